What follows belongs to an exercise in optimizing a design on an open flow for small area; a production flow would make more cautious choices.
At most, simulation tests tie the RTL to the original design; equivalence was not proved.
Order is by start time. A run may have started before the one above it ended, and the first run may already hold edits.
Not every run is shown, and edits may drop behaviour that the tests do not exercise.
Function not checked in run 10: the RTL went through the layout flow alone.
In runs 16 to 18 the design's own scripts or RTL, not TritonCTS, make the clock network.
The flow treats the clock pin as an ideal source. Dropping or thinning the clock tree relies on that and would not hold on a real chip.
No activity file was given, so power comes from the tool's default toggle rates.

==> design/flow/design.v <==
module lift_go_to_target (
    input wire clk,            
    input wire rst,            
    input wire btn_set,        
    input wire [3:0] sw,       
    output reg [14:0] leds,    
    output reg [3:0] floor,     
    output reg  [3:0] target_floor
);
    parameter integer MOVE_TICKS =  500;  
    reg [31:0] move_counter;
    reg b0, b1;
    always @(posedge clk) begin
        b0 <= btn_set;
        b1 <= b0;
    end
    wire set_pulse = b0 & ~b1;    
    always @(posedge clk) begin
        if (rst) begin
            target_floor <= 4'd0;
        end else if (set_pulse) begin
            target_floor <= sw;        
        end
    end
    always @(posedge clk) begin
        if (rst) begin
            floor <= 4'd0;
            move_counter <= 0;
        end else begin
            if (floor == target_floor) begin
                move_counter <= 0;   
            end else begin
                if (move_counter + 1 >= MOVE_TICKS) begin
                    move_counter <= 0;
                    if (floor < target_floor)
                        floor <= floor + 1;
                    else if (floor > target_floor)
                        floor <= floor - 1;
                end else begin
                    move_counter <= move_counter + 1;
                end
            end
        end
    end
    always @(posedge clk) begin
        leds <= 16'b0;
        leds[floor] <= 1'b1;
    end
endmodule
module sevenseg_display (
    input  wire clk,           
    input  wire rst,           
    input  wire music_en,      
    input  wire door_open,     
    output reg  [6:0] seg,
    output reg  [3:0] an
);
    localparam BLANK = 7'b1111111;
    localparam NSEG  = 7'b0101011;  
    localparam OSEG  = 7'b1000000;  
    localparam CSEG  = 7'b1000110;  
    reg [15:0] refresh;
    always @(posedge clk) begin
        if (rst) refresh <= 16'd0;
        else     refresh <= refresh + 1;
    end
    wire [1:0] digit = refresh[15:14];
    always @(*) begin
        an = 4'b1111;
        seg = BLANK;
        case (digit)
            2'd0: begin
                an = 4'b1110;
                seg = music_en ? NSEG : BLANK;
            end
            2'd1: begin
                an = 4'b1101;
                seg = door_open ? OSEG : CSEG;
            end
            default: begin
                an = 4'b1111; 
                seg = BLANK;
            end
        endcase
    end
endmodule
module top_lift_with_doors (
    input  wire clk,
    input  wire rst,
    input  wire btn_set,
    input  wire [3:0] sw,
    output wire [14:0] leds,
    output wire [6:0] seg,
    output wire [3:0] an
);
    wire [3:0] floor;
    wire [3:0] target_floor;
    lift_go_to_target lift_inst (
        .clk(clk),
        .rst(rst),
        .btn_set(btn_set),
        .sw(sw),
        .leds(leds),
        .floor(floor),
        .target_floor(target_floor)
    );
    wire music_en = (floor != 4'd0 && floor != 4'd14);
    reg door_open;
    reg [33:0] door_timer;
    reg [33:0] door_limit;
    localparam TIME_UNIT = 1000;  
    reg [3:0] prev_floor;
    reg arrived;
    always @(posedge clk) begin
        if (rst) begin
            door_open  <= 0;
            door_timer <= 0;
            door_limit <= 0;
            arrived    <= 0;
            prev_floor <= 0;
        end else begin
            if (prev_floor != floor && floor == target_floor) begin
                arrived    <= 1;
                door_timer <= 0;
                if (floor == 0) begin
                    door_limit <= TIME_UNIT;
                end else if (floor[0] == 1'b1) begin
                    door_limit <= (4 * floor) * TIME_UNIT;
                end else begin
                    door_limit <= (7 * floor) * TIME_UNIT;
                end
                door_open <= 1;
            end
            prev_floor <= floor;
            if (floor != target_floor) begin
                arrived    <= 0;
                door_open  <= 0;
                door_limit <= 0;
                door_timer <= 0;
            end
            if (arrived && door_open) begin
                if (door_timer < door_limit)
                    door_timer <= door_timer + 1;
                else
                    door_open <= 0;    
            end
        end
    end
    sevenseg_display sseg (
        .clk(clk),
        .rst(rst),
        .music_en(music_en),
        .door_open(door_open),
        .seg(seg),
        .an(an)
    );
endmodule
==> design/flow/config.mk <==
export PLATFORM = sky130hd
export DESIGN_NAME = top_lift_with_doors
export DESIGN_NICKNAME = top_lift_with_doors
export VERILOG_FILES = /design/flow/design.v
export SDC_FILE = /design/flow/constraint.sdc
export NUM_CORES = 4
export LEC_CHECK = 0
export CAP_MARGIN = 20
export CORE_MARGIN = 2
export CORE_UTILIZATION = 40
export SLEW_MARGIN = 20
==> design/flow/constraint.sdc <==
create_clock -name core_clock -period 10.0 [get_ports {clk}]
set_input_delay 2.0000 -clock core_clock [delete_from_list [all_inputs] [get_ports {clk}]]
set_output_delay 2.0000 -clock core_clock [all_outputs]
set_load 0.01 [all_outputs]
==> design/flow/run.sh <==
#!/bin/bash
# synth_recipe.tcl (not shown) runs the flow's synth.tcl, then flattens the netlist and writes it again
# the make line also repeats each setting of config.mk as NAME=value (left out here)
make -C /OpenROAD-flow-scripts/flow DESIGN_CONFIG=/design/flow/config.mk WORK_HOME=/design/flow/orfs CLKGATE_MAP_FILE= SYNTH_SCRIPT=/design/flow/synth_recipe.tcl finish
==> results by group, run 1 <==
Critical path
  • CP Launch Type: register
  • Critical Path AT: about 6600 ps
  • Worst reg2reg path startpoint: lift_inst.floor[1]$_SDFFE_PP0P_
  • Crit Path Category: reg -> reg
  • Worst Reg-to-Reg Cells: 20
  • Crit path from: lift_inst.floor[1]$_SDFFE_PP0P_
  • R2R Setup Slk: 3670 ps
  • Critical path's slowest cell: fa_1
  • Critical Path RT: 10300 ps
  • FF-to-FF End: door_limit[14]$_SDFFE_PP0P_
  • CP endpoint: door_limit[14]$_SDFFE_PP0P_
  • Worst path cell trace: fa_1 -> inv_1 -> fa_1 -> inv_1 -> ha_1 -> ha_1 -> inv_1 -> fa_1 -> inv_1 -> ha_1 -> xor2_1 -> ha_1 -> a21o_1 -> a21oi_1 -> o21bai_1 -> a2111oi_0 -> nor2_1 -> xor2_1 -> a21oi_1 -> o41ai_1
  • Worst-path fanout max: 17
  • Crit end category: register
  • Slowest stage delay, CP: approximately 850 ps

Synth
  • Ranking of synthesized cells by area: dfxtp_1, ha_1, fa_1
  • EDFF count, synth: 0
  • Flops & latches, synth: approximately 130
  • Most common cell in the netlist: dfxtp_1
  • Count of different cell masters after synthesis: between 50 and 60
  • Synthesized area: around 0.0075 sq mm
  • Top_reg_cell synth: dfxtp_1
  • Register area share after synthesis: between 30% and 40%
  • Mapped Cells: 827
  • Asr flop ratio synth: 0%
  • Commonest cells post-synth: dfxtp_1, ha_1, nor2_1
  • Post-synth top area cell: dfxtp_1
  • Avg Cell Area, Syn: 9.02 sq um
  • Yosys warns: 3
  • Area share of the largest cell type after synthesis: roughly a third

Route
  • Vias per inst: approximately 5.1
  • Vias: roughly 5700
  • DR DRC count: 0
  • ANT nets after route: 0
  • DRT Wirelength: ~15000 microns
  • DRT Pass-1 Iters: 5
  • Drt wl/cell: around 14 microns
  • Iter 0 DRT Violations: between 300 and 400

Global routing
  • GRT Util Overall: roughly 17%
  • Vias in the first global route: around 5400
  • GR Overflow Total: 0
  • First-pass GRT wire length: roughly 26000 microns
  • Maximum number of pins on one net before global-route repair: 32
  • Initial antenna violation count: 0

CTS
  • Post-CTS Setup Inserts: 0
  • CTS Hold Buffers Added: 0
  • CTS buffer count: 17
  • H-tree levels: 4
  • CTS tree: built
  • Clock Pin Slew Worst Setup and Hold Paths: about 60 ps
  • Clk sinks: approximately 130
  • Root buf cell: clkbuf_16
  • Clk buf depth: 2
  • CTS resizes: 0
  • Clock latency (worst-skew pair): ~430 ps

Final layout
  • Layout cells sized above 1: under 10%
  • Nets@finish: about 1000
  • # diodes: 0
  • Area growth from synthesis to final layout: 15.9%

Flow run
  • MaxCap Viol Count: 0

STA
  • Pins Over Slew Limit: 0
  • Hold WS: about 350 ps
  • Clock Skew: 7.90 ps
  • Setup TNS: 0 ps
  • Final setup viols: 0
  • Final min period: between 6000 and 7000 ps
  • Worst slew margin: 43.7%
  • Worst slew pin tran: between 800 and 900 ps
  • Final hold violations: 0
  • Maximum clock rate: 158 MHz
  • Fin crit share: a little over three fifths
  • RSZ-0062 raised after global routing: no

Floorplan
  • I/O pin cnt: 33
  • Cell Rows: 49
  • Starting Density: 41.1%
  • Die ar.: just under 0.02 sq mm
  • Area of the core: roughly 0.018 sq mm
  • Die W: approximately 140 microns
  • Height of the die: 141 microns

Place
  • Post-DP HPWL: ~11000 microns
  • GP Congestion: just under 0.9
  • Port Buffers: 30

Hold path
  • Hold crit path type: reg -> reg

Status
  • Outcome: timing/DRC/antenna clean
flip-flops by register name (all words and copies together), names as in the netlist, 4 cells and up:
name,cells
lift_inst.floor,4
lift_inst.target_floor,4
prev_floor,4
lift_inst.move_counter,32
sseg.refresh,16
lift_inst.leds,15
door_limit,14
door_timer,34
worst min-delay path by stage:
stage / endpoint / slack (ps) / from / cells after the start
global placement: lift_inst.b1$_DFF_P_ / 330 / lift_inst.b0$_DFF_P_ / 0
global route: lift_inst.b1$_DFF_P_ / 370 / lift_inst.b0$_DFF_P_ / 0
finish: lift_inst.b1$_DFF_P_ / 350 / lift_inst.b0$_DFF_P_ / 0
floorplan: lift_inst.b1$_DFF_P_ / 320 / lift_inst.b0$_DFF_P_ / 0
detailed placement: lift_inst.b1$_DFF_P_ / 340 / lift_inst.b0$_DFF_P_ / 0
CTS: lift_inst.b1$_DFF_P_ / 350 / lift_inst.b0$_DFF_P_ / 0
worst max-delay path: cells and delay by family, from the launching register on:
| family | cells | cell delay [ps] |
|---|---|---|
| buffers and inverters | 4 | 310 |
| AOI/OAI and AO/OA | 6 | 1470 |
| DFF | 1 | 590 |
| adders and majority gates | 7 | 3330 |
| xor gates and xnor gates | 2 | 350 |
| and+or+nand+nor | 1 | 140 |
kinds of logic (layout without fill, tap and decap cells):
logic type | count (synthesis) | in the layout | synth area share (%)
and+or+nand+nor | 275 | 275 | 19.2
AOI/OAI and AO/OA | 145 | 145 | 12.4
DFF | 127 | 127 | 34.1
adders and majority gates | 104 | 104 | 19.8
buffers and inverters | 100 | 135 | 5.44
xor gates and xnor gates | 61 | 61 | 7.16
muxes | 13 | 13 | 1.83
other | 2 | 25 | 0.101
layout by cell type (no fill, tap or decap), drive strengths merged, types with 30 or more instances in the layout:
cell type and instances:
a21oi 36, and3 34, clkdlybuf4s50 30, dfxtp 127, ha 81, inv 70
nand2 38, nand3 36, nor2 80, o21ai 34, xor2 34
area by class of cell:
type | instances | area [sq um]
Clock buffer | 18 | 429
Fill cell | 1733 | 9500
Inverter | 68 | 255
Clock inverter | 14 | 189
Multi-Input combinational cell | 623 | 4600
Tap cell | 229 | 287
Sequential cell | 127 | 2540
Timing Repair Buffer | 35 | 338
routing by layer:
layer	up-vias	global-route usage, %	wire length, microns
met5	-	0	0
met4	0	6.16	268
met3	20	3.69	437
met2	82	26.1	6860
met1	2646	22.4	7820
li1	2924	-	-
metrics by stage:
stage / cell area [sq um] / setup slack, ps / std cells / utilization, %
after floorplan: 7540 / 4420 / 850 / -
after global placement: 8030 / 4030 / 1082 / 44.2
after CTS: 8640 / 3750 / 1114 / 47.6
final: 8640 / 3670 / 1114 / 47.6
after detailed placement: 8030 / 3790 / 1082 / 44.2
after global routing: 8640 / 3330 / 1114 / 47.6
Power of run 1 is left out: the tool's default activity adds up to more than one toggle a clock period on the data nets, which glitch-free logic cannot reach.
==> run 2, diff against run 1 <==
==> design/flow/design.v (replaced) <==
module lift_go_to_target (
    input  wire clk,
    input  wire rst,
    input  wire btn_set,
    input  wire [3:0] sw,
    output wire [14:0] leds,
    output reg  [3:0] floor,
    output reg  [3:0] target_floor,
    output reg  door_open
);
    reg b0, b1;
    always @(posedge clk) begin
        b0 <= btn_set;
        b1 <= b0;
    end
    wire set_pulse = b0 & ~b1;
    reg [3:0] prev_floor;    
    reg       stepped;       
    reg [8:0] p;
    reg [7:0] u;
    wire at_target = (floor == target_floor);
    wire p_end = (p == 9'd499);
    wire start_move = set_pulse && (sw != floor);
    reg [7:0] half_units;
    always @(*) begin
        if (floor == 4'd0)   half_units = 8'd2;
        else if (floor[0])   half_units = {floor, 3'b000};
        else                 half_units = floor * 8'd14;
    end
    wire door_end = p_end && (u == half_units);
    always @(posedge clk) begin
        if (rst) target_floor <= 4'd0;
        else if (set_pulse) target_floor <= sw;
    end
    always @(posedge clk) begin
        prev_floor <= floor;
        if (rst) begin
            floor <= 4'd0;
            stepped <= 1'b0;
            door_open <= 1'b0;
            p <= 9'd0;
        end else if (!at_target) begin
            door_open <= 1'b0;
            stepped <= p_end;
            p <= p_end ? 9'd0 : p + 9'd1;
            if (p_end) floor <= (floor < target_floor) ? floor + 4'd1 : floor - 4'd1;
        end else begin
            stepped <= 1'b0;
            door_open <= stepped | (door_open & ~door_end);
            if (start_move) p <= 9'd0;
            else if (stepped) begin p <= 9'd499; end
            else p <= p_end ? 9'd0 : p + 9'd1;
            if (stepped) u <= 8'd0;
            else if (p_end) u <= u + 8'd1;
        end
    end
    assign leds = (prev_floor == 4'd15) ? 15'd0 : (15'd1 << prev_floor);
endmodule
module sevenseg_display (
    input  wire clk,
    input  wire rst,
    input  wire music_en,
    input  wire door_open,
    output reg  [6:0] seg,
    output reg  [3:0] an
);
    localparam BLANK = 7'b1111111;
    localparam NSEG  = 7'b0101011;
    localparam OSEG  = 7'b1000000;
    localparam CSEG  = 7'b1000110;
    reg [15:0] refresh;
    always @(posedge clk) begin
        if (rst) refresh <= 16'd0;
        else     refresh <= refresh + 1;
    end
    always @(*) begin
        case (refresh[15:14])
            2'd0: begin an = 4'b1110; seg = music_en ? NSEG : BLANK; end
            2'd1: begin an = 4'b1101; seg = door_open ? OSEG : CSEG; end
            default: begin an = 4'b1111; seg = BLANK; end
        endcase
    end
endmodule
module top_lift_with_doors (
    input  wire clk,
    input  wire rst,
    input  wire btn_set,
    input  wire [3:0] sw,
    output wire [14:0] leds,
    output wire [6:0] seg,
    output wire [3:0] an
);
    wire [3:0] floor;
    wire [3:0] target_floor;
    wire       door_open;
    lift_go_to_target lift_inst (
        .clk(clk), .rst(rst), .btn_set(btn_set), .sw(sw),
        .leds(leds), .floor(floor), .target_floor(target_floor),
        .door_open(door_open)
    );
    wire music_en = (floor != 4'd0 && floor != 4'd14);
    sevenseg_display sseg (
        .clk(clk), .rst(rst), .music_en(music_en), .door_open(door_open),
        .seg(seg), .an(an)
    );
endmodule
==> run 2 against run 1 <==
- still clean
- global-route usage shrank 2.3 points
- core utilization grew 0.42 points
- via count shrank 63%
- cell count shrank 61%
- critical path type is now reg -> out
==> results by group, run 2 <==
Status
  • Outcome: timing/DRC/antenna clean

Synth
  • Yosys warns: 2 (-1)
  • Register area share after synthesis: 37.9% (+3.8 points)
  • Synthesized area: 0.00280 sq mm (-62%)
  • Count of different cell masters after synthesis: 45 (-22%)
  • Commonest cells post-synth: nor2_1, dfxtp_1, nand2_1
  • Area share of the largest cell type after synthesis: 29.3% (-4.8 points)
  • Avg Cell Area, Syn: 8.92 sq um (-1.1%)
  • Asr flop ratio synth: 0% (unchanged)
  • EDFF count, synth: 8 (+8)
  • Ranking of synthesized cells by area: dfxtp_1, edfxtp_1, ha_1
  • Post-synth top area cell: dfxtp_1
  • Flops & latches, synth: 49 (-61%)
  • Most common cell in the netlist: nor2_1
  • Mapped Cells: 314 (-62%)
  • Top_reg_cell synth: dfxtp_1

Power
  • NetSw: about 76 uW
  • Maximum VDD drop: around 0.000069 V
  • Seq pwr share: 55.4%
  • Pint: roughly 290 uW
  • Sw Share: between 20% and 30%
  • Clock power frac: between 30% and 40%
  • Static Leak: between 0.001 and 0.0015 uW
  • P per Cell Area: 113 mW/mm^2
  • Logic gate share of total power: under 10%

Place
  • Pre-CTS WS: 5610 ps (+1820 ps)
  • GP Congestion: 0.796 (-9.3%)
  • Port Buffers: 30 (unchanged)
  • Post-DP HPWL: 3720 microns (-67%)

Critical path
  • Cell count along the critical path: 7 (-65%)
  • Crit Path Category: reg -> out
  • Critical path's slowest cell: dfxtp_1
  • Bufs and invs on worst path: 2 (-2)
  • Worst Reg-to-Reg Cells: 11 (-45%)
  • Crit path from: lift_inst.floor[0]$_SDFFE_PP0P_
  • FF-to-FF End: lift_inst.floor[3]$_SDFFE_PP0P_
  • Worst-path fanout max: 13 (-4)
  • Worst reg2reg path startpoint: lift_inst.floor[1]$_SDFFE_PP0P_
  • Critical Path RT: 8000 ps (-2300 ps)
  • Crit end category: primary output
  • R2R Setup Slk: 6780 ps (+3110 ps)
  • Critical Path AT: 2670 ps (-3950 ps)
  • CP endpoint: seg[2]
  • CP Launch Type: register
  • Critical path's top delay family: buffers and inverters
  • Slowest stage delay, CP: 660 ps (-190 ps)
  • Worst path cell trace: inv_1 -> ha_1 -> and2_1 -> a21oi_1 -> nand2_1 -> and2_1 -> clkdlybuf4s50_1
  • Most used cell, CP: and2_1

Route
  • Drt wl/cell: 11.6 microns (-16%)
  • ANT nets after route: 0 (unchanged)
  • Vias: 2100 (-63%)
  • DRT Pass-1 Iters: 4 (-1)
  • Vias per inst: 4.82 (-5.4%)
  • Iter 0 DRT Violations: 80 (-75%)
  • DRT Wirelength: 5070 microns (-67%)
  • DR DRC count: 0 (unchanged)

Floorplan
  • Starting Density: 41.2% (+0.13 points)
  • Height of the die: 87.7 microns (-38%)
  • Die ar.: 0.00769 sq mm (-61%)
  • Cell Rows: 30 (-39%)
  • I/O pin cnt: 33 (unchanged)
  • Die W: 87.7 microns (-38%)
  • Area of the core: 0.00679 sq mm (-63%)

CTS
  • Clock Pin Slew Worst Setup and Hold Paths: 80 ps (+20 ps)
  • CTS Hold Buffers Added: 0 (unchanged)
  • Post-CTS Setup Inserts: 0 (unchanged)
  • CTS buffer count: 5 (-12)
  • CTS resizes: 0 (unchanged)
  • Clk buf depth: 2 (unchanged)
  • Root buf cell: clkbuf_8
  • CTS tree: built
  • H-tree levels: 2 (-2)
  • Clk sinks: 49 (-61%)
  • Clock latency (worst-skew pair): 300 ps (-130 ps)

Final layout
  • Multi-input logic area: 0.00161 sq mm (-65%)
  • Max reg flops: 16 (-53%)
  • Largest reg by FF count: sseg.refresh
  • Nets@finish: 369 (-62%)
  • Area growth from synthesis to final layout: 16.5%
  • # diodes: 0 (unchanged)
  • Most frequent cells in the layout: nor2_1, dfxtp_1, clkdlybuf4s50_1, nand2_1, a21oi_1
  • Layout cells sized above 1: 5.00% (-0.76 points)
  • Regs by FF count: sseg.refresh: 16 flops, lift_inst.p: 9 flops, lift_inst.u: 8 flops
  • # fillers: 650 (-62%)
  • Reg area: 0.00106 sq mm (-58%)
  • Commonest non-fill, non-tap cell in the layout: nor2_1

Global routing
  • Initial antenna violation count: 0 (unchanged)
  • Maximum number of pins on one net before global-route repair: 32 (unchanged)
  • First-pass GRT wire length: 8840 microns (-66%)
  • GR Overflow Total: 0 (unchanged)
  • GRT Util Overall: 14.3% (-2.3 points)
  • Vias in the first global route: 1866 (-66%)

STA
  • Clock Skew: 9.64 ps (+1.75 ps)
  • Final hold violations: 0 (unchanged)
  • Pins Over Slew Limit: 0 (unchanged)
  • Final setup viols: 0 (unchanged)
  • Worst slew pin tran: 621 ps (-223 ps)
  • Final min period: 4670 ps (-1660 ps)
  • Setup TNS: 0 ps (unchanged)
  • Worst slew margin: 58.4% (+15 points)
  • Setup ws final: 5330 ps (+1660 ps)
  • Maximum clock rate: 214 MHz (+36%)
  • RSZ-0062 raised after global routing: no
  • Fin crit share: 46.7% (-17 points)

Hold path
  • Hold crit path type: reg -> reg

Flow run
  • MaxCap Viol Count: 0 (unchanged)
run 2: worst min-delay path by stage:
stage                               startpoint                   end  depth (start not counted)
after floorplan           lift_inst.b0$_DFF_P_  lift_inst.b1$_DFF_P_                          0
after global placement    lift_inst.b0$_DFF_P_  lift_inst.b1$_DFF_P_                          0
after detailed placement  lift_inst.b0$_DFF_P_  lift_inst.b1$_DFF_P_                          0
after CTS                 lift_inst.b0$_DFF_P_  lift_inst.b1$_DFF_P_                          0
after global routing      lift_inst.b0$_DFF_P_  lift_inst.b1$_DFF_P_                          0
final                     lift_inst.b0$_DFF_P_  lift_inst.b1$_DFF_P_                          0
run 2: cell type report:
class	instances	area share (%)
repair buffers	31	9.43
multi-input cells	238	49.2
flip-flops and latches	49	32.5
clock inverters	1	0.920
well taps	96	3.68
clock buffers	7	2.64
inverters	14	1.61
run 2: power groups by stage:
stage	clock [uW]	sequential (uW)	combinational, uW
2_1_floorplan	0	209	15.8
3_3_place_gp	0	210	20.7
3_5_place_dp	0	210	20.7
4_1_cts	149	205	20.9
5_1_grt	158	206	24.1
6_report	144	205	20.8
run 2: logic make-up (layout without fill, tap and decap cells):
| kind of cell | after synthesis | in the layout | synth area share (%) |
|---|---|---|---|
| XOR/XNOR | 33 | 33 | 10.3 |
| AO/OA/AOI/OAI | 44 | 44 | 10.0 |
| flip-flops | 49 | 49 | 37.9 |
| buffers and inverters | 28 | 53 | 5.09 |
| adder cells (fa/ha/maj) | 23 | 23 | 11.6 |
| multiplexers | 4 | 4 | 1.47 |
| AND/OR/NAND/NOR | 132 | 132 | 23.5 |
| other | 1 | 2 | 0.134 |
run 2: stage by stage:
stage / cell area (sq um) / hold WS [ps] / total power, uW / util [%] / std cells
after floorplan: 2810 / 324 / 225 / - / 315
after global placement: 3140 / 328 / 230 / 46.3 / 428
after detailed placement: 3140 / 337 / 230 / 46.3 / 428
after CTS: 3260 / 354 / 375 / 48.0 / 436
after global routing: 3260 / 365 / 387 / 48.0 / 436
final: 3260 / 350 / 370 / 48.0 / 436
run 2: per-layer routing:
metal  vias to the layer above  GRT usage (%)  wire length [microns]
li1                       1114              -                      -
met1                       940           20.6                   2590
met2                        39           21.5                   2240
met3                         7           2.26                    151
met4                         0           5.45                     85
met5                         -              0                      0
==> run 3, diff against run 2 <==
==> design/flow/design.v (replaced) <==
module lift_go_to_target (
    input  wire clk,
    input  wire rst,
    input  wire btn_set,
    input  wire [3:0] sw,
    output wire [14:0] leds,
    output reg  [3:0] floor,
    output reg  [3:0] target_floor,
    output reg  door_open
);
    localparam [8:0] P_END    = 9'd55;
    localparam [8:0] P_START  = 9'd110;
    localparam [8:0] P_START1 = 9'd220;
    localparam [8:0] P_MASK   = 9'd0;
    localparam [7:0] U_END    = 8'd1;
    localparam [7:0] U_MASK   = 8'd0;
    reg b0, b1;
    always @(posedge clk) begin
        b0 <= btn_set;
        b1 <= b0;
    end
    wire set_pulse = b0 & ~b1;
    reg [3:0] prev_floor;    
    reg       stepped;       
    reg [8:0] pq;
    reg [7:0] uq;
    wire [8:0] p = pq ^ P_MASK;
    wire [7:0] u = uq ^ U_MASK;
    wire [3:0] dif = floor ^ target_floor;
    wire at_target = ~|dif;
    wire below = (dif[3] & target_floor[3]) |
                 (~dif[3] & dif[2] & target_floor[2]) |
                 (~dif[3] & ~dif[2] & dif[1] & target_floor[1]) |
                 (~dif[3] & ~dif[2] & ~dif[1] & target_floor[0]);
    wire p_end    = (p == P_END);
    wire [8:0] p_step = {p[7:0], p[8] ^ p[4] ^ p_end};
    wire [7:0] u_step = {u[6:0], u[7] ^ u[5] ^ u[4] ^ u[3]};
    wire door_end = p_end & (u == U_END);
    wire [15:0] f_is;
    genvar i;
    generate for (i = 0; i < 16; i = i + 1) begin : g_dec
        assign f_is[i] = (floor == i);
    end endgenerate
    wire [7:0] u_load;
    assign u_load[0] = f_is[1] | f_is[2] | f_is[5] | f_is[6] | f_is[9] | f_is[10] | f_is[11] | f_is[13];
    assign u_load[1] = f_is[2] | f_is[3] | f_is[4] | f_is[6] | f_is[7] | f_is[8] | f_is[11] | f_is[12] | f_is[13] | f_is[14];
    assign u_load[2] = f_is[1] | f_is[2] | f_is[3] | f_is[4] | f_is[5] | f_is[6] | f_is[7] | f_is[9] | f_is[13] | f_is[15];
    assign u_load[3] = f_is[1] | f_is[2] | f_is[3] | f_is[4] | f_is[6] | f_is[7] | f_is[9] | f_is[10] | f_is[11] | f_is[12] | f_is[14];
    assign u_load[4] = f_is[2] | f_is[3] | f_is[6] | f_is[8] | f_is[10] | f_is[11] | f_is[12] | f_is[14];
    assign u_load[5] = f_is[3] | f_is[5] | f_is[6] | f_is[10] | f_is[11] | f_is[12] | f_is[13] | f_is[15];
    assign u_load[6] = f_is[0] | f_is[3] | f_is[5] | f_is[8] | f_is[9] | f_is[10] | f_is[11] | f_is[12] | f_is[14];
    assign u_load[7] = f_is[1] | f_is[2] | f_is[3] | f_is[5] | f_is[6] | f_is[9] | f_is[13] | f_is[14] | f_is[15];
    wire first_move = ~at_target & door_open;   
    wire move_step  = ~at_target & ~door_open & p_end;
    reg [8:0] p_nx;
    always @(*) begin
        if (at_target & stepped)             p_nx = P_END;      
        else if (at_target & ~door_open)     p_nx = P_START;    
        else if (first_move)                 p_nx = P_START1;
        else                                 p_nx = p_step;     
    end
    wire [3:0] tog;
    assign tog[0] = 1'b1;
    assign tog[1] = ~(floor[0] ^ below);
    assign tog[2] = tog[1] & ~(floor[1] ^ below);
    assign tog[3] = tog[2] & ~(floor[2] ^ below);
    always @(posedge clk) begin
        if (rst) target_floor <= 4'd0;
        else if (set_pulse) target_floor <= sw;
    end
    always @(posedge clk) begin
        prev_floor <= floor;
        pq <= p_nx ^ P_MASK;
        if (at_target & stepped) uq <= u_load ^ U_MASK;
        else if (p_end) uq <= u_step ^ U_MASK;
        if (rst) begin
            floor <= 4'd0;
            stepped <= 1'b0;
            door_open <= 1'b0;
        end else begin
            stepped <= move_step;
            door_open <= at_target & (stepped | (door_open & ~door_end));
            if (move_step) floor <= floor ^ tog;
        end
    end
    generate for (i = 0; i < 15; i = i + 1) begin : g_leds
        assign leds[i] = (prev_floor == i);
    end endgenerate
endmodule
module sevenseg_display (
    input  wire clk,
    input  wire rst,
    input  wire music_en,
    input  wire door_open,
    output reg  [6:0] seg,
    output reg  [3:0] an
);
    localparam BLANK = 7'b1111111;
    localparam NSEG  = 7'b0101011;
    localparam OSEG  = 7'b1000000;
    localparam CSEG  = 7'b1000110;
    localparam [13:0] R_MASK = 14'd0;
    reg [13:0] rq;
    wire [13:0] r = rq ^ R_MASK;
    reg [1:0]  digit;
    wire low_zero = ~|r[12:0];
    wire wrap     = low_zero & ~r[13];
    wire [13:0] r_nx = rst ? 14'd1 : {r[12:0], r[13] ^ r[4] ^ r[2] ^ r[0] ^ low_zero};
    always @(posedge clk) begin
        rq <= r_nx ^ R_MASK;
        if (rst) digit <= 2'd0;
        else digit <= {digit[1] ^ (digit[0] & wrap), digit[0] ^ wrap};
    end
    always @(*) begin
        case (digit)
            2'd0: begin an = 4'b1110; seg = music_en ? NSEG : BLANK; end
            2'd1: begin an = 4'b1101; seg = door_open ? OSEG : CSEG; end
            default: begin an = 4'b1111; seg = BLANK; end
        endcase
    end
endmodule
module top_lift_with_doors (
    input  wire clk,
    input  wire rst,
    input  wire btn_set,
    input  wire [3:0] sw,
    output wire [14:0] leds,
    output wire [6:0] seg,
    output wire [3:0] an
);
    wire [3:0] floor;
    wire [3:0] target_floor;
    wire       door_open;
    lift_go_to_target lift_inst (
        .clk(clk), .rst(rst), .btn_set(btn_set), .sw(sw),
        .leds(leds), .floor(floor), .target_floor(target_floor),
        .door_open(door_open)
    );
    wire music_en = (floor != 4'd0 && floor != 4'd14);
    sevenseg_display sseg (
        .clk(clk), .rst(rst), .music_en(music_en), .door_open(door_open),
        .seg(seg), .an(an)
    );
endmodule
==> run 3 against run 2 <==
- largest power group unchanged
- combinational power up 66%
- still clean on timing, DRC and antenna
- register-to-register slack better by 470 ps
- power up 0.40%
- count of clock-buffer cells in the layout down 2
- largest cell class unchanged
- die area down 18%
==> results by group, run 3 <==
Final layout
  • Regs by FF count: sseg.rq: 14 flops, lift_inst.pq: 9 flops, lift_inst.uq: 8 flops
  • Area growth from synthesis to final layout: 17.5%
  • Commonest non-fill, non-tap cell in the layout: dfxtp_1
  • Nets@finish: 286 (-22%)
  • Max reg flops: 14 (-2)
  • # diodes: 0 (unchanged)
  • Layout cells sized above 1: 5.04% (+0.036 points)
  • Most frequent cells in the layout: dfxtp_1, nor2_1, clkdlybuf4s50_1, nor2b_1, nand2_1
  • Largest reg by FF count: sseg.rq

Power
  • Static Leak: 0.000968 uW (-22%)
  • P per Cell Area: 139 mW/mm^2 (+23%)
  • Pwr Total: 371 uW (+0.40%)
  • Maximum VDD drop: 0.0000993 V (+44%)

Synth
  • Commonest cells post-synth: dfxtp_1, nor2_1, nor2b_1
  • Top_reg_cell synth: dfxtp_1
  • Ranking of synthesized cells by area: dfxtp_1, edfxtp_1, nor2_1
  • Count of different cell masters after synthesis: 43 (-4.4%)
  • Flops & latches, synth: 49 (unchanged)
  • Register area share after synthesis: 46.6% (+8.7 points)
  • Area share of the largest cell type after synthesis: 36.1% (+6.8 points)
  • Most common cell in the netlist: dfxtp_1
  • EDFF count, synth: 8 (unchanged)
  • Mapped Cells: 257 (-18%)
  • Asr flop ratio synth: 0% (unchanged)
  • Synthesized area: 0.00228 sq mm (-19%)
  • Yosys warns: 2 (unchanged)
  • Post-synth top area cell: dfxtp_1
  • Avg Cell Area, Syn: 8.86 sq um (-0.74%)

Floorplan
  • I/O pin cnt: 33 (unchanged)
  • Height of the die: 79.4 microns (-9.4%)
  • Die ar.: 0.00631 sq mm (-18%)
  • Die W: 79.4 microns (-9.4%)
  • Cell Rows: 27 (-10%)
  • Area of the core: 0.00551 sq mm (-19%)
  • Starting Density: 41.3% (+0.098 points)

Global routing
  • First-pass GRT wire length: 7220 microns (-18%)
  • GR Overflow Total: 0 (unchanged)
  • Maximum number of pins on one net before global-route repair: 30 (-6.3%)
  • Vias in the first global route: 1532 (-18%)
  • GRT Util Overall: 14.6% (+0.31 points)
  • Initial antenna violation count: 0 (unchanged)

Route
  • Top sig layer: met4
  • DR WL met2: 1870 microns (-17%)
  • WL met3: 137 microns (-9.3%)
  • DR DRC count: 0 (unchanged)
  • Vias per inst: 4.93 (+2.4%)
  • Iter 0 DRT Violations: 61 (-24%)
  • Routed met1 length: 2320 microns (-11%)
  • DRT Pass-1 Iters: 4 (unchanged)
  • Vias: 1727 (-18%)
  • ANT nets after route: 0 (unchanged)
  • DRT Wirelength: 4370 microns (-14%)
  • Drt wl/cell: 12.5 microns (+7.5%)

STA
  • RSZ-0062 raised after global routing: no
  • Setup TNS: 0 ps (unchanged)
  • Final min period: 4350 ps (-317 ps)
  • Worst slew margin: 36.2% (-22 points)
  • Final setup viols: 0 (unchanged)
  • Worst slew pin tran: 954 ps (+334 ps)
  • Maximum clock rate: 230 MHz (+7.3%)
  • Final hold violations: 0 (unchanged)
  • Clock Skew: 6.11 ps (-3.53 ps)
  • Fin crit share: 43.5% (-3.2 points)
  • Pins Over Slew Limit: 0 (unchanged)

CTS
  • Root buf cell: clkbuf_8
  • Clock latency (worst-skew pair): 300 ps (about the same)
  • H-tree levels: 2 (unchanged)
  • CTS buffer count: 5 (unchanged)
  • Clk buf depth: 2 (unchanged)
  • Clk sinks: 49 (unchanged)
  • Clock Pin Slew Worst Setup and Hold Paths: 100 ps (+20 ps)
  • Post-CTS Setup Inserts: 0 (unchanged)
  • CTS resizes: 0 (unchanged)
  • CTS Hold Buffers Added: 0 (unchanged)
  • CTS tree: built

Critical path
  • Worst Reg-to-Reg Cells: 5 (-6)
  • Worst-path fanout max: 20 (+7)
  • CP Launch Type: register
  • Critical Path AT: 2350 ps (-320 ps)
  • Critical Path RT: 8000 ps (about the same)
  • Crit Path Category: reg -> out
  • Crit end category: primary output

Hold path
  • Hold path depth: 0 (unchanged)
  • Hold crit path type: reg -> reg

Place
  • Port Buffers: 30 (unchanged)
  • GP Congestion: 0.811 (+1.9%)
  • Post-DP HPWL: 3130 microns (-16%)

Status
  • Outcome: timing/DRC/antenna clean

Flow run
  • MaxCap Viol Count: 0 (unchanged)
-- run 3: cell count changes in the layout (fill, tap and decap cells not counted), moves of 11 or more --
cell	delta
xor2_1	-16
nand3_1	-13
nor2b_1	+13
ha_1	-16
nor2_1	-11
-- run 3: routing by layer --
| metal | vias to the layer above | track usage (%) |
|---|---|---|
| met5 | - | 0 |
| met4 | 0 | 5.17 |
| met1 | 780 | 21.0 |
| met3 | 5 | 3.39 |
| met2 | 23 | 21.3 |
| li1 | 919 | - |
-- run 3: path summary, 6_finish.rpt --
| path | from | to | slack, ps |
|---|---|---|---|
| max | lift_inst.floor[1]$_SDFFE_PP0P_ | seg[2] | 5650 |
| min | lift_inst.b0$_DFF_P_ | lift_inst.b1$_DFF_P_ | 350 |
| max reg2reg | lift_inst.floor[3]$_SDFFE_PP0P_ | lift_inst.uq[3]$_DFFE_PP_ | 7250 |
| min reg2reg | lift_inst.b0$_DFF_P_ | lift_inst.b1$_DFF_P_ | 350 |
-- run 3: through the flow --
step                utilization (%)  cells  hold slack (ps)  setup WS (ps)  area, sq um
global route                   48.6    350              364           5420         2670
global placement               46.9    342              328           5980         2580
finish                         48.6    350              352           5650         2670
floorplan                         -    258              324           6730         2280
CTS                            48.6    350              354           5630         2670
detailed placement             46.9    342              334           5970         2580
-- run 3: kinds of logic (layout without fill, tap and decap cells) --
kind of cell               count (synthesis)  count (layout)  synth area share [%]
AOI/OAI and AO/OA                         47              47                  12.7
muxes                                      9               9                  4.12
and+or+nand+nor                          111             111                  25.2
DFF                                       49              49                  46.6
other                                      1               2                 0.165
buffers and inverters                     25              45                  5.11
xor gates and xnor gates                  13              13                  5.00
adders and majority gates                  2               2                  1.10
-- run 3: layout make-up --
type | instances | area (sq um)
Inverter | 7 | 26.3
Timing Repair Buffer | 30 | 300
Sequential cell | 49 | 1060
Clock buffer | 5 | 68.8
Multi-Input combinational cell | 184 | 1100
Tap cell | 72 | 90.1
Clock inverter | 3 | 25.0
Fill cell | 530 | 2830
-- run 3: where the power goes --
group	internal, uW	switching [uW]
Combinational	18.0	16.5
Clock	51.2	71.4
Sequential	208	6.41
-- run 3: critical path, stage by stage, from the launching register on --
cell             delay (ps)
dfxtp_1                 740
nor2_1                  160
nand2_1                 100
a21oi_1                  90
or2_2                   330
and2_1                  150
clkdlybuf4s50_1         470
==> run 4, diff against run 3 <==
--- a/design/flow/config.mk
+++ b/design/flow/config.mk
@@ -7,5 +7,5 @@
 export LEC_CHECK = 0
 export CAP_MARGIN = 20
 export CORE_MARGIN = 2
-export CORE_UTILIZATION = 40
+export CORE_UTILIZATION = 85
 export SLEW_MARGIN = 20
==> run 4 against run 3 <==
- the flow now stops in global placement without I/O
- synthesized cell count did not move
- synthesized area did not move
==> results by group, run 4 <==
Status
  • Outcome: aborted with a tool error
  • Fail Step: global placement without I/O
  • Error msg: [ERROR GPL-0301] Utilization 101.278 % exceeds 100%.

Synth
  • Compound-Gate Fraction of Synth Area: 12.7% (unchanged)
  • Simple-Gate Fraction of Synth Area: 25.2% (unchanged)
  • EDFF count, synth: 8 (unchanged)
  • Area share of the largest cell type after synthesis: 36.1% (unchanged)
  • Ranking of synthesized cells by area: dfxtp_1, edfxtp_1, nor2_1
  • Yosys warns: 2 (unchanged)
  • Post-synth top area cell: dfxtp_1
  • Post-Synth Adder-Cell Area: 1.10% (unchanged)
  • Flops & latches, synth: 49 (unchanged)
  • XOR/XNOR Fraction of Synth Area: 5.00% (unchanged)
  • Main combinational cell family by area after synthesis: simple AND/OR/NAND/NOR gates
  • Register area share after synthesis: 46.6% (unchanged)
  • Commonest cells post-synth: dfxtp_1, nor2_1, nor2b_1
  • Post-synthesis mux area share: 4.12% (unchanged)
  • Mapped Cells: 257 (unchanged)
  • Avg Cell Area, Syn: 8.86 sq um (unchanged)
  • Count of different cell masters after synthesis: 43 (unchanged)
  • Asr flop ratio synth: 0% (unchanged)
  • Top_reg_cell synth: dfxtp_1
  • Most common cell in the netlist: dfxtp_1
  • Synthesized area: 0.00228 sq mm (unchanged)

Floorplan
  • Height of the die: 55.7 microns (-30%)
  • Cell Rows: 18 (-33%)
  • Starting Density: 91.0% (+50 points)
  • Die W: 55.7 microns (-30%)
[run 4: cell counts after synthesis]
No cell type changed its count.
[run 4: logic make-up after synthesis]
kind of cell / Yosys count
other: 1
flip-flops: 49
AO/OA/AOI/OAI: 47
XOR/XNOR: 13
buffers and inverters: 25
multiplexers: 9
adder cells (fa/ha/maj): 2
AND/OR/NAND/NOR: 111
==> run 5, diff against run 4 <==
--- a/design/flow/config.mk
+++ b/design/flow/config.mk
@@ -7,5 +7,8 @@
 export LEC_CHECK = 0
 export CAP_MARGIN = 20
 export CORE_MARGIN = 2
-export CORE_UTILIZATION = 85
+export CORE_UTILIZATION = 70
+export CTS_BUF_LIST = sky130_fd_sc_hd__clkbuf_8
+export CTS_CLUSTER_DIAMETER = 200
+export CTS_CLUSTER_SIZE = 64
 export SLEW_MARGIN = 20
==> run 5 against run 4 <==
- now clean on timing, DRC and antenna
- synthesized area unchanged
- synthesized cell count unchanged
==> results by group, run 5 <==
Synth
  • Avg Cell Area, Syn: 8.86 sq um (unchanged)
  • Synthesized area: 0.00228 sq mm (unchanged)
  • Post-synthesis mux area share: 4.12% (unchanged)
  • Top_reg_cell synth: dfxtp_1
  • Mapped Cells: 257 (unchanged)
  • Asr flop ratio synth: 0% (unchanged)
  • Yosys warns: 2 (unchanged)
  • Simple-Gate Fraction of Synth Area: 25.2% (unchanged)
  • Ranking of synthesized cells by area: dfxtp_1, edfxtp_1, nor2_1
  • Post-Synth Adder-Cell Area: 1.10% (unchanged)
  • EDFF count, synth: 8 (unchanged)
  • Main combinational cell family by area after synthesis: simple AND/OR/NAND/NOR gates
  • Area share of the largest cell type after synthesis: 36.1% (unchanged)
  • Register area share after synthesis: 46.6% (unchanged)
  • Post-synth top area cell: dfxtp_1
  • Commonest cells post-synth: dfxtp_1, nor2_1, nor2b_1
  • Count of different cell masters after synthesis: 43 (unchanged)
  • Flops & latches, synth: 49 (unchanged)
  • Most common cell in the netlist: dfxtp_1
  • XOR/XNOR Fraction of Synth Area: 5.00% (unchanged)
  • Compound-Gate Fraction of Synth Area: 12.7% (unchanged)

Final layout
  • Most frequent cells in the layout: dfxtp_1, nor2_1, clkdlybuf4s50_1, nor2b_1, nand2_1
  • Commonest non-fill, non-tap cell in the layout: dfxtp_1
  • Nets@finish: 286
  • Largest reg by FF count: sseg.rq
  • Post-Layout Cell Count: between 300 and 400
  • Regs by FF count: sseg.rq: 14 flops, lift_inst.pq: 9 flops, lift_inst.uq: 8 flops
  • Layout cells sized above 1: ~4.3%
  • # diodes: 0
  • Area growth from synthesis to final layout: 15.6%
  • Max reg flops: 14

CTS
  • Clk buf depth: 2
  • Clk sinks: 49
  • CTS Hold Buffers Added: 0
  • Post-CTS Setup Inserts: 0
  • Clock Pin Slew Worst Setup and Hold Paths: 80 ps
  • CTS buffer count: 5
  • CTS tree: built
  • Clock latency (worst-skew pair): roughly 300 ps
  • Root buf cell: clkbuf_8
  • H-tree levels: 2
  • CTS resizes: 0

Global routing
  • GRT Util Overall: about a quarter
  • Initial antenna violation count: 0
  • First-pass GRT wire length: ~7400 microns
  • Maximum number of pins on one net before global-route repair: 30
  • Vias in the first global route: approximately 1700
  • GR Overflow Total: 0

Floorplan
  • Area of the core: 0.00308 sq mm
  • Height of the die: 61.0 microns (+9.5%)
  • Cell Rows: 20 (+2)
  • Die ar.: 0.00372 sq mm
  • Starting Density: 73.9% (-17 points)
  • Die W: 61.0 microns (+9.5%)
  • I/O pin cnt: 33

Critical path
  • Critical Path AT: about 2300 ps
  • Crit end category: primary output
  • Worst Reg-to-Reg Cells: 5
  • Worst-path fanout max: 20
  • Critical path's slowest cell: dfxtp_1
  • Slowest stage delay, CP: 720 ps
  • Crit Path Category: reg -> out
  • Cell count along the critical path: 6
  • Bufs and invs on worst path: 1
  • CP Launch Type: register
  • Worst path cell trace: nor2_1 -> nand2_1 -> a21oi_1 -> or2_2 -> and2_1 -> clkdlybuf4s50_1
  • Critical path's top delay family: simple AND/OR/NAND/NOR gates
  • Critical Path RT: around 8000 ps

STA
  • Worst slew margin: around a third
  • Worst slew pin tran: between 1000 and 1500 ps
  • Setup TNS: 0 ps
  • Final hold violations: 0
  • Final setup viols: 0
  • Final min period: around 4300 ps
  • Setup ws final: approximately 5700 ps
  • RSZ-0062 raised after global routing: no
  • Maximum clock rate: ~230 MHz
  • Clock Skew: around 4.7 ps
  • Hold WS: 353 ps
  • Pins Over Slew Limit: 0
  • Fin crit share: 43.3%

Route
  • DR DRC count: 0
  • Drt wl/cell: around 14 microns
  • Vias: 1884
  • Vias per inst: just under 6
  • Iter 0 DRT Violations: ~100
  • DRT Wirelength: around 4600 microns
  • DRT Pass-1 Iters: 4
  • ANT nets after route: 0

Place
  • Post-DP HPWL: roughly 3200 microns
  • GP Congestion: ~0.86
  • Inst Count DP: between 300 and 400
  • Port Buffers: 30
  • Pre-CTS WS: between 6000 and 7000 ps

Flow run
  • MaxCap Viol Count: 0

Power
  • P per Cell Area: between 100 and 150 mW/mm^2
  • Static Leak: between 0.0009 and 0.001 uW
  • Maximum VDD drop: approximately 0.00014 V

Hold path
  • Hold path depth: 0
  • Hold crit path type: reg -> reg

Status
  • Outcome: timing/DRC/antenna clean
## run 5: cell counts after synthesis
No cell type changed its count.
## run 5: layout make-up
type / instances / area, sq um
clock buffer: 6 / 82.6
clock inverter: 1 / 3.75
fill: 193 / 447
inverter: 7 / 26.3
multi-input combinational: 184 / 1100
sequential: 49 / 1060
tap: 44 / 55.1
timing repair buffer: 30 / 300
## run 5: metal layers
metal  vias to the layer above  routed length, microns  GRT usage, %
met5                         -                       0             0
met4                         0                     103          8.70
met3                        12                     269          6.51
met2                        81                    2210          45.7
met1                       876                    2000          32.9
li1                        915                       -             -
## run 5: kinds of logic (layout without fill, tap and decap cells)
family                     Yosys count  in the layout
and+or+nand+nor                    111            111
DFF                                 49             49
AOI/OAI and AO/OA                   47             47
buffers and inverters               25             44
xor gates and xnor gates            13             13
muxes                                9              9
adders and majority gates            2              2
other                                1              2
## run 5: path summary, 6_finish.rpt
path	startpoint	end	slack (ps)
worst max-delay path	lift_inst.floor[1]$_SDFFE_PP0P_	seg[2]	5670
worst min-delay path	lift_inst.b0$_DFF_P_	lift_inst.b1$_DFF_P_	350
worst max register to register	lift_inst.floor[3]$_SDFFE_PP0P_	lift_inst.uq[0]$_DFFE_PP_	7190
worst min register to register	lift_inst.b0$_DFF_P_	lift_inst.b1$_DFF_P_	350
## run 5: where the power goes
group          internal [uW]  total (uW)  switching [uW]  leakage (uW)
clock network           53.9         114            60.0     0.0000485
registers                208         214            6.78      0.000407
logic                   18.0        36.6            18.6      0.000515
total                    280         365            85.4      0.000970
## run 5: stage by stage
stage	area [sq um]	power (uW)	util, %
final	2630	365	85.5
after global routing	2630	376	85.5
after CTS	2630	365	85.5
after detailed placement	2540	254	82.7
after global placement	2540	252	82.7
after floorplan	2280	244	-
==> run 6, diff against run 5 <==
--- a/design/flow/config.mk
+++ b/design/flow/config.mk
@@ -7,8 +7,8 @@
 export LEC_CHECK = 0
 export CAP_MARGIN = 20
 export CORE_MARGIN = 2
-export CORE_UTILIZATION = 70
-export CTS_BUF_LIST = sky130_fd_sc_hd__clkbuf_8
-export CTS_CLUSTER_DIAMETER = 200
-export CTS_CLUSTER_SIZE = 64
+export CORE_UTILIZATION = 60
+export CTS_BUF_LIST = sky130_fd_sc_hd__clkbuf_16
+export CTS_CLUSTER_DIAMETER = 500
+export CTS_CLUSTER_SIZE = 100
 export SLEW_MARGIN = 20
==> run 6 against run 5 <==
- still clean on timing, DRC and antenna
- synthesized cell count unchanged
- die area is 16% higher
- sequential share of layout area is 0.90 points lower
- cell count rose by 1.6%
- largest cell class unchanged
- largest power group unchanged
==> results by group, run 6 <==
Status
  • Outcome: timing/DRC/antenna clean

STA
  • Worst slew margin: 33.4% (+1.5 points)
  • RSZ-0062 raised after global routing: no
  • Fin crit share: 42.9% (-0.38 points)
  • Pins Over Slew Limit: 0 (unchanged)
  • Setup ws final: 5710 ps (+38.2 ps)
  • Final hold violations: 0 (unchanged)
  • Final setup viols: 0 (unchanged)
  • Setup TNS: 0 ps (unchanged)
  • Worst slew pin tran: 996 ps (-22.9 ps)
  • Final min period: 4290 ps (-38.2 ps)
  • Clock Skew: 4.95 ps (+0.263 ps)
  • Maximum clock rate: 233 MHz (+0.89%)

Global routing
  • GR Overflow Total: 0 (unchanged)
  • Initial antenna violation count: 0 (unchanged)
  • Maximum number of pins on one net before global-route repair: 30 (unchanged)
  • Vias in the first global route: 1676 (+0.60%)
  • First-pass GRT wire length: 7370 microns (+0.19%)
  • GRT Util Overall: 22.6% (-4.0 points)

Synth
  • Ranking of synthesized cells by area: dfxtp_1, edfxtp_1, nor2_1
  • Most common cell in the netlist: dfxtp_1
  • Yosys warns: 2 (unchanged)
  • Mapped Cells: 257 (unchanged)
  • Register area share after synthesis: 46.6% (unchanged)
  • Post-synth top area cell: dfxtp_1
  • Commonest cells post-synth: dfxtp_1, nor2_1, nor2b_1
  • Asr flop ratio synth: 0% (unchanged)
  • Count of different cell masters after synthesis: 43 (unchanged)
  • Synthesized area: 0.00228 sq mm (unchanged)
  • Top_reg_cell synth: dfxtp_1
  • Flops & latches, synth: 49 (unchanged)
  • Avg Cell Area, Syn: 8.86 sq um (unchanged)
  • Area share of the largest cell type after synthesis: 36.1% (unchanged)
  • EDFF count, synth: 8 (unchanged)

Floorplan
  • Starting Density: 62.2% (-12 points)
  • Die ar.: 0.00430 sq mm (+16%)
  • I/O pin cnt: 33 (unchanged)
  • Area of the core: 0.00366 sq mm (+19%)
  • Cell Rows: 22 (+10%)
  • Die W: 65.6 microns (+7.5%)
  • Height of the die: 65.6 microns (+7.5%)

Critical path
  • Critical Path AT: 2290 ps (-40 ps)
  • R2R Setup Slk: 7240 ps (+50 ps)
  • Crit Path Category: reg -> out
  • Slowest stage delay, CP: 700 ps (-20 ps)
  • Critical Path RT: 8000 ps (about the same)
  • Worst path cell trace: nor2_1 -> nand2_1 -> a21oi_1 -> or2_2 -> and2_1 -> clkdlybuf4s50_1
  • Critical path's slowest cell: dfxtp_1
  • Crit end category: primary output
  • Worst Reg-to-Reg Cells: 5 (unchanged)
  • CP Launch Type: register
  • Worst-path fanout max: 20 (unchanged)

CTS
  • Clk buf depth: 2 (unchanged)
  • CTS tree: built
  • CTS resizes: 0 (unchanged)
  • Clk sinks: 49 (unchanged)
  • Root buf cell: clkbuf_16
  • Clock Pin Slew Worst Setup and Hold Paths: 60 ps (-20 ps)
  • Clock latency (worst-skew pair): 290 ps (about the same)
  • CTS buffer count: 5 (unchanged)
  • H-tree levels: 2 (unchanged)
  • CTS Hold Buffers Added: 0 (unchanged)
  • Post-CTS Setup Inserts: 0 (unchanged)

Final layout
  • Area growth from synthesis to final layout: 18.3%
  • Regs by FF count: sseg.rq: 14 flops, lift_inst.pq: 9 flops, lift_inst.uq: 8 flops
  • Nets@finish: 286 (unchanged)
  • Max reg flops: 14 (unchanged)
  • Most frequent cells in the layout: dfxtp_1, nor2_1, clkdlybuf4s50_1, nor2b_1, nand2_1
  • Commonest non-fill, non-tap cell in the layout: dfxtp_1
  • # diodes: 0 (unchanged)
  • Final instance area: 0.00269 sq mm (+2.3%)
  • Largest reg by FF count: sseg.rq
  • Layout cells sized above 1: 5.04% (+0.70 points)

Place
  • Post-DP HPWL: 3070 microns (-2.6%)
  • Port Buffers: 30 (unchanged)
  • Placed Area: 0.00255 sq mm (+0.20%)
  • Pre-CTS WS: 6030 ps (+7.64 ps)
  • GP Congestion: 0.853 (-1.1%)

Route
  • Iter 0 DRT Violations: 127 (+25%)
  • Vias per inst: 5.43 (-7.5%)
  • DRT Pass-1 Iters: 4 (unchanged)
  • DR DRC count: 0 (unchanged)
  • Drt wl/cell: 13.2 microns (-7.3%)
  • ANT nets after route: 0 (unchanged)
  • Vias: 1770 (-6.1%)
  • DRT Wirelength: 4310 microns (-5.8%)

Flow run
  • MaxCap Viol Count: 0 (unchanged)

Power
  • P per Cell Area: 153 mW/mm^2 (+10%)
  • Logic gate share of total power: 8.7% (-1.3 points)
  • Maximum VDD drop: 0.000136 V (-0.16%)
  • NetSw: 93.1 uW (+9.0%)
  • Static Leak: 0.000995 uW (+2.6%)
  • Pint: 318 uW (+14%)
  • Clock power frac: 39.2% (+8.0 points)
  • Sw Share: 22.6% (-0.75 points)
  • Seq pwr share: 52.1% (-6.7 points)

Hold path
  • Hold crit path type: reg -> reg
  • Hold path depth: 0 (unchanged)
[run 6: cell counts after synthesis]
Identical to the previous run, type by type.
[run 6: power groups by stage]
stage,logic [uW],registers [uW],clock network (uW)
3_5_place_dp,35.5,219,0
3_3_place_gp,34.5,218,0
5_1_grt,39.3,215,172
6_report,35.6,214,161
4_1_cts,36.0,214,165
2_1_floorplan,26.8,217,0
[run 6: area by class of cell]
type	count	area (sq um)
tap	48	60.1
sequential	49	1060
multi-input combinational	184	1100
timing repair buffer	30	300
inverter	7	26.3
clock buffer	5	125
fill	297	970
clock inverter	3	16.3
[run 6: worst max-delay path, delay by kind of cell, from the launching register on]
family	cells	cell delay [ps]
AND/OR/NAND/NOR	4	750
flip-flops	1	700
buffers and inverters	1	470
AO/OA/AOI/OAI	1	90
[run 6: per-layer routing]
layer / part of all wire, % / vias up / track usage, %
met4: 1.9 / 0 / 10.2
met2: 47 / 38 / 37.1
met3: 3.8 / 6 / 4.62
li1: - / 912 / -
met5: 0 / - / 0
met1: 47 / 814 / 28.7
[run 6: through the flow]
step                      instances  utilization [%]  power [uW]  hold slack, ps
after global routing            326             73.5         427             370
after detailed placement        318             69.7         254             335
final                           326             73.5         411             350
after global placement          318             69.7         253             329
after CTS                       326             73.5         415             349
after floorplan                 258                -         244             324
[run 6: final timing paths]
check / from / to
hold / removal: lift_inst.b0$_DFF_P_ / lift_inst.b1$_DFF_P_
setup reg to reg: lift_inst.floor[3]$_SDFFE_PP0P_ / lift_inst.uq[7]$_DFFE_PP_
setup / recovery: lift_inst.floor[1]$_SDFFE_PP0P_ / seg[2]
hold reg to reg: lift_inst.b0$_DFF_P_ / lift_inst.b1$_DFF_P_
[run 6: cells by family after synthesis]
group,count (synthesis),synth area share (%)
AND/OR/NAND/NOR,111,25.2
flip-flops,49,46.6
AO/OA/AOI/OAI,47,12.7
buffers and inverters,25,5.11
XOR/XNOR,13,5.00
multiplexers,9,4.12
adder cells (fa/ha/maj),2,1.10
other,1,0.165
==> run 7, diff against run 6 <==
--- a/design/flow/design.v
+++ b/design/flow/design.v
@@ -24,6 +24,8 @@
     reg       stepped;       
     reg [8:0] pq;
     reg [7:0] uq;
+    reg [3:0] hv;    
+    reg [3:0] w;     
     wire [8:0] p = pq ^ P_MASK;
     wire [7:0] u = uq ^ U_MASK;
     wire [3:0] dif = floor ^ target_floor;
@@ -35,7 +37,10 @@
     wire p_end    = (p == P_END);
     wire [8:0] p_step = {p[7:0], p[8] ^ p[4] ^ p_end};
     wire [7:0] u_step = {u[6:0], u[7] ^ u[5] ^ u[4] ^ u[3]};
-    wire door_end = p_end & (u == U_END);
+    wire f_zero = ~|floor;
+    wire hv_lim = f_zero ? (hv == 4'd1) : floor[0] ? (hv == 4'd7) : (hv == 4'd13);
+    wire grp_end = p_end & hv_lim;
+    wire door_end = grp_end & ~|w[3:1];
     wire [15:0] f_is;
     genvar i;
     generate for (i = 0; i < 16; i = i + 1) begin : g_dec
@@ -71,8 +76,13 @@
     always @(posedge clk) begin
         prev_floor <= floor;
         pq <= p_nx ^ P_MASK;
-        if (at_target & stepped) uq <= u_load ^ U_MASK;
-        else if (p_end) uq <= u_step ^ U_MASK;
+        if (at_target & stepped) begin
+            hv <= 4'd15;
+            w <= floor;
+        end else begin
+            if (p_end) hv <= hv_lim ? 4'd0 : hv + 4'd1;
+            if (grp_end) w <= w - 4'd1;
+        end
         if (rst) begin
             floor <= 4'd0;
             stepped <= 1'b0;
==> design/flow/flow/run.sh (new file) <==
#!/bin/bash
# Standard ORFS layout with smaller port buffers and a flatter clock tree.
set -o pipefail
bash standard.sh \
  BUFFER_PORTS_ARGS="-buffer_cell sky130_fd_sc_hd__buf_1" \
  CTS_ARGS="-sink_clustering_enable -repair_clock_nets -dont_use_dummy_load -buf_list sky130_fd_sc_hd__clkbuf_8 -sink_clustering_size 64 -sink_clustering_max_diameter 300" \
  finish > standard.log 2>&1
==> design/flow/standard.sh (new file) <==
#!/bin/bash
# synth_recipe.tcl (not shown) runs the flow's synth.tcl, then flattens the netlist and writes it again
# the make line also repeats each setting of config.mk as NAME=value (left out here)
make -C /OpenROAD-flow-scripts/flow DESIGN_CONFIG=/design/flow/config.mk WORK_HOME=/design/flow/orfs CLKGATE_MAP_FILE= SYNTH_SCRIPT=/design/flow/synth_recipe.tcl "${@:-finish}"
--- a/design/flow/config.mk
+++ b/design/flow/config.mk
@@ -7,8 +7,5 @@
 export LEC_CHECK = 0
 export CAP_MARGIN = 20
 export CORE_MARGIN = 2
-export CORE_UTILIZATION = 60
-export CTS_BUF_LIST = sky130_fd_sc_hd__clkbuf_16
-export CTS_CLUSTER_DIAMETER = 500
-export CTS_CLUSTER_SIZE = 100
+export CORE_UTILIZATION = 65
 export SLEW_MARGIN = 20
removed: design/flow/run.sh
==> run 7 against run 6 <==
- still clean on timing, DRC and antenna
- synthesized area decreased by 2.9%
- via count decreased by 5.1%
- worst hold slack got worse by 1.6 ps
- sequential power about the same
==> results by group, run 7 <==
Critical path
  • Worst-path fanout max: 13 (-35%)
  • Slowest stage delay, CP: 430 ps (-270 ps)
  • Worst path cell trace: or3_1 -> a21oi_1 -> or2_2 -> and2_1 -> buf_1
  • Crit end category: primary output
  • Crit Path Category: reg -> out
  • CP Launch Type: register
  • Critical path's slowest cell: dfxtp_1
  • Critical Path AT: 1760 ps (-530 ps)
  • Critical Path RT: 8000 ps (about the same)

CTS
  • CTS tree: built
  • Clock Pin Slew Worst Setup and Hold Paths: 80 ps (+20 ps)
  • CTS resizes: 0 (unchanged)
  • H-tree levels: 2 (unchanged)
  • CTS buffer count: 5 (unchanged)
  • Clk sinks: 49 (unchanged)
  • Clk buf depth: 2 (unchanged)
  • Post-CTS Setup Inserts: 0 (unchanged)
  • Clock latency (worst-skew pair): 300 ps (about the same)
  • CTS Hold Buffers Added: 0 (unchanged)
  • Root buf cell: clkbuf_8

Power
  • Clock power frac: 29.2% (-10 points)
  • Maximum VDD drop: 0.000105 V (-23%)
  • Seq pwr share: 61.4% (+9.3 points)
  • Pint: 267 uW (-16%)
  • Pwr Total: 347 uW (-16%)
  • P per Cell Area: 146 mW/mm^2 (-4.7%)
  • Sw Share: 23.1% (+0.45 points)
  • Logic gate share of total power: 9.4% (+0.7 points)
  • NetSw: 80.2 uW (-14%)
  • Static Leak: 0.000929 uW (-6.6%)

STA
  • RSZ-0062 raised after global routing: no
  • Setup ws final: 6240 ps (+527 ps)
  • Setup TNS: 0 ps (unchanged)
  • Fin crit share: 37.6% (-5.3 points)
  • Worst slew margin: 64.7% (+31 points)
  • Hold WS: 348 ps (-1.61 ps)
  • Final min period: 3760 ps (-527 ps)
  • Maximum clock rate: 266 MHz (+14%)
  • Final setup viols: 0 (unchanged)
  • Final hold violations: 0 (unchanged)
  • Clock Skew: 13.9 ps (+8.92 ps)
  • Worst slew pin tran: 524 ps (-472 ps)
  • Pins Over Slew Limit: 0 (unchanged)

Status
  • Outcome: timing/DRC/antenna clean

Synth
  • Most common cell in the netlist: dfxtp_1
  • Flops & latches, synth: 49 (unchanged)
  • Post-synth top area cell: dfxtp_1
  • Ranking of synthesized cells by area: dfxtp_1, edfxtp_1, nor2_1
  • Avg Cell Area, Syn: 8.95 sq um (+1.0%)
  • Area share of the largest cell type after synthesis: 40.8% (+4.7 points)
  • Count of different cell masters after synthesis: 44 (+2.3%)
  • Commonest cells post-synth: dfxtp_1, nor2_1, nor2b_1
  • Top_reg_cell synth: dfxtp_1
  • Mapped Cells: 247 (-3.9%)
  • Asr flop ratio synth: 0% (unchanged)
  • Synthesized area: 0.00221 sq mm (-2.9%)
  • Register area share after synthesis: 46.2% (-0.41 points)
  • EDFF count, synth: 4 (-4)
  • Yosys warns: 2 (unchanged)

Floorplan
  • Height of the die: 62.3 microns (-5.0%)
  • Die ar.: 0.00388 sq mm (-9.8%)
  • Cell Rows: 21 (-4.5%)
  • Die W: 62.3 microns (-5.0%)
  • Starting Density: 66.7% (+4.6 points)
  • I/O pin cnt: 33 (unchanged)
  • Area of the core: 0.00331 sq mm (-9.6%)

Final layout
  • Commonest non-fill, non-tap cell in the layout: dfxtp_1
  • Area growth from synthesis to final layout: 7.93%
  • Reg area: 0.00102 sq mm (-3.8%)
  • Largest reg by FF count: sseg.rq
  • Layout cells sized above 1: 6.30% (+1.3 points)
  • # diodes: 0 (unchanged)
  • Nets@finish: 283 (-1.0%)
  • Multi-input logic area: 0.00107 sq mm (-3.1%)
  • Regs by FF count: sseg.rq: 14 flops, lift_inst.pq: 9 flops
  • Most frequent cells in the layout: dfxtp_1, nor2_1, buf_1, nor2b_1
  • # fillers: 275 (-7.4%)
  • Max reg flops: 14 (unchanged)

Route
  • Drt wl/cell: 11.8 microns (-11%)
  • DRT Wirelength: 3730 microns (-13%)
  • ANT nets after route: 0 (unchanged)
  • DR DRC count: 0 (unchanged)
  • Vias: 1680 (-5.1%)
  • DRT Pass-1 Iters: 4 (unchanged)
  • Vias per inst: 5.32 (-2.1%)
  • Iter 0 DRT Violations: 80 (-37%)

Global routing
  • GRT Util Overall: 20.7% (-1.9 points)
  • GR Overflow Total: 0 (unchanged)
  • Maximum number of pins on one net before global-route repair: 30 (unchanged)
  • First-pass GRT wire length: 6530 microns (-11%)
  • Vias in the first global route: 1548 (-7.6%)
  • Initial antenna violation count: 0 (unchanged)

Place
  • Pre-CTS WS: 6550 ps (+521 ps)
  • Port Buffers: 30 (unchanged)
  • Post-DP HPWL: 2660 microns (-13%)
  • GP Congestion: 0.769 (-9.8%)

Flow run
  • MaxCap Viol Count: 0 (unchanged)

Hold path
  • Hold crit path type: reg -> reg
[run 7: worst paths after layout]
path | startpoint | endpoint | slack, ps | cells past startpoint
worst max-delay path | lift_inst.floor[1]$_SDFFE_PP0P_ | seg[2] | 6240 | 5
worst min-delay path | lift_inst.b0$_DFF_P_ | lift_inst.b1$_DFF_P_ | 350 | 0
worst min register to register | lift_inst.b0$_DFF_P_ | lift_inst.b1$_DFF_P_ | 350 | 0
worst max register to register | lift_inst.floor[0]$_SDFFE_PP0P_ | lift_inst.w[0]$_DFFE_PP_ | 7670 | 4
[run 7: final cells by class]
class | instances | area share (%)
Multi-Input combinational cell | 172 | 44.8
Sequential cell | 49 | 42.8
Timing Repair Buffer | 31 | 5.04
Clock buffer | 5 | 2.89
Tap cell | 46 | 2.41
Inverter | 13 | 2.05
[run 7: worst max-delay path: cells and delay by family (launching register included)]
| kind | cells | cell delay, ps |
|---|---|---|
| and+or+nand+nor | 3 | 660 |
| AOI/OAI and AO/OA | 1 | 240 |
| buffers and inverters | 1 | 150 |
| DFF | 1 | 430 |
[run 7: per-layer routing]
layer	global-route usage [%]	share of wire, %
met5	0	0
met4	9.17	2.1
met3	3.99	4.7
met2	33.2	44
met1	27.4	49
[run 7: stage by stage]
step           instance area [sq um]  util, %  cells
3_5_place_dp                    2320     70.0    311
2_1_floorplan                   2210        -    248
5_1_grt                         2380     72.0    316
6_report                        2380     72.0    316
3_3_place_gp                    2320     70.0    311
4_1_cts                         2380     72.0    316
[run 7: cells by family (layout without fill, tap and decap cells)]
kind of cell               after synthesis  after routing  synth area share (%)
adders and majority gates                4              4                  2.27
xor gates and xnor gates                12             12                  4.76
buffers and inverters                   27             49                  5.61
and+or+nand+nor                        110            110                  27.2
other                                    1              2                 0.170
DFF                                     49             49                  46.2
AOI/OAI and AO/OA                       37             37                  10.5
muxes                                    7              7                  3.34
[run 7: power groups by stage]
stage / clock (uW) / sequential (uW) / combinational (uW)
detailed placement: 0 / 217 / 32.5
floorplan: 0 / 216 / 28.5
finish: 101 / 213 / 32.6
CTS: 104 / 213 / 32.8
global route: 111 / 214 / 37.4
global placement: 0 / 217 / 32.2
==> run 8, diff against run 7 <==
==> design/flow/flow/run.sh (replaced) <==
#!/bin/bash
# Layout flow: the standard ORFS flow with three changes.
#  1. Synthesis is the standard flow's own synthesis script unchanged, except that the
#     ABC mapping step uses flow/abc_area.script (area-oriented mapping)
#     instead of ORFS's speed script. Registers are mapped before ABC, so
#     they are exactly the standard synthesis's.
#  2. Port buffers use the smallest buffer cell (buf_1).
#  3. Clock tree: no dummy loads, clkbuf_8 only.
# Each step's full output goes to its own log file in this folder.
set -o pipefail
here=$(pwd)
{
  cat <<'T'
proc abc {args} {
  set i [lsearch -exact $args -script]
  if { $i >= 0 } { lset args [expr {$i + 1}] $::env(AREA_ABC_SCRIPT) }
  yosys abc {*}$args
}
T
  cat synth_recipe.tcl
} > synth_area.tcl
export AREA_ABC_SCRIPT=$here/flow/abc_area.script
bash standard.sh SYNTH_SCRIPT=$here/synth_area.tcl synth > synth.log 2>&1 || exit 1
bash standard.sh \
  BUFFER_PORTS_ARGS="-buffer_cell sky130_fd_sc_hd__buf_1" \
  CTS_ARGS="-sink_clustering_enable -repair_clock_nets -dont_use_dummy_load -buf_list sky130_fd_sc_hd__clkbuf_8" \
  finish > layout.log 2>&1
==> design/flow/flow/abc_area.script (new file) <==
strash
dch -f
amap
strash
dch -f
amap
topo
stime -c
==> run 8 against run 7 <==
- critical endpoint unchanged
- flip-flop and latch count did not move
- design area fell by 9.0%
- power fell by 3.2%
- still clean
- wire length fell by 11%
- largest cell class is now sequential cells
- worst hold slack improved by 0.85 ps
- non-clock buffer count fell by 1
- sequential power barely moved
- clock skew rose by 8.1 ps
- first-iteration DRC count fell by 14%
- maximum frequency rose by 1.7%
==> results by group, run 8 <==
Status
  • Outcome: timing/DRC/antenna clean

Route
  • ANT nets after route: 0 (unchanged)
  • DR DRC count: 0 (unchanged)
  • DRT Pass-1 Iters: 5 (+1)
  • DRT Wirelength: 3330 microns (-11%)
  • Drt wl/cell: 11.1 microns (-5.8%)
  • Vias per inst: 5.30 (-0.23%)
  • Iter 0 DRT Violations: 69 (-14%)
  • Vias: 1586 (-5.6%)

Synth
  • Synthesized area: 0.00198 sq mm (-10%)
  • Avg Cell Area, Syn: 8.43 sq um (-5.8%)
  • Commonest cells post-synth: nor2_1, dfxtp_1, clkinv_1
  • Post-synth top area cell: dfxtp_1
  • Register area share after synthesis: 51.5% (+5.3 points)
  • Most common cell in the netlist: nor2_1
  • Area share of the largest cell type after synthesis: 45.5% (+4.7 points)
  • Top_reg_cell synth: dfxtp_1
  • Yosys warns: 2 (unchanged)
  • Mapped Cells: 235 (-4.9%)
  • Flops & latches, synth: 49 (unchanged)
  • Ranking of synthesized cells by area: dfxtp_1, nor2_1, edfxtp_1
  • Asr flop ratio synth: 0% (unchanged)
  • Count of different cell masters after synthesis: 29 (-34%)
  • EDFF count, synth: 4 (unchanged)

Power
  • P per Cell Area: 155 mW/mm^2 (+6.4%)
  • Static Leak: 0.000818 uW (-12%)
  • Maximum VDD drop: 0.000129 V (+23%)

Floorplan
  • Die ar.: 0.00350 sq mm (-9.7%)
  • Cell Rows: 20 (-4.8%)
  • Die W: 59.2 microns (-5.0%)
  • Area of the core: 0.00298 sq mm (-10%)
  • I/O pin cnt: 33 (unchanged)
  • Starting Density: 66.5% (-0.23 points)
  • Height of the die: 59.2 microns (-5.0%)

Final layout
  • Layout cells sized above 1: 1.88% (-4.4 points)
  • Nets@finish: 279 (-1.4%)
  • Area growth from synthesis to final layout: 9.54%
  • Most frequent cells in the layout: nor2_1, dfxtp_1, clkinv_1, buf_1, nand2_1
  • Largest reg by FF count: sseg.rq
  • Regs by FF count: sseg.rq: 14 flops, lift_inst.pq: 9 flops
  • Commonest non-fill, non-tap cell in the layout: nor2_1
  • Max reg flops: 14 (unchanged)
  • Final core utilization: 72.9% (+0.82 points)
  • # diodes: 0 (unchanged)

Critical path
  • Crit end category: primary output
  • Worst Reg-to-Reg Cells: 9 (+5)
  • Crit Path Category: reg -> out
  • Worst-path fanout max: 7 (-6)
  • Critical Path AT: 1700 ps (-60 ps)
  • CP Launch Type: register
  • Critical Path RT: 8000 ps (about the same)
  • FF-to-FF End: lift_inst.floor[3]$_SDFFE_PP0P_
  • Worst reg2reg path startpoint: lift_inst.pq[7]$_SDFF_PP0_
  • Critical path's slowest cell: nor4_1
  • R2R Setup Slk: 6870 ps (-800 ps)
  • Slowest stage delay, CP: 490 ps (+60 ps)
  • Worst path cell trace: nor4_1 -> a41oi_1 -> nor2b_1 -> nor2_1 -> buf_1

Flow run
  • MaxCap Viol Count: 0 (unchanged)

Place
  • Port Buffers: 30 (unchanged)
  • Post-DP HPWL: 2530 microns (-4.9%)
  • GP Congestion: 0.822 (+6.8%)

STA
  • Pins Over Slew Limit: 0 (unchanged)
  • Final min period: 3700 ps (-63.6 ps)
  • Maximum clock rate: 270 MHz (+1.7%)
  • Final setup viols: 0 (unchanged)
  • Worst slew margin: 30.7% (-34 points)
  • Hold WS: 349 ps (+0.854 ps)
  • Setup TNS: 0 ps (unchanged)
  • Fin crit share: 37.0% (-0.64 points)
  • RSZ-0062 raised after global routing: no
  • Clock Skew: 21.9 ps (+8.06 ps)
  • Final hold violations: 0 (unchanged)
  • Worst slew pin tran: 1040 ps (+516 ps)

Hold path
  • Hold crit path type: reg -> reg
  • Hold path depth: 0 (unchanged)
  • Hold_sp: lift_inst.b0$_DFF_P_
  • Hold path endpoint: lift_inst.b1$_DFF_P_

CTS
  • Clock Pin Slew Worst Setup and Hold Paths: 80 ps (about the same)
  • CTS resizes: 0 (unchanged)
  • CTS Hold Buffers Added: 0 (unchanged)
  • Clk sinks: 49 (unchanged)
  • Clk buf depth: 2 (unchanged)
  • H-tree levels: 2 (unchanged)
  • CTS buffer count: 5 (unchanged)
  • CTS tree: built
  • Clock latency (worst-skew pair): 290 ps (about the same)
  • Post-CTS Setup Inserts: 0 (unchanged)
  • Root buf cell: clkbuf_8

Global routing
  • Vias in the first global route: 1323 (-15%)
  • GRT Util Overall: 20.9% (+0.20 points)
  • First-pass GRT wire length: 5500 microns (-16%)
  • Maximum number of pins on one net before global-route repair: 27 (-10%)
  • GR Overflow Total: 0 (unchanged)
  • Initial antenna violation count: 0 (unchanged)
run 8: cell types whose count changed after synthesis, moves of 6 or more:
cell / previous run / this run
clkinv_1: 0 / 30
nor2_1: 32 / 50
inv_1: 13 / 0
nand2_1: 11 / 24
a21oi_1: 13 / 3
nand2b_1: 10 / 0
a22oi_1: 0 / 8
xnor2_1: 8 / 0
clkbuf_1: 6 / 0
nor3_1: 10 / 4
run 8: cell type report:
type	instances	area [sq um]
repair buffers	30	113
multi-input cells	152	813
flip-flops and latches	49	1020
fillers	243	808
clock buffers	5	68.8
inverters	30	113
well taps	33	41.3
run 8: where the power goes:
group	internal, uW	switching (uW)
sequential	206	5.38
combinational	10.6	15.4
clock	45.1	53.5
run 8: kinds of logic after synthesis:
group | after synthesis | share of synthesized area (%)
AO/OA/AOI/OAI | 41 | 14.6
adder cells (fa/ha/maj) | 4 | 2.53
buffers and inverters | 35 | 7.58
flip-flops | 49 | 51.5
other | 1 | 0.189
AND/OR/NAND/NOR | 105 | 23.6
run 8: how the worst max path moves through the flow:
stage	end	start	slack, ps
after floorplan	seg[2]	lift_inst.floor[0]$_SDFFE_PP0P_	6850
after global placement	seg[6]	lift_inst.floor[0]$_SDFFE_PP0P_	6660
after detailed placement	seg[6]	lift_inst.floor[0]$_SDFFE_PP0P_	6630
after CTS	seg[6]	lift_inst.floor[0]$_SDFFE_PP0P_	6300
after global routing	seg[6]	lift_inst.floor[0]$_SDFFE_PP0P_	6150
final	seg[2]	lift_inst.floor[0]$_SDFFE_PP0P_	6300
run 8: layer usage:
layer	wire length, microns	vias up	track usage, %
met2	1500	38	33.4
li1	-	858	-
met1	1670	687	26.4
met5	0	-	0
met3	135	3	7.21
met4	18	0	6.82
run 8: through the flow:
| step | total power (uW) | cells | setup slack, ps | instance area, sq um |
|---|---|---|---|---|
| floorplan | 236 | 236 | 6850 | 1980 |
| global placement | 241 | 294 | 6660 | 2100 |
| detailed placement | 242 | 294 | 6630 | 2100 |
| CTS | 340 | 299 | 6300 | 2170 |
| global route | 353 | 299 | 6150 | 2170 |
| finish | 336 | 299 | 6300 | 2170 |
run 8: critical path: cells and delay by family, from the launching register on:
kind | cells | cell delay [ps]
AO/OA/AOI/OAI | 1 | 130
AND/OR/NAND/NOR | 3 | 750
buffers and inverters | 1 | 150
flip-flops | 1 | 370
==> run 9, diff against run 8 <==
--- a/design/flow/flow/run.sh
+++ b/design/flow/flow/run.sh
@@ -5,7 +5,8 @@
 #     instead of ORFS's speed script. Registers are mapped before ABC, so
 #     they are exactly the standard synthesis's.
 #  2. Port buffers use the smallest buffer cell (buf_1).
-#  3. Clock tree: no dummy loads, clkbuf_8 only.
+#  3. Clock tree: a single clock buffer drives every register (CTS builds
+#     the tree, flow/one_clkbuf.tcl then folds it into its root buffer).
 # Each step's full output goes to its own log file in this folder.
 set -o pipefail
 here=$(pwd)
@@ -21,7 +22,9 @@
 } > synth_area.tcl
 export AREA_ABC_SCRIPT=$here/flow/abc_area.script
 bash standard.sh SYNTH_SCRIPT=$here/synth_area.tcl synth > synth.log 2>&1 || exit 1
+export ONE_CLKBUF_CELL=sky130_fd_sc_hd__clkbuf_16
 bash standard.sh \
+  POST_CTS_TCL=$here/flow/one_clkbuf.tcl \
   BUFFER_PORTS_ARGS="-buffer_cell sky130_fd_sc_hd__buf_1" \
   CTS_ARGS="-sink_clustering_enable -repair_clock_nets -dont_use_dummy_load -buf_list sky130_fd_sc_hd__clkbuf_8" \
   finish > layout.log 2>&1
==> design/flow/flow/one_clkbuf.tcl (new file) <==
# POST_CTS_TCL hook: collapse the clock tree that CTS built into its root
# buffer alone. Every clock sink that a leaf buffer drove is moved to the
# root buffer's output net, the leaf buffers are removed, and the root is
# sized up so that it drives all sinks itself. All registers then see the
# same clock buffer (no skew between them).
set block [ord::get_db_block]
set root ""
set leaves {}
foreach inst [$block getInsts] {
  set name [$inst getName]
  if { [string match "clkbuf_0_*" $name] } {
    set root $inst
  } elseif { [string match "clkbuf_*" $name] } {
    lappend leaves $inst
  }
}
if { $root ne "" && [llength $leaves] > 0 } {
  set rootnet [[$root findITerm X] getNet]
  foreach leaf $leaves {
    set outnet [[$leaf findITerm X] getNet]
    set inet [[$leaf findITerm A] getNet]
    if { $inet ne "" && [$inet getName] ne [$rootnet getName] } { continue }
    foreach it [$outnet getITerms] {
      if { [$it getInst] eq $leaf } { continue }
      $it disconnect
      $it connect $rootnet
    }
    [$leaf findITerm A] disconnect
    [$leaf findITerm X] disconnect
    odb::dbInst_destroy $leaf
    odb::dbNet_destroy $outnet
  }
  replace_cell $root $::env(ONE_CLKBUF_CELL)
  detailed_placement
  estimate_parasitics -placement
  repair_timing -hold -verbose
  detailed_placement
  check_placement -verbose
  report_clock_skew
  report_check_types -max_slew -max_capacitance
}
==> run 9 against run 8 <==
- the run now fails in clock tree synthesis
- synthesized cell count did not move
- synthesized area did not move
==> results by group, run 9 <==
Status
  • Fail Step: clock tree synthesis
  • Error msg: [ERROR STA-0124] instance type 'odb__dbInst' is not an instance.
  • Outcome: aborted with a tool error

Synth
  • Synthesized area: 0.00198 sq mm (unchanged)
  • Register area share after synthesis: 51.5% (unchanged)
  • EDFF count, synth: 4 (unchanged)
  • Commonest cells post-synth: nor2_1, dfxtp_1, clkinv_1
  • Post-synth top area cell: dfxtp_1
  • Flops & latches, synth: 49 (unchanged)
  • Most common cell in the netlist: nor2_1
  • Ranking of synthesized cells by area: dfxtp_1, nor2_1, edfxtp_1
  • Top_reg_cell synth: dfxtp_1
  • Avg Cell Area, Syn: 8.43 sq um (unchanged)
  • Asr flop ratio synth: 0% (unchanged)
  • Mapped Cells: 235 (unchanged)
  • Yosys warns: 2 (unchanged)
  • Area share of the largest cell type after synthesis: 45.5% (unchanged)
  • Count of different cell masters after synthesis: 29 (unchanged)

Floorplan
  • Cell Rows: 20 (unchanged)
  • I/O pin cnt: 33 (unchanged)
  • Starting Density: 66.5% (unchanged)
  • Height of the die: 59.2 microns (unchanged)
  • Die W: 59.2 microns (unchanged)

Place
  • Port Buffers: 30 (unchanged)
  • Post-DP HPWL: 2530 microns (unchanged)
  • Placed Area: 0.00210 sq mm (unchanged)
  • GP Congestion: 0.822 (unchanged)

CTS
  • Clk sinks: 49 (unchanged)
-- run 9: cell counts after synthesis --
No cell type changed its count.
-- run 9: worst min path at each step --
stage / from / slack, ps / cells after the start / to
after detailed placement: lift_inst.b0$_DFF_P_ / 340 / 0 / lift_inst.b1$_DFF_P_
after floorplan: lift_inst.b0$_DFF_P_ / 320 / 0 / lift_inst.b1$_DFF_P_
after global placement: lift_inst.b0$_DFF_P_ / 330 / 0 / lift_inst.b1$_DFF_P_
-- run 9: metrics by stage --
step	hold WS (ps)	setup WS, ps	cells
2_1_floorplan	324	6850	236
3_3_place_gp	329	6660	294
3_5_place_dp	336	6630	294
-- run 9: cell families after synthesis --
| family | Yosys count | share of synthesized area (%) |
|---|---|---|
| AO/OA/AOI/OAI | 41 | 14.6 |
| AND/OR/NAND/NOR | 105 | 23.6 |
| other | 1 | 0.189 |
| buffers and inverters | 35 | 7.58 |
| adder cells (fa/ha/maj) | 4 | 2.53 |
| flip-flops | 49 | 51.5 |
==> run 10, diff against run 9 <==
--- a/design/flow/design.v
+++ b/design/flow/design.v
@@ -12,8 +12,6 @@
     localparam [8:0] P_START  = 9'd110;
     localparam [8:0] P_START1 = 9'd220;
     localparam [8:0] P_MASK   = 9'd0;
-    localparam [7:0] U_END    = 8'd1;
-    localparam [7:0] U_MASK   = 8'd0;
     reg b0, b1;
     always @(posedge clk) begin
         b0 <= btn_set;
@@ -23,11 +21,9 @@
     reg [3:0] prev_floor;    
     reg       stepped;       
     reg [8:0] pq;
-    reg [7:0] uq;
-    reg [3:0] hv;    
-    reg [3:0] w;     
+    reg [3:0] hv;            
+    reg [3:0] w;             
     wire [8:0] p = pq ^ P_MASK;
-    wire [7:0] u = uq ^ U_MASK;
     wire [3:0] dif = floor ^ target_floor;
     wire at_target = ~|dif;
     wire below = (dif[3] & target_floor[3]) |
@@ -36,30 +32,16 @@
                  (~dif[3] & ~dif[2] & ~dif[1] & target_floor[0]);
     wire p_end    = (p == P_END);
     wire [8:0] p_step = {p[7:0], p[8] ^ p[4] ^ p_end};
-    wire [7:0] u_step = {u[6:0], u[7] ^ u[5] ^ u[4] ^ u[3]};
-    wire f_zero = ~|floor;
-    wire hv_lim = f_zero ? (hv == 4'd1) : floor[0] ? (hv == 4'd7) : (hv == 4'd13);
-    wire grp_end = p_end & hv_lim;
+    wire f_zero   = ~|floor;
+    wire hv_last  = f_zero ? (hv == 4'd1) : floor[0] ? (hv == 4'd7) : (hv == 4'd13);
+    wire grp_end  = p_end & hv_last;
     wire door_end = grp_end & ~|w[3:1];
-    wire [15:0] f_is;
-    genvar i;
-    generate for (i = 0; i < 16; i = i + 1) begin : g_dec
-        assign f_is[i] = (floor == i);
-    end endgenerate
-    wire [7:0] u_load;
-    assign u_load[0] = f_is[1] | f_is[2] | f_is[5] | f_is[6] | f_is[9] | f_is[10] | f_is[11] | f_is[13];
-    assign u_load[1] = f_is[2] | f_is[3] | f_is[4] | f_is[6] | f_is[7] | f_is[8] | f_is[11] | f_is[12] | f_is[13] | f_is[14];
-    assign u_load[2] = f_is[1] | f_is[2] | f_is[3] | f_is[4] | f_is[5] | f_is[6] | f_is[7] | f_is[9] | f_is[13] | f_is[15];
-    assign u_load[3] = f_is[1] | f_is[2] | f_is[3] | f_is[4] | f_is[6] | f_is[7] | f_is[9] | f_is[10] | f_is[11] | f_is[12] | f_is[14];
-    assign u_load[4] = f_is[2] | f_is[3] | f_is[6] | f_is[8] | f_is[10] | f_is[11] | f_is[12] | f_is[14];
-    assign u_load[5] = f_is[3] | f_is[5] | f_is[6] | f_is[10] | f_is[11] | f_is[12] | f_is[13] | f_is[15];
-    assign u_load[6] = f_is[0] | f_is[3] | f_is[5] | f_is[8] | f_is[9] | f_is[10] | f_is[11] | f_is[12] | f_is[14];
-    assign u_load[7] = f_is[1] | f_is[2] | f_is[3] | f_is[5] | f_is[6] | f_is[9] | f_is[13] | f_is[14] | f_is[15];
+    wire arrival    = at_target & stepped;
     wire first_move = ~at_target & door_open;   
     wire move_step  = ~at_target & ~door_open & p_end;
     reg [8:0] p_nx;
     always @(*) begin
-        if (at_target & stepped)             p_nx = P_END;      
+        if (arrival)                         p_nx = P_END;      
         else if (at_target & ~door_open)     p_nx = P_START;    
         else if (first_move)                 p_nx = P_START1;
         else                                 p_nx = p_step;     
@@ -76,11 +58,11 @@
     always @(posedge clk) begin
         prev_floor <= floor;
         pq <= p_nx ^ P_MASK;
-        if (at_target & stepped) begin
+        if (arrival) begin
             hv <= 4'd15;
             w <= floor;
         end else begin
-            if (p_end) hv <= hv_lim ? 4'd0 : hv + 4'd1;
+            if (p_end) hv <= hv_last ? 4'd0 : hv + 4'd1;
             if (grp_end) w <= w - 4'd1;
         end
         if (rst) begin
@@ -93,6 +75,7 @@
             if (move_step) floor <= floor ^ tog;
         end
     end
+    genvar i;
     generate for (i = 0; i < 15; i = i + 1) begin : g_leds
         assign leds[i] = (prev_floor == i);
     end endgenerate
==> design/flow/flow/run.sh (replaced) <==
#!/bin/bash
# Layout flow: the standard ORFS flow (standard.sh) with these changes.
#  1. Synthesis is the standard flow's own synthesis script (synth_recipe.tcl) unchanged,
#     except that its ABC mapping step tries the area-oriented ABC scripts
#     flow/abc_*.script on the same netlist and keeps the smallest mapping
#     (flow/area_abc.tcl). Registers are mapped before ABC, so they are
#     exactly the standard synthesis's.
#  2. Port buffers use the smallest buffer cell (buf_1): every port still
#     gets its own buffer.
#  3. Clock tree: CTS without dummy loads, with the buffer list below.
# Each step's full output goes to its own log file in this folder.
set -o pipefail
here=$(pwd)
cat flow/area_abc.tcl synth_recipe.tcl > synth_area.tcl
export AREA_ABC_SCRIPTS="$(ls $here/flow/abc_*.script | tr '\n' ' ')"
bash standard.sh SYNTH_SCRIPT=$here/synth_area.tcl synth > synth.log 2>&1 || exit 1
bash standard.sh \
  BUFFER_PORTS_ARGS="-buffer_cell sky130_fd_sc_hd__buf_1" \
  CTS_ARGS="-sink_clustering_enable -repair_clock_nets -dont_use_dummy_load -buf_list ${CTS_BUFS:-sky130_fd_sc_hd__clkbuf_8}" \
  finish > layout.log 2>&1
==> design/flow/flow/abc_amap.script (new file) <==
strash
dch -f
amap
topo
stime -c
==> design/flow/flow/abc_amap2.script (new file) <==
strash
dch -f
amap
strash
dch -f
amap
topo
stime -c
==> design/flow/flow/abc_dc2_amap.script (new file) <==
strash
dc2
dch -f
amap
topo
stime -c
==> design/flow/flow/abc_nf.script (new file) <==
&get -n
&st
&dch -f
&nf -R 1000
&put
topo
stime -c
==> design/flow/flow/abc_resub_amap.script (new file) <==
strash
balance
resub -K 6
rewrite
resub -K 8
refactor
balance
resub -K 10
rewrite -z
balance
dch -f
amap
topo
stime -c
==> design/flow/flow/area_abc.tcl (new file) <==
# Replaces the ABC mapping step of synth_recipe.tcl: map the same netlist with
# each script in AREA_ABC_SCRIPTS and keep the mapping with the smallest cell
# area. Everything else in the synthesis is unchanged.
proc abc {args} {
  set i [lsearch -exact $args -script]
  set libargs {}
  for {set j 0} {$j < [llength $args]} {incr j} {
    if {[lindex $args $j] eq "-liberty"} { lappend libargs -liberty [lindex $args [expr {$j + 1}]] }
  }
  yosys design -save pre_abc
  set best ""
  set best_area 1e18
  foreach s $::env(AREA_ABC_SCRIPTS) {
    yosys design -load pre_abc
    set a $args
    lset a [expr {$i + 1}] $s
    if { [catch { yosys abc {*}$a } err] } {
      puts "AREA_ABC: $s failed: $err"
      continue
    }
    set st [tee -q -s result.string stat {*}$libargs]
    if { [regexp {Chip area for module '[^']*': ([0-9.]+)} $st -> area] } {
      puts "AREA_ABC: $s $area"
      if { $area < $best_area } { set best_area $area; set best $s }
    }
  }
  yosys design -load pre_abc
  if { $best ne "" } {
    puts "AREA_ABC: using $best ($best_area)"
    lset args [expr {$i + 1}] $best
  }
  yosys abc {*}$args
}
removed: design/flow/flow/abc_area.script
removed: design/flow/flow/one_clkbuf.tcl
==> run 10 against run 9 <==
- now clean on timing, DRC and antenna
- synthesized area increased by 2.0%
- synthesized cell count up 1.7%
==> results by group, run 10 <==
Status
  • Outcome: timing/DRC/antenna clean

Power
  • Sw Share: a little under a quarter
  • P per Cell Area: between 150 and 200 mW/mm^2
  • Clock power frac: between 20 and 30%
  • Static Leak: 0.000804 uW
  • Maximum VDD drop: 0.000129 V
  • NetSw: a little under 80 uW
  • Pwr Total: approximately 340 uW
  • Logic gate share of total power: 8.9%
  • Pint: 265 uW
  • Seq pwr share: between 60% and 70%

Route
  • Iter 0 DRT Violations: 66
  • DRT Pass-1 Iters: 4
  • Drt wl/cell: 11.8 microns
  • ANT nets after route: 0
  • DRT Wirelength: approximately 3600 microns
  • Vias per inst: about 5.5
  • Vias: 1657
  • DR DRC count: 0

STA
  • Maximum clock rate: ~250 MHz
  • RSZ-0062 raised after global routing: no
  • Clock Skew: 5.57 ps
  • Setup TNS: 0 ps
  • Worst slew margin: between 30% and 40%
  • Final hold violations: 0
  • Final min period: 3960 ps
  • Pins Over Slew Limit: 0
  • Final setup viols: 0
  • Worst slew pin tran: 1000 ps
  • Fin crit share: around two fifths

CTS
  • Clock Pin Slew Worst Setup and Hold Paths: 80 ps
  • CTS buffer count: 5
  • H-tree levels: 2
  • CTS resizes: 0
  • Clk buf depth: 2
  • Post-CTS Setup Inserts: 0
  • Root buf cell: clkbuf_8
  • Clk sinks: 49 (unchanged)
  • CTS tree: built
  • CTS Hold Buffers Added: 0
  • Clock latency (worst-skew pair): roughly 290 ps

Floorplan
  • Die W: 59.7 microns (+0.91%)
  • Cell Rows: 20 (unchanged)
  • Height of the die: 59.7 microns (+0.91%)
  • Area of the core: around 0.0030 sq mm
  • Starting Density: 67.3% (+0.74 points)
  • Die ar.: ~0.0036 sq mm
  • I/O pin cnt: 33 (unchanged)

Critical path
  • Critical path's slowest cell: o41ai_1
  • Critical Path RT: around 8000 ps
  • Crit end category: primary output
  • Worst path cell trace: clkinv_1 -> o41ai_1 -> or3_1 -> and2_0 -> buf_1
  • Critical Path AT: between 1500 and 2000 ps
  • CP Launch Type: register
  • Worst-path fanout max: 8
  • Slowest stage delay, CP: between 600 and 700 ps
  • Crit path from: lift_inst.floor[2]$_SDFFE_PP0P_
  • Bufs and invs on worst path: 2
  • Critical path's top delay family: compound AO/OA/AOI/OAI gates
  • Crit Path Category: reg -> out
  • Worst reg2reg path startpoint: lift_inst.floor[3]$_SDFFE_PP0P_

Synth
  • Ranking of synthesized cells by area: dfxtp_1, nor2_1, clkinv_1
  • Register area share after synthesis: 50.6% (-0.99 points)
  • Area share of the largest cell type after synthesis: 44.6% (-0.87 points)
  • Yosys warns: 2 (unchanged)
  • Asr flop ratio synth: 0% (unchanged)
  • Post-synth top area cell: dfxtp_1
  • EDFF count, synth: 4 (unchanged)
  • Synthesized area: 0.00202 sq mm (+2.0%)
  • Mapped Cells: 239 (+1.7%)
  • Top_reg_cell synth: dfxtp_1
  • Commonest cells post-synth: dfxtp_1, nor2_1, clkinv_1
  • Count of different cell masters after synthesis: 30 (+3.4%)
  • Flops & latches, synth: 49 (unchanged)
  • Avg Cell Area, Syn: 8.45 sq um (+0.25%)

Global routing
  • First-pass GRT wire length: 6030 microns
  • Initial antenna violation count: 0
  • GR Overflow Total: 0
  • Vias in the first global route: approximately 1400
  • GRT Util Overall: 22.3%
  • Maximum number of pins on one net before global-route repair: 26

Final layout
  • Final core utilization: between 70% and 80%
  • Layout cells sized above 1: around 1.9%
  • Area growth from synthesis to final layout: 9.36%
  • Nets@finish: approximately 290
  • # diodes: 0
  • Most frequent cells in the layout: nor2_1, dfxtp_1, clkinv_1, buf_1, nand2_1
  • Largest reg by FF count: sseg.rq
  • Max reg flops: 14
  • Regs by FF count: sseg.rq: 14 flops, lift_inst.pq: 9 flops
  • # fillers: ~230

Hold path
  • Hold crit path type: reg -> reg
  • Hold_sp: lift_inst.b0$_DFF_P_

Flow run
  • MaxCap Viol Count: 0

Place
  • Post-DP HPWL: 2600 microns (+3.0%)
  • Port Buffers: 30 (unchanged)
  • GP Congestion: 0.787 (-4.2%)
==> run 10: cell types whose count changed after synthesis, sizes merged, moves of 2 or more <==
cell / delta
a22oi: -6
clkinv: +6
nor2b: -6
nand3: +5
nor2: -5
o21ai: +5
nand2: -4
a21oi: +3
ha: +3
nor4: -3
o221ai: +3
a221oi: +2
or2: +2
==> run 10: layer usage <==
metal,wire [microns],vias up,share of wire [%],track usage (%)
met5,0,-,0,0
met4,47,0,1.3,8.25
met2,1630,54,46,36.5
met1,1730,731,48,28.8
li1,-,867,-,-
met3,166,5,4.7,4.76
==> run 10: logic make-up after synthesis <==
family / count (synthesis) / share of synthesized area (%)
compound gates: 46 / 15.3
flops: 49 / 50.6
other cells: 1 / 0.186
buf+inv: 41 / 8.55
simple gates: 94 / 20.6
xor+xnor: 1 / 0.434
fa+ha+maj: 7 / 4.34
==> run 10: power groups by stage <==
stage          clock network [uW]  logic, uW  registers (uW)
4_1_cts                       103       30.5             213
3_3_place_gp                    0       29.6             218
3_5_place_dp                    0       30.0             218
2_1_floorplan                   0       24.1             216
6_report                     99.7       30.5             214
5_1_grt                       110       35.3             215
==> run 10: area by class of cell <==
cell class / count / area (sq um) / area share (%)
clock buffer: 5 / 68.8 / 3.12
multi-input combinational: 150 / 830 / 37.6
sequential: 49 / 1020 / 46.2
tap: 33 / 41.3 / 1.87
timing repair buffer: 30 / 113 / 5.10
inverter: 36 / 135 / 6.12
==> run 10: final timing paths <==
| kind | to | slack, ps | cells after the start |
|---|---|---|---|
| max | seg[2] | 6040 | 5 |
| min reg2reg | lift_inst.b1$_DFF_P_ | 360 | 0 |
| max reg2reg | lift_inst.floor[3]$_SDFFE_PP0P_ | 7150 | 13 |
| min | lift_inst.b1$_DFF_P_ | 360 | 0 |
==> run 10: per-stage QoR <==
step / hold slack, ps / std cells / setup WS (ps) / cell area, sq um
CTS: 360 / 303 / 6070 / 2210
global placement: 344 / 298 / 6440 / 2140
detailed placement: 346 / 298 / 6400 / 2140
finish: 358 / 303 / 6040 / 2210
global route: 370 / 303 / 5920 / 2210
floorplan: 324 / 240 / 6690 / 2020
==> run 11, diff against run 10 <==
==> design/flow/design.v: back to that of run 7 <==
==> design/flow/flow/run.sh (replaced) <==
#!/bin/bash
# Layout flow: the standard ORFS flow with three changes.
#  1. Synthesis is the standard flow's own synthesis script unchanged, except that the
#     ABC mapping step uses flow/abc_area.script (area-oriented mapping)
#     instead of ORFS's speed script. Registers are mapped before ABC, so
#     they are exactly the standard synthesis's.
#  2. Port buffers use the smallest buffer cell (buf_1).
#  3. Clock tree: a single clock buffer drives every register (CTS builds
#     the tree, flow/one_clkbuf.tcl then folds it into its root buffer).
# Each step's full output goes to its own log file in this folder.
set -o pipefail
here=$(pwd)
{
  cat <<'T'
proc abc {args} {
  set i [lsearch -exact $args -script]
  if { $i >= 0 } { lset args [expr {$i + 1}] $::env(AREA_ABC_SCRIPT) }
  yosys abc {*}$args
}
T
  cat synth_recipe.tcl
} > synth_area.tcl
export AREA_ABC_SCRIPT=$here/flow/abc_area.script
bash standard.sh SYNTH_SCRIPT=$here/synth_area.tcl synth > synth.log 2>&1 || exit 1
export ONE_CLKBUF_CELL=sky130_fd_sc_hd__clkbuf_8
bash standard.sh \
  POST_CTS_TCL=$here/flow/drop_root.tcl \
  BUFFER_PORTS_ARGS="-buffer_cell sky130_fd_sc_hd__buf_1" \
  CTS_ARGS="-sink_clustering_enable -repair_clock_nets -dont_use_dummy_load -buf_list sky130_fd_sc_hd__clkbuf_8" \
  finish > layout.log 2>&1
==> design/flow/flow/abc_area.script (new file) <==
strash
dch -f
amap
strash
dch -f
amap
topo
stime -c
==> design/flow/flow/drop_root.tcl (new file) <==
set block [ord::get_db_block]
set root ""
set nleaves 0
foreach inst [$block getInsts] {
  set name [$inst getName]
  if { [string match "clkbuf_0_*" $name] } { set root $inst }
  if { [string match "clkbuf_*" $name] && ![string match "clkbuf_0_*" $name] } { incr nleaves }
}
if { $root ne "" && $nleaves > 0 && $nleaves <= 4 } {
  set innet [[$root findITerm A] getNet]
  set outnet [[$root findITerm X] getNet]
  set ok 1
  foreach it [$outnet getITerms] {
    if { [$it getInst] eq $root } { continue }
    if { ![string match "clkbuf_*" [[$it getInst] getName]] } { set ok 0 }
  }
  if { $ok } {
    foreach it [$outnet getITerms] {
      if { [$it getInst] eq $root } { continue }
      $it disconnect
      $it connect $innet
    }
    [$root findITerm A] disconnect
    [$root findITerm X] disconnect
    odb::dbInst_destroy $root
    odb::dbNet_destroy $outnet
    puts "drop_root: clock port now drives $nleaves leaf buffers"
    estimate_parasitics -placement
    repair_timing -hold -verbose
    detailed_placement
    check_placement -verbose
    report_clock_skew
  }
}
==> design/flow/flow/one_clkbuf.tcl (new file) <==
# POST_CTS_TCL hook: collapse the clock tree that CTS built into its root
# buffer alone. Every clock sink that a leaf buffer drove is moved to the
# root buffer's output net, the leaf buffers are removed, and the root is
# sized up so that it drives all sinks itself. All registers then see the
# same clock buffer (no skew between them).
set block [ord::get_db_block]
set root ""
set leaves {}
foreach inst [$block getInsts] {
  set name [$inst getName]
  if { [string match "clkbuf_0_*" $name] } {
    set root $inst
  } elseif { [string match "clkbuf_*" $name] } {
    lappend leaves $inst
  }
}
if { $root ne "" && [llength $leaves] > 0 } {
  set rootnet [[$root findITerm X] getNet]
  foreach leaf $leaves {
    set outnet [[$leaf findITerm X] getNet]
    set inet [[$leaf findITerm A] getNet]
    if { $inet ne "" && [$inet getName] ne [$rootnet getName] } { continue }
    foreach it [$outnet getITerms] {
      if { [$it getInst] eq $leaf } { continue }
      $it disconnect
      $it connect $rootnet
    }
    [$leaf findITerm A] disconnect
    [$leaf findITerm X] disconnect
    odb::dbInst_destroy $leaf
    odb::dbNet_destroy $outnet
  }
  # the trunk net carried CTS's non-default routing rule; it now reaches
  # the register pins, so route it with the default rule
  $rootnet setNonDefaultRule NULL
  $root swapMaster [[ord::get_db] findMaster $::env(ONE_CLKBUF_CELL)]
  detailed_placement
  estimate_parasitics -placement
  repair_timing -hold -verbose
  detailed_placement
  check_placement -verbose
  report_clock_skew
  report_check_types -max_slew -max_capacitance
}
removed: design/flow/flow/abc_amap.script
removed: design/flow/flow/abc_amap2.script
removed: design/flow/flow/abc_dc2_amap.script
removed: design/flow/flow/abc_nf.script
removed: design/flow/flow/abc_resub_amap.script
removed: design/flow/flow/area_abc.tcl
==> run 11 against run 10 <==
- still clean
- synthesized area shrank 1.9%
- design area decreased by 2.4%
- power decreased by 7.3%
- die area is 1.8% lower
- critical endpoint unchanged
==> results by group, run 11 <==
Synth
  • XOR/XNOR Fraction of Synth Area: 0% (-0.43 points)
  • Yosys warns: 2 (unchanged)
  • Simple-Gate Fraction of Synth Area: 23.6% (+2.9 points)
  • Asr flop ratio synth: 0% (unchanged)
  • Count of different cell masters after synthesis: 29 (-3.3%)
  • Commonest cells post-synth: nor2_1, dfxtp_1, clkinv_1
  • Top_reg_cell synth: dfxtp_1
  • Register area share after synthesis: 51.5% (+0.99 points)
  • Post-Synth Adder-Cell Area: 2.53% (-1.8 points)
  • Ranking of synthesized cells by area: dfxtp_1, nor2_1, edfxtp_1
  • Post-synthesis mux area share: 0% (unchanged)
  • Most common cell in the netlist: nor2_1
  • Main combinational cell family by area after synthesis: simple AND/OR/NAND/NOR gates
  • Avg Cell Area, Syn: 8.43 sq um (-0.25%)
  • EDFF count, synth: 4 (unchanged)
  • Flops & latches, synth: 49 (unchanged)
  • Synthesized area: 0.00198 sq mm (-1.9%)
  • Mapped Cells: 235 (-1.7%)
  • Compound-Gate Fraction of Synth Area: 14.6% (-0.71 points)
  • Post-synth top area cell: dfxtp_1
  • Area share of the largest cell type after synthesis: 45.5% (+0.87 points)

Final layout
  • Layout cells sized above 1: 1.51% (-0.34 points)
  • Area growth from synthesis to final layout: 8.84%
  • # fillers: 246 (+6.0%)
  • Final instance area: 0.00216 sq mm (-2.4%)
  • Reg area: 0.00102 sq mm (unchanged)
  • # diodes: 0 (unchanged)
  • Max reg flops: 14 (unchanged)
  • Multi-input logic area: 813 sq um (-2.0%)
  • Post-Layout Cell Count: 298 (-1.7%)
  • Regs by FF count: sseg.rq: 14 flops, lift_inst.pq: 9 flops
  • Commonest non-fill, non-tap cell in the layout: nor2_1
  • Nets@finish: 278 (-2.8%)
  • Most frequent cells in the layout: nor2_1, dfxtp_1, clkinv_1, buf_1, nand2_1
  • Largest reg by FF count: sseg.rq

STA
  • Setup ws final: 6450 ps (+412 ps)
  • Final setup viols: 0 (unchanged)
  • Setup TNS: 0 ps (unchanged)
  • Final min period: 3550 ps (-412 ps)
  • Fin crit share: 35.5% (-4.1 points)
  • Final hold violations: 0 (unchanged)
  • Worst slew margin: 30.8% (-2.5 points)
  • Clock Skew: 22.8 ps (+17.2 ps)
  • Maximum clock rate: 282 MHz (+12%)
  • Pins Over Slew Limit: 0 (unchanged)
  • RSZ-0062 raised after global routing: no
  • Worst slew pin tran: 1040 ps (+37.2 ps)

Global routing
  • Maximum number of pins on one net before global-route repair: 27 (+3.8%)
  • Global Route met1 Usage: 26.4% (-2.4 points)
  • M3 GR Usage: 5.24% (+0.48 points)
  • Vias in the first global route: 1313 (-8.9%)
  • GR Overflow Total: 0 (unchanged)
  • First-pass GRT wire length: 5470 microns (-9.3%)
  • Met2 usage: 33.4% (-3.1 points)
  • Initial antenna violation count: 0 (unchanged)
  • Grt peak-use layer: met2
  • GRT Util Overall: 20.5% (-1.8 points)

Place
  • GP Congestion: 0.822 (+4.3%)
  • Post-DP HPWL: 2530 microns (-2.9%)
  • Pre-CTS WS: 6630 ps (+230 ps)
  • Inst Count DP: 294 (-1.3%)
  • Placed Area: 0.00210 sq mm (-1.8%)
  • Port Buffers: 30 (unchanged)

CTS
  • Clk sinks: 49 (unchanged)
  • Clock Pin Slew Worst Setup and Hold Paths: 80 ps (about the same)
  • Clock latency (worst-skew pair): 140 ps (-150 ps)

Critical path
  • Crit Path Category: reg -> out
  • Worst-path fanout max: 7 (-1)
  • Critical Path AT: 1550 ps (-410 ps)
  • Crit end category: primary output
  • CP Launch Type: register
  • Critical Path RT: 8000 ps (about the same)

Power
  • Static Leak: 0.000811 uW (+0.90%)
  • Pwr Total: 319 uW (-7.3%)
  • Clock power frac: 25.6% (-3.4 points)
  • Pint: 253 uW (-4.4%)
  • Maximum VDD drop: 0.000129 V (+0.42%)
  • NetSw: 65.7 uW (-17%)
  • Sw Share: 20.6% (-2.4 points)
  • P per Cell Area: 148 mW/mm^2 (-5.0%)
  • Seq pwr share: 66.3% (+4.2 points)
  • Logic gate share of total power: 8.2% (-0.7 points)

Floorplan
  • Area of the core: 0.00298 sq mm (-0.83%)
  • Cell Rows: 20 (unchanged)
  • I/O pin cnt: 33 (unchanged)
  • Die ar.: 0.00350 sq mm (-1.8%)
  • Height of the die: 59.2 microns (-0.90%)
  • Die W: 59.2 microns (-0.90%)
  • Starting Density: 66.5% (-0.74 points)

Route
  • DRT Pass-1 Iters: 5 (+1)
  • DRT Wirelength: 3320 microns (-7.1%)
  • Vias: 1577 (-4.8%)
  • DR DRC count: 0 (unchanged)
  • Vias per inst: 5.29 (-3.2%)
  • ANT nets after route: 0 (unchanged)
  • Iter 0 DRT Violations: 92 (+39%)
  • Drt wl/cell: 11.1 microns (-5.5%)

Status
  • Outcome: timing/DRC/antenna clean

Hold path
  • Hold crit path type: reg -> reg

Flow run
  • MaxCap Viol Count: 0 (unchanged)
## run 11: worst paths after layout
check | from | end | slack [ps] | cells after the start
worst max-delay path | lift_inst.floor[0]$_SDFFE_PP0P_ | seg[2] | 6450 | 5
worst max register to register | lift_inst.pq[7]$_SDFF_PP0_ | lift_inst.floor[3]$_SDFFE_PP0P_ | 6900 | 9
worst min-delay path | lift_inst.b0$_DFF_P_ | lift_inst.b1$_DFF_P_ | 350 | 0
worst min register to register | lift_inst.b0$_DFF_P_ | lift_inst.b1$_DFF_P_ | 350 | 0
## run 11: worst max-delay path, stage by stage, from the launching register on
cell	delay, ps
dfxtp_1	370
nor4_1	490
a41oi_1	130
nor2b_1	180
nor2_1	80
buf_1	150
## run 11: layout make-up
class	instances	area share (%)
multi-input cells	152	37.7
repair buffers	30	5.22
flip-flops and latches	49	47.4
well taps	33	1.92
inverters	30	5.22
clock buffers	4	2.55
## run 11: through the flow
step,hold WS (ps),utilization [%]
6_report,349,72.4
5_1_grt,368,72.4
3_5_place_dp,336,70.5
3_3_place_gp,329,70.5
2_1_floorplan,324,-
## run 11: cells by family after synthesis
| kind of cell | count (synthesis) |
|---|---|
| adders and majority gates | 4 |
| AOI/OAI and AO/OA | 41 |
| and+or+nand+nor | 105 |
| DFF | 49 |
| other | 1 |
| buffers and inverters | 35 |
## run 11: power groups by stage
stage	registers (uW)	logic (uW)	clock network, uW
after floorplan	214	21.6	0
after global placement	216	25.8	0
after detailed placement	216	26.2	0
after global routing	212	30.3	90.5
final	211	26.0	81.5
## run 11: layer usage
layer / wire (microns) / part of all wire (%)
met1: 1690 / 51
met2: 1440 / 43
met3: 133 / 4.0
met4: 48 / 1.4
met5: 0 / 0
==> run 12, diff against run 11 <==
--- a/design/flow/flow/run.sh
+++ b/design/flow/flow/run.sh
@@ -22,9 +22,9 @@
 } > synth_area.tcl
 export AREA_ABC_SCRIPT=$here/flow/abc_area.script
 bash standard.sh SYNTH_SCRIPT=$here/synth_area.tcl synth > synth.log 2>&1 || exit 1
-export ONE_CLKBUF_CELL=sky130_fd_sc_hd__clkbuf_8
+export LEAF_COUNT=2 LEAF_CELL=sky130_fd_sc_hd__clkbuf_16
 bash standard.sh \
-  POST_CTS_TCL=$here/flow/drop_root.tcl \
+  POST_CTS_TCL=$here/flow/leaf_tree.tcl \
   BUFFER_PORTS_ARGS="-buffer_cell sky130_fd_sc_hd__buf_1" \
   CTS_ARGS="-sink_clustering_enable -repair_clock_nets -dont_use_dummy_load -buf_list sky130_fd_sc_hd__clkbuf_8" \
   finish > layout.log 2>&1
==> design/flow/flow/leaf_tree.tcl (new file) <==
set block [ord::get_db_block]
set k $::env(LEAF_COUNT)
set root ""
set leaves {}
foreach inst [$block getInsts] {
  set name [$inst getName]
  if { [string match "clkbuf_0_*" $name] } { set root $inst } elseif { [string match "clkbuf_*" $name] } { lappend leaves $inst }
}
if { $root ne "" && [llength $leaves] >= $k } {
  set clknet [[$root findITerm A] getNet]
  # clock sinks
  set sinks {}
  foreach leaf $leaves {
    foreach it [[[$leaf findITerm X] getNet] getITerms] {
      if { [$it getInst] ne $leaf } { lappend sinks $it }
    }
  }
  set xs {}; set ys {}
  foreach it $sinks {
    set bb [[$it getInst] getBBox]
    lappend xs [expr {([$bb xMin] + [$bb xMax]) / 2.0}]
    lappend ys [expr {([$bb yMin] + [$bb yMax]) / 2.0}]
  }
  set n [llength $sinks]
  # k-means, seeded with sinks spread along the sorted x order
  set order [lsort -real -indices $xs]
  set cx {}; set cy {}
  for {set c 0} {$c < $k} {incr c} {
    set s [lindex $order [expr {int(($c + 0.5) * $n / $k)}]]
    lappend cx [lindex $xs $s]; lappend cy [lindex $ys $s]
  }
  for {set iter 0} {$iter < 50} {incr iter} {
    set asg {}
    for {set i 0} {$i < $n} {incr i} {
      set best 0; set bd 1e30
      for {set c 0} {$c < $k} {incr c} {
        set d [expr {abs([lindex $xs $i] - [lindex $cx $c]) + abs([lindex $ys $i] - [lindex $cy $c])}]
        if { $d < $bd } { set bd $d; set best $c }
      }
      lappend asg $best
    }
    set nx {}; set ny {}
    for {set c 0} {$c < $k} {incr c} {
      set sx 0.0; set sy 0.0; set m 0
      for {set i 0} {$i < $n} {incr i} {
        if { [lindex $asg $i] == $c } { set sx [expr {$sx + [lindex $xs $i]}]; set sy [expr {$sy + [lindex $ys $i]}]; incr m }
      }
      if { $m > 0 } { lappend nx [expr {$sx / $m}]; lappend ny [expr {$sy / $m}] } else { lappend nx [lindex $cx $c]; lappend ny [lindex $cy $c] }
    }
    set cx $nx; set cy $ny
  }
  # disconnect everything from the old tree
  foreach it $sinks { $it disconnect }
  set oldnets {}
  foreach b [concat [list $root] $leaves] {
    lappend oldnets [[$b findITerm X] getNet]
    [$b findITerm A] disconnect
    [$b findITerm X] disconnect
  }
  foreach b [lrange $leaves $k end] { odb::dbInst_destroy $b }
  odb::dbInst_destroy $root
  foreach net $oldnets { odb::dbNet_destroy $net }
  set master [[ord::get_db] findMaster $::env(LEAF_CELL)]
  for {set c 0} {$c < $k} {incr c} {
    set b [lindex $leaves $c]
    $b swapMaster $master
    set net [odb::dbNet_create $block "clknet_leaf_$c"]
    $net setSigType CLOCK
    [$b findITerm A] connect $clknet
    [$b findITerm X] connect $net
    $b setLocation [expr {int([lindex $cx $c])}] [expr {int([lindex $cy $c])}]
    $b setPlacementStatus PLACED
    for {set i 0} {$i < $n} {incr i} {
      if { [lindex $asg $i] == $c } { [lindex $sinks $i] connect $net }
    }
  }
  $clknet setNonDefaultRule NULL
  puts "leaf_tree: $k leaf buffers for $n clock sinks"
  detailed_placement
  estimate_parasitics -placement
  repair_timing -hold -verbose
  detailed_placement
  check_placement -verbose
  report_clock_skew
}
==> run 12 against run 11 <==
- wire length down 1.7%
- register-to-register slack worse by 20 ps
- clock power about the same
- largest cell class unchanged
==> results by group, run 12 <==
Final layout
  • Largest reg by FF count: sseg.rq
  • Most frequent cells in the layout: nor2_1, dfxtp_1, clkinv_1, buf_1, nand2_1
  • Commonest non-fill, non-tap cell in the layout: nor2_1
  • Regs by FF count: sseg.rq: 14 flops, lift_inst.pq: 9 flops
  • Area growth from synthesis to final layout: 8.59%
  • Layout cells sized above 1: 0.760% (-0.75 points)
  • Final instance area: 0.00215 sq mm (-0.23%)
  • Nets@finish: 276 (-0.72%)
  • # fillers: 245 (-0.41%)
  • # diodes: 0 (unchanged)
  • Max reg flops: 14 (unchanged)

Floorplan
  • Cell Rows: 20 (unchanged)
  • I/O pin cnt: 33 (unchanged)
  • Height of the die: 59.2 microns (unchanged)
  • Starting Density: 66.5% (unchanged)
  • Area of the core: 0.00298 sq mm (unchanged)
  • Die W: 59.2 microns (unchanged)
  • Die ar.: 0.00350 sq mm (unchanged)

Route
  • Iter 0 DRT Violations: 78 (-15%)
  • ANT nets after route: 0 (unchanged)
  • DRT Pass-1 Iters: 5 (unchanged)
  • Drt wl/cell: 11.0 microns (-1.1%)
  • Vias: 1579 (+0.13%)
  • DR DRC count: 0 (unchanged)
  • DRT Wirelength: 3260 microns (-1.7%)
  • Vias per inst: 5.33 (+0.80%)

Synth
  • Avg Cell Area, Syn: 8.43 sq um (unchanged)
  • Count of different cell masters after synthesis: 29 (unchanged)
  • Synthesized area: 0.00198 sq mm (unchanged)
  • Top_reg_cell synth: dfxtp_1
  • Asr flop ratio synth: 0% (unchanged)
  • Commonest cells post-synth: nor2_1, dfxtp_1, clkinv_1
  • Yosys warns: 2 (unchanged)
  • Post-synth top area cell: dfxtp_1
  • Mapped Cells: 235 (unchanged)
  • Register area share after synthesis: 51.5% (unchanged)
  • EDFF count, synth: 4 (unchanged)
  • Area share of the largest cell type after synthesis: 45.5% (unchanged)
  • Flops & latches, synth: 49 (unchanged)
  • Ranking of synthesized cells by area: dfxtp_1, nor2_1, edfxtp_1
  • Most common cell in the netlist: nor2_1

CTS
  • Clock latency (worst-skew pair): 160 ps (+20 ps)
  • Clock Pin Slew Worst Setup and Hold Paths: 80 ps (about the same)
  • Clk sinks: 49 (unchanged)

STA
  • Setup TNS: 0 ps (unchanged)
  • Final setup viols: 0 (unchanged)
  • Maximum clock rate: 281 MHz (-0.38%)
  • Setup ws final: 6440 ps (-13.7 ps)
  • Fin crit share: 35.6% (+0.14 points)
  • Final hold violations: 0 (unchanged)
  • Clock Skew: 17.0 ps (-5.83 ps)
  • Worst slew margin: 30.9% (+0.14 points)
  • Pins Over Slew Limit: 0 (unchanged)
  • Worst slew pin tran: 1040 ps (-2.04 ps)
  • Final min period: 3560 ps (+13.7 ps)
  • RSZ-0062 raised after global routing: no

Global routing
  • First-pass GRT wire length: 5420 microns (-0.88%)
  • Maximum number of pins on one net before global-route repair: 28 (+3.7%)
  • GR Overflow Total: 0 (unchanged)
  • Initial antenna violation count: 0 (unchanged)
  • Vias in the first global route: 1303 (-0.76%)
  • GRT Util Overall: 18.9% (-1.6 points)

Place
  • Port Buffers: 30 (unchanged)
  • Placed Area: 0.00210 sq mm (unchanged)
  • Pre-CTS WS: 6630 ps (unchanged)
  • GP Congestion: 0.822 (unchanged)
  • Post-DP HPWL: 2530 microns (unchanged)

Critical path
  • CP Launch Type: register
  • Critical Path AT: 1560 ps (about the same)
  • Worst reg2reg path startpoint: lift_inst.pq[7]$_SDFF_PP0_
  • Crit end category: primary output
  • Critical Path RT: 8000 ps (about the same)
  • Crit path from: lift_inst.floor[0]$_SDFFE_PP0P_
  • Worst-path fanout max: 7 (unchanged)
  • Crit Path Category: reg -> out

Power
  • Maximum VDD drop: 0.0000882 V (-32%)
  • P per Cell Area: 148 mW/mm^2 (+0.24%)
  • Static Leak: 0.000807 uW (-0.51%)

Hold path
  • Hold_sp: lift_inst.b0$_DFF_P_
  • Hold crit path type: reg -> reg

Flow run
  • MaxCap Viol Count: 0 (unchanged)

Status
  • Outcome: timing/DRC/antenna clean
[run 12: cell count changes in the layout (fill, tap and decap cells not counted), sizes merged]
cell    previous run  this run
clkbuf             4         2
[run 12: layout make-up]
class | count | area (sq um) | area share, %
Sequential cell | 49 | 1020 | 47.5
Inverter | 30 | 113 | 5.24
Timing Repair Buffer | 30 | 113 | 5.24
Multi-Input combinational cell | 152 | 813 | 37.8
Clock buffer | 2 | 50.0 | 2.33
Tap cell | 33 | 41.3 | 1.92
[run 12: metrics by stage]
stage	util [%]	instances	power [uW]	hold WS [ps]
floorplan	-	236	236	324
global route	72.2	296	333	368
global placement	70.5	294	241	329
finish	72.2	296	319	350
detailed placement	70.5	294	242	336
[run 12: final timing paths]
path | endpoint | slack [ps] | cells after the start
setup / recovery | seg[2] | 6440 | 5
hold / removal | lift_inst.b1$_DFF_P_ | 350 | 0
setup reg to reg | lift_inst.floor[3]$_SDFFE_PP0P_ | 6880 | 9
hold reg to reg | lift_inst.b1$_DFF_P_ | 350 | 0
[run 12: worst max-delay path, cell delays in order (launching register included)]
cell and delay [ps]:
dfxtp_1 370, nor4_1 490, a41oi_1 130, nor2b_1 190, nor2_1 80, buf_1 150
[run 12: logic make-up after synthesis]
| family | Yosys count | synth area share (%) |
|---|---|---|
| AOI/OAI and AO/OA | 41 | 14.6 |
| adders and majority gates | 4 | 2.53 |
| buffers and inverters | 35 | 7.58 |
| DFF | 49 | 51.5 |
| other | 1 | 0.189 |
| and+or+nand+nor | 105 | 23.6 |
[run 12: layer usage]
metal / wire length (microns) / vias up / global-route usage [%]
met4: 33 / 0 / 1.62
met2: 1460 / 35 / 33.6
met5: 0 / - / 0
met1: 1660 / 685 / 26.5
li1: - / 855 / -
met3: 106 / 4 / 0.873
[run 12: power by group]
group / total, uW / switching, uW / internal, uW
combinational: 26.1 / 15.5 / 10.6
sequential: 211 / 5.35 / 206
clock: 81.5 / 44.9 / 36.6
total: 319 / 65.8 / 253
==> run 13, diff against run 12 <==
--- a/design/flow/flow/run.sh
+++ b/design/flow/flow/run.sh
@@ -22,7 +22,7 @@
 } > synth_area.tcl
 export AREA_ABC_SCRIPT=$here/flow/abc_area.script
 bash standard.sh SYNTH_SCRIPT=$here/synth_area.tcl synth > synth.log 2>&1 || exit 1
-export LEAF_COUNT=2 LEAF_CELL=sky130_fd_sc_hd__clkbuf_16
+export LEAF_COUNT=3 LEAF_CELL=sky130_fd_sc_hd__clkbuf_8
 bash standard.sh \
   POST_CTS_TCL=$here/flow/leaf_tree.tcl \
   BUFFER_PORTS_ARGS="-buffer_cell sky130_fd_sc_hd__buf_1" \
==> run 13 against run 12 <==
- still clean
- synthesized cell count did not move
- flip-flop and latch count did not move
- count of clock-buffer cells in the layout rose by 1
- first-iteration DRC count fell by 27%
- sequential power barely moved
==> results by group, run 13 <==
Place
  • Post-DP HPWL: 2530 microns (unchanged)
  • Inst Count DP: 294 (unchanged)
  • Placed Area: 0.00210 sq mm (unchanged)
  • GP Congestion: 0.822 (unchanged)
  • Port Buffers: 30 (unchanged)

Synth
  • Top_reg_cell synth: dfxtp_1
  • Simple-Gate Fraction of Synth Area: 23.6% (unchanged)
  • Register area share after synthesis: 51.5% (unchanged)
  • Main combinational cell family by area after synthesis: simple AND/OR/NAND/NOR gates
  • Post-Synth Adder-Cell Area: 2.53% (unchanged)
  • Area share of the largest cell type after synthesis: 45.5% (unchanged)
  • Ranking of synthesized cells by area: dfxtp_1, nor2_1, edfxtp_1
  • EDFF count, synth: 4 (unchanged)
  • Yosys warns: 2 (unchanged)
  • Most common cell in the netlist: nor2_1
  • Mapped Cells: 235 (unchanged)
  • Post-synth top area cell: dfxtp_1
  • XOR/XNOR Fraction of Synth Area: 0% (unchanged)
  • Asr flop ratio synth: 0% (unchanged)
  • Post-synthesis mux area share: 0% (unchanged)
  • Synthesized area: 0.00198 sq mm (unchanged)
  • Compound-Gate Fraction of Synth Area: 14.6% (unchanged)
  • Avg Cell Area, Syn: 8.43 sq um (unchanged)
  • Flops & latches, synth: 49 (unchanged)
  • Commonest cells post-synth: nor2_1, dfxtp_1, clkinv_1
  • Count of different cell masters after synthesis: 29 (unchanged)

Route
  • Top sig layer: met4
  • Drt wl/cell: 11.3 microns (+2.5%)
  • Vias: 1579 (unchanged)
  • DRT Wirelength: 3350 microns (+2.8%)
  • Routed met1 length: 1730 microns (+4.5%)
  • ANT nets after route: 0 (unchanged)
  • DR DRC count: 0 (unchanged)
  • WL met3: 116 microns (+9.4%)
  • Iter 0 DRT Violations: 57 (-27%)
  • DRT Pass-1 Iters: 4 (-1)
  • Vias per inst: 5.32 (-0.34%)
  • DR WL met2: 1470 microns (+0.27%)

Final layout
  • # diodes: 0 (unchanged)
  • Area growth from synthesis to final layout: 8.15%
  • Post-Layout Cell Count: 297 (+0.34%)
  • Layout cells sized above 1: 1.14% (+0.38 points)
  • Max reg flops: 14 (unchanged)
  • Nets@finish: 277 (+0.36%)
  • Commonest non-fill, non-tap cell in the layout: nor2_1
  • # fillers: 245 (unchanged)
  • Regs by FF count: sseg.rq: 14 flops, lift_inst.pq: 9 flops
  • Largest reg by FF count: sseg.rq
  • Most frequent cells in the layout: nor2_1, dfxtp_1, clkinv_1, buf_1, nand2_1
  • Final instance area: 0.00214 sq mm (-0.41%)

STA
  • Clock Skew: 12.8 ps (-4.20 ps)
  • Maximum clock rate: 280 MHz (-0.17%)
  • Final min period: 3570 ps (+6.22 ps)
  • Setup TNS: 0 ps (unchanged)
  • Pins Over Slew Limit: 0 (unchanged)
  • Worst slew pin tran: 1040 ps (+3.76 ps)
  • Final setup viols: 0 (unchanged)
  • Fin crit share: 35.7% (+0.062 points)
  • RSZ-0062 raised after global routing: no
  • Final hold violations: 0 (unchanged)
  • Hold WS: 351 ps (+1.23 ps)
  • Worst slew margin: 30.7% (-0.25 points)

Critical path
  • Critical path's slowest cell: nor4_1
  • Crit Path Category: reg -> out
  • Worst-path fanout max: 7 (unchanged)
  • Worst path cell trace: nor4_1 -> a41oi_1 -> nor2b_1 -> nor2_1 -> buf_1
  • CP Launch Type: register
  • Critical Path AT: 1570 ps (about the same)
  • Slowest stage delay, CP: 490 ps (about the same)
  • Critical Path RT: 8000 ps (about the same)
  • Crit end category: primary output

CTS
  • Clock latency (worst-skew pair): 160 ps (about the same)
  • Clock Pin Slew Worst Setup and Hold Paths: 90 ps (about the same)
  • Clk sinks: 49 (unchanged)

Global routing
  • GRT Util Overall: 19.1% (+0.18 points)
  • GR Overflow Total: 0 (unchanged)
  • First-pass GRT wire length: 5490 microns (+1.1%)
  • Initial antenna violation count: 0 (unchanged)
  • Maximum number of pins on one net before global-route repair: 27 (-3.6%)
  • Vias in the first global route: 1315 (+0.92%)

Floorplan
  • I/O pin cnt: 33 (unchanged)
  • Die ar.: 0.00350 sq mm (unchanged)
  • Cell Rows: 20 (unchanged)
  • Height of the die: 59.2 microns (unchanged)
  • Die W: 59.2 microns (unchanged)
  • Starting Density: 66.5% (unchanged)
  • Area of the core: 0.00298 sq mm (unchanged)

Power
  • Static Leak: 0.000804 uW (-0.38%)
  • Maximum VDD drop: 0.000120 V (+37%)
  • P per Cell Area: 145 mW/mm^2 (-2.2%)
  • Pwr Total: 311 uW (-2.6%)

Flow run
  • MaxCap Viol Count: 0 (unchanged)

Status
  • Outcome: timing/DRC/antenna clean

Hold path
  • Hold crit path type: reg -> reg
==> run 13: kinds of logic (layout without fill, tap and decap cells) <==
kind of cell / after synthesis / count (layout)
and+or+nand+nor: 105 / 105
buffers and inverters: 35 / 63
adders and majority gates: 4 / 4
AOI/OAI and AO/OA: 41 / 41
other: 1 / 2
DFF: 49 / 49
==> run 13: worst max-delay path: cells and delay by family (launching register included) <==
family,cells,cell delay (ps)
AOI/OAI and AO/OA,1,130
buffers and inverters,1,150
DFF,1,380
and+or+nand+nor,3,750
==> run 13: metal layers <==
| metal | GRT usage [%] | vias to the layer above |
|---|---|---|
| li1 | - | 854 |
| met1 | 26.8 | 690 |
| met2 | 33.4 | 31 |
| met3 | 1.31 | 4 |
| met4 | 1.95 | 0 |
| met5 | 0 | - |
==> run 13: path summary, 6_finish.rpt <==
| kind | endpoint | slack, ps | cells after the start | from |
|---|---|---|---|---|
| worst max-delay path | seg[2] | 6430 | 5 | lift_inst.floor[0]$_SDFFE_PP0P_ |
| worst min register to register | lift_inst.b1$_DFF_P_ | 350 | 0 | lift_inst.b0$_DFF_P_ |
| worst max register to register | lift_inst.floor[3]$_SDFFE_PP0P_ | 6780 | 9 | lift_inst.pq[7]$_SDFF_PP0_ |
| worst min-delay path | lift_inst.b1$_DFF_P_ | 350 | 0 | lift_inst.b0$_DFF_P_ |
==> run 13: final cells by class <==
type	instances	area, sq um	area share [%]
flip-flops and latches	49	1020	47.7
multi-input cells	152	813	38.0
repair buffers	30	113	5.26
inverters	30	113	5.26
clock buffers	3	41.3	1.93
well taps	33	41.3	1.93
==> run 13: power breakdown <==
group | total, uW | internal [uW] | switching (uW)
Sequential | 211 | 206 | 5.44
Clock | 73.0 | 27.8 | 45.3
Combinational | 26.2 | 10.6 | 15.6
Total | 311 | 244 | 66.3
==> run 13: per-stage QoR <==
| step | util [%] | setup WS (ps) |
|---|---|---|
| 2_1_floorplan | - | 6850 |
| 5_1_grt | 71.9 | 6290 |
| 3_5_place_dp | 70.5 | 6630 |
| 3_3_place_gp | 70.5 | 6660 |
| 6_report | 71.9 | 6430 |
==> run 14, diff against run 13 <==
--- a/design/flow/flow/run.sh
+++ b/design/flow/flow/run.sh
@@ -22,7 +22,7 @@
 } > synth_area.tcl
 export AREA_ABC_SCRIPT=$here/flow/abc_area.script
 bash standard.sh SYNTH_SCRIPT=$here/synth_area.tcl synth > synth.log 2>&1 || exit 1
-export LEAF_COUNT=3 LEAF_CELL=sky130_fd_sc_hd__clkbuf_8
+export LEAF_COUNT=4 LEAF_CELL=sky130_fd_sc_hd__clkbuf_4
 bash standard.sh \
   POST_CTS_TCL=$here/flow/leaf_tree.tcl \
   BUFFER_PORTS_ARGS="-buffer_cell sky130_fd_sc_hd__buf_1" \
==> run 14 against run 13 <==
- still clean
- count of clock-buffer cells in the layout increased by 1
- worst setup slack got worse by 19 ps
- first-iteration DRC count increased by 7.0%
- sequential power about the same
- sequential share of layout area increased by 0.25 points
- maximum frequency decreased by 0.53%
- cell count increased by 0.34%
- die area unchanged
- non-clock buffer count unchanged
- clock skew decreased by 1.5 ps
- via count increased by 0.51%
- power decreased by 3.1%
==> results by group, run 14 <==
Synth
  • Most common cell in the netlist: nor2_1
  • Compound-Gate Fraction of Synth Area: 14.6% (unchanged)
  • Post-Synth Adder-Cell Area: 2.53% (unchanged)
  • XOR/XNOR Fraction of Synth Area: 0% (unchanged)
  • Synthesized area: 0.00198 sq mm (unchanged)
  • EDFF count, synth: 4 (unchanged)
  • Ranking of synthesized cells by area: dfxtp_1, nor2_1, edfxtp_1
  • Area share of the largest cell type after synthesis: 45.5% (unchanged)
  • Top_reg_cell synth: dfxtp_1
  • Simple-Gate Fraction of Synth Area: 23.6% (unchanged)
  • Flops & latches, synth: 49 (unchanged)
  • Asr flop ratio synth: 0% (unchanged)
  • Post-synthesis mux area share: 0% (unchanged)
  • Main combinational cell family by area after synthesis: simple AND/OR/NAND/NOR gates
  • Avg Cell Area, Syn: 8.43 sq um (unchanged)
  • Register area share after synthesis: 51.5% (unchanged)
  • Mapped Cells: 235 (unchanged)
  • Yosys warns: 2 (unchanged)
  • Count of different cell masters after synthesis: 29 (unchanged)
  • Post-synth top area cell: dfxtp_1
  • Commonest cells post-synth: nor2_1, dfxtp_1, clkinv_1

Critical path
  • Critical Path AT: 1590 ps (+20 ps)
  • Critical Path RT: 8000 ps (about the same)
  • Worst reg2reg path startpoint: lift_inst.pq[7]$_SDFF_PP0_
  • Worst-path fanout max: 7 (unchanged)
  • Critical path's slowest cell: nor4_1
  • CP Launch Type: register
  • R2R Setup Slk: 6860 ps (+80 ps)
  • Slowest stage delay, CP: 480 ps (about the same)
  • Crit end category: primary output
  • Worst path cell trace: nor4_1 -> a41oi_1 -> nor2b_1 -> nor2_1 -> buf_1
  • Worst Reg-to-Reg Cells: 8 (-1)
  • Crit Path Category: reg -> out
  • FF-to-FF End: lift_inst.floor[3]$_SDFFE_PP0P_

STA
  • Final hold violations: 0 (unchanged)
  • Fin crit share: 35.9% (+0.19 points)
  • Worst slew margin: 30.7% (about the same)
  • Worst slew pin tran: 1040 ps (-0.297 ps)
  • Maximum clock rate: 279 MHz (-0.53%)
  • Clock Skew: 11.3 ps (-1.48 ps)
  • Final min period: 3590 ps (+19.0 ps)
  • RSZ-0062 raised after global routing: no
  • Final setup viols: 0 (unchanged)
  • Hold WS: 355 ps (+4.09 ps)
  • Setup TNS: 0 ps (unchanged)
  • Pins Over Slew Limit: 0 (unchanged)

Place
  • Post-DP HPWL: 2530 microns (unchanged)
  • GP Congestion: 0.822 (unchanged)
  • Port Buffers: 30 (unchanged)
  • Placed Area: 0.00210 sq mm (unchanged)

Floorplan
  • Starting Density: 66.5% (unchanged)
  • Die W: 59.2 microns (unchanged)
  • Area of the core: 0.00298 sq mm (unchanged)
  • Die ar.: 0.00350 sq mm (unchanged)
  • I/O pin cnt: 33 (unchanged)
  • Height of the die: 59.2 microns (unchanged)
  • Cell Rows: 20 (unchanged)

Route
  • DR DRC count: 0 (unchanged)
  • Vias per inst: 5.33 (+0.17%)
  • DRT Wirelength: 3320 microns (-0.78%)
  • Drt wl/cell: 11.2 microns (-1.1%)
  • DRT Pass-1 Iters: 5 (+1)
  • Iter 0 DRT Violations: 61 (+7.0%)
  • Vias: 1587 (+0.51%)
  • ANT nets after route: 0 (unchanged)

Final layout
  • Layout cells sized above 1: 1.51% (+0.37 points)
  • Largest reg by FF count: sseg.rq
  • Final instance area: 0.00213 sq mm (-0.53%)
  • # diodes: 0 (unchanged)
  • Most frequent cells in the layout: nor2_1, dfxtp_1, clkinv_1, buf_1, nand2_1
  • Regs by FF count: sseg.rq: 14 flops, lift_inst.pq: 9 flops
  • Max reg flops: 14 (unchanged)
  • # fillers: 251 (+2.4%)
  • Area growth from synthesis to final layout: 7.58%
  • Nets@finish: 278 (+0.36%)
  • Commonest non-fill, non-tap cell in the layout: nor2_1

Global routing
  • GR Overflow Total: 0 (unchanged)
  • Vias in the first global route: 1310 (-0.38%)
  • Initial antenna violation count: 0 (unchanged)
  • GRT Util Overall: 19.1% (-0.046 points)
  • Maximum number of pins on one net before global-route repair: 27 (unchanged)
  • First-pass GRT wire length: 5430 microns (-1.0%)

Power
  • Sw Share: 21.7% (+0.30 points)
  • Maximum VDD drop: 0.000123 V (+1.7%)
  • Logic gate share of total power: 8.7% (+0.2 points)
  • P per Cell Area: 141 mW/mm^2 (-2.6%)
  • Pint: 236 uW (-3.4%)
  • Pwr Total: 301 uW (-3.1%)
  • Clock power frac: 21.1% (-2.4 points)
  • Seq pwr share: 70.2% (+2.2 points)
  • NetSw: 65.2 uW (-1.7%)
  • Static Leak: 0.000800 uW (-0.39%)

Status
  • Outcome: timing/DRC/antenna clean

CTS
  • Clock Pin Slew Worst Setup and Hold Paths: 120 ps (+30 ps)
  • Clock latency (worst-skew pair): 170 ps (about the same)
  • Clk sinks: 49 (unchanged)

Hold path
  • Hold crit path type: reg -> reg
  • Hold path depth: 0 (unchanged)
  • Hold path endpoint: lift_inst.b1$_DFF_P_
  • Hold_sp: lift_inst.b0$_DFF_P_

Flow run
  • MaxCap Viol Count: 0 (unchanged)
==> run 14: kinds of logic (layout without fill, tap and decap cells) <==
logic type | count (synthesis) | count (layout)
simple gates | 105 | 105
flops | 49 | 49
compound gates | 41 | 41
buf+inv | 35 | 64
fa+ha+maj | 4 | 4
other cells | 1 | 2
==> run 14: power by group through the flow <==
stage          Clock (uW)  Combinational [uW]  Sequential, uW
2_1_floorplan           0                21.6             214
3_3_place_gp            0                25.8             216
5_1_grt              71.8                30.3             212
6_report             63.5                26.2             211
3_5_place_dp            0                26.2             216
==> run 14: worst max-delay path, delay by kind of cell (launching register included) <==
kind | cells | cell delay, ps
AOI/OAI and AO/OA | 1 | 130
buffers and inverters | 1 | 150
DFF | 1 | 380
and+or+nand+nor | 3 | 740
==> run 14: area by class of cell <==
class / instances / area (sq um) / share of cell area [%]
well taps: 33 / 41.3 / 1.94
clock buffers: 4 / 30.0 / 1.41
inverters: 30 / 113 / 5.28
multi-input cells: 152 / 813 / 38.2
repair buffers: 30 / 113 / 5.28
flip-flops and latches: 49 / 1020 / 47.9
==> run 14: how the worst max path moves through the flow <==
stage                                    startpoint      to  depth (start not counted)
floorplan           lift_inst.floor[0]$_SDFFE_PP0P_  seg[2]                          4
global placement    lift_inst.floor[0]$_SDFFE_PP0P_  seg[6]                          5
detailed placement  lift_inst.floor[0]$_SDFFE_PP0P_  seg[6]                          5
global route        lift_inst.floor[0]$_SDFFE_PP0P_  seg[6]                          5
finish              lift_inst.floor[0]$_SDFFE_PP0P_  seg[2]                          5
==> run 14: layer usage <==
layer  up-vias  wire length (microns)  track usage, %
met5         -                      0               0
met4         0                     42            2.27
met3         5                    148            2.40
met2        33                   1450            33.0
met1       688                   1680            26.3
li1        861                      -               -
==> run 14: stage by stage <==
step	cells	util, %	worst slack, ps
after floorplan	236	-	6850
after global placement	294	70.5	6660
after detailed placement	294	70.5	6630
after global routing	298	71.6	6260
final	298	71.6	6410
==> run 15, diff against run 14 <==
==> design/flow/design.v (replaced) <==
module lift_go_to_target (
    input  wire clk,
    input  wire rst,
    input  wire btn_set,
    input  wire [3:0] sw,
    output wire [14:0] leds,
    output reg  [3:0] floor,
    output reg  [3:0] target_floor,
    output reg  door_open
);
    localparam [8:0] P_END    = 9'd55;
    localparam [8:0] P_START  = 9'd110;
    localparam [8:0] P_START1 = 9'd220;
    localparam [8:0] P_MASK   = 9'd341;
    reg b0, b1;
    always @(posedge clk) begin
        b0 <= btn_set;
        b1 <= b0;
    end
    wire set_pulse = b0 & ~b1;
    reg [3:0] g;
    reg       stepped;       
    reg       sb;            
    wire      rst_d   = ~stepped & sb;
    wire      step_up = sb;
    wire [3:0] gtog;
    assign gtog[0] = 1'b1;
    assign gtog[1] = ~(g[0] ^ step_up);
    assign gtog[2] = gtog[1] & ~(g[1] ^ step_up);
    assign gtog[3] = gtog[2] & ~(g[2] ^ step_up);
    always @(*) floor = {4{~rst_d}} & (g ^ ({4{stepped}} & gtog));
    reg [8:0] pq;
    reg [3:0] hv;            
    reg [3:0] w;             
    wire [8:0] p = pq ^ P_MASK;
    wire [3:0] dif = floor ^ target_floor;
    wire at_target = ~|dif;
    wire below = (dif[3] & target_floor[3]) |
                 (~dif[3] & dif[2] & target_floor[2]) |
                 (~dif[3] & ~dif[2] & dif[1] & target_floor[1]) |
                 (~dif[3] & ~dif[2] & ~dif[1] & target_floor[0]);
    wire p_end    = (p == P_END);
    wire [8:0] p_step = {p[7:0], p[8] ^ p[4] ^ p_end};
    wire f_zero   = ~|floor;
    wire hv_last  = f_zero ? (hv == 4'd1) : floor[0] ? (hv == 4'd7) : (hv == 4'd13);
    wire grp_end  = p_end & hv_last;
    wire door_end = grp_end & ~|w[3:1];
    wire arrival    = at_target & stepped;
    wire first_move = ~at_target & door_open;   
    wire move_step  = ~at_target & ~door_open & p_end;
    reg [8:0] p_nx;
    always @(*) begin
        if (arrival)                         p_nx = P_END;      
        else if (at_target & ~door_open)     p_nx = P_START;    
        else if (first_move)                 p_nx = P_START1;
        else                                 p_nx = p_step;     
    end
    always @(posedge clk) begin
        if (rst) target_floor <= 4'd0;
        else if (set_pulse) target_floor <= sw;
    end
    always @(posedge clk) begin
        g <= floor;
        sb <= rst | (move_step & below);
        pq <= p_nx ^ P_MASK;
        if (arrival) begin
            hv <= 4'd15;
            w <= floor;
        end else begin
            if (p_end) hv <= hv_last ? 4'd0 : hv + 4'd1;
            if (grp_end) w <= w - 4'd1;
        end
        if (rst) begin
            stepped <= 1'b0;
            door_open <= 1'b0;
        end else begin
            stepped <= move_step;
            door_open <= at_target & (stepped | (door_open & ~door_end));
        end
    end
    genvar i;
    generate for (i = 0; i < 15; i = i + 1) begin : g_leds
        assign leds[i] = (g == i);
    end endgenerate
endmodule
module sevenseg_display (
    input  wire clk,
    input  wire rst,
    input  wire music_en,
    input  wire door_open,
    output reg  [6:0] seg,
    output reg  [3:0] an
);
    localparam BLANK = 7'b1111111;
    localparam NSEG  = 7'b0101011;
    localparam OSEG  = 7'b1000000;
    localparam CSEG  = 7'b1000110;
    localparam [13:0] R_MASK = 14'd5461;
    reg [13:0] rq;
    wire [13:0] r = rq ^ R_MASK;
    reg [1:0]  digit;
    wire low_zero = ~|r[12:0];
    wire wrap     = low_zero & ~r[13];
    wire [13:0] r_nx = rst ? 14'd1 : {r[12:0], r[13] ^ r[4] ^ r[2] ^ r[0] ^ low_zero};
    always @(posedge clk) begin
        rq <= r_nx ^ R_MASK;
        if (rst) digit <= 2'd0;
        else digit <= wrap ? {digit[0], ~digit[1]} : digit;
    end
    always @(*) begin
        case (digit)
            2'd0: begin an = 4'b1110; seg = music_en ? NSEG : BLANK; end
            2'd1: begin an = 4'b1101; seg = door_open ? OSEG : CSEG; end
            default: begin an = 4'b1111; seg = BLANK; end
        endcase
    end
endmodule
module top_lift_with_doors (
    input  wire clk,
    input  wire rst,
    input  wire btn_set,
    input  wire [3:0] sw,
    output wire [14:0] leds,
    output wire [6:0] seg,
    output wire [3:0] an
);
    wire [3:0] floor;
    wire [3:0] target_floor;
    wire       door_open;
    lift_go_to_target lift_inst (
        .clk(clk), .rst(rst), .btn_set(btn_set), .sw(sw),
        .leds(leds), .floor(floor), .target_floor(target_floor),
        .door_open(door_open)
    );
    wire music_en = (floor != 4'd0 && floor != 4'd14);
    sevenseg_display sseg (
        .clk(clk), .rst(rst), .music_en(music_en), .door_open(door_open),
        .seg(seg), .an(an)
    );
endmodule
==> design/flow/flow/run.sh (replaced) <==
#!/bin/bash
# Layout flow: the standard ORFS flow (standard.sh) with these changes.
#  1. Synthesis is the standard flow's own synthesis script (synth_recipe.tcl) unchanged,
#     except that its ABC mapping step maps the same netlist with several
#     area-oriented ABC scripts (written below into abc/) and keeps the
#     smallest mapping (flow/area_abc.tcl). Registers are mapped before ABC,
#     so they are exactly the standard synthesis's.
#  2. Port buffers use the smallest buffer cell (buf_1): every port still
#     gets its own buffer.
set -o pipefail
here=$(pwd)
mkdir -p abc
pre=("" "dc2" "balance;resub -K 6;rewrite;resub -K 8;refactor;balance" "ifraig" "dc2;dc2"
     "balance;rewrite;refactor;balance;rewrite -z;refactor -z")
map=("dch -f;amap" "dch -f;map -a" "&get -n;&dch -f;&nf -R 1000;&put" "dch;amap" "amap"
     "dch -f;map -a;amap")
i=0
for p in "${pre[@]}"; do
  for m in "${map[@]}"; do
    i=$((i + 1))
    { echo strash; [ -n "$p" ] && echo "$p" | tr ';' '\n'; echo "$m" | tr ';' '\n'
      echo topo; echo "stime -c"; } > abc/s$(printf %02d $i).script
  done
done
cat flow/area_abc.tcl synth_recipe.tcl > synth_area.tcl
export AREA_ABC_SCRIPTS="$(ls $here/abc/*.script | tr '\n' ' ')"
bash standard.sh SYNTH_SCRIPT=$here/synth_area.tcl synth > synth.log 2>&1 || exit 1
bash standard.sh \
  POST_CTS_TCL=$here/flow/drop_root.tcl \
  BUFFER_PORTS_ARGS="-buffer_cell sky130_fd_sc_hd__buf_1" \
  CTS_ARGS="-sink_clustering_enable -repair_clock_nets -dont_use_dummy_load -buf_list sky130_fd_sc_hd__clkbuf_8" \
  finish > layout.log 2>&1
==> design/flow/flow/area_abc.tcl (new file) <==
# Replaces the ABC mapping step of synth_recipe.tcl: map the same netlist with
# each script in AREA_ABC_SCRIPTS and keep the mapping with the smallest cell
# area. Everything else in the synthesis is unchanged.
proc abc {args} {
  set i [lsearch -exact $args -script]
  set libargs {}
  for {set j 0} {$j < [llength $args]} {incr j} {
    if {[lindex $args $j] eq "-liberty"} { lappend libargs -liberty [lindex $args [expr {$j + 1}]] }
  }
  yosys design -save pre_abc
  set best ""
  set best_area 1e18
  foreach s $::env(AREA_ABC_SCRIPTS) {
    yosys design -load pre_abc
    set a $args
    lset a [expr {$i + 1}] $s
    if { [catch { yosys abc {*}$a } err] } {
      puts "AREA_ABC: $s failed: $err"
      continue
    }
    set st [tee -q -s result.string stat {*}$libargs]
    if { [regexp {Chip area for module '[^']*': ([0-9.]+)} $st -> area] } {
      puts "AREA_ABC: $s $area"
      if { $area < $best_area } { set best_area $area; set best $s }
    }
  }
  yosys design -load pre_abc
  if { $best ne "" } {
    puts "AREA_ABC: using $best ($best_area)"
    lset args [expr {$i + 1}] $best
  }
  yosys abc {*}$args
}
--- a/design/flow/config.mk
+++ b/design/flow/config.mk
@@ -7,5 +7,5 @@
 export LEC_CHECK = 0
 export CAP_MARGIN = 20
 export CORE_MARGIN = 2
-export CORE_UTILIZATION = 65
+export CORE_UTILIZATION = 50
 export SLEW_MARGIN = 20
removed: design/flow/flow/abc_area.script
removed: design/flow/flow/leaf_tree.tcl
removed: design/flow/flow/one_clkbuf.tcl
==> run 15 against run 14 <==
- global-route usage is 0.79 points lower
- flip-flop and latch count is 3 lower
- first-iteration DRC count is 56% higher
- count of clock-buffer cells in the layout stayed put
- worst hold slack worse by 8.3 ps
- still clean on timing, DRC and antenna
- clock skew is 2.8 ps higher
- design area is 2.9% lower
- die area is 21% higher
==> results by group, run 15 <==
Critical path
  • Worst Reg-to-Reg Cells: 14 (+6)
  • Worst path cell trace: clkinv_1 -> nand2_1 -> nor2_1 -> o21ai_0 -> clkinv_1 -> a222oi_1 -> nor4_1 -> a41oi_1 -> nand3_1 -> and2_0 -> buf_1
  • Most used cell, CP: clkinv_1
  • Crit end category: primary output
  • Critical path's slowest cell: a222oi_1
  • Crit Path Category: reg -> out
  • R2R Setup Slk: 5490 ps (-1370 ps)
  • Worst-path fanout max: 5 (-2)
  • CP endpoint: seg[2]
  • Critical Path RT: 8000 ps (about the same)
  • Crit path from: lift_inst.g[0]$_DFF_P_
  • CP Launch Type: register
  • Slowest stage delay, CP: 540 ps (+60 ps)
  • FF-to-FF End: lift_inst.w[1]$_DFFE_PP_
  • Worst reg2reg path startpoint: lift_inst.g[0]$_DFF_P_
  • Critical Path AT: 2810 ps (+1220 ps)

Global routing
  • Initial antenna violation count: 0 (unchanged)
  • Global Route met1 Usage: 24.3% (-1.9 points)
  • Met2 usage: 30.5% (-2.5 points)
  • Grt peak-use layer: met2
  • GR Overflow Total: 0 (unchanged)
  • M3 GR Usage: 3.60% (+1.2 points)
  • First-pass GRT wire length: 6180 microns (+14%)
  • GRT Util Overall: 18.3% (-0.79 points)
  • Maximum number of pins on one net before global-route repair: 18 (-33%)
  • Vias in the first global route: 1438 (+9.8%)

Synth
  • Most common cell in the netlist: nor2_1
  • Area share of the largest cell type after synthesis: 44.8% (-0.65 points)
  • Mapped Cells: 225 (-4.3%)
  • Post-synth top area cell: dfxtp_1
  • Yosys warns: 2 (unchanged)
  • EDFF count, synth: 4 (unchanged)
  • Register area share after synthesis: 51.2% (-0.31 points)
  • Ranking of synthesized cells by area: dfxtp_1, nor2_1, edfxtp_1
  • Flops & latches, synth: 46 (-6.1%)
  • Count of different cell masters after synthesis: 37 (+28%)
  • Avg Cell Area, Syn: 8.34 sq um (-1.1%)
  • Asr flop ratio synth: 0% (unchanged)
  • Commonest cells post-synth: nor2_1, dfxtp_1, clkinv_1
  • Synthesized area: 0.00188 sq mm (-5.3%)
  • Top_reg_cell synth: dfxtp_1

Status
  • Outcome: timing/DRC/antenna clean

STA
  • Pins Over Slew Limit: 0 (unchanged)
  • Final setup viols: 0 (unchanged)
  • Worst slew margin: 50.2% (+19 points)
  • Worst slew pin tran: 745 ps (-294 ps)
  • Setup TNS: 0 ps (unchanged)
  • Maximum clock rate: 208 MHz (-25%)
  • Fin crit share: 48.1% (+12 points)
  • Clock Skew: 14.1 ps (+2.80 ps)
  • RSZ-0062 raised after global routing: no
  • Final hold violations: 0 (unchanged)
  • Final min period: 4810 ps (+1220 ps)

Floorplan
  • Cell Rows: 22 (+10%)
  • I/O pin cnt: 33 (unchanged)
  • Area of the core: 0.00363 sq mm (+22%)
  • Die W: 65.2 microns (+10%)
  • Height of the die: 65.2 microns (+10%)
  • Die ar.: 0.00426 sq mm (+21%)
  • Starting Density: 51.6% (-15 points)

Route
  • Vias per inst: 5.14 (-3.6%)
  • Iter 0 DRT Violations: 95 (+56%)
  • ANT nets after route: 0 (unchanged)
  • DRT Pass-1 Iters: 4 (-1)
  • DRT Wirelength: 3500 microns (+5.3%)
  • Vias: 1556 (-2.0%)
  • Drt wl/cell: 11.5 microns (+3.6%)
  • DR DRC count: 0 (unchanged)

Final layout
  • Nets@finish: 267 (-4.0%)
  • # diodes: 0 (unchanged)
  • # fillers: 342 (+36%)
  • Most frequent cells in the layout: nor2_1, dfxtp_1, buf_1, clkinv_1, nand2_1
  • Final instance area: 0.00207 sq mm (-2.9%)
  • Max reg flops: 14 (unchanged)
  • Regs by FF count: sseg.rq: 14 flops, lift_inst.pq: 9 flops
  • Layout cells sized above 1: 1.57% (+0.059 points)
  • Post-Layout Cell Count: 303 (+1.7%)
  • Commonest non-fill, non-tap cell in the layout: nor2_1
  • Area growth from synthesis to final layout: 10.3%
  • Largest reg by FF count: sseg.rq

Place
  • Placed Area: 0.00201 sq mm (-4.1%)
  • Post-DP HPWL: 2700 microns (+6.9%)
  • GP Congestion: 0.844 (+2.7%)
  • Port Buffers: 30 (unchanged)
  • Inst Count DP: 299 (+1.7%)

CTS
  • Clk sinks: 46 (-6.1%)
  • Clock latency (worst-skew pair): 140 ps (-30 ps)
  • Clock Pin Slew Worst Setup and Hold Paths: 80 ps (-40 ps)

Power
  • Maximum VDD drop: 0.000101 V (-18%)
  • P per Cell Area: 146 mW/mm^2 (+3.5%)
  • Static Leak: 0.000743 uW (-7.2%)

Hold path
  • Hold path depth: 0 (unchanged)
  • Hold crit path type: reg -> reg

Flow run
  • MaxCap Viol Count: 0 (unchanged)
-- run 15: changes by cell type after synthesis, moves of 4 or more --
cell      previous run  this run
o21ai_0              7        13
nor2b_1             14         4
a22oi_1              8         4
nand3_1              0         6
a21oi_1              3         9
clkinv_1            30        25
nor2_1              50        45
-- run 15: final cells by class --
type | instances | area, sq um | area share [%]
multi-input cells | 150 | 787 | 38.0
repair buffers | 30 | 113 | 5.44
flip-flops and latches | 46 | 961 | 46.4
well taps | 48 | 60.1 | 2.90
clock buffers | 4 | 55.1 | 2.66
inverters | 25 | 93.8 | 4.53
-- run 15: per-layer routing --
layer	routed length [microns]	part of all wire, %	vias to the layer above
li1	-	-	838
met1	1730	49	682
met5	0	0	-
met4	21	0.60	0
met3	157	4.5	3
met2	1600	46	33
-- run 15: worst min path at each step --
stage / start / to / slack (ps)
2_1_floorplan: lift_inst.b0$_DFF_P_ / lift_inst.b1$_DFF_P_ / 320
3_3_place_gp: lift_inst.b0$_DFF_P_ / lift_inst.b1$_DFF_P_ / 330
3_5_place_dp: lift_inst.b0$_DFF_P_ / lift_inst.b1$_DFF_P_ / 330
5_1_grt: lift_inst.b0$_DFF_P_ / lift_inst.b1$_DFF_P_ / 360
6_report: lift_inst.b0$_DFF_P_ / lift_inst.b1$_DFF_P_ / 350
-- run 15: cell families (layout without fill, tap and decap cells) --
kind of cell	Yosys count	in the layout	share of synthesized area (%)
XOR/XNOR	2	2	0.934
AND/OR/NAND/NOR	97	97	22.7
other	1	2	0.200
adder cells (fa/ha/maj)	3	3	2.00
flip-flops	46	46	51.2
AO/OA/AOI/OAI	46	46	15.9
buffers and inverters	30	59	7.00
-- run 15: worst max-delay path, delay by kind of cell, from the launching register on --
family	cells	cell delay, ps
buffers and inverters	3	410
flip-flops	1	400
AO/OA/AOI/OAI	3	1140
AND/OR/NAND/NOR	5	720
-- run 15: where the power goes --
part	internal, uW	switching, uW	leakage (uW)	total [uW]
clock network	36.5	43.0	0.0000288	79.5
registers	194	5.63	0.000380	200
logic	9.07	14.1	0.000335	23.1
-- run 15: metrics by stage --
step / hold slack, ps / power (uW) / utilization [%] / setup slack, ps
5_1_grt: 362 / 317 / 57.0 / 4880
3_3_place_gp: 326 / 228 / 55.4 / 5490
2_1_floorplan: 324 / 221 / - / 5790
6_report: 347 / 302 / 57.0 / 5190
3_5_place_dp: 328 / 227 / 55.4 / 5390
==> run 16, diff against run 15 <==
--- a/design/flow/flow/run.sh
+++ b/design/flow/flow/run.sh
@@ -25,8 +25,9 @@
 cat flow/area_abc.tcl synth_recipe.tcl > synth_area.tcl
 export AREA_ABC_SCRIPTS="$(ls $here/abc/*.script | tr '\n' ' ')"
 bash standard.sh SYNTH_SCRIPT=$here/synth_area.tcl synth > synth.log 2>&1 || exit 1
+export LEAF_MAX_SLEW=${LEAF_MAX_SLEW:-0.100}
 bash standard.sh \
-  POST_CTS_TCL=$here/flow/drop_root.tcl \
+  POST_CTS_TCL=$here/flow/leaf_tree.tcl \
   BUFFER_PORTS_ARGS="-buffer_cell sky130_fd_sc_hd__buf_1" \
   CTS_ARGS="-sink_clustering_enable -repair_clock_nets -dont_use_dummy_load -buf_list sky130_fd_sc_hd__clkbuf_8" \
   finish > layout.log 2>&1
==> design/flow/flow/leaf_tree.tcl (new file) <==
set block [ord::get_db_block]
set clknet [$block findNet clk]
set lib_cells {}

proc clock_sinks {} {
  set block [ord::get_db_block]
  set sinks {}
  foreach inst [$block getInsts] {
    if { ![string match "clkbuf_*" [$inst getName]] } { continue }
    set net [[$inst findITerm X] getNet]
    if { $net eq "NULL" || $net eq "" } { continue }
    foreach it [$net getITerms] {
      if { [$it getInst] ne $inst && ![string match "clkbuf_*" [[$it getInst] getName]] } { lappend sinks $it }
    }
  }
  return $sinks
}

proc clear_tree {} {
  set block [ord::get_db_block]
  set nets {}
  foreach inst [$block getInsts] {
    if { ![string match "clkbuf_*" [$inst getName]] } { continue }
    set net [[$inst findITerm X] getNet]
    if { $net ne "NULL" && $net ne "" } {
      foreach it [$net getITerms] { $it disconnect }
      lappend nets $net
    }
    [$inst findITerm A] disconnect
    odb::dbInst_destroy $inst
  }
  foreach net $nets { odb::dbNet_destroy $net }
}

proc build_tree { sinks k cellname } {
  set block [ord::get_db_block]
  set clknet [$block findNet clk]
  set xs {}; set ys {}
  foreach it $sinks {
    set bb [[$it getInst] getBBox]
    lappend xs [expr {([$bb xMin] + [$bb xMax]) / 2.0}]
    lappend ys [expr {([$bb yMin] + [$bb yMax]) / 2.0}]
  }
  set n [llength $sinks]
  set order [lsort -real -indices $xs]
  set cx {}; set cy {}
  for {set c 0} {$c < $k} {incr c} {
    set s [lindex $order [expr {int(($c + 0.5) * $n / $k)}]]
    lappend cx [lindex $xs $s]; lappend cy [lindex $ys $s]
  }
  for {set iter 0} {$iter < 50} {incr iter} {
    set asg {}
    for {set i 0} {$i < $n} {incr i} {
      set best 0; set bd 1e30
      for {set c 0} {$c < $k} {incr c} {
        set d [expr {abs([lindex $xs $i] - [lindex $cx $c]) + abs([lindex $ys $i] - [lindex $cy $c])}]
        if { $d < $bd } { set bd $d; set best $c }
      }
      lappend asg $best
    }
    set nx {}; set ny {}
    for {set c 0} {$c < $k} {incr c} {
      set sx 0.0; set sy 0.0; set m 0
      for {set i 0} {$i < $n} {incr i} {
        if { [lindex $asg $i] == $c } { set sx [expr {$sx + [lindex $xs $i]}]; set sy [expr {$sy + [lindex $ys $i]}]; incr m }
      }
      if { $m > 0 } { lappend nx [expr {$sx / $m}]; lappend ny [expr {$sy / $m}] } else { lappend nx [lindex $cx $c]; lappend ny [lindex $cy $c] }
    }
    set cx $nx; set cy $ny
  }
  set master [[ord::get_db] findMaster $cellname]
  for {set c 0} {$c < $k} {incr c} {
    set b [odb::dbInst_create $block $master "clkbuf_leaf_$c"]
    set net [odb::dbNet_create $block "clknet_leaf_$c"]
    $net setSigType CLOCK
    [$b findITerm A] connect $clknet
    [$b findITerm X] connect $net
    $b setLocation [expr {int([lindex $cx $c])}] [expr {int([lindex $cy $c])}]
    $b setPlacementStatus PLACED
    for {set i 0} {$i < $n} {incr i} {
      if { [lindex $asg $i] == $c } { [lindex $sinks $i] connect $net }
    }
  }
}

proc worst_clock_slew {} {
  estimate_parasitics -placement
  set w 0
  foreach p [get_pins -hierarchical */CLK] {
    set s [get_property $p slew_max]
    if { $s > $w } { set w $s }
  }
  return $w
}

set sinks [clock_sinks]
set cands {}
foreach k {1 2 3 4} {
  foreach cell {sky130_fd_sc_hd__clkbuf_4 sky130_fd_sc_hd__clkbuf_8 sky130_fd_sc_hd__clkbuf_16} {
    set m [[ord::get_db] findMaster $cell]
    lappend cands [list [expr {$k * [$m getWidth]}] $k $cell]
  }
}
set cands [lsort -integer -index 0 $cands]
set done 0
foreach cand $cands {
  lassign $cand w k cell
  clear_tree
  build_tree $sinks $k $cell
  detailed_placement
  set s [worst_clock_slew]
  puts "leaf_tree: $k x $cell: worst clock-pin slew $s ns"
  if { $s < $::env(LEAF_MAX_SLEW) } { set done 1; break }
}
if { !$done } { error "leaf_tree: no candidate met the clock slew target" }
$clknet setNonDefaultRule NULL
puts "leaf_tree: kept $k x $cell for [llength $sinks] clock sinks"
estimate_parasitics -placement
repair_timing -hold -verbose
detailed_placement
check_placement -verbose
report_clock_skew
removed: design/flow/flow/drop_root.tcl
==> run 16 against run 15 <==
- still clean
- synthesized cell count stayed put
- cell count is 0.66% lower
- power hardly changed
- worst setup slack better by 2.8 ps
- critical endpoint unchanged
- first-iteration DRC count is 9.5% lower
- die area stayed put
- clock power hardly changed
- global-route usage is 0.77 points lower
==> results by group, run 16 <==
Synth
  • Ranking of synthesized cells by area: dfxtp_1, nor2_1, edfxtp_1
  • Avg Cell Area, Syn: 8.34 sq um (unchanged)
  • Asr flop ratio synth: 0% (unchanged)
  • Top_reg_cell synth: dfxtp_1
  • Register area share after synthesis: 51.2% (unchanged)
  • Mapped Cells: 225 (unchanged)
  • Most common cell in the netlist: nor2_1
  • EDFF count, synth: 4 (unchanged)
  • Post-synth top area cell: dfxtp_1
  • Commonest cells post-synth: nor2_1, dfxtp_1, clkinv_1
  • Synthesized area: 0.00188 sq mm (unchanged)
  • Area share of the largest cell type after synthesis: 44.8% (unchanged)
  • Yosys warns: 2 (unchanged)
  • Flops & latches, synth: 46 (unchanged)
  • Count of different cell masters after synthesis: 37 (unchanged)

Final layout
  • Post-Layout Cell Count: 301 (-0.66%)
  • Most frequent cells in the layout: nor2_1, dfxtp_1, buf_1, clkinv_1, nand2_1
  • # diodes: 0 (unchanged)
  • Final instance area: 0.00206 sq mm (-0.24%)
  • Largest reg by FF count: sseg.rq
  • Regs by FF count: sseg.rq: 14 flops, lift_inst.pq: 9 flops
  • Area growth from synthesis to final layout: 10.1%
  • Layout cells sized above 1: 0.791% (-0.78 points)
  • Commonest non-fill, non-tap cell in the layout: nor2_1
  • Max reg flops: 14 (unchanged)
  • # fillers: 341 (-0.29%)
  • Nets@finish: 265 (-0.75%)

STA
  • Worst slew pin tran: 747 ps (+2.20 ps)
  • Setup ws final: 5190 ps (+2.75 ps)
  • Final min period: 4810 ps (-2.75 ps)
  • Final setup viols: 0 (unchanged)
  • Maximum clock rate: 208 MHz (about the same)
  • Pins Over Slew Limit: 0 (unchanged)
  • Setup TNS: 0 ps (unchanged)
  • Final hold violations: 0 (unchanged)
  • RSZ-0062 raised after global routing: no
  • Clock Skew: 5.44 ps (-8.66 ps)
  • Worst slew margin: 50.0% (-0.15 points)
  • Fin crit share: 48.1% (about the same)

Status
  • Outcome: timing/DRC/antenna clean

Place
  • Port Buffers: 30 (unchanged)
  • GP Congestion: 0.844 (unchanged)
  • Pre-CTS WS: 5390 ps (unchanged)
  • Placed Area: 0.00201 sq mm (unchanged)
  • Post-DP HPWL: 2700 microns (unchanged)
  • Inst Count DP: 299 (unchanged)

Route
  • DRT Wirelength: 3520 microns (+0.51%)
  • Iter 0 DRT Violations: 86 (-9.5%)
  • Top sig layer: met4
  • Vias per inst: 5.11 (-0.50%)
  • Routed met1 length: 1740 microns (+0.87%)
  • Drt wl/cell: 11.7 microns (+1.2%)
  • WL met3: 120 microns (-24%)
  • DR DRC count: 0 (unchanged)
  • DR WL met2: 1620 microns (+1.3%)
  • ANT nets after route: 0 (unchanged)
  • DRT Pass-1 Iters: 4 (unchanged)
  • Vias: 1538 (-1.2%)

Floorplan
  • I/O pin cnt: 33 (unchanged)
  • Die W: 65.2 microns (unchanged)
  • Cell Rows: 22 (unchanged)
  • Height of the die: 65.2 microns (unchanged)
  • Area of the core: 0.00363 sq mm (unchanged)
  • Starting Density: 51.6% (unchanged)
  • Die ar.: 0.00426 sq mm (unchanged)

Flow run
  • MaxCap Viol Count: 0 (unchanged)

Power
  • Static Leak: 0.000739 uW (-0.55%)
  • Maximum VDD drop: 0.000161 V (+60%)
  • P per Cell Area: 146 mW/mm^2 (+0.24%)

Global routing
  • GRT Util Overall: 17.5% (-0.77 points)
  • Maximum number of pins on one net before global-route repair: 26 (+8)
  • GR Overflow Total: 0 (unchanged)
  • Vias in the first global route: 1440 (+0.14%)
  • Initial antenna violation count: 0 (unchanged)
  • First-pass GRT wire length: 6220 microns (+0.66%)

Critical path
  • Crit Path Category: reg -> out
  • Worst-path fanout max: 5 (unchanged)
  • Worst Reg-to-Reg Cells: 16 (+2)
  • Crit end category: primary output
  • Critical Path RT: 8000 ps (about the same)
  • CP Launch Type: register
  • Critical Path AT: 2810 ps (about the same)

CTS
  • Clock latency (worst-skew pair): 150 ps (about the same)
  • Clk sinks: 46 (unchanged)
  • Clock Pin Slew Worst Setup and Hold Paths: 80 ps (about the same)

Hold path
  • Hold path depth: 0 (unchanged)
  • Hold crit path type: reg -> reg
## run 16: layer usage
metal  track usage, %  vias up
li1                 -      829
met1             24.5      677
met2             30.9       28
met3             1.03        4
met4             1.82        0
met5                0        -
## run 16: kinds of logic after synthesis
family / synth area share (%)
simple gates: 22.7
other cells: 0.200
flops: 51.2
buf+inv: 7.00
fa+ha+maj: 2.00
compound gates: 15.9
xor+xnor: 0.934
## run 16: critical path, cell delays in order, from the launching register on
cell and delay (ps):
dfxtp_1 400, clkinv_1 150, nand2_1 160, nor2_1 50
o21ai_0 260, clkinv_1 140, a222oi_1 540, nor4_1 190
a41oi_1 340, nand3_1 140, and2_0 170, buf_1 120
## run 16: area by class of cell
cell class / count / area [sq um] / area share, %
Buffer: 2 / 50.0 / 2.42
Inverter: 25 / 93.8 / 4.55
Multi-Input combinational cell: 150 / 787 / 38.1
Sequential cell: 46 / 961 / 46.5
Tap cell: 48 / 60.1 / 2.91
Timing Repair Buffer: 30 / 113 / 5.45
## run 16: per-stage QoR
step	hold slack, ps	util (%)	total power (uW)
final	347	56.8	302
after detailed placement	328	55.4	227
after global routing	361	56.8	317
after floorplan	324	-	221
after global placement	326	55.4	228
## run 16: path summary, 6_finish.rpt
check | from | end | slack [ps]
setup / recovery | lift_inst.g[0]$_DFF_P_ | seg[2] | 5190
hold / removal | lift_inst.b0$_DFF_P_ | lift_inst.b1$_DFF_P_ | 350
setup reg to reg | lift_inst.g[0]$_DFF_P_ | lift_inst.w[0]$_DFFE_PP_ | 5500
hold reg to reg | lift_inst.b0$_DFF_P_ | lift_inst.b1$_DFF_P_ | 350
## run 16: report_power, final
group          switching [uW]  total (uW)  leakage (uW)  internal, uW
clock network            42.9        79.4     0.0000246          36.5
registers                5.87         200      0.000380           194
logic                    14.0        23.1      0.000335          9.07
==> run 17, diff against run 16 <==
--- a/design/flow/config.mk
+++ b/design/flow/config.mk
@@ -8,4 +8,5 @@
 export CAP_MARGIN = 20
 export CORE_MARGIN = 2
 export CORE_UTILIZATION = 50
+export PLACE_DENSITY = 0.9
 export SLEW_MARGIN = 20
==> run 17 against run 16 <==
- still clean
- combinational power grew 5%
- design area stayed put
- register-to-register slack lost 210 ps
- synthesized cell count stayed put
==> results by group, run 17 <==
Status
  • Outcome: timing/DRC/antenna clean

Place
  • Post-DP HPWL: 2730 microns (+1.0%)
  • Port Buffers: 30 (unchanged)
  • Pre-CTS WS: 5360 ps (-23.9 ps)
  • GP Congestion: 0.786 (-6.9%)
  • Placed Area: 0.00201 sq mm (unchanged)

Route
  • Iter 0 DRT Violations: 62 (-28%)
  • DRT Wirelength: 3790 microns (+7.7%)
  • Drt wl/cell: 12.6 microns (+7.7%)
  • DRT Pass-1 Iters: 4 (unchanged)
  • DR DRC count: 0 (unchanged)
  • ANT nets after route: 0 (unchanged)
  • Vias: 1641 (+6.7%)
  • Vias per inst: 5.45 (+6.7%)

Final layout
  • Nets@finish: 265 (unchanged)
  • Regs by FF count: sseg.rq: 14 flops, lift_inst.pq: 9 flops
  • Multi-input logic area: 787 sq um (unchanged)
  • Commonest non-fill, non-tap cell in the layout: nor2_1
  • # diodes: 0 (unchanged)
  • Final instance area: 0.00206 sq mm (unchanged)
  • Most frequent cells in the layout: nor2_1, dfxtp_1, buf_1, clkinv_1, nand2_1
  • Layout cells sized above 1: 0.791% (unchanged)
  • Largest reg by FF count: sseg.rq
  • # fillers: 307 (-10%)
  • Reg area: 961 sq um (unchanged)
  • Area growth from synthesis to final layout: 10.1% (unchanged)
  • Max reg flops: 14 (unchanged)

Power
  • Pwr Total: 303 uW (+0.31%)
  • P per Cell Area: 147 mW/mm^2 (+0.31%)
  • Pint: 240 uW (about the same)
  • Seq pwr share: 65.9% (-0.2 points)
  • Static Leak: 0.000739 uW (unchanged)
  • Clock power frac: 26.1% (-0.2 points)
  • NetSw: 63.8 uW (+1.5%)
  • Sw Share: 21.0% (+0.25 points)
  • Maximum VDD drop: 0.000127 V (-21%)
  • Logic gate share of total power: 8.0% (+0.4 points)

Global routing
  • GRT Util Overall: 17.8% (+0.30 points)
  • Maximum number of pins on one net before global-route repair: 26 (unchanged)
  • First-pass GRT wire length: 6270 microns (+0.90%)
  • Initial antenna violation count: 0 (unchanged)
  • Vias in the first global route: 1468 (+1.9%)
  • GR Overflow Total: 0 (unchanged)

Critical path
  • Most used cell, CP: clkinv_1
  • Worst-path fanout max: 5 (unchanged)
  • Bufs and invs on worst path: 3 (unchanged)
  • Worst Reg-to-Reg Cells: 14 (-2)
  • Critical path's slowest cell: a222oi_1
  • Worst path cell trace: clkinv_1 -> nand2_1 -> nor2_1 -> o21ai_0 -> clkinv_1 -> a222oi_1 -> nor4_1 -> a41oi_1 -> nand3_1 -> and2_0 -> buf_1
  • Critical path's top delay family: compound AO/OA/AOI/OAI gates
  • CP Launch Type: register
  • Critical Path RT: 8000 ps (about the same)
  • R2R Setup Slk: 5290 ps (-210 ps)
  • Crit Path Category: reg -> out
  • FF-to-FF End: lift_inst.w[3]$_DFFE_PP_
  • Critical Path AT: 2850 ps (+40 ps)
  • Slowest stage delay, CP: 610 ps (+70 ps)
  • Crit end category: primary output
  • Worst reg2reg path startpoint: lift_inst.g[0]$_DFF_P_

Synth
  • Commonest cells post-synth: nor2_1, dfxtp_1, clkinv_1
  • Avg Cell Area, Syn: 8.34 sq um (unchanged)
  • Top_reg_cell synth: dfxtp_1
  • Synthesized area: 0.00188 sq mm (unchanged)
  • Count of different cell masters after synthesis: 37 (unchanged)
  • Most common cell in the netlist: nor2_1
  • Mapped Cells: 225 (unchanged)
  • Yosys warns: 2 (unchanged)
  • Post-synth top area cell: dfxtp_1
  • Area share of the largest cell type after synthesis: 44.8% (unchanged)
  • Flops & latches, synth: 46 (unchanged)
  • Ranking of synthesized cells by area: dfxtp_1, nor2_1, edfxtp_1
  • Asr flop ratio synth: 0% (unchanged)
  • EDFF count, synth: 4 (unchanged)
  • Register area share after synthesis: 51.2% (unchanged)

STA
  • Maximum clock rate: 206 MHz (-0.89%)
  • Fin crit share: 48.5% (+0.43 points)
  • Setup TNS: 0 ps (unchanged)
  • Hold WS: 353 ps (+6.48 ps)
  • Worst slew margin: 42.7% (-7.3 points)
  • Final hold violations: 0 (unchanged)
  • Final setup viols: 0 (unchanged)
  • Clock Skew: 6.56 ps (+1.12 ps)
  • Worst slew pin tran: 857 ps (+110 ps)
  • Pins Over Slew Limit: 0 (unchanged)
  • RSZ-0062 raised after global routing: no
  • Setup ws final: 5150 ps (-43.3 ps)
  • Final min period: 4850 ps (+43.3 ps)

Floorplan
  • Die W: 65.2 microns (unchanged)
  • Cell Rows: 22 (unchanged)
  • Die ar.: 0.00426 sq mm (unchanged)
  • Starting Density: 51.6% (unchanged)
  • Area of the core: 0.00363 sq mm (unchanged)
  • Height of the die: 65.2 microns (unchanged)
  • I/O pin cnt: 33 (unchanged)

CTS
  • Clock Pin Slew Worst Setup and Hold Paths: 90 ps (about the same)
  • Clock latency (worst-skew pair): 150 ps (about the same)
  • Clk sinks: 46 (unchanged)

Hold path
  • Hold path endpoint: lift_inst.b1$_DFF_P_
  • Hold_sp: lift_inst.b0$_DFF_P_
  • Hold crit path type: reg -> reg
  • Hold path depth: 0 (unchanged)

Flow run
  • MaxCap Viol Count: 0 (unchanged)
## run 17: kinds of logic after synthesis
group | count (synthesis) | synth area share [%]
flops | 46 | 51.2
compound gates | 46 | 15.9
buf+inv | 30 | 7.00
xor+xnor | 2 | 0.934
fa+ha+maj | 3 | 2.00
simple gates | 97 | 22.7
other cells | 1 | 0.200
## run 17: final cells by class
type,count,area share (%)
Tap cell,48,2.91
Buffer,2,2.42
Multi-Input combinational cell,150,38.1
Inverter,25,4.55
Sequential cell,46,46.5
Timing Repair Buffer,30,5.45
## run 17: power groups by stage
stage          Sequential, uW  Combinational (uW)  Clock [uW]
3_3_place_gp              203                22.2           0
2_1_floorplan             202                18.9           0
6_report                  200                24.2        79.2
3_5_place_dp              204                23.3           0
5_1_grt                   201                27.8        86.7
## run 17: worst max path at each step
stage / depth (start not counted) / slack (ps) / endpoint / startpoint
3_5_place_dp: 11 / 5360 / seg[2] / lift_inst.g[0]$_DFF_P_
5_1_grt: 11 / 4870 / seg[2] / lift_inst.g[0]$_DFF_P_
3_3_place_gp: 11 / 5550 / seg[2] / lift_inst.g[0]$_DFF_P_
2_1_floorplan: 10 / 5790 / seg[2] / lift_inst.g[0]$_DFF_P_
6_report: 11 / 5150 / seg[2] / lift_inst.g[0]$_DFF_P_
## run 17: per-layer routing
| metal | track usage [%] | vias to the layer above | part of all wire [%] | routed length (microns) |
|---|---|---|---|---|
| met5 | 0 | - | 0 | 0 |
| met4 | 1.30 | 0 | 0.87 | 33 |
| met3 | 0.685 | 3 | 3.9 | 148 |
| met2 | 36.4 | 42 | 51 | 1920 |
| met1 | 21.1 | 765 | 44 | 1680 |
| li1 | - | 831 | - | - |
## run 17: through the flow
step           cells  utilization [%]
2_1_floorplan    226                -
3_3_place_gp     299             55.4
3_5_place_dp     299             55.4
5_1_grt          301             56.8
6_report         301             56.8
==> run 18, diff against run 17 <==
--- a/design/flow/flow/run.sh
+++ b/design/flow/flow/run.sh
@@ -25,7 +25,7 @@
 cat flow/area_abc.tcl synth_recipe.tcl > synth_area.tcl
 export AREA_ABC_SCRIPTS="$(ls $here/abc/*.script | tr '\n' ' ')"
 bash standard.sh SYNTH_SCRIPT=$here/synth_area.tcl synth > synth.log 2>&1 || exit 1
-export LEAF_MAX_SLEW=${LEAF_MAX_SLEW:-0.100}
+export LEAF_MAX_SLEW=${LEAF_MAX_SLEW:-0.110}
 bash standard.sh \
   POST_CTS_TCL=$here/flow/leaf_tree.tcl \
   BUFFER_PORTS_ARGS="-buffer_cell sky130_fd_sc_hd__buf_1" \
==> run 18 against run 17 <==
- critical path type unchanged
- highest routed layer unchanged
- critical endpoint unchanged
- sequential share of layout area is 0.20 points higher
- first-iteration DRC count rose by 18%
- largest power group unchanged
- register-to-register slack hardly changed
==> results by group, run 18 <==
Synth
  • Post-synth top area cell: dfxtp_1
  • Register area share after synthesis: 51.2% (unchanged)
  • Count of different cell masters after synthesis: 37 (unchanged)
  • Avg Cell Area, Syn: 8.34 sq um (unchanged)
  • Synthesized area: 0.00188 sq mm (unchanged)
  • Flops & latches, synth: 46 (unchanged)
  • Asr flop ratio synth: 0% (unchanged)
  • Area share of the largest cell type after synthesis: 44.8% (unchanged)
  • Ranking of synthesized cells by area: dfxtp_1, nor2_1, edfxtp_1
  • Mapped Cells: 225 (unchanged)
  • Most common cell in the netlist: nor2_1
  • Top_reg_cell synth: dfxtp_1
  • Yosys warns: 2 (unchanged)
  • EDFF count, synth: 4 (unchanged)
  • Commonest cells post-synth: nor2_1, dfxtp_1, clkinv_1

Route
  • DR DRC count: 0 (unchanged)
  • Vias per inst: 5.37 (-1.5%)
  • DRT Pass-1 Iters: 4 (unchanged)
  • ANT nets after route: 0 (unchanged)
  • Iter 0 DRT Violations: 73 (+18%)
  • Vias: 1622 (-1.2%)
  • Drt wl/cell: 12.2 microns (-2.9%)
  • DRT Wirelength: 3690 microns (-2.6%)

Critical path
  • FF-to-FF End: lift_inst.w[0]$_DFFE_PP_
  • Critical Path AT: 2870 ps (+20 ps)
  • Worst reg2reg path startpoint: lift_inst.g[0]$_DFF_P_
  • Crit Path Category: reg -> out
  • Crit path from: lift_inst.g[0]$_DFF_P_
  • CP Launch Type: register
  • R2R Setup Slk: 5300 ps (about the same)
  • Crit end category: primary output
  • Critical Path RT: 8000 ps (about the same)
  • Worst Reg-to-Reg Cells: 14 (unchanged)
  • CP endpoint: seg[2]
  • Worst-path fanout max: 5 (unchanged)

Global routing
  • GR Overflow Total: 0 (unchanged)
  • Vias in the first global route: 1456 (-0.82%)
  • Initial antenna violation count: 0 (unchanged)
  • Maximum number of pins on one net before global-route repair: 19 (-27%)
  • GRT Util Overall: 17.3% (-0.47 points)
  • First-pass GRT wire length: 6110 microns (-2.6%)

Final layout
  • Regs by FF count: sseg.rq: 14 flops, lift_inst.pq: 9 flops
  • Nets@finish: 266 (+0.38%)
  • Most frequent cells in the layout: nor2_1, dfxtp_1, buf_1, clkinv_1, nand2_1
  • Commonest non-fill, non-tap cell in the layout: nor2_1
  • Area growth from synthesis to final layout: 9.61%
  • # fillers: 309 (+0.65%)
  • Max reg flops: 14 (unchanged)
  • # diodes: 0 (unchanged)
  • Layout cells sized above 1: 1.18% (+0.39 points)
  • Largest reg by FF count: sseg.rq

CTS
  • Clk sinks: 46 (unchanged)
  • Clock Pin Slew Worst Setup and Hold Paths: 100 ps (about the same)
  • Clock latency (worst-skew pair): 160 ps (about the same)

Power
  • Static Leak: 0.000736 uW (-0.42%)
  • Pwr Total: 295 uW (-2.6%)
  • P per Cell Area: 144 mW/mm^2 (-2.2%)
  • Maximum VDD drop: 0.000110 V (-14%)

Hold path
  • Hold crit path type: reg -> reg

Place
  • Port Buffers: 30 (unchanged)
  • Pre-CTS WS: 5360 ps (unchanged)
  • Post-DP HPWL: 2730 microns (unchanged)
  • GP Congestion: 0.786 (unchanged)

Floorplan
  • Die ar.: 0.00426 sq mm (unchanged)
  • Starting Density: 51.6% (unchanged)
  • Height of the die: 65.2 microns (unchanged)
  • Area of the core: 0.00363 sq mm (unchanged)
  • I/O pin cnt: 33 (unchanged)
  • Cell Rows: 22 (unchanged)
  • Die W: 65.2 microns (unchanged)

STA
  • Setup ws final: 5130 ps (-24.3 ps)
  • Final setup viols: 0 (unchanged)
  • Setup TNS: 0 ps (unchanged)
  • Fin crit share: 48.7% (+0.24 points)
  • Final min period: 4870 ps (+24.3 ps)
  • RSZ-0062 raised after global routing: no
  • Pins Over Slew Limit: 0 (unchanged)
  • Worst slew margin: 44.3% (+1.5 points)
  • Worst slew pin tran: 834 ps (-23.0 ps)
  • Maximum clock rate: 205 MHz (-0.50%)
  • Final hold violations: 0 (unchanged)
  • Clock Skew: 15.9 ps (+9.37 ps)

Flow run
  • MaxCap Viol Count: 0 (unchanged)

Status
  • Outcome: timing/DRC/antenna clean
run 18: through the flow:
stage | cells | instance area (sq um) | utilization [%] | hold slack [ps]
detailed placement | 299 | 2010 | 55.4 | 337
global route | 302 | 2060 | 56.6 | 346
floorplan | 226 | 1880 | - | 324
global placement | 299 | 2010 | 55.4 | 329
finish | 302 | 2060 | 56.6 | 332
run 18: logic make-up after synthesis:
kind of cell	after synthesis	share of synthesized area [%]
xor gates and xnor gates	2	0.934
buffers and inverters	30	7.00
and+or+nand+nor	97	22.7
AOI/OAI and AO/OA	46	15.9
other	1	0.200
adders and majority gates	3	2.00
DFF	46	51.2
run 18: worst max-delay path, stage by stage, from the launching register on:
cell	delay (ps)
dfxtp_1	410
clkinv_1	140
nand2_1	170
nor2_1	60
o21ai_0	240
clkinv_1	120
a222oi_1	610
nor4_1	210
a41oi_1	330
nand3_1	130
and2_0	160
buf_1	120
run 18: report_power, final:
group | total (uW) | switching (uW) | leakage, uW | internal [uW]
logic | 23.8 | 14.8 | 0.000335 | 9.09
registers | 200 | 5.68 | 0.000380 | 194
clock network | 71.9 | 44.1 | 0.0000216 | 27.7
total | 295 | 64.6 | 0.000736 | 231
run 18: layout make-up:
class / instances / area [sq um] / share of cell area [%]
tap: 48 / 60.1 / 2.92
timing repair buffer: 30 / 113 / 5.48
sequential: 46 / 961 / 46.7
buffer: 3 / 41.3 / 2.01
multi-input combinational: 150 / 787 / 38.3
inverter: 25 / 93.8 / 4.56
run 18: routing by layer:
layer / global-route usage [%] / share of wire [%]
met5: 0 / 0
met4: 2.34 / 1.4
met3: 0.856 / 3.6
met2: 34.4 / 50
met1: 20.8 / 45
run 18: worst min path at each step:
| stage | start | endpoint | slack, ps | cells after the start |
|---|---|---|---|---|
| global placement | lift_inst.b0$_DFF_P_ | lift_inst.b1$_DFF_P_ | 330 | 0 |
| finish | lift_inst.b0$_DFF_P_ | lift_inst.b1$_DFF_P_ | 330 | 0 |
| floorplan | lift_inst.b0$_DFF_P_ | lift_inst.b1$_DFF_P_ | 320 | 0 |
| detailed placement | lift_inst.b0$_DFF_P_ | lift_inst.b1$_DFF_P_ | 340 | 0 |
| global route | lift_inst.b0$_DFF_P_ | lift_inst.b1$_DFF_P_ | 350 | 0 |

-- separate check: timing with driven ports --
The results above use ideal ports. As a check the final layouts listed here were re-extracted and re-timed, cells and wires unchanged.
Step 1 assumes that a clkbuf_16 drives the clock port and a buf_2 every other input.
Step 2 moves the port delays by t, midway between the first and last clock arrival at a register: inputs arrive t later, outputs are due t later. That takes back most of the time a late clock gives input paths.
a / b / c = no drivers / after step 1 / after step 2; a / b = the first two.
run	shift t [ns]	slack for setup (ns)	worst setup path after step 2	worst register clock-pin slew, ns
run 1	0.469	3.674 / 3.674 / 3.674	register to register	0.06 / 0.06
run 2	0.322	5.334 / 5.305 / 5.627	register to output	0.09 / 0.09
run 3	0.331	5.651 / 5.623 / 5.953	register to output	0.10 / 0.10
run 5	0.318	5.670 / 5.647 / 5.965	register to output	0.08 / 0.08
run 6	0.319	5.708 / 5.673 / 5.992	register to output	0.06 / 0.06
run 7	0.316	6.235 / 6.209 / 6.525	register to output	0.08 / 0.08
run 8	0.305	6.299 / 6.275 / 6.581	register to output	0.08 / 0.08
run 10	0.307	6.039 / 6.015 / 6.322	register to output	0.08 / 0.08
run 11	0.186	6.451 / 6.398 / 6.585	register to output	0.09 / 0.09
run 12	0.194	6.437 / 6.393 / 6.587	register to output	0.10 / 0.10
run 13	0.198	6.431 / 6.385 / 6.582	register to output	0.10 / 0.10
run 14	0.212	6.412 / 6.366 / 6.578	register to output	0.12 / 0.12
run 15	0.184	5.192 / 5.143 / 5.327	register to output	0.08 / 0.08
run 16	0.189	5.195 / 5.153 / 5.342	register to output	0.09 / 0.09
run 17	0.192	5.151 / 5.107 / 5.289	register to register	0.09 / 0.09
run 18	0.193	5.127 / 5.083 / 5.276	register to output	0.10 / 0.10
After both steps every run listed still meets setup and hold.
